From an optimization exercise on the open Yosys and OpenROAD flow, aimed at a short achievable clock period and few clock cycles; shortcuts taken in it are not production practice. RTL that was checked went through simulation tests only; none was proved equivalent to the original. Order is by start time. A run may have started before the one above it ended, and the first run may already hold edits. Some runs may be left out. An edit can pass the tests and still lose a function that they never use. For run 3, only the layout was checked, not whether the RTL still works.

==> flow/design.v <==
`timescale 1ns / 1ps
module y86 (
    input             clk,
    input             rst,
    output            imem_req,
    output     [63:0] imem_addr,
    input             imem_ready,
    input      [79:0] imem_rdata,
    output            dmem_req,
    output            dmem_we,
    output     [63:0] dmem_addr,
    output     [63:0] dmem_wdata,
    input             dmem_ready,
    input      [63:0] dmem_rdata,
    output            halted,
    output     [1:0]  stat,
    output     [63:0] halt_pc,
    input      [3:0]  dbg_raddr,
    output     [63:0] dbg_rdata
);
    localparam S_FETCH  = 3'd0;
    localparam S_DECODE = 3'd1;
    localparam S_EXEC   = 3'd2;
    localparam S_MEM    = 3'd3;
    localparam S_WB     = 3'd4;
    localparam S_HALT   = 3'd5;
    localparam STAT_HLT = 2'd1;
    localparam STAT_INS = 2'd2;
    reg [2:0]  state;
    reg [63:0] pc;
    reg [79:0] ir;
    reg [63:0] valA, valB, valE, valM;
    reg        cnd;
    reg        zf, sf, of;
    reg [1:0]  stat_r;
    wire        wb_e, wb_m;
    wire [3:0]  dstE, dstM;
    wire [63:0] rf_a, rf_b;
    wire [3:0]  srcA, srcB;
    wire [3:0] icode = ir[79:76];
    wire [3:0] ifun  = ir[75:72];
    wire [3:0] rA    = ir[71:68];
    wire [3:0] rB    = ir[67:64];
    wire needRegids = (icode == 4'h2) || (icode == 4'h3) || (icode == 4'h4) ||
                      (icode == 4'h5) || (icode == 4'h6) || (icode == 4'hA) ||
                      (icode == 4'hB);
    wire needValC   = (icode == 4'h3) || (icode == 4'h4) || (icode == 4'h5) ||
                      (icode == 4'h7) || (icode == 4'h8);
    wire [63:0] valC = needRegids ? ir[63:0] : ir[71:8];
    wire [63:0] valP = pc + 64'd1 + {63'd0, needRegids} + (needValC ? 64'd8 : 64'd0);
    wire icode_valid = (icode <= 4'hB);
    wire ifun_valid  = (icode == 4'h2) ? (ifun <= 4'h6) :
                       (icode == 4'h6) ? (ifun <= 4'h3) :
                       (icode == 4'h7) ? (ifun <= 4'h6) :
                       (ifun == 4'h0);
    wire instr_valid = icode_valid & ifun_valid;
    assign srcA = (icode == 4'h9 || icode == 4'hB) ? 4'h4 : rA;
    assign srcB = (icode == 4'h8 || icode == 4'h9 || icode == 4'hA || icode == 4'hB) ? 4'h4 : rB;
    y86_regfile regs (
        .clk(clk), .rst(rst),
        .srcA(srcA), .srcB(srcB), .dbg(dbg_raddr),
        .outA(rf_a), .outB(rf_b), .outD(dbg_rdata),
        .weE(wb_e), .dstE(dstE), .valE(valE),
        .weM(wb_m), .dstM(dstM), .valM(valM)
    );
    reg  [63:0] aluA, aluB;
    reg  [1:0]  alufun;
    wire [63:0] aluOut;
    wire        alu_zf, alu_sf, alu_of;
    always @(*) begin
        aluA   = 64'd0;
        aluB   = 64'd0;
        alufun = 2'd0;
        case (icode)
            4'h2: begin aluA = valA; aluB = 64'd0; end
            4'h3: begin aluA = valC; aluB = 64'd0; end
            4'h4, 4'h5: begin aluA = valC; aluB = valB; end
            4'h6: begin aluA = valA; aluB = valB; alufun = ifun[1:0]; end
            4'h8, 4'hA: begin aluA = 64'd8; aluB = valB; alufun = 2'd1; end
            4'h9, 4'hB: begin aluA = 64'd8; aluB = valB; end
            default: ;
        endcase
    end
    y86_alu alu (
        .a(aluA), .b(aluB), .fun(alufun),
        .out(aluOut), .zf(alu_zf), .sf(alu_sf), .of(alu_of)
    );
    reg cond;
    always @(*) begin
        case (ifun)
            4'h0: cond = 1'b1;
            4'h1: cond = (sf ^ of) | zf;
            4'h2: cond = sf ^ of;
            4'h3: cond = zf;
            4'h4: cond = ~zf;
            4'h5: cond = ~(sf ^ of);
            4'h6: cond = ~(sf ^ of) & ~zf;
            default: cond = 1'b0;
        endcase
    end
    wire mem_read  = (icode == 4'h5) || (icode == 4'h9) || (icode == 4'hB);
    wire mem_write = (icode == 4'h4) || (icode == 4'h8) || (icode == 4'hA);
    assign dmem_req   = (state == S_MEM) && (mem_read || mem_write);
    assign dmem_we    = mem_write;
    assign dmem_addr  = (icode == 4'h9 || icode == 4'hB) ? valA : valE;
    assign dmem_wdata = (icode == 4'h8) ? valP : valA;
    assign wb_e = (state == S_WB) &&
                  (((icode == 4'h2) && cnd) || (icode == 4'h3) || (icode == 4'h6) ||
                   (icode == 4'h8) || (icode == 4'h9) || (icode == 4'hA) || (icode == 4'hB));
    assign dstE = (icode == 4'h8 || icode == 4'h9 || icode == 4'hA || icode == 4'hB) ? 4'h4 : rB;
    assign wb_m = (state == S_WB) && ((icode == 4'h5) || (icode == 4'hB));
    assign dstM = rA;
    assign imem_req  = (state == S_FETCH);
    assign imem_addr = pc;
    assign halted    = (state == S_HALT);
    assign stat      = stat_r;
    assign halt_pc   = pc;
    always @(posedge clk) begin
        if (rst) begin
            state  <= S_FETCH;
            pc     <= 64'd0;
            zf     <= 1'b1;
            sf     <= 1'b0;
            of     <= 1'b0;
            stat_r <= 2'd0;
        end else begin
            case (state)
                S_FETCH: begin
                    if (imem_ready) begin
                        ir    <= imem_rdata;
                        state <= S_DECODE;
                    end
                end
                S_DECODE: begin
                    if (!instr_valid) begin
                        stat_r <= STAT_INS;
                        state  <= S_HALT;
                    end else if (icode == 4'h0) begin
                        stat_r <= STAT_HLT;
                        state  <= S_HALT;
                    end else begin
                        valA  <= rf_a;
                        valB  <= rf_b;
                        state <= S_EXEC;
                    end
                end
                S_EXEC: begin
                    valE <= aluOut;
                    cnd  <= cond;
                    if (icode == 4'h6) begin
                        zf <= alu_zf;
                        sf <= alu_sf;
                        of <= alu_of;
                    end
                    state <= S_MEM;
                end
                S_MEM: begin
                    if (!(mem_read || mem_write) || dmem_ready) begin
                        if (mem_read)
                            valM <= dmem_rdata;
                        state <= S_WB;
                    end
                end
                S_WB: begin
                    if (icode == 4'h7)
                        pc <= cnd ? valC : valP;
                    else if (icode == 4'h8)
                        pc <= valC;
                    else if (icode == 4'h9)
                        pc <= valM;
                    else
                        pc <= valP;
                    state <= S_FETCH;
                end
                default: state <= S_HALT;
            endcase
        end
    end
endmodule
module y86_regfile (
    input             clk,
    input             rst,
    input      [3:0]  srcA,
    input      [3:0]  srcB,
    input      [3:0]  dbg,
    output     [63:0] outA,
    output     [63:0] outB,
    output     [63:0] outD,
    input             weE,
    input      [3:0]  dstE,
    input      [63:0] valE,
    input             weM,
    input      [3:0]  dstM,
    input      [63:0] valM
);
    reg [63:0] r [0:15];
    integer i;
    assign outA = r[srcA];
    assign outB = r[srcB];
    assign outD = r[dbg];
    always @(posedge clk) begin
        if (rst) begin
            for (i = 0; i < 16; i = i + 1)
                r[i] <= 64'd0;
        end else begin
            for (i = 0; i < 16; i = i + 1) begin
                if (weM && dstM == i[3:0])
                    r[i] <= valM;
                else if (weE && dstE == i[3:0])
                    r[i] <= valE;
            end
        end
    end
endmodule
module y86_alu (
    input      [63:0] a,
    input      [63:0] b,
    input      [1:0]  fun,
    output reg [63:0] out,
    output            zf,
    output            sf,
    output reg        of
);
    always @(*) begin
        case (fun)
            2'd0: out = b + a;
            2'd1: out = b - a;
            2'd2: out = b & a;
            default: out = b ^ a;
        endcase
        case (fun)
            2'd0: of = (a[63] == b[63]) && (out[63] != a[63]);
            2'd1: of = (a[63] != b[63]) && (out[63] != b[63]);
            default: of = 1'b0;
        endcase
    end
    assign zf = (out == 64'd0);
    assign sf = out[63];
endmodule
==> flow/run.sh <==
#!/bin/bash
# synth_recipe.tcl (not shown) runs the flow's synth.tcl, then flattens the netlist and writes it again
# the make line also repeats each setting of config.mk as NAME=value (left out here)
make -C /OpenROAD-flow-scripts/flow DESIGN_CONFIG=/design/flow/config.mk WORK_HOME=/design/flow/orfs CLKGATE_MAP_FILE= SYNTH_SCRIPT=/design/flow/synth_recipe.tcl finish
==> flow/config.mk <==
export PLATFORM = sky130hd
export DESIGN_NAME = y86
export DESIGN_NICKNAME = y86
export VERILOG_FILES = /design/flow/design.v
export SDC_FILE = /design/flow/constraint.sdc
export NUM_CORES = 8
export LEC_CHECK = 0
export CAP_MARGIN = 20
export CORE_MARGIN = 2
export CORE_UTILIZATION = 30
export PLACE_DENSITY = 0.5
export SLEW_MARGIN = 20
==> flow/constraint.sdc <==
create_clock -name core_clock -period 12.0 [get_ports {clk}]
set_input_delay 2.4000 -clock core_clock [delete_from_list [all_inputs] [get_ports {clk}]]
set_output_delay 2.4000 -clock core_clock [all_outputs]
set_load 0.01 [all_outputs]
==> results.txt, run 1 <==
- Top library cells by usage in the layout, fill and taps aside: 1320 x nor2_1, 1135 x mux2i_1, 1096 x dfxtp_1
- Iter 0 DRT Violations: 20700
- Final worst-path cycle share: 93.3%
- Fraction of registers with async set/reset: 0%
- Area of the die: 0.307 mm2
- Number of top-level design ports: 478
- Pins over their slew limit: 0
- Overall routing resource usage: 37.9%
- Number of nets at the end of the flow: 10400
- Number of clock sinks: 1433
- Count of flip-flops with a built-in enable after synthesis: 337
- Router iterations before antenna repair: 15
- Cell Chain, Critical Path: buf_4 -> a21o_4 -> inv_1 -> ha_1 -> inv_1 -> ha_1 -> a31oi_1 -> nand3b_1 -> nor4_1 -> and2_1 -> and3_1 -> nand4_1 -> nor3_1 -> nand3_1 -> xor2_1 -> o21ai_0 -> clkdlybuf4s50_1
- Skew final: 0.101 ns
- Peak Freq: 89.3 MHz
- Via count: 102000
- Synth Warn #: 4
- Share of the synthesized netlist area taken by xor and xnor gates: 1.69%
- Layout cell share with drive strength beyond 1: 7.61%
- Post-detailed-routing wire length: 613 mm
- Clock transition at the registers of the reported paths: 0.06 ns
- Number of global-route vias before repair: 92800
- Mux cell area share after synthesis: 13.5%
- Slew at the pin closest to its max-slew limit: 1.33 ns
- Final Critical Period: 11.20 ns
- Library cell contributing the largest single delay on the critical path: nor4_1
- Worst Setup Path Type: flop to output port
- Delay of the slowest cell on the worst path: 1.09 ns
- Synth Area in Simple Gates: 13.6%
- Final hold violations: 0
- Final setup violation count: 0
- # placed instances: 14000
- Run status: no timing/DRC/antenna violations
- Most frequent standard cell in the layout excluding fill and tap cells: nor2_1
- GRT overflow: 0
- Startpoint type of the worst setup path: flop
- Number of distinct library cell variants in the gate-level netlist after synthesis: 87
- Post-synthesis compound-gate area fraction: 28.0%
- Count of maximum capacitance violations: 0
- Number of buffers on the longest clock path: 4
- Buffers inserted during post-CTS setup optimization: 0
- Synth-to-Final Area Change: 15.2%
- Final HPWL DP: 377 mm
- Antenna-violating nets left: 0
- Arr. time, crit path: 8.80 ns
- TritonCTS clock tree: done
- Library cell used as clock root buffer: clkbuf_16
- Type of destination of the critical path: output port
- Final setup TNS: 0 ns
- Global placer's final weighted congestion: 0.997
- Number of antenna violations at the first check in global routing: 101
- Number of cells in the finished layout apart from fillers: 14300
- Maximum number of pins on one net before global-route repair: 191
- Data required time at the worst endpoint: 9.60 ns
- Cell area after placement: 0.0987 mm2
- Total DRC errors in the routed layout: 0
- Worst-case register-to-register setup slack: 1.72 ns
- Post-synthesis share of cell area spent on full adders, half adders and majority gates: 1.83%
- Core Box Area: 0.302 mm2
- Routed via count divided by cell count: 7.08
- Routed length per instance: 42.8 um
- Depth of the most critical reg-to-reg path: 26
- RSZ-0062 raised after global routing: false
- Later-pin clock latency in the skew report: 0.92 ns
- Largest fanout on the critical path: 64
- Global-route wire length before repair: 815 mm
- Sequential fraction of the synthesis area: 35.3%
- Combined flip-flop and latch cell area: 0.0321 mm2
- Synthesized flop and latch total: 1433
- Syn Area/Cell: 8.64 um2
- Synth Flop Type: dfxtp_1
- Combinational family with the most area after synthesis: compound AO/OA/AOI/OAI gates
- Standard-cell rows: 202
- Number of inserted filler cells in the final layout: 30800
- Worst hold path type: flop to flop
- Post-synthesis cell count: 10500
- H-tree depth: 4
- Hold_buf cts: 0
- Width of the die: 554 um
- Fin Hold WS: 0.512 ns
- Netlist area before placement: 0.0909 mm2
- Effective utilization at floorplan: 30.1%
- Cell area after layout: 0.105 mm2
- Multi-input gate area: 0.0542 mm2
- Worst slew margin relative to its limit: 11.6%
- Die extent in y: 554 um
- Number of buffers inserted by port buffering: 477
- Number of instances on the worst hold path: 2
- # resized after CTS: 0
- Number of buffers created by CTS: 183
-- metal layers --
metal / vias to the layer above / wire [um] / GRT usage [%]
met4: 54 / 44300 / 21.8
met1: 49500 / 234000 / 48.2
met3: 2689 / 96900 / 17.9
met2: 9707 / 237000 / 51.4
li1: 39600 / - / -
met5: - / 887 / 1.30
-- cells in the mapped netlist (42+ instances only) --
| library cell | count | share of area, % |
|---|---|---|
| a31oi_1 | 59 | 0.41 |
| buf_1 | 174 | 0.72 |
| mux2_2 | 77 | 0.95 |
| clkbuf_1 | 1044 | 4.3 |
| a21o_1 | 44 | 0.36 |
| and3_1 | 42 | 0.29 |
| nor3_1 | 79 | 0.44 |
| nand2_1 | 558 | 2.3 |
| nor2b_1 | 110 | 0.76 |
| a222oi_1 | 132 | 1.5 |
| nand3_1 | 178 | 0.98 |
| a22oi_1 | 869 | 7.2 |
| a221oi_1 | 197 | 1.9 |
| o21ai_0 | 221 | 1.2 |
| a22o_1 | 114 | 1.1 |
| nor2_1 | 1368 | 5.6 |
| a211oi_1 | 1062 | 8.8 |
| edfxtp_1 | 337 | 11 |
| dfxtp_1 | 1096 | 24 |
| a21oi_1 | 351 | 1.9 |
| xor2_1 | 68 | 0.66 |
| mux2i_1 | 1137 | 13 |
| o211ai_1 | 56 | 0.46 |
| nor4bb_1 | 48 | 0.53 |
| inv_1 | 68 | 0.28 |
| nand4_1 | 208 | 1.4 |
| buf_4 | 67 | 0.55 |
| o22a_1 | 152 | 1.5 |
| xnor2_1 | 106 | 1.0 |
| ha_1 | 131 | 1.8 |
-- path summary, 6_finish.rpt --
check                           startpoint             end
worst max-delay path                ir[78]  dmem_wdata[60]
worst min-delay path             stat_r[1]       stat_r[1]
worst max register to register      ir[78]              zf
worst min register to register   stat_r[1]       stat_r[1]
-- stage by stage --
stage | setup slack (ns) | utilization, %
finish | 0.802 | 34.7
global route | 0.593 | 34.6
CTS | 0.727 | 34.6
detailed placement | 1.54 | 32.7
global placement | 1.69 | 32.7
floorplan | 2.41 | -
-- cell families after synthesis --
group / Yosys count
compound gates: 3446
buf+inv: 1382
simple gates: 2739
flops: 1433
xor+xnor: 175
mux: 1216
fa+ha+maj: 132
-- worst max-delay path: cells and delay by family (launching register included) --
| kind | cells | cell delay [ns] |
|---|---|---|
| compound gates | 3 | 1.19 |
| buf+inv | 4 | 1.25 |
| fa+ha+maj | 2 | 0.49 |
| xor+xnor | 1 | 0.22 |
| flops | 1 | 0.96 |
| simple gates | 7 | 3.76 |
-- registers in the layout, summed over array words and instances (netlist names), 2 cells and up --
signal / count
regs.r: 1024
ir: 80
pc: 64
valA: 64
valB: 64
valE: 64
valM: 64
state: 3
stat_r: 2
-- final cells by class --
cell class / instances / area share, %
clock inverters: 50 / 0.464
clock buffers: 279 / 5.13
inverters: 69 / 0.247
diodes: 53 / 0.127
flip-flops and latches: 1433 / 30.6
well taps: 3978 / 4.75
multi-input cells: 7708 / 51.7
repair buffers: 770 / 6.95
Testbench counts, summed over its fixed seeds: cycles 125,636.
Power of run 1 is not shown: the default activity estimate is doubtful for this run.
==> run 2: changes to the inputs <==
==> flow/design.v (replaced) <==
`timescale 1ns / 1ps
module y86 (
    input             clk,
    input             rst,
    output            imem_req,
    output     [63:0] imem_addr,
    input             imem_ready,
    input      [79:0] imem_rdata,
    output            dmem_req,
    output            dmem_we,
    output     [63:0] dmem_addr,
    output     [63:0] dmem_wdata,
    input             dmem_ready,
    input      [63:0] dmem_rdata,
    output            halted,
    output     [1:0]  stat,
    output     [63:0] halt_pc,
    input      [3:0]  dbg_raddr,
    output     [63:0] dbg_rdata
);
    localparam STAT_HLT = 2'd1;
    localparam STAT_INS = 2'd2;
    reg [63:0] pc;           
    reg        halt_r;
    reg [1:0]  stat_r;
    reg [63:0] hpc_r;
    reg        zf, sf, of;
    reg [63:0] rf [0:15];
    reg        e_v;          
    reg [1:0]  e_fun;        
    reg        e_setcc;
    reg        e_wE;
    reg [3:0]  e_dstE;
    reg        e_wM;
    reg [3:0]  e_dstM;
    reg        e_rd, e_wr;
    reg        e_addrb;      
    reg        e_ret;
    reg [63:0] e_a, e_b, e_d;
    reg  [63:0] alu_out;
    reg         alu_of;
    always @(*) begin
        case (e_fun)
            2'd0: alu_out = e_b + e_a;
            2'd1: alu_out = e_b - e_a;
            2'd2: alu_out = e_b & e_a;
            default: alu_out = e_b ^ e_a;
        endcase
        case (e_fun)
            2'd0: alu_of = (e_a[63] == e_b[63]) && (alu_out[63] != e_a[63]);
            2'd1: alu_of = (e_a[63] != e_b[63]) && (alu_out[63] != e_b[63]);
            default: alu_of = 1'b0;
        endcase
    end
    wire alu_zf = (alu_out == 64'd0);
    wire alu_sf = alu_out[63];
    wire e_mem = e_v & (e_rd | e_wr);
    wire stall = e_mem & ~dmem_ready;
    assign dmem_req   = e_mem;
    assign dmem_we    = e_wr;
    assign dmem_addr  = e_addrb ? e_b : alu_out;
    assign dmem_wdata = e_d;
    wire weE = e_v & e_wE & ~stall;
    wire weM = e_v & e_wM & ~stall;
    wire        redirect = e_v & e_ret;
    wire [63:0] fpc = redirect ? dmem_rdata : pc;
    assign imem_req  = ~halt_r;
    assign imem_addr = fpc;
    wire f_ok = imem_ready & ~halt_r & ~stall;
    wire [3:0] icode = imem_rdata[79:76];
    wire [3:0] ifun  = imem_rdata[75:72];
    wire [3:0] rA    = imem_rdata[71:68];
    wire [3:0] rB    = imem_rdata[67:64];
    wire i_halt = (icode == 4'h0);
    wire i_rr   = (icode == 4'h2);
    wire i_ir   = (icode == 4'h3);
    wire i_rm   = (icode == 4'h4);
    wire i_mr   = (icode == 4'h5);
    wire i_op   = (icode == 4'h6);
    wire i_j    = (icode == 4'h7);
    wire i_call = (icode == 4'h8);
    wire i_ret  = (icode == 4'h9);
    wire i_push = (icode == 4'hA);
    wire i_pop  = (icode == 4'hB);
    wire needRegids = i_rr | i_ir | i_rm | i_mr | i_op | i_push | i_pop;
    wire needValC   = i_ir | i_rm | i_mr | i_j | i_call;
    wire icode_valid = (icode <= 4'hB);
    wire ifun_valid  = (i_rr | i_j) ? (ifun <= 4'h6) :
                       i_op ? (ifun <= 4'h3) :
                       (ifun == 4'h0);
    wire instr_valid = icode_valid & ifun_valid;
    wire stop = ~instr_valid | i_halt;
    wire [63:0] valC = needRegids ? imem_rdata[63:0] : imem_rdata[71:8];
    wire [3:0]  ilen = needRegids ? (needValC ? 4'd10 : 4'd2) : (needValC ? 4'd9 : 4'd1);
    wire [63:0] valP = fpc + {60'd0, ilen};
    wire c_zf = (e_v & e_setcc) ? alu_zf : zf;
    wire c_sf = (e_v & e_setcc) ? alu_sf : sf;
    wire c_of = (e_v & e_setcc) ? alu_of : of;
    reg cond;
    always @(*) begin
        case (ifun)
            4'h0: cond = 1'b1;
            4'h1: cond = (c_sf ^ c_of) | c_zf;
            4'h2: cond = c_sf ^ c_of;
            4'h3: cond = c_zf;
            4'h4: cond = ~c_zf;
            4'h5: cond = ~(c_sf ^ c_of);
            4'h6: cond = ~(c_sf ^ c_of) & ~c_zf;
            default: cond = 1'b0;
        endcase
    end
    wire [63:0] npc = ((i_j & cond) | i_call) ? valC : valP;
    wire [3:0] srcA = (i_ret | i_pop) ? 4'h4 : rA;
    wire [3:0] srcB = (i_call | i_ret | i_push | i_pop) ? 4'h4 : rB;
    wire [63:0] rdA = (weM && e_dstM == srcA) ? dmem_rdata :
                      (weE && e_dstE == srcA) ? alu_out : rf[srcA];
    wire [63:0] rdB = (weM && e_dstM == srcB) ? dmem_rdata :
                      (weE && e_dstE == srcB) ? alu_out : rf[srcB];
    wire stk = i_call | i_ret | i_push | i_pop;
    always @(posedge clk) begin
        if (rst) begin
            pc     <= 64'd0;
            halt_r <= 1'b0;
            stat_r <= 2'd0;
            e_v    <= 1'b0;
            zf     <= 1'b1;
            sf     <= 1'b0;
            of     <= 1'b0;
        end else begin
            if (e_v & e_setcc) begin
                zf <= alu_zf;
                sf <= alu_sf;
                of <= alu_of;
            end
            if (!stall) begin
                e_v <= f_ok & ~stop;
                if (f_ok & stop) begin
                    halt_r <= 1'b1;
                    stat_r <= instr_valid ? STAT_HLT : STAT_INS;
                    hpc_r  <= fpc;
                end
                pc <= (f_ok & ~stop) ? npc : fpc;
            end
        end
        if (!stall) begin
            e_fun   <= i_op ? ifun[1:0] : (i_call | i_push) ? 2'd1 : 2'd0;
            e_setcc <= i_op;
            e_wE    <= i_op | (i_rr & cond) | i_ir | stk;
            e_dstE  <= stk ? 4'h4 : rB;
            e_wM    <= i_mr | i_pop;
            e_dstM  <= rA;
            e_rd    <= i_mr | i_ret | i_pop;
            e_wr    <= i_rm | i_call | i_push;
            e_addrb <= i_ret | i_pop;
            e_ret   <= i_ret;
            e_a     <= (i_ir | i_rm | i_mr) ? valC : stk ? 64'd8 : rdA;
            e_b     <= (i_rr | i_ir) ? 64'd0 : rdB;
            e_d     <= i_call ? valP : rdA;
        end
    end
    integer i;
    always @(posedge clk) begin
        if (rst) begin
            for (i = 0; i < 16; i = i + 1)
                rf[i] <= 64'd0;
        end else begin
            for (i = 0; i < 16; i = i + 1) begin
                if (weM && e_dstM == i[3:0])
                    rf[i] <= dmem_rdata;
                else if (weE && e_dstE == i[3:0])
                    rf[i] <= alu_out;
            end
        end
    end
    assign dbg_rdata = rf[dbg_raddr];
    assign halted    = halt_r;
    assign stat      = stat_r;
    assign halt_pc   = hpc_r;
endmodule
==> results.txt, run 2 <==
- Final HPWL DP: 403 mm
- Most instantiated library cell after synthesis: nor2_1
- Reg-to-reg critical path endpoint: pc[50]
- Share of the synthesized netlist area taken by xor and xnor gates: 1.39%
- Pins over their slew limit: 0
- Post-detailed-routing wire length: 671 mm
- Mux cell area share after synthesis: 3.80%
- Standard-cell rows: 204
- Number of buffers on the longest clock path: 4
- Startpoint type of the worst setup path: flop
- Number of buffers created by CTS: 175
- Number of antenna violations at the first check in global routing: 68
- Flip-flop count of the largest register, all copies and words added: 1024
- Layout cell share with drive strength beyond 1: 8.77%
- Global-route wire length before repair: 900 mm
- Most instantiated cells after synthesis: 1846 x nor2_1, 1283 x clkbuf_1, 1164 x nand2_1
- Main area contributors after synthesis: dfxtp_1 24%, edfxtp_1 8.8%, a22oi_1 8.3%, nor2_1 7.4%, a211oi_1 6.0%
- Number of top-level design ports: 478
- GRT overflow: 0
- Routed via count divided by cell count: 7.22
- Share of Yosys cell area claimed by the top area cell type: 23.5%
- Number of global-route vias before repair: 105000
- Data required time at the worst endpoint: 9.60 ns
- Netlist area before placement: 0.0933 mm2
- Skew final: 0.0875 ns
- Synth Area in Simple Gates: 19.3%
- TritonCTS clock tree: done
- Worst hold path type: flop to flop
- Later-pin clock latency in the skew report: 0.92 ns
- Total DRC errors in the routed layout: 0
- Layout Check Fail Reasons: antenna violations
- Area of the die: 0.315 mm2
- Number of instances on the worst hold path: 2
- Most frequent standard cell in the layout excluding fill and tap cells: nor2_1
- Library cell used as clock root buffer: clkbuf_16
- Type of destination of the critical path: output port
- Overall routing resource usage: 40.4%
- Depth of the most critical reg-to-reg path: 30
- Hold_buf cts: 0
- Startpoint of the lowest-slack hold path: halt_r
- H-tree depth: 4
- Number of distinct library cell variants in the gate-level netlist after synthesis: 91
- Final worst-path cycle share: 98.2%
- Number of inserted filler cells in the final layout: 32100
- Combined flip-flop and latch cell area: 0.0301 mm2
- Post-synthesis cell count: 12400
- Sequential fraction of the synthesis area: 32.3%
- RSZ-0062 raised after global routing: false
- Maximum number of pins on one net before global-route repair: 201
- Die extent in y: 562 um
- Routed length per instance: 41.0 um
- Post-synthesis share of cell area spent on full adders, half adders and majority gates: 1.80%
- Syn Area/Cell: 7.52 um2
- Multi-input gate area: 0.0584 mm2
- Final setup violation count: 0
- Number of clock sinks: 1368
- Run status: complete, but fails checks
- Router iterations before antenna repair: 14
- Clock transition at the registers of the reported paths: 0.06 ns
- Worst slew margin relative to its limit: 4.43%
- Synth Flop Type: dfxtp_1
- Worst Setup Path Type: flop to output port
- Core Box Area: 0.309 mm2
- Post-synthesis compound-gate area fraction: 35.1%
- Fraction of registers with async set/reset: 0%
- Largest fanout on the critical path: 8
- Crit Reg-Reg Startpoint: e_a[2]
- Buffers inserted during post-CTS setup optimization: 0
- Number of buffers inserted by port buffering: 477
- Global placer's final weighted congestion: 1.01
- Final setup TNS: 0 ns
- Synthesized flop and latch total: 1368
- Antenna-violating nets left: 1
- Iter 0 DRT Violations: 25900
- Utilization after layout: 35.0%
- Top library cells by usage in the layout, fill and taps aside: 1797 x nor2_1, 1139 x nand2_1, 1095 x dfxtp_1
- Arr. time, crit path: 9.38 ns
- Synth area leader: dfxtp_1
- Via count: 118000
- Register with the highest flop count: rf
- Synth Warn #: 2
- Final Critical Period: 11.78 ns
- Combinational family with the most area after synthesis: compound AO/OA/AOI/OAI gates
- Effective utilization at floorplan: 30.2%
- Worst-case register-to-register setup slack: 1.57 ns
- Hold EP: halt_r
- Width of the die: 562 um
- Final hold violations: 0
- Crit. Startpoint: e_a[2]
- Slew at the pin closest to its max-slew limit: 1.42 ns
- Number of nets at the end of the flow: 12300
- Synth-to-Final Area Change: 15.9%
- Count of maximum capacitance violations: 0
- Count of flip-flops with a built-in enable after synthesis: 273
- Peak Freq: 84.9 MHz
-- run 2: cell count changes in the layout (fill, tap and decap cells not counted), moves of 102 or more --
cell | before | now
mux2i_1 | 1135 | 221
buf_4 | 268 | 370
a21oi_1 | 346 | 1012
a22oi_1 | 869 | 1033
a222oi_1 | 132 | 0
o211ai_1 | 56 | 447
a311oi_1 | 5 | 115
o21ai_0 | 213 | 460
a211oi_1 | 1061 | 738
nor2_1 | 1320 | 1797
nand2_1 | 534 | 1139
nor3_1 | 66 | 231
o22ai_1 | 11 | 154
-- run 2: per-layer routing --
metal	share of wire, %	global-route usage [%]	up-vias
li1	-	-	45900
met1	37	51.2	56200
met2	37	53.3	12100
met3	15	17.3	3718
met4	9.7	29.9	34
met5	0.047	0.286	-
-- run 2: kinds of logic (layout without fill, tap and decap cells) --
family	Yosys count	after routing
AO/OA/AOI/OAI	4722	4722
XOR/XNOR	148	148
adder cells (fa/ha/maj)	133	133
buffers and inverters	1558	1323
flip-flops	1368	1368
multiplexers	340	340
other	0	66
AND/OR/NAND/NOR	4125	4125
-- run 2: worst max-delay path, cell delays in order (launching register included) --
cell and delay [ns]:
edfxtp_1 0.47, nor4_1 0.61, nand2_1 0.23, or4_1 0.59
or2_2 0.36, or3_1 0.53, nor3_2 0.48, or3b_2 0.53
nor4_1 0.45, and2_1 0.32, inv_1 0.08, o21ai_0 0.24
xor2_1 0.14, ha_1 0.43, and2_1 0.23, nand3_1 0.18
or3_1 0.45, or4_1 0.44, nand4_2 0.24, o21ai_2 0.11
o21ai_1 0.67, clkdlybuf4s50_1 0.70
-- run 2: worst max path at each step --
stage                     slack [ns]       endpoint
final                           0.22  dmem_addr[63]
after global routing            0.04  dmem_addr[63]
after CTS                       0.05  dmem_addr[62]
after detailed placement        0.97  dmem_addr[62]
after global placement          0.96  dmem_addr[62]
after floorplan                 3.01       hpc_r[0]
-- run 2: layout make-up --
| cell class | instances | area share [%] |
|---|---|---|
| Clock inverter | 68 | 0.647 |
| Antenna cell | 66 | 0.153 |
| Inverter | 139 | 0.490 |
| Multi-Input combinational cell | 9468 | 54.0 |
| Clock buffer | 243 | 4.56 |
| Sequential cell | 1368 | 27.9 |
| Tap cell | 4120 | 4.77 |
| Timing Repair Buffer | 873 | 7.48 |
-- run 2: per-stage QoR --
step                      hold WS (ns)  cell area, um2  cells  setup slack (ns)
after floorplan                  0.470           93300  12400              3.01
after global placement           0.497          102000  16000             0.955
after detailed placement         0.498          102000  16000             0.971
after CTS                        0.511          108000  16300            0.0476
after global routing             0.528          108000  16300            0.0371
final                            0.509          108000  16300             0.217
-- run 2: what timing repair did --
action,4_1_cts,5_1_grt
resized for setup,0,3
hold endpoints to repair,0,0
endpoints found under the setup margin,0,5
Testbench counts for the RTL of run 2, summed over its fixed seeds: cycles 25,156.
Power of run 2 is not shown: the default activity estimate is doubtful for this run.
==> run 3: changes to the inputs <==
==> flow/design.v (replaced) <==
`timescale 1ns / 1ps
module y86 (
    input             clk,
    input             rst,
    output            imem_req,
    output     [63:0] imem_addr,
    input             imem_ready,
    input      [79:0] imem_rdata,
    output            dmem_req,
    output            dmem_we,
    output     [63:0] dmem_addr,
    output     [63:0] dmem_wdata,
    input             dmem_ready,
    input      [63:0] dmem_rdata,
    output            halted,
    output     [1:0]  stat,
    output     [63:0] halt_pc,
    input      [3:0]  dbg_raddr,
    output     [63:0] dbg_rdata
);
    localparam STAT_HLT = 2'd1;
    localparam STAT_INS = 2'd2;
    reg [63:0] pc;           
    reg [63:0] fa;           
    reg [79:0] buf_r;        
    reg [10:0] avh;          
    reg        halt_r;
    reg [1:0]  stat_r;
    reg [63:0] hpc_r;
    reg        zf, sf, of;
    reg [63:0] rf [0:15];
    reg        v1, v2;                   
    reg [1:0]  fun1, fun2;               
    reg        setcc1, setcc2;
    reg        wE1, wE2;
    reg [3:0]  dstE1, dstE2;
    reg [63:0] a1, b1, a2, b2;           
    reg        mv;                       
    reg        m_rd, m_wr, m_ret, m_wM;
    reg [3:0]  m_dstM;
    reg [63:0] m_b, m_off, m_d;          
    wire [63:0] alu1, alu2;
    wire        zf1, sf1, of1, zf2, sf2, of2;
    y86_alu alu_1 (.a(a1), .b(b1), .fun(fun1), .out(alu1), .zf(zf1), .sf(sf1), .of(of1));
    y86_alu alu_2 (.a(a2), .b(b2), .fun(fun2), .out(alu2), .zf(zf2), .sf(sf2), .of(of2));
    wire [63:0] addr;
    y86_add64 addr_add (.a(m_b), .b(m_off), .cin(1'b0), .s(addr));
    wire stall = mv & ~dmem_ready;
    assign dmem_req   = mv;
    assign dmem_we    = m_wr;
    assign dmem_addr  = addr;
    assign dmem_wdata = m_d;
    wire fE1 = v1 & wE1;
    wire fE2 = v2 & wE2;
    wire fM  = mv & m_wM;
    wire weE1 = fE1 & ~stall;
    wire weE2 = fE2 & ~stall;
    wire weM  = fM & ~stall;
    wire c_zf = (v2 & setcc2) ? zf2 : (v1 & setcc1) ? zf1 : zf;
    wire c_sf = (v2 & setcc2) ? sf2 : (v1 & setcc1) ? sf1 : sf;
    wire c_of = (v2 & setcc2) ? of2 : (v1 & setcc1) ? of1 : of;
    wire        redirect = mv & m_ret;
    wire [63:0] base  = redirect ? dmem_rdata : pc;
    wire [63:0] fa_e  = redirect ? dmem_rdata : fa;
    wire [10:0] av    = redirect ? 11'd1 : avh;
    assign imem_req  = ~halt_r;
    assign imem_addr = fa_e;
    wire fetch_ok = imem_ready & ~halt_r & ~stall;
    wire [159:0] win;
    genvar j, k;
    generate
        for (j = 0; j < 20; j = j + 1) begin : wbyte
            wire [7:0] from_buf;
            if (j < 10) begin : inb
                assign from_buf = (|av[10:j+1]) ? buf_r[79 - 8 * j -: 8] : 8'd0;
            end else begin : nob
                assign from_buf = 8'd0;
            end
            wire [7:0] from_mem [0:10];
            for (k = 0; k <= 10; k = k + 1) begin : src
                if (k <= j && j - k < 10) begin : on
                    assign from_mem[k] = av[k] ? imem_rdata[79 - 8 * (j - k) -: 8] : 8'd0;
                end else begin : off
                    assign from_mem[k] = 8'd0;
                end
            end
            assign win[159 - 8 * j -: 8] = from_buf |
                from_mem[0] | from_mem[1] | from_mem[2] | from_mem[3] | from_mem[4] | from_mem[5] |
                from_mem[6] | from_mem[7] | from_mem[8] | from_mem[9] | from_mem[10];
        end
    endgenerate
    wire [3:0]  ic1, fn1, rA1, rB1, ic2, fn2, rA2, rB2;
    wire [63:0] valC1, valC2;
    wire [3:0]  len1, len2;
    wire [3:0]  lh1, lh2;      
    wire        stop1, stop2, valid1;
    y86_dec dec1 (.ins(win[159:80]), .icode(ic1), .ifun(fn1), .rA(rA1), .rB(rB1), .valC(valC1),
                  .len(len1), .lh(lh1), .valid(valid1), .stop(stop1));
    wire [79:0] ins2 = ({80{lh1[0]}} & win[151:72]) | ({80{lh1[1]}} & win[143:64]) |
                       ({80{lh1[2]}} & win[87:8])   | ({80{lh1[3]}} & win[79:0]);
    wire valid2;
    y86_dec dec2 (.ins(ins2), .icode(ic2), .ifun(fn2), .rA(rA2), .rB(rB2), .valC(valC2),
                  .len(len2), .lh(lh2), .valid(valid2), .stop(stop2));
    wire rr1 = (ic1 == 4'h2), ir1 = (ic1 == 4'h3), rm1 = (ic1 == 4'h4), mr1 = (ic1 == 4'h5);
    wire op1 = (ic1 == 4'h6), jx1 = (ic1 == 4'h7), cl1 = (ic1 == 4'h8), rt1 = (ic1 == 4'h9);
    wire ps1 = (ic1 == 4'hA), pp1 = (ic1 == 4'hB);
    wire rr2 = (ic2 == 4'h2), ir2 = (ic2 == 4'h3), rm2 = (ic2 == 4'h4), mr2 = (ic2 == 4'h5);
    wire op2 = (ic2 == 4'h6), jx2 = (ic2 == 4'h7), cl2 = (ic2 == 4'h8), rt2 = (ic2 == 4'h9);
    wire ps2 = (ic2 == 4'hA), pp2 = (ic2 == 4'hB);
    wire stk1 = cl1 | rt1 | ps1 | pp1;
    wire stk2 = cl2 | rt2 | ps2 | pp2;
    wire mem1 = rm1 | mr1 | stk1;
    wire mem2 = rm2 | mr2 | stk2;
    wire cond1 = y86_cond(fn1, c_zf, c_sf, c_of);
    wire cond2 = y86_cond(fn2, c_zf, c_sf, c_of);
    wire [10:0] avge;
    generate
        for (j = 0; j <= 10; j = j + 1) begin : ages
            assign avge[j] = |av[10:j];
        end
    endgenerate
    function integer LEN;
        input integer x;
        begin
            LEN = (x == 0) ? 1 : (x == 1) ? 2 : (x == 2) ? 9 : 10;
        end
    endfunction
    function tge;
        input integer n;
        begin
            tge = (n <= 10) ? (fetch_ok | avge[(n <= 10) ? n : 0]) : (fetch_ok & avge[(n > 10) ? n - 10 : 0]);
        end
    endfunction
    wire have1 = (lh1[0] & tge(1)) | (lh1[1] & tge(2)) | (lh1[2] & tge(9)) | (lh1[3] & tge(10));
    wire [15:0] lh2c;
    generate
        for (j = 0; j < 4; j = j + 1) begin : l2c
            wire [3:0] c = win[159 - 8 * LEN(j) -: 4];
            wire nr = (c == 4'h2) | (c == 4'h3) | (c == 4'h4) | (c == 4'h5) |
                      (c == 4'h6) | (c == 4'hA) | (c == 4'hB);
            wire nv = (c == 4'h3) | (c == 4'h4) | (c == 4'h5) | (c == 4'h7) | (c == 4'h8);
            assign lh2c[4 * j +: 4] = {nr & nv, ~nr & nv, nr & ~nv, ~nr & ~nv};
        end
    endgenerate
    wire [15:0] pair_oh;      
    wire [15:0] pair_have;
    generate
        for (j = 0; j < 4; j = j + 1) begin : pa
            for (k = 0; k < 4; k = k + 1) begin : pb
                assign pair_oh[4 * j + k]   = lh1[j] & lh2c[4 * j + k];
                assign pair_have[4 * j + k] = tge(LEN(j) + LEN(k));
            end
        end
    endgenerate
    wire have2 = |(pair_oh & pair_have);
    wire run   = ~halt_r & ~stall;
    wire any1  = run & (fetch_ok | ~av[0]);
    wire iss1  = any1 & have1 & ~stop1;
    wire take1 = (jx1 & cond1) | cl1;
    wire       wEm1 = op1 | rr1 | ir1 | stk1;
    wire [3:0] dE1  = stk1 ? 4'h4 : rB1;
    wire       wM1  = mr1 | pp1;
    wire       wEm2 = op2 | rr2 | ir2 | stk2;
    wire [3:0] dE2  = stk2 ? 4'h4 : rB2;
    wire       wM2  = mr2 | pp2;
    wire       uA2  = op2 | rr2 | rm2 | ps2;
    wire       uB2  = op2 | rm2 | mr2;
    wire raw = (wEm1 & ((uA2 & dE1 == rA2) | (uB2 & dE1 == rB2) | (stk2 & dE1 == 4'h4))) |
               (wM1  & ((uA2 & rA1 == rA2) | (uB2 & rA1 == rB2) | (stk2 & rA1 == 4'h4)));
    wire waw = (wEm1 & wEm2 & dE1 == dE2) | (wEm1 & wM2 & dE1 == rA2) |
               (wM1 & wEm2 & rA1 == dE2) | (wM1 & wM2 & rA1 == rA2);
    wire ccd = op1 & (rr2 | jx2) & (fn2 != 4'h0);
    wire iss2 = iss1 & ~take1 & ~rt1 & have2 & ~stop2 & ~raw & ~waw & ~ccd & ~(mem1 & mem2);
    wire take2 = (jx2 & cond2) | cl2;
    wire [63:0] inc [0:30];
    generate
        for (j = 0; j <= 30; j = j + 1) begin : incs
            if (j == 0) begin : z
                assign inc[j] = base;
            end else begin : nz
                y86_add64 a_inc (.a(base), .b(j), .cin(1'b0), .s(inc[j]));
            end
        end
    endgenerate
    wire [63:0] fa10;
    y86_add64 a_fa10 (.a(fa_e), .b(64'd10), .cin(1'b0), .s(fa10));
    wire [239:0] winx = {win, 80'd0};
    wire [20:0]  tot_oh = fetch_ok ? {av, 10'd0} : {10'd0, av};
    function [10:0] left_oh;
        input integer c;
        integer t;
        begin
            for (t = 0; t < 10; t = t + 1)
                left_oh[t] = (t + c <= 20) ? tot_oh[(t + c <= 20) ? t + c : 0] : 1'b0;
            left_oh[10] = 1'b0;
            for (t = 10; t <= 20; t = t + 1)
                if (t + c <= 20) left_oh[10] = left_oh[10] | tot_oh[(t + c <= 20) ? t + c : 0];
        end
    endfunction
    wire [63:0] pc_s0 = base;
    wire [63:0] fa_s0 = fetch_ok ? inc[10] : fa_e;
    wire [10:0] av_s0 = left_oh(0);
    wire [79:0] bf_s0 = winx[239 -: 80];
    reg  [63:0] pc_s1, fa_s1, pc_s2, fa_s2;
    reg  [10:0] av_s1, av_s2;
    reg  [79:0] bf_s1, bf_s2;
    integer x, y;
    always @(*) begin
        pc_s1 = 64'd0; fa_s1 = 64'd0; av_s1 = 11'd0; bf_s1 = 80'd0;
        for (x = 0; x < 4; x = x + 1)
            if (lh1[x]) begin
                pc_s1 = inc[LEN(x)];
                fa_s1 = ~fetch_ok ? fa_e : avge[LEN(x)] ? inc[LEN(x) + 10] : fa10;
                av_s1 = left_oh(LEN(x));
                bf_s1 = winx[239 - 8 * LEN(x) -: 80];
            end
        pc_s2 = 64'd0; fa_s2 = 64'd0; av_s2 = 11'd0; bf_s2 = 80'd0;
        for (x = 0; x < 4; x = x + 1)
            for (y = 0; y < 4; y = y + 1)
                if (pair_oh[4 * x + y]) begin
                    pc_s2 = inc[LEN(x) + LEN(y)];
                    fa_s2 = ~fetch_ok ? fa_e :
                            (LEN(x) + LEN(y) < 10 && avge[(LEN(x) + LEN(y) < 10) ? LEN(x) + LEN(y) + 1 : 0]) ?
                            inc[LEN(x) + LEN(y) + 10] : fa10;
                    av_s2 = left_oh(LEN(x) + LEN(y));
                    bf_s2 = winx[239 - 8 * (LEN(x) + LEN(y)) -: 80];
                end
    end
    wire [63:0] ret1 = inc[9];
    wire [63:0] ret2 = ({64{lh1[0]}} & inc[10]) | ({64{lh1[1]}} & inc[11]) |
                       ({64{lh1[2]}} & inc[18]) | ({64{lh1[3]}} & inc[19]);
    function [63:0] fwd;
        input [3:0]  r;
        input [63:0] v;
        begin
            fwd = (fM  && m_dstM == r) ? dmem_rdata :
                  (fE2 && dstE2 == r)  ? alu2 :
                  (fE1 && dstE1 == r)  ? alu1 : v;
        end
    endfunction
    wire [7:0]  rg2_0 = win[159 - 8 * 2 -: 8], rg2_1 = win[159 - 8 * 3 -: 8],
                rg2_2 = win[159 - 8 * 10 -: 8], rg2_3 = win[159 - 8 * 11 -: 8];
    wire [63:0] rfA2 = ({64{lh1[0]}} & rf[rg2_0[7:4]]) | ({64{lh1[1]}} & rf[rg2_1[7:4]]) |
                       ({64{lh1[2]}} & rf[rg2_2[7:4]]) | ({64{lh1[3]}} & rf[rg2_3[7:4]]);
    wire [63:0] rfB2 = ({64{lh1[0]}} & rf[rg2_0[3:0]]) | ({64{lh1[1]}} & rf[rg2_1[3:0]]) |
                       ({64{lh1[2]}} & rf[rg2_2[3:0]]) | ({64{lh1[3]}} & rf[rg2_3[3:0]]);
    wire [63:0] rdA1 = fwd(rA1, rf[rA1]);
    wire [63:0] rdB1 = fwd(rB1, rf[rB1]);
    wire [63:0] rdA2 = fwd(rA2, rfA2);
    wire [63:0] rdB2 = fwd(rB2, rfB2);
    wire [63:0] rdSP = fwd(4'h4, rf[4]);
    wire [63:0] m8 = 64'hffff_ffff_ffff_fff8;
    wire [63:0] a1_n = (op1 | rr1) ? rdA1 : ir1 ? valC1 : (cl1 | ps1) ? m8 : 64'd8;
    wire [63:0] b1_n = (op1 | rm1 | mr1) ? rdB1 : stk1 ? rdSP : 64'd0;
    wire [63:0] a2_n = (op2 | rr2) ? rdA2 : ir2 ? valC2 : (cl2 | ps2) ? m8 : 64'd8;
    wire [63:0] b2_n = (op2 | rm2 | mr2) ? rdB2 : stk2 ? rdSP : 64'd0;
    always @(posedge clk) begin
        if (rst) begin
            pc     <= 64'd0;
            fa     <= 64'd0;
            avh    <= 11'd1;
            halt_r <= 1'b0;
            stat_r <= 2'd0;
            v1     <= 1'b0;
            v2     <= 1'b0;
            mv     <= 1'b0;
            zf     <= 1'b1;
            sf     <= 1'b0;
            of     <= 1'b0;
        end else begin
            if (v2 & setcc2) begin
                zf <= zf2;
                sf <= sf2;
                of <= of2;
            end else if (v1 & setcc1) begin
                zf <= zf1;
                sf <= sf1;
                of <= of1;
            end
            if (!stall) begin
                v1 <= iss1;
                v2 <= iss2;
                mv <= (iss1 & mem1) | (iss2 & mem2);
                if (any1 & stop1) begin
                    halt_r <= 1'b1;
                    stat_r <= valid1 ? STAT_HLT : STAT_INS;
                    hpc_r  <= base;
                end
                if (iss1 & take1) begin
                    pc  <= valC1;
                    fa  <= valC1;
                    avh <= 11'd1;
                end else if (iss1 & rt1) begin
                    avh <= 11'd1;
                end else if (iss2 & take2) begin
                    pc  <= valC2;
                    fa  <= valC2;
                    avh <= 11'd1;
                end else if (iss2 & rt2) begin
                    avh <= 11'd1;
                end else begin
                    pc    <= iss2 ? pc_s2 : iss1 ? pc_s1 : pc_s0;
                    fa    <= iss2 ? fa_s2 : iss1 ? fa_s1 : fa_s0;
                    avh   <= iss2 ? av_s2 : iss1 ? av_s1 : av_s0;
                    buf_r <= iss2 ? bf_s2 : iss1 ? bf_s1 : bf_s0;
                end
            end
        end
        if (!stall) begin
            fun1   <= op1 ? fn1[1:0] : 2'd0;
            setcc1 <= op1;
            wE1    <= op1 | (rr1 & cond1) | ir1 | stk1;
            dstE1  <= dE1;
            a1     <= a1_n;
            b1     <= b1_n;
            fun2   <= op2 ? fn2[1:0] : 2'd0;
            setcc2 <= op2;
            wE2    <= op2 | (rr2 & cond2) | ir2 | stk2;
            dstE2  <= dE2;
            a2     <= a2_n;
            b2     <= b2_n;
            if (mem1) begin
                m_rd   <= mr1 | rt1 | pp1;
                m_wr   <= rm1 | cl1 | ps1;
                m_ret  <= rt1;
                m_wM   <= wM1;
                m_dstM <= rA1;
                m_b    <= b1_n;
                m_off  <= (rm1 | mr1) ? valC1 : (cl1 | ps1) ? m8 : 64'd0;
                m_d    <= cl1 ? ret1 : rdA1;
            end else begin
                m_rd   <= mr2 | rt2 | pp2;
                m_wr   <= rm2 | cl2 | ps2;
                m_ret  <= rt2;
                m_wM   <= wM2;
                m_dstM <= rA2;
                m_b    <= b2_n;
                m_off  <= (rm2 | mr2) ? valC2 : (cl2 | ps2) ? m8 : 64'd0;
                m_d    <= cl2 ? ret2 : rdA2;
            end
        end
    end
    integer i;
    always @(posedge clk) begin
        if (rst) begin
            for (i = 0; i < 16; i = i + 1)
                rf[i] <= 64'd0;
        end else begin
            for (i = 0; i < 16; i = i + 1) begin
                if (weM && m_dstM == i[3:0])
                    rf[i] <= dmem_rdata;
                else if (weE2 && dstE2 == i[3:0])
                    rf[i] <= alu2;
                else if (weE1 && dstE1 == i[3:0])
                    rf[i] <= alu1;
            end
        end
    end
    assign dbg_rdata = rf[dbg_raddr];
    assign halted    = halt_r;
    assign stat      = stat_r;
    assign halt_pc   = hpc_r;
    function y86_cond;
        input [3:0] f;
        input       z, s, o;
        begin
            case (f)
                4'h0: y86_cond = 1'b1;
                4'h1: y86_cond = (s ^ o) | z;
                4'h2: y86_cond = s ^ o;
                4'h3: y86_cond = z;
                4'h4: y86_cond = ~z;
                4'h5: y86_cond = ~(s ^ o);
                4'h6: y86_cond = ~(s ^ o) & ~z;
                default: y86_cond = 1'b0;
            endcase
        end
    endfunction
endmodule
module y86_dec (
    input  [79:0] ins,
    output [3:0]  icode,
    output [3:0]  ifun,
    output [3:0]  rA,
    output [3:0]  rB,
    output [63:0] valC,
    output [3:0]  len,
    output [3:0]  lh,        
    output        valid,
    output        stop       
);
    assign icode = ins[79:76];
    assign ifun  = ins[75:72];
    assign rA    = ins[71:68];
    assign rB    = ins[67:64];
    wire needRegids = (icode == 4'h2) | (icode == 4'h3) | (icode == 4'h4) | (icode == 4'h5) |
                      (icode == 4'h6) | (icode == 4'hA) | (icode == 4'hB);
    wire needValC   = (icode == 4'h3) | (icode == 4'h4) | (icode == 4'h5) | (icode == 4'h7) |
                      (icode == 4'h8);
    assign valC = needRegids ? ins[63:0] : ins[71:8];
    assign lh   = {needRegids & needValC, ~needRegids & needValC,
                   needRegids & ~needValC, ~needRegids & ~needValC};
    assign len  = needRegids ? (needValC ? 4'd10 : 4'd2) : (needValC ? 4'd9 : 4'd1);
    wire ifun_ok = ((icode == 4'h2) | (icode == 4'h7)) ? (ifun <= 4'h6) :
                   (icode == 4'h6) ? (ifun <= 4'h3) : (ifun == 4'h0);
    assign valid = (icode <= 4'hB) & ifun_ok;
    assign stop  = ~valid | (icode == 4'h0);
endmodule
module y86_alu (
    input  [63:0] a,
    input  [63:0] b,
    input  [1:0]  fun,
    output [63:0] out,
    output        zf,
    output        sf,
    output        of
);
    wire        sub = (fun == 2'd1);
    wire [63:0] ax  = a ^ {64{sub}};
    wire [63:0] sum;
    y86_add64 add (.a(b), .b(ax), .cin(sub), .s(sum));
    wire [63:0] lg = fun[0] ? (b ^ a) : (b & a);
    assign out = fun[1] ? lg : sum;
    assign of  = ~fun[1] & (ax[63] == b[63]) & (sum[63] != b[63]);
    wire [63:0] zp = ax ^ b;
    wire [63:0] zk = {ax[62:0] | b[62:0], sub};
    assign zf = fun[1] ? (lg == 64'd0) : (zp == zk);
    assign sf = out[63];
endmodule
module y86_add64 (
    input  [63:0] a,
    input  [63:0] b,
    input         cin,
    output [63:0] s
);
    wire [63:0] p = a ^ b;
    wire [63:0] g0 = a & b;
    wire [63:0] G [0:6];
    wire [63:0] P [0:6];
    assign G[0] = {g0[63:1], g0[0] | (p[0] & cin)};
    assign P[0] = p;
    genvar k, i;
    generate
        for (k = 0; k < 6; k = k + 1) begin : lvl
            for (i = 0; i < 64; i = i + 1) begin : bitk
                if (i >= (1 << k)) begin : comb
                    assign G[k+1][i] = G[k][i] | (P[k][i] & G[k][i - (1 << k)]);
                    assign P[k+1][i] = P[k][i] & P[k][i - (1 << k)];
                end else begin : pass
                    assign G[k+1][i] = G[k][i];
                    assign P[k+1][i] = P[k][i];
                end
            end
        end
    endgenerate
    assign s = p ^ {G[6][62:0], cin};
endmodule
==> flow/flow/run.sh (new file) <==
#!/bin/bash
# Layout: the standard ORFS flow (standard synthesis unchanged), with
# port buffers that resizing may change to any drive strength, timing repair
# that aims for a shorter period than the clock's, and more antenna repair
# passes in routing. All of ORFS's own logs are kept under orfs/logs.
set -euo pipefail
bash standard.sh MATCH_CELL_FOOTPRINT=0 \
  "BUFFER_PORTS_ARGS=-buffer_cell sky130_fd_sc_hd__buf_6" \
  SETUP_SLACK_MARGIN=7 \
  MAX_REPAIR_ANTENNAS_ITER_DRT=10 \
  finish > standard_flow.log 2>&1
==> flow/standard.sh (new file) <==
#!/bin/bash
# synth_recipe.tcl (not shown) runs the flow's synth.tcl, then flattens the netlist and writes it again
# the make line also repeats each setting of config.mk as NAME=value (left out here)
make -C /OpenROAD-flow-scripts/flow DESIGN_CONFIG=/design/flow/config.mk WORK_HOME=/design/flow/orfs CLKGATE_MAP_FILE= SYNTH_SCRIPT=/design/flow/synth_recipe.tcl "${@:-finish}"
--- a/flow/config.mk
+++ b/flow/config.mk
@@ -7,6 +7,6 @@
 export LEC_CHECK = 0
 export CAP_MARGIN = 20
 export CORE_MARGIN = 2
-export CORE_UTILIZATION = 30
-export PLACE_DENSITY = 0.5
+export CORE_UTILIZATION = 35
+export PLACE_DENSITY = 0.55
 export SLEW_MARGIN = 20
removed: flow/run.sh
==> results.txt, run 3 <==
- Synthesized flop and latch total: 1787
- Number of distinct library cell variants in the gate-level netlist after synthesis: 112
- H-tree depth: 5
- Number of global-route vias before repair: 466000
- Standard-cell rows: 303
- Syn Area/Cell: 6.78 um2
- Run status: did not finish
- Number of buffers on the longest clock path: 4
- Effective utilization at floorplan: 35.1%
- Final HPWL DP: 2240 mm
- Global placer's final weighted congestion: 1.35
- Library cell used as clock root buffer: clkbuf_16
- Sequential fraction of the synthesis area: 17.6%
- Synth area leader: a22oi_1
- Netlist area before placement: 0.239 mm2
- Terminating stage of the flow: 5_1_grt
- Width of the die: 830 um
- Most instantiated library cell after synthesis: clkbuf_1
- Overall routing resource usage: 109%
- Number of top-level design ports: 478
- Die extent in y: 830 um
- Number of buffers created by CTS: 275
- Number of clock sinks: 1787
- Main area contributors after synthesis: a22oi_1 12%, dfxtp_1 9.8%, edfxtp_1 7.7%, clkbuf_1 7.1%, nand2_1 5.8%
- Synth Flop Type: dfxtp_1
- Share of Yosys cell area claimed by the top area cell type: 12.5%
- Maximum number of pins on one net before global-route repair: 142
- Synth Warn #: 34
- Global-route wire length before repair: 5230 mm
- Fraction of registers with async set/reset: 0%
- GRT overflow: 75000
- Hold_buf cts: 0
- Error msg: [ERROR GRT-0116] Global routing finished with congestion. Check the congestion regions in the DRC Viewer.
- Post-synthesis cell count: 35200
- Count of flip-flops with a built-in enable after synthesis: 615
- Number of buffers inserted by port buffering: 477
- Most instantiated cells after synthesis: 4502 x clkbuf_1, 3972 x a22oi_1, 3674 x nand2_1
## run 3: cell count changes after synthesis, moves of 417 or more
cell      change
a22oi_1    +2939
a221oi_1    +821
o21ai_0    +1434
a21oi_1    +1607
clkbuf_1   +3219
o211ai_1    +797
nand4_1     +698
nor2_1     +1088
nand3_1     +880
o221ai_1    +705
xnor2_1     +863
nand2_1    +2510
a22o_1      +700
nor3_1      +417
## run 3: cells by family after synthesis
| group | share of synthesized area, % |
|---|---|
| AO/OA/AOI/OAI | 46.5 |
| XOR/XNOR | 4.22 |
| adder cells (fa/ha/maj) | 2.40 |
| buffers and inverters | 8.83 |
| flip-flops | 17.6 |
| multiplexers | 1.44 |
| AND/OR/NAND/NOR | 19.0 |
## run 3: timing repair
action	4_1_cts
gates resized for setup	7921
setup buffers	2840
gates cloned	416
pin swaps	2262
endpoints found under the setup margin	2147
## run 3: layer usage
layer,GRT overflow,track usage (%)
met1,13300,102
met2,41400,127
met3,8239,97.6
met4,11100,109
met5,1043,88.8
## run 3: worst max path at each step
stage,start,endpoint,cells past startpoint,slack (ns)
floorplan,dmem_ready,buf_r[0],16,-1.82
global placement,imem_rdata[78],m_b[21],17,0.99
detailed placement,imem_rdata[77],pc[28],20,1.88
CTS,m_b[13],dmem_addr[52],16,4.50
## run 3: metrics by stage
step                std cells  utilization, %  area, um2  setup slack (ns)
floorplan               35200               -     239000             -1.82
global placement        42100            38.8     264000             0.989
detailed placement      42200            39.0     265000              1.88
CTS                     45900            50.5     344000              4.50
==> run 4: changes to the inputs <==
--- a/flow/design.v
+++ b/flow/design.v
@@ -172,14 +172,13 @@
     wire ccd = op1 & (rr2 | jx2) & (fn2 != 4'h0);
     wire iss2 = iss1 & ~take1 & ~rt1 & have2 & ~stop2 & ~raw & ~waw & ~ccd & ~(mem1 & mem2);
     wire take2 = (jx2 & cond2) | cl2;
+    wire [63:0] hi_inc;
+    y86_add64 a_hi (.a({5'd0, base[63:5]}), .b(64'd0), .cin(1'b1), .s(hi_inc));
     wire [63:0] inc [0:30];
     generate
         for (j = 0; j <= 30; j = j + 1) begin : incs
-            if (j == 0) begin : z
-                assign inc[j] = base;
-            end else begin : nz
-                y86_add64 a_inc (.a(base), .b(j), .cin(1'b0), .s(inc[j]));
-            end
+            wire [5:0] lo = {1'b0, base[4:0]} + j;
+            assign inc[j] = {lo[5] ? hi_inc[58:0] : base[63:5], lo[4:0]};
         end
     endgenerate
     wire [63:0] fa10;
@@ -238,16 +237,10 @@
                   (fE1 && dstE1 == r)  ? alu1 : v;
         end
     endfunction
-    wire [7:0]  rg2_0 = win[159 - 8 * 2 -: 8], rg2_1 = win[159 - 8 * 3 -: 8],
-                rg2_2 = win[159 - 8 * 10 -: 8], rg2_3 = win[159 - 8 * 11 -: 8];
-    wire [63:0] rfA2 = ({64{lh1[0]}} & rf[rg2_0[7:4]]) | ({64{lh1[1]}} & rf[rg2_1[7:4]]) |
-                       ({64{lh1[2]}} & rf[rg2_2[7:4]]) | ({64{lh1[3]}} & rf[rg2_3[7:4]]);
-    wire [63:0] rfB2 = ({64{lh1[0]}} & rf[rg2_0[3:0]]) | ({64{lh1[1]}} & rf[rg2_1[3:0]]) |
-                       ({64{lh1[2]}} & rf[rg2_2[3:0]]) | ({64{lh1[3]}} & rf[rg2_3[3:0]]);
     wire [63:0] rdA1 = fwd(rA1, rf[rA1]);
     wire [63:0] rdB1 = fwd(rB1, rf[rB1]);
-    wire [63:0] rdA2 = fwd(rA2, rfA2);
-    wire [63:0] rdB2 = fwd(rB2, rfB2);
+    wire [63:0] rdA2 = fwd(rA2, rf[rA2]);
+    wire [63:0] rdB2 = fwd(rB2, rf[rB2]);
     wire [63:0] rdSP = fwd(4'h4, rf[4]);
     wire [63:0] m8 = 64'hffff_ffff_ffff_fff8;
     wire [63:0] a1_n = (op1 | rr1) ? rdA1 : ir1 ? valC1 : (cl1 | ps1) ? m8 : 64'd8;
==> flow/flow/run.sh (replaced) <==
#!/bin/bash
# Layout: the standard ORFS flow (standard synthesis unchanged), with
# port buffers that resizing may change to any drive strength, timing repair
# that aims for a shorter period than the clock's, and antenna diodes placed
# with a margin after global routing. ORFS's own logs stay under orfs/logs.
set -euo pipefail
here=$(pwd)
bash standard.sh MATCH_CELL_FOOTPRINT=0 \
  "BUFFER_PORTS_ARGS=-buffer_cell sky130_fd_sc_hd__buf_6" \
  SETUP_SLACK_MARGIN=5 \
  POST_GLOBAL_ROUTE_TCL=$here/flow/antenna.tcl \
  MAX_REPAIR_ANTENNAS_ITER_DRT=10 \
  finish > standard_flow.log 2>&1
==> flow/flow/antenna.tcl (new file) <==
# After global routing: insert antenna diodes with a wide margin on the
# global routes, so that detailed routing leaves no antenna violation to fix
# by routing again.
repair_antennas -ratio_margin 50 -iterations 5
check_placement
--- a/flow/config.mk
+++ b/flow/config.mk
@@ -7,6 +7,6 @@
 export LEC_CHECK = 0
 export CAP_MARGIN = 20
 export CORE_MARGIN = 2
-export CORE_UTILIZATION = 35
-export PLACE_DENSITY = 0.55
+export CORE_UTILIZATION = 30
+export PLACE_DENSITY = 0.5
 export SLEW_MARGIN = 20
==> results.txt, run 4 <==
- Run status: did not finish
- Terminating stage of the flow: 5_1_grt
- Error msg: [ERROR GRT-0116] Global routing finished with congestion. Check the congestion regions in the DRC Viewer.
- Number of distinct library cell variants in the gate-level netlist after synthesis: 122
- Overall routing resource usage: 80.5%
- Global placer's final weighted congestion: 1.22
- Effective utilization at floorplan: 30.1%
- DP Worst Slack: 2.08 ns
- Number of global-route vias before repair: 317000
- Post-synthesis cell count: 29200
- Final HPWL DP: 1840 mm
- Number of top-level design ports: 478
- Synth Warn #: 3
- Sequential fraction of the synthesis area: 20.8%
- Die extent in y: 823 um
- # placed instances: 37100
- Number of buffers inserted by port buffering: 477
- Synth area leader: dfxtp_1
- Netlist area before placement: 0.201 mm2
- Number of clock sinks: 1787
- Synth Flop Type: dfxtp_1
- Syn Area/Cell: 6.88 um2
- Most instantiated library cell after synthesis: nand2_1
- Share of Yosys cell area claimed by the top area cell type: 11.7%
- Most instantiated cells after synthesis: 3302 x nand2_1, 2980 x nor2_1, 2872 x clkbuf_1
- Global-route wire length before repair: 3700 mm
- Width of the die: 823 um
- Main area contributors after synthesis: dfxtp_1 12%, edfxtp_1 9.2%, a22oi_1 7.6%, a21oi_1 6.6%, nand2_1 6.2%
- Number of buffers on the longest clock path: 4
- Fraction of registers with async set/reset: 0%
- Cell area after placement: 0.227 mm2
- Count of flip-flops with a built-in enable after synthesis: 615
- Maximum number of pins on one net before global-route repair: 157
- Synthesized flop and latch total: 1787
- GRT overflow: 501
- H-tree depth: 5
- Library cell used as clock root buffer: clkbuf_16
- Standard-cell rows: 300
- Hold_buf cts: 0
- Number of buffers created by CTS: 267
-- run 4: changes by cell type after synthesis, moves of 75 or more --
cell      change
a211oi_1    +195
a221oi_1    -473
a22o_1      -443
a22oi_1    -1947
a311oi_1     -78
buf_1       -136
buf_2       +147
clkbuf_1   -1630
nand2_1     -372
nand3_1     -395
nand4_1     -469
nor3_1       +94
o221ai_1    -381
xor2_1       -75
-- run 4: logic make-up after synthesis --
| kind of cell | count (synthesis) | synth area share (%) |
|---|---|---|
| AOI/OAI and AO/OA | 12500 | 42.4 |
| and+or+nand+nor | 9094 | 19.8 |
| buffers and inverters | 3976 | 7.67 |
| DFF | 1787 | 20.8 |
| xor gates and xnor gates | 1000 | 4.35 |
| adders and majority gates | 454 | 2.84 |
| muxes | 397 | 2.04 |
-- run 4: worst max path at each step --
stage,startpoint,end,slack (ns),depth (start not counted)
2_1_floorplan,dmem_ready,buf_r[0],-2.96,20
3_3_place_gp,fun2[1],fa[21],1.35,21
3_5_place_dp,imem_rdata[79],m_d[41],2.08,18
4_1_cts,m_b[15],dmem_addr[63],3.82,20
-- run 4: metal layers --
| metal | overflow | GRT usage, % |
|---|---|---|
| met5 | 5 | 43.6 |
| met4 | 205 | 75.3 |
| met2 | 241 | 91.0 |
| met3 | 28 | 69.5 |
| met1 | 22 | 83.7 |
-- run 4: through the flow --
step	TNS, ns	hold WS [ns]
floorplan	-387.37	0.433
CTS	0	0.461
global placement	0	0.449
detailed placement	0	0.453
-- run 4: what timing repair did --
action	CTS
cloned	49
setup buffers	289
setup endpoints to repair	921
pin swaps	172
gates resized for setup	806
endpoints found under the hold margin	0
Testbench counts for the RTL of run 4, summed over its fixed seeds: cycles 19,689.
==> run 5: changes to the inputs <==
--- a/flow/design.v
+++ b/flow/design.v
@@ -21,9 +21,7 @@
     localparam STAT_HLT = 2'd1;
     localparam STAT_INS = 2'd2;
     reg [63:0] pc;           
-    reg [63:0] fa;           
-    reg [79:0] buf_r;        
-    reg [10:0] avh;          
+    wire [79:0] buf_r = 80'd0;
     reg        halt_r;
     reg [1:0]  stat_r;
     reg [63:0] hpc_r;
@@ -61,8 +59,8 @@
     wire c_of = (v2 & setcc2) ? of2 : (v1 & setcc1) ? of1 : of;
     wire        redirect = mv & m_ret;
     wire [63:0] base  = redirect ? dmem_rdata : pc;
-    wire [63:0] fa_e  = redirect ? dmem_rdata : fa;
-    wire [10:0] av    = redirect ? 11'd1 : avh;
+    wire [63:0] fa_e  = base;
+    wire [10:0] av    = 11'd1;
     assign imem_req  = ~halt_r;
     assign imem_addr = fa_e;
     wire fetch_ok = imem_ready & ~halt_r & ~stall;
@@ -237,10 +235,21 @@
                   (fE1 && dstE1 == r)  ? alu1 : v;
         end
     endfunction
-    wire [63:0] rdA1 = fwd(rA1, rf[rA1]);
-    wire [63:0] rdB1 = fwd(rB1, rf[rB1]);
-    wire [63:0] rdA2 = fwd(rA2, rf[rA2]);
-    wire [63:0] rdB2 = fwd(rB2, rf[rB2]);
+    wire [1023:0] rf_all;
+    generate
+        for (j = 0; j < 16; j = j + 1) begin : rfa
+            assign rf_all[64 * j +: 64] = rf[j];
+        end
+    endgenerate
+    wire [63:0] rfA1, rfB1, rfA2, rfB2;
+    y86_rdmux rd_a1 (.regs(rf_all), .sel(rA1), .out(rfA1));
+    y86_rdmux rd_b1 (.regs(rf_all), .sel(rB1), .out(rfB1));
+    y86_rdmux rd_a2 (.regs(rf_all), .sel(rA2), .out(rfA2));
+    y86_rdmux rd_b2 (.regs(rf_all), .sel(rB2), .out(rfB2));
+    wire [63:0] rdA1 = fwd(rA1, rfA1);
+    wire [63:0] rdB1 = fwd(rB1, rfB1);
+    wire [63:0] rdA2 = fwd(rA2, rfA2);
+    wire [63:0] rdB2 = fwd(rB2, rfB2);
     wire [63:0] rdSP = fwd(4'h4, rf[4]);
     wire [63:0] m8 = 64'hffff_ffff_ffff_fff8;
     wire [63:0] a1_n = (op1 | rr1) ? rdA1 : ir1 ? valC1 : (cl1 | ps1) ? m8 : 64'd8;
@@ -250,8 +259,6 @@
     always @(posedge clk) begin
         if (rst) begin
             pc     <= 64'd0;
-            fa     <= 64'd0;
-            avh    <= 11'd1;
             halt_r <= 1'b0;
             stat_r <= 2'd0;
             v1     <= 1'b0;
@@ -281,21 +288,12 @@
                 end
                 if (iss1 & take1) begin
                     pc  <= valC1;
-                    fa  <= valC1;
-                    avh <= 11'd1;
                 end else if (iss1 & rt1) begin
-                    avh <= 11'd1;
                 end else if (iss2 & take2) begin
                     pc  <= valC2;
-                    fa  <= valC2;
-                    avh <= 11'd1;
                 end else if (iss2 & rt2) begin
-                    avh <= 11'd1;
                 end else begin
                     pc    <= iss2 ? pc_s2 : iss1 ? pc_s1 : pc_s0;
-                    fa    <= iss2 ? fa_s2 : iss1 ? fa_s1 : fa_s0;
-                    avh   <= iss2 ? av_s2 : iss1 ? av_s1 : av_s0;
-                    buf_r <= iss2 ? bf_s2 : iss1 ? bf_s1 : bf_s0;
                 end
             end
         end
@@ -349,7 +347,7 @@
             end
         end
     end
-    assign dbg_rdata = rf[dbg_raddr];
+    y86_rdmux rd_dbg (.regs(rf_all), .sel(dbg_raddr), .out(dbg_rdata));
     assign halted    = halt_r;
     assign stat      = stat_r;
     assign halt_pc   = hpc_r;
@@ -448,3 +446,10 @@
     endgenerate
     assign s = p ^ {G[6][62:0], cin};
 endmodule
+module y86_rdmux (
+    input  [1023:0] regs,
+    input  [3:0]    sel,
+    output [63:0]   out
+);
+    assign out = regs[64 * sel +: 64];
+endmodule
--- a/flow/config.mk
+++ b/flow/config.mk
@@ -8,5 +8,6 @@
 export CAP_MARGIN = 20
 export CORE_MARGIN = 2
 export CORE_UTILIZATION = 30
-export PLACE_DENSITY = 0.5
+export PLACE_DENSITY = 0.45
 export SLEW_MARGIN = 20
+export SYNTH_HIERARCHICAL = 1
==> results.txt, run 5 <==
- Routed via count divided by cell count: 7.02
- # resized after CTS: 231
- Startpoint of the lowest-slack hold path: pc[56]
- Number of clock sinks: 1632
- Number of antenna violations at the first check in global routing: 184
- Arr. time, crit path: 8.21 ns
- Top library cells by usage in the layout, fill and taps aside: 2959 x nor2_1, 2467 x a21oi_1, 1710 x nand2_1
- Type of destination of the critical path: flop
- Pins over their slew limit: 12
- Worst hold path type: flop to flop
- Via count: 200000
- Startpoint type of the worst setup path: input pin
- Area of the die: 0.588 mm2
- Number of buffers inserted by port buffering: 477
- Synth Warn #: 9
- Final HPWL DP: 840 mm
- Effective utilization at floorplan: 30.1%
- Worst-case register-to-register setup slack: 4.93 ns
- Worst slew margin relative to its limit: -43.7%
- TritonCTS clock tree: done
- Data required time at the worst endpoint: 12.87 ns
- Final setup TNS: 0 ns
- Number of buffers created by CTS: 229
- Peak Freq: 136 MHz
- Count of maximum capacitance violations: 4
- Final setup violation count: 0
- Total DRC errors in the routed layout: 0
- Number of buffers on the longest clock path: 4
- Flip-flop count of the largest register, all copies and words added: 1024
- Router iterations before antenna repair: 10
- Post-synthesis cell count: 21200
- Maximum number of pins on one net before global-route repair: 152
- Hold EP: pc[56]
- Syn Area/Cell: 8.23 um2
- Hold_buf cts: 0
- Core Box Area: 0.581 mm2
- Global placer's final weighted congestion: 1.07
- GRT overflow: 0
- Skew final: 0.116 ns
- Layout cell share with drive strength beyond 1: 18.6%
- Worst Setup Path Type: input pin to flop
- Netlist area before placement: 0.175 mm2
- Run status: complete, but fails checks
- Global-route wire length before repair: 1650 mm
- Crit Reg-Reg Startpoint: fun2[1]
- Number of top-level design ports: 478
- Overall routing resource usage: 40.4%
- Final worst-path cycle share: 61.2%
- Buffers inserted during post-CTS setup optimization: 66
- Register with the highest flop count: rf
- Library cell used as clock root buffer: clkbuf_16
- Largest fanout on the critical path: 24
- Iter 0 DRT Violations: 41700
- Clock transition at the registers of the reported paths: 0.06 ns
- Routed length per instance: 44.4 um
- Depth of the most critical reg-to-reg path: 24
- Final Critical Period: 7.35 ns
- Final hold violations: 0
- Later-pin clock latency in the skew report: 1.09 ns
- Antenna-violating nets left: 0
- Reg-to-reg critical path endpoint: m_d[54]
- Width of the die: 767 um
- Die extent in y: 767 um
- Most frequent standard cell in the layout excluding fill and tap cells: nor2_1
- Layout Check Fail Reasons: max-capacitance violations, max-slew violations
- H-tree depth: 4
- Post-detailed-routing wire length: 1260 mm
- Slew at the pin closest to its max-slew limit: 2.10 ns
- Number of nets at the end of the flow: 21000
- Synth-to-Final Area Change: 14.3%
- Standard-cell rows: 280
- Number of instances on the worst hold path: 2
- Number of global-route vias before repair: 177000
-- run 5: metrics by stage --
stage | std cells | utilization [%] | setup slack, ns | instance area (um2) | hold WS, ns
final | 28500 | 34.4 | 4.65 | 200000 | 0.454
after CTS | 28200 | 33.9 | 4.92 | 197000 | 0.450
after detailed placement | 27600 | 32.2 | 2.72 | 187000 | 0.442
after global placement | 27600 | 32.2 | 2.83 | 187000 | 0.445
after floorplan | 21300 | - | 1.87 | 175000 | 0.424
-- run 5: layout make-up --
cell class	instances	area, um2
diodes	260	651
clock inverters	115	1420
clock buffers	312	6400
inverters	439	1680
well taps	7755	9700
flip-flops and latches	1632	38000
repair buffers	1332	13600
fillers	60900	381000
multi-input cells	16700	128000
-- run 5: worst max-delay path, cell delays in order --
cell and delay (ns):
buf_6 0.22, nor2b_1 0.10, a211oi_1 0.37, a21oi_4 0.13, nor2_4 0.36, buf_6 0.40, a22o_2 0.46, buf_4 0.42
and2_4 0.53, buf_4 0.39, a22oi_1 0.11, nand2_1 0.23, mux2i_1 0.12, a211oi_1 0.88, a21oi_1 0.39, nand2_1 0.29
a21oi_1 0.10, a21oi_1 0.15
-- run 5: metal layers --
metal  global-route usage [%]  wire (um)
met4                     28.2     108000
met2                     55.5     497000
met3                     16.5     192000
met5                    0.576       2110
met1                     51.0     466000
-- run 5: worst max-delay path by stage --
stage,startpoint,end,cells after the start
global placement,dmem_rdata[5],pc[59],21
finish,imem_rdata[77],m_d[14],18
floorplan,dmem_ready,a1[0],3
CTS,dbg_raddr[1],dbg_rdata[8],6
detailed placement,dmem_rdata[5],pc[59],21
Testbench counts for the RTL of run 5, summed over its fixed seeds: cycles 21,692.
Power of run 5 is not shown: the default activity estimate is doubtful for this run.
==> run 6: changes to the inputs <==
==> flow/flow/run.sh (replaced) <==
#!/bin/bash
# Layout: the standard ORFS flow (standard synthesis unchanged), with
# port buffers that resizing may change to any drive strength, timing repair
# that aims for a shorter period than the clock's, and, after global routing,
# a slew and capacitance repair and antenna diodes placed with a margin
# (flow/antenna.tcl). ORFS's own logs stay under orfs/logs.
set -euo pipefail
here=$(pwd)
bash standard.sh MATCH_CELL_FOOTPRINT=0 \
  "BUFFER_PORTS_ARGS=-buffer_cell sky130_fd_sc_hd__buf_6" \
  SETUP_SLACK_MARGIN=5 \
  POST_GLOBAL_ROUTE_TCL=$here/flow/antenna.tcl \
  MAX_REPAIR_ANTENNAS_ITER_DRT=10 \
  finish > standard_flow.log 2>&1
==> flow/flow/antenna.tcl (replaced) <==
# After global routing and its timing repair: fix the max slew and max
# capacitance that timing repair may have left (on the global routes, with
# a wide margin), then insert antenna diodes with a wide margin, so that
# detailed routing leaves no antenna violation to fix by routing again.
estimate_parasitics -global_routing
global_route -start_incremental
repair_design -slew_margin 40 -cap_margin 40
detailed_placement
global_route -end_incremental
estimate_parasitics -global_routing
repair_antennas -ratio_margin 50 -iterations 5
check_placement
==> results.txt, run 6 <==
- Cell area after placement: 0.187 mm2
- Slew at the pin closest to its max-slew limit: 1.42 ns
- Routed length on met3: 195 mm
- Worst-case register-to-register setup slack: 4.94 ns
- Width of the die: 767 um
- Area of the die: 0.588 mm2
- Worst slew margin relative to its limit: 4.36%
- Met2 routed WL: 497 mm
- Library cell used as clock root buffer: clkbuf_16
- Worst hold path type: flop to flop
- Type of destination of the critical path: flop
- Syn Area/Cell: 8.23 um2
- Final worst-path cycle share: 61.1%
- Critical path buffer and inverter count: 4
- Skew final: 0.122 ns
- Count of maximum capacitance violations: 0
- Number of top-level design ports: 478
- Flip-flop count of the largest register, all copies and words added: 1024
- Number of instances on the worst hold path: 2
- Routed via count divided by cell count: 7.01
- Number of buffers created by CTS: 229
- Number of antenna violations at the first check in global routing: 184
- Hold_buf cts: 0
- Final HPWL DP: 840 mm
- Number of inserted filler cells in the final layout: 60700
- Clock transition at the registers of the reported paths: 0.07 ns
- Post-detailed-routing wire length: 1270 mm
- Number of buffers inserted by port buffering: 477
- Global-route wire length before repair: 1650 mm
- Post-synthesis cell count: 21200
- Number of buffers on the longest clock path: 4
- GRT overflow: 0
- Netlist area before placement: 0.175 mm2
- Data required time at the worst endpoint: 12.87 ns
- Number of nets at the end of the flow: 21000
- Final setup violation count: 0
- Total DRC errors in the routed layout: 0
- Startpoint of the lowest-slack hold path: pc[33]
- Cell area after layout: 0.202 mm2
- Worst Setup Path Type: input pin to flop
- # resized after CTS: 231
- Later-pin clock latency in the skew report: 1.09 ns
- Final Critical Period: 7.33 ns
- Peak Freq: 136 MHz
- Router iterations before antenna repair: 9
- Synth-to-Final Area Change: 15.5%
- TritonCTS clock tree: done
- Layout cell share with drive strength beyond 1: 19.1%
- Global placer's final weighted congestion: 1.07
- Hold EP: pc[33]
- Kind of cell adding the most delay to the critical path: compound AO/OA/AOI/OAI gates
- Top library cells by usage in the layout, fill and taps aside: 2958 x nor2_1, 2457 x a21oi_1, 1709 x nand2_1
- Pins over their slew limit: 0
- Core Box Area: 0.581 mm2
- Iter 0 DRT Violations: 42200
- Final hold violations: 0
- Largest fanout on the critical path: 24
- Via count: 201000
- Cell Chain, Critical Path: buf_6 -> nor2b_1 -> a211oi_1 -> a21oi_4 -> nor2_4 -> buf_6 -> a22o_2 -> buf_4 -> and2_4 -> buf_4 -> a22oi_1 -> nand2_1 -> mux2i_1 -> a211oi_1 -> a21oi_1 -> nand2_1 -> a21oi_1 -> a21oi_1
- Die extent in y: 767 um
- Standard-cell rows: 280
- Routed length per instance: 44.2 um
- Maximum number of pins on one net before global-route repair: 152
- Library cell contributing the largest single delay on the critical path: a211oi_1
- Worst path setup slack after routing: 4.67 ns
- Startpoint type of the worst setup path: input pin
- Run status: no timing/DRC/antenna violations
- Cell repeated most along the worst path: a21oi_1
- Synth Warn #: 9
- Number of clock sinks: 1632
- Fin Hold WS: 0.459 ns
- Delay of the slowest cell on the worst path: 0.92 ns
- Reg-to-reg critical path endpoint: m_d[54]
- Max layer used: met5
- DP Worst Slack: 2.72 ns
- Depth of the most critical reg-to-reg path: 24
- Most frequent standard cell in the layout excluding fill and tap cells: nor2_1
- Number of global-route vias before repair: 177000
- Wl on met1: 463 mm
- Antenna-violating nets left: 0
- Arr. time, crit path: 8.20 ns
- Effective utilization at floorplan: 30.1%
- Crit Reg-Reg Startpoint: fun2[1]
- H-tree depth: 4
- Final setup TNS: 0 ns
- Buffers inserted during post-CTS setup optimization: 66
- Overall routing resource usage: 40.4%
- Register with the highest flop count: rf
## run 6: through the flow
stage          util, %  std cells
6_report          34.7      28600
4_1_cts           33.9      28200
3_5_place_dp      32.2      27600
3_3_place_gp      32.2      27600
2_1_floorplan        -      21300
## run 6: layer usage
layer	vias to the layer above	global-route usage, %
met1	99400	51.0
met2	18200	55.5
met3	4423	16.5
met4	128	28.2
li1	78500	-
met5	-	0.576
## run 6: tightest hold or removal path: cells and delay by family, from the launching register on
family / cells / cell delay [ns]
compound gates: 1 / 0.05
simple gates: 1 / 0.05
flops: 1 / 0.31
## run 6: how the worst max path moves through the flow
| stage | from | end | slack, ns | depth (start not counted) |
|---|---|---|---|---|
| after global placement | dmem_rdata[5] | pc[59] | 2.83 | 21 |
| final | imem_rdata[77] | m_d[14] | 4.67 | 18 |
| after floorplan | dmem_ready | a1[0] | 1.87 | 3 |
| after CTS | dbg_raddr[1] | dbg_rdata[8] | 4.92 | 6 |
| after detailed placement | dmem_rdata[5] | pc[59] | 2.72 | 21 |
## run 6: final cells by class
type | instances | area, um2 | area share [%]
diodes | 274 | 686 | 0.340
clock buffers | 312 | 6400 | 3.17
clock inverters | 115 | 1420 | 0.703
inverters | 439 | 1680 | 0.835
multi-input cells | 16700 | 129000 | 63.8
flip-flops and latches | 1632 | 38000 | 18.8
well taps | 7755 | 9700 | 4.81
repair buffers | 1404 | 15200 | 7.54
Power of run 6 is not shown: the default activity estimate is doubtful for this run.
==> run 7: changes to the inputs <==
--- a/flow/design.v
+++ b/flow/design.v
@@ -21,7 +21,10 @@
     localparam STAT_HLT = 2'd1;
     localparam STAT_INS = 2'd2;
     reg [63:0] pc;           
-    wire [79:0] buf_r = 80'd0;
+    reg [63:0] fa;           
+    localparam CAP = 2;      
+    reg [8*CAP-1:0] buf_r;   
+    reg [CAP:0]     avh;     
     reg        halt_r;
     reg [1:0]  stat_r;
     reg [63:0] hpc_r;
@@ -59,8 +62,8 @@
     wire c_of = (v2 & setcc2) ? of2 : (v1 & setcc1) ? of1 : of;
     wire        redirect = mv & m_ret;
     wire [63:0] base  = redirect ? dmem_rdata : pc;
-    wire [63:0] fa_e  = base;
-    wire [10:0] av    = 11'd1;
+    wire [63:0] fa_e  = redirect ? dmem_rdata : fa;
+    wire [10:0] av    = redirect ? 11'd1 : {{(10 - CAP){1'b0}}, avh};
     assign imem_req  = ~halt_r;
     assign imem_addr = fa_e;
     wire fetch_ok = imem_ready & ~halt_r & ~stall;
@@ -69,14 +72,14 @@
     generate
         for (j = 0; j < 20; j = j + 1) begin : wbyte
             wire [7:0] from_buf;
-            if (j < 10) begin : inb
-                assign from_buf = (|av[10:j+1]) ? buf_r[79 - 8 * j -: 8] : 8'd0;
+            if (j < CAP) begin : inb
+                assign from_buf = (|av[10:j+1]) ? buf_r[8 * CAP - 1 - 8 * j -: 8] : 8'd0;
             end else begin : nob
                 assign from_buf = 8'd0;
             end
             wire [7:0] from_mem [0:10];
             for (k = 0; k <= 10; k = k + 1) begin : src
-                if (k <= j && j - k < 10) begin : on
+                if (k <= CAP && k <= j && j - k < 10) begin : on
                     assign from_mem[k] = av[k] ? imem_rdata[79 - 8 * (j - k) -: 8] : 8'd0;
                 end else begin : off
                     assign from_mem[k] = 8'd0;
@@ -154,7 +157,6 @@
     wire run   = ~halt_r & ~stall;
     wire any1  = run & (fetch_ok | ~av[0]);
     wire iss1  = any1 & have1 & ~stop1;
-    wire take1 = (jx1 & cond1) | cl1;
     wire       wEm1 = op1 | rr1 | ir1 | stk1;
     wire [3:0] dE1  = stk1 ? 4'h4 : rB1;
     wire       wM1  = mr1 | pp1;
@@ -168,8 +170,10 @@
     wire waw = (wEm1 & wEm2 & dE1 == dE2) | (wEm1 & wM2 & dE1 == rA2) |
                (wM1 & wEm2 & rA1 == dE2) | (wM1 & wM2 & rA1 == rA2);
     wire ccd = op1 & (rr2 | jx2) & (fn2 != 4'h0);
-    wire iss2 = iss1 & ~take1 & ~rt1 & have2 & ~stop2 & ~raw & ~waw & ~ccd & ~(mem1 & mem2);
-    wire take2 = (jx2 & cond2) | cl2;
+    wire iss2n = iss1 & ~cl1 & ~rt1 & have2 & ~stop2 & ~raw & ~waw & ~ccd & ~(mem1 & mem2);
+    wire jt1   = iss1 & jx1 & cond1;
+    wire jt2   = iss2n & jx2 & cond2;
+    wire iss2  = iss2n & ~jt1;
     wire [63:0] hi_inc;
     y86_add64 a_hi (.a({5'd0, base[63:5]}), .b(64'd0), .cin(1'b1), .s(hi_inc));
     wire [63:0] inc [0:30];
@@ -183,46 +187,64 @@
     y86_add64 a_fa10 (.a(fa_e), .b(64'd10), .cin(1'b0), .s(fa10));
     wire [239:0] winx = {win, 80'd0};
     wire [20:0]  tot_oh = fetch_ok ? {av, 10'd0} : {10'd0, av};
-    function [10:0] left_oh;
+    function [CAP:0] left_oh;
         input integer c;
         integer t;
         begin
-            for (t = 0; t < 10; t = t + 1)
+            for (t = 0; t < CAP; t = t + 1)
                 left_oh[t] = (t + c <= 20) ? tot_oh[(t + c <= 20) ? t + c : 0] : 1'b0;
-            left_oh[10] = 1'b0;
-            for (t = 10; t <= 20; t = t + 1)
-                if (t + c <= 20) left_oh[10] = left_oh[10] | tot_oh[(t + c <= 20) ? t + c : 0];
+            left_oh[CAP] = 1'b0;
+            for (t = CAP; t <= 20; t = t + 1)
+                if (t + c <= 20) left_oh[CAP] = left_oh[CAP] | tot_oh[(t + c <= 20) ? t + c : 0];
+        end
+    endfunction
+    function [63:0] fa_after;
+        input integer c;
+        integer d;
+        begin
+            d = c + CAP - 10;
+            if (d < 0)
+                fa_after = inc[(c + CAP <= 30) ? c + CAP : 0];
+            else if (d >= CAP)
+                fa_after = fa10;
+            else
+                fa_after = avge[(d >= 0 && d < CAP) ? d + 1 : 0] ? inc[(c + CAP <= 30) ? c + CAP : 0] : fa10;
         end
     endfunction
     wire [63:0] pc_s0 = base;
-    wire [63:0] fa_s0 = fetch_ok ? inc[10] : fa_e;
-    wire [10:0] av_s0 = left_oh(0);
-    wire [79:0] bf_s0 = winx[239 -: 80];
+    wire [63:0] fa_s0 = fetch_ok ? inc[CAP] : fa_e;
+    wire [CAP:0] av_s0 = left_oh(0);
+    wire [8*CAP-1:0] bf_s0 = winx[239 -: 8 * CAP];
     reg  [63:0] pc_s1, fa_s1, pc_s2, fa_s2;
-    reg  [10:0] av_s1, av_s2;
-    reg  [79:0] bf_s1, bf_s2;
+    reg  [CAP:0] av_s1, av_s2;
+    reg  [8*CAP-1:0] bf_s1, bf_s2;
     integer x, y;
     always @(*) begin
-        pc_s1 = 64'd0; fa_s1 = 64'd0; av_s1 = 11'd0; bf_s1 = 80'd0;
+        pc_s1 = 64'd0; fa_s1 = 64'd0; av_s1 = 0; bf_s1 = 0;
         for (x = 0; x < 4; x = x + 1)
             if (lh1[x]) begin
                 pc_s1 = inc[LEN(x)];
-                fa_s1 = ~fetch_ok ? fa_e : avge[LEN(x)] ? inc[LEN(x) + 10] : fa10;
+                fa_s1 = ~fetch_ok ? fa_e : fa_after(LEN(x));
                 av_s1 = left_oh(LEN(x));
-                bf_s1 = winx[239 - 8 * LEN(x) -: 80];
+                bf_s1 = winx[239 - 8 * LEN(x) -: 8 * CAP];
             end
-        pc_s2 = 64'd0; fa_s2 = 64'd0; av_s2 = 11'd0; bf_s2 = 80'd0;
+        pc_s2 = 64'd0; fa_s2 = 64'd0; av_s2 = 0; bf_s2 = 0;
         for (x = 0; x < 4; x = x + 1)
             for (y = 0; y < 4; y = y + 1)
                 if (pair_oh[4 * x + y]) begin
                     pc_s2 = inc[LEN(x) + LEN(y)];
-                    fa_s2 = ~fetch_ok ? fa_e :
-                            (LEN(x) + LEN(y) < 10 && avge[(LEN(x) + LEN(y) < 10) ? LEN(x) + LEN(y) + 1 : 0]) ?
-                            inc[LEN(x) + LEN(y) + 10] : fa10;
+                    fa_s2 = ~fetch_ok ? fa_e : fa_after(LEN(x) + LEN(y));
                     av_s2 = left_oh(LEN(x) + LEN(y));
-                    bf_s2 = winx[239 - 8 * (LEN(x) + LEN(y)) -: 80];
+                    bf_s2 = winx[239 - 8 * (LEN(x) + LEN(y)) -: 8 * CAP];
                 end
     end
+    wire kt1 = iss1 & cl1;
+    wire kt2 = iss2n & cl2;
+    wire flush = (iss1 & rt1) | (iss2n & rt2);
+    wire [63:0] pc_n0  = kt1 ? valC1 : kt2 ? valC2 : iss2n ? pc_s2 : iss1 ? pc_s1 : pc_s0;
+    wire [63:0] fa_n0  = kt1 ? valC1 : kt2 ? valC2 : iss2n ? fa_s2 : iss1 ? fa_s1 : fa_s0;
+    wire [CAP:0] avh_n0 = (kt1 | kt2 | flush) ? 1 : iss2n ? av_s2 : iss1 ? av_s1 : av_s0;
+    wire [8*CAP-1:0] buf_n0 = iss2n ? bf_s2 : iss1 ? bf_s1 : bf_s0;
     wire [63:0] ret1 = inc[9];
     wire [63:0] ret2 = ({64{lh1[0]}} & inc[10]) | ({64{lh1[1]}} & inc[11]) |
                        ({64{lh1[2]}} & inc[18]) | ({64{lh1[3]}} & inc[19]);
@@ -259,6 +281,8 @@
     always @(posedge clk) begin
         if (rst) begin
             pc     <= 64'd0;
+            fa     <= 64'd0;
+            avh    <= 1;
             halt_r <= 1'b0;
             stat_r <= 2'd0;
             v1     <= 1'b0;
@@ -286,15 +310,10 @@
                     stat_r <= valid1 ? STAT_HLT : STAT_INS;
                     hpc_r  <= base;
                 end
-                if (iss1 & take1) begin
-                    pc  <= valC1;
-                end else if (iss1 & rt1) begin
-                end else if (iss2 & take2) begin
-                    pc  <= valC2;
-                end else if (iss2 & rt2) begin
-                end else begin
-                    pc    <= iss2 ? pc_s2 : iss1 ? pc_s1 : pc_s0;
-                end
+                pc    <= jt1 ? valC1 : jt2 ? valC2 : pc_n0;
+                fa    <= jt1 ? valC1 : jt2 ? valC2 : fa_n0;
+                avh   <= (jt1 | jt2) ? 1 : avh_n0;
+                buf_r <= buf_n0;
             end
         end
         if (!stall) begin
@@ -302,22 +321,16 @@
             setcc1 <= op1;
             wE1    <= op1 | (rr1 & cond1) | ir1 | stk1;
             dstE1  <= dE1;
-            a1     <= a1_n;
-            b1     <= b1_n;
             fun2   <= op2 ? fn2[1:0] : 2'd0;
             setcc2 <= op2;
             wE2    <= op2 | (rr2 & cond2) | ir2 | stk2;
             dstE2  <= dE2;
-            a2     <= a2_n;
-            b2     <= b2_n;
             if (mem1) begin
                 m_rd   <= mr1 | rt1 | pp1;
                 m_wr   <= rm1 | cl1 | ps1;
                 m_ret  <= rt1;
                 m_wM   <= wM1;
                 m_dstM <= rA1;
-                m_b    <= b1_n;
-                m_off  <= (rm1 | mr1) ? valC1 : (cl1 | ps1) ? m8 : 64'd0;
                 m_d    <= cl1 ? ret1 : rdA1;
             end else begin
                 m_rd   <= mr2 | rt2 | pp2;
@@ -325,12 +338,23 @@
                 m_ret  <= rt2;
                 m_wM   <= wM2;
                 m_dstM <= rA2;
-                m_b    <= b2_n;
-                m_off  <= (rm2 | mr2) ? valC2 : (cl2 | ps2) ? m8 : 64'd0;
                 m_d    <= cl2 ? ret2 : rdA2;
             end
         end
     end
+    wire [63:0] m_b_n   = mem1 ? b1_n : b2_n;
+    wire [63:0] m_off_n = mem1 ? ((rm1 | mr1) ? valC1 : (cl1 | ps1) ? m8 : 64'd0) :
+                                 ((rm2 | mr2) ? valC2 : (cl2 | ps2) ? m8 : 64'd0);
+    always @(posedge clk) begin
+        if (!stall) begin
+            a1    <= a1_n;
+            b1    <= b1_n;
+            a2    <= a2_n;
+            b2    <= b2_n;
+            m_b   <= m_b_n;
+            m_off <= m_off_n;
+        end
+    end
     integer i;
     always @(posedge clk) begin
         if (rst) begin
--- a/flow/config.mk
+++ b/flow/config.mk
@@ -6,6 +6,8 @@
 export NUM_CORES = 8
 export LEC_CHECK = 0
 export CAP_MARGIN = 20
+export CELL_PAD_IN_SITES_DETAIL_PLACEMENT = 1
+export CELL_PAD_IN_SITES_GLOBAL_PLACEMENT = 2
 export CORE_MARGIN = 2
 export CORE_UTILIZATION = 30
 export PLACE_DENSITY = 0.45
==> results.txt, run 7 <==
- Number of buffers created by CTS: 267
- Flip-flop count of the largest register, all copies and words added: 1024
- Number of antenna violations at the first check in global routing: 384
- Hold_buf cts: 0
- Syn Area/Cell: 7.94 um2
- Hold EP: fa[37]
- Router iterations before antenna repair: 14
- # placed instances: 33300
- Effective utilization at floorplan: 30.1%
- Startpoint of the lowest-slack hold path: fa[37]
- Multi-input gate area: 0.157 mm2
- Utilization after layout: 36.4%
- Number of global-route vias before repair: 235000
- Worst-case register-to-register setup slack: 4.23 ns
- Overall routing resource usage: 53.9%
- Width of the die: 825 um
- Data required time at the worst endpoint: 12.94 ns
- Number of cells in the finished layout apart from fillers: 35200
- Routed length per instance: 55.2 um
- Synth-to-Final Area Change: 20.9%
- Final worst-path cycle share: 65.9%
- Final HPWL DP: 1360 mm
- Number of buffers on the longest clock path: 4
- Number of nets at the end of the flow: 25800
- Number of buffers inserted by port buffering: 477
- TritonCTS clock tree: done
- Reg-to-reg critical path endpoint: pc[22]
- Synth Warn #: 9
- Type of destination of the critical path: flop
- Startpoint type of the worst setup path: input pin
- # resized after CTS: 781
- Total DRC errors in the routed layout: 0
- Global placer's final weighted congestion: 1.12
- Run status: no timing/DRC/antenna violations
- Final Critical Period: 7.91 ns
- Final hold violations: 0
- Core Box Area: 0.672 mm2
- Arr. time, crit path: 8.85 ns
- Via count: 262000
- Number of clock sinks: 1715
- Worst slew margin relative to its limit: 20.5%
- Post-synthesis cell count: 25500
- Global-route wire length before repair: 2460 mm
- Library cell used as clock root buffer: clkbuf_16
- Layout cell share with drive strength beyond 1: 21.9%
- Register with the highest flop count: rf
- Buffers inserted during post-CTS setup optimization: 212
- Maximum number of pins on one net before global-route repair: 166
- Area of the die: 0.681 mm2
- Standard-cell rows: 301
- Die extent in y: 825 um
- Clock transition at the registers of the reported paths: 0.06 ns
- Combined flip-flop and latch cell area: 0.0399 mm2
- Post-detailed-routing wire length: 1940 mm
- Final setup violation count: 0
- Iter 0 DRT Violations: 51700
- Top library cells by usage in the layout, fill and taps aside: 3545 x nor2_1, 2799 x a21oi_1, 1687 x nand2_1
- Slew at the pin closest to its max-slew limit: 1.19 ns
- Peak Freq: 126 MHz
- Crit Reg-Reg Startpoint: mv
- Antenna-violating nets left: 0
- Largest fanout on the critical path: 24
- Later-pin clock latency in the skew report: 1.14 ns
- Depth of the most critical reg-to-reg path: 18
- Routed via count divided by cell count: 7.46
- Pins over their slew limit: 0
- Skew final: 0.147 ns
- Number of inserted filler cells in the final layout: 78500
- Most frequent standard cell in the layout excluding fill and tap cells: nor2_1
- Worst hold path type: flop to flop
- Final setup TNS: 0 ns
- H-tree depth: 5
- Netlist area before placement: 0.202 mm2
- Worst Setup Path Type: input pin to flop
- Number of top-level design ports: 478
- Count of maximum capacitance violations: 0
- GRT overflow: 0
- Number of instances on the worst hold path: 2
[run 7: cell count changes in the layout (fill, tap and decap cells not counted), moves of 76 or more]
cell / change
nor3_1: +162
a22oi_1: +129
a221oi_1: +76
o22ai_1: +96
a211oi_1: +389
buf_4: +667
a21o_1: +132
o21ai_0: +412
a21oi_1: +342
buf_12: +94
nor2_1: +587
diode_2: +692
mux2i_1: +211
[run 7: worst max-delay path by stage]
stage,startpoint,depth (start not counted),endpoint
final,dmem_rdata[2],17,pc[22]
after CTS,fun1[0],31,pc[60]
after detailed placement,dmem_rdata[19],24,fa[62]
after global placement,imem_rdata[77],17,fa[20]
after floorplan,imem_rdata[76],28,pc[28]
[run 7: area by class of cell]
class / instances / share of cell area (%)
tap: 8938 / 4.57
clock inverter: 128 / 0.635
inverter: 485 / 0.845
timing repair buffer: 2201 / 9.28
timing repair inverter: 8 / 0.0553
antenna: 966 / 0.989
clock buffer: 355 / 3.02
multi-input combinational: 20400 / 64.3
sequential: 1715 / 16.3
[run 7: per-stage QoR]
stage | setup WS [ns] | instance area [um2] | hold slack [ns]
floorplan | 4.77 | 203000 | 0.425
global placement | 1.79 | 221000 | 0.464
detailed placement | 2.07 | 221000 | 0.459
CTS | 4.69 | 236000 | 0.467
finish | 4.09 | 245000 | 0.468
[run 7: layer usage]
layer	track usage, %	part of all wire, %	vias to the layer above
li1	-	-	97200
met3	28.9	16	7219
met1	62.0	35	134000
met2	72.2	38	24000
met4	45.3	10	247
met5	4.40	0.26	-
[run 7: worst max-delay path: stages]
cell      delay (ns)
buf_6           0.27
and3_1          0.40
a21oi_4         0.05
inv_2           0.33
ha_1            0.26
clkinv_1        0.50
o211ai_2        0.21
buf_4           0.48
a21oi_4         0.36
buf_4           0.32
nand3_1         0.14
and2_1          0.75
o22ai_1         0.19
o21ai_1         0.93
nand4_1         0.47
and3_1          0.36
nor4_2          0.25
Testbench counts for the RTL of run 7, summed over its fixed seeds: cycles 20,188.
Power of run 7 is not shown: the default activity estimate is doubtful for this run.
==> run 8: changes to the inputs <==
--- a/flow/flow/run.sh
+++ b/flow/flow/run.sh
@@ -8,7 +8,7 @@
 here=$(pwd)
 bash standard.sh MATCH_CELL_FOOTPRINT=0 \
   "BUFFER_PORTS_ARGS=-buffer_cell sky130_fd_sc_hd__buf_6" \
-  SETUP_SLACK_MARGIN=5 \
+  SETUP_SLACK_MARGIN=7 \
   POST_GLOBAL_ROUTE_TCL=$here/flow/antenna.tcl \
   MAX_REPAIR_ANTENNAS_ITER_DRT=10 \
   finish > standard_flow.log 2>&1
==> results.txt, run 8 <==
- Run status: no timing/DRC/antenna violations
- Worst-case register-to-register setup slack: 4.27 ns
- Worst slew margin relative to its limit: 11.4%
- Number of global-route vias before repair: 248000
- Type of destination of the critical path: flop
- Number of buffers on the longest clock path: 4
- Global placer's final weighted congestion: 1.11
- Router iterations before antenna repair: 14
- Standard-cell rows: 301
- Global-route wire length before repair: 2640 mm
- Iter 0 DRT Violations: 61200
- Largest fanout on the critical path: 33
- Cell repeated most along the worst path: buf_4
- Pins over their slew limit: 0
- Syn Area/Cell: 7.94 um2
- Final setup violation count: 0
- Core Box Area: 0.672 mm2
- Final worst-path cycle share: 64.5%
- Final Critical Period: 7.73 ns
- Clock transition at the registers of the reported paths: 0.07 ns
- GRT overflow: 0
- Layout cell share with drive strength beyond 1: 35.2%
- Number of nets at the end of the flow: 27700
- Worst hold path type: flop to flop
- Synth-to-Final Area Change: 43.0%
- Library cell used as clock root buffer: clkbuf_16
- Worst Setup Path Type: flop to flop
- Top library cells by usage in the layout, fill and taps aside: 3407 x nor2_1, 2470 x a21oi_1, 1763 x buf_4
- Synth Warn #: 9
- TritonCTS clock tree: done
- Arr. time, crit path: 8.75 ns
- Skew final: 0.135 ns
- Overall routing resource usage: 58.6%
- Hold_buf cts: 0
- Number of buffers inserted by port buffering: 477
- Delay of the slowest cell on the worst path: 0.61 ns
- Data required time at the worst endpoint: 13.02 ns
- Effective utilization at floorplan: 30.1%
- # resized after CTS: 4237
- Via count: 287000
- Area of the die: 0.681 mm2
- Peak Freq: 129 MHz
- Post-detailed-routing wire length: 2170 mm
- Later-pin clock latency in the skew report: 1.15 ns
- Buffers inserted during post-CTS setup optimization: 1231
- Final setup TNS: 0 ns
- Library cell contributing the largest single delay on the critical path: buf_4
- Number of buffers created by CTS: 266
- Antenna-violating nets left: 0
- Width of the die: 825 um
- Crit. Startpoint: avh[2]
- Critical path buffer and inverter count: 10
- Flip-flop count of the largest register, all copies and words added: 1024
- Startpoint of the lowest-slack hold path: fa[37]
- Kind of cell adding the most delay to the critical path: buffers and inverters
- Count of maximum capacitance violations: 0
- Post-synthesis cell count: 25500
- Number of top-level design ports: 478
- Slew at the pin closest to its max-slew limit: 1.33 ns
- Register with the highest flop count: rf
- Startpoint type of the worst setup path: flop
- Number of clock sinks: 1715
- Total DRC errors in the routed layout: 0
- Number of antenna violations at the first check in global routing: 380
- H-tree depth: 5
- Final HPWL DP: 1360 mm
- Most frequent standard cell in the layout excluding fill and tap cells: nor2_1
- Routed length per instance: 58.3 um
- Die extent in y: 825 um
- Crit Reg-Reg Startpoint: avh[2]
- Routed via count divided by cell count: 7.71
- Final hold violations: 0
- Netlist area before placement: 0.202 mm2
- Maximum number of pins on one net before global-route repair: 130
==> run 8: metrics by stage <==
stage               util (%)  setup WS (ns)  cell area (um2)  hold WS (ns)  instances
floorplan                  -           4.78           204000         0.426      25600
global placement        33.0           1.28           221000         0.448      33300
detailed placement      33.0           2.06           222000         0.450      33300
CTS                     39.6           4.84           266000         0.467      35300
finish                  43.1           4.27           289000         0.473      37200
==> run 8: metal layers <==
layer	GRT usage (%)	share of wire, %	vias up
li1	-	-	101000
met5	8.25	0.49	-
met4	53.1	12	360
met3	37.1	18	10200
met1	64.6	33	145000
met2	75.2	36	30400
==> run 8: worst paths after layout <==
| check | to | depth (start not counted) |
|---|---|---|
| worst max register to register | pc[22] | 26 |
| worst min-delay path | fa[37] | 2 |
| worst max-delay path | pc[22] | 26 |
| worst min register to register | fa[37] | 2 |
==> run 8: final cells by class <==
type / count / area [um2]
Antenna cell: 1078 / 2700
Clock buffer: 354 / 7280
Clock inverter: 125 / 1950
Fill cell: 75500 / 383000
Inverter: 485 / 2200
Multi-Input combinational cell: 20400 / 172000
Sequential cell: 1715 / 39900
Tap cell: 8938 / 11200
Timing Repair Buffer: 4067 / 51800
Timing Repair inverter: 12 / 238
==> run 8: tightest hold or removal path: stages (launching register included) <==
cell and delay [ns]:
dfxtp_1 0.32, nand2_1 0.05, a21oi_1 0.05
Power of run 8 is not shown: the default activity estimate is doubtful for this run.
==> run 9: changes to the inputs <==
==> flow/design.v: back to that of run 5 <==
--- a/flow/config.mk
+++ b/flow/config.mk
@@ -6,8 +6,6 @@
 export NUM_CORES = 8
 export LEC_CHECK = 0
 export CAP_MARGIN = 20
-export CELL_PAD_IN_SITES_DETAIL_PLACEMENT = 1
-export CELL_PAD_IN_SITES_GLOBAL_PLACEMENT = 2
 export CORE_MARGIN = 2
 export CORE_UTILIZATION = 30
 export PLACE_DENSITY = 0.45
==> results.txt, run 9 <==
- Final HPWL DP: 853 mm
- Top library cells by usage in the layout, fill and taps aside: 2736 x nor2_1, 2008 x a21oi_1, 1500 x nand2_1
- Capture point of the worst path: dmem_addr[57]
- Final worst-path cycle share: 59.4%
- Standard-cell rows: 280
- Number of nets at the end of the flow: 23200
- Arr. time, crit path: 4.73 ns
- Overall routing resource usage: 47.6%
- Buffers inserted during post-CTS setup optimization: 1372
- Worst Setup Path Type: flop to output port
- Final Critical Period: 7.13 ns
- Router iterations before antenna repair: 13
- Via count: 226000
- # placed instances: 27700
- Peak Freq: 140 MHz
- Data required time at the worst endpoint: 9.60 ns
- Global-route wire length before repair: 1900 mm
- Startpoint type of the worst setup path: flop
- Final setup TNS: 0 ns
- Largest fanout on the critical path: 5
- Number of top-level design ports: 478
- TritonCTS clock tree: done
- Maximum number of pins on one net before global-route repair: 187
- Hold_buf cts: 0
- Antenna-violating nets left: 0
- Post-detailed-routing wire length: 1510 mm
- Iter 0 DRT Violations: 48400
- Final setup violation count: 0
- Synth-to-Final Area Change: 44.5%
- Routed via count divided by cell count: 7.30
- Total DRC errors in the routed layout: 0
- Global placer's final weighted congestion: 1.05
- Crit. Startpoint: m_b[31]
- Routed length per instance: 48.9 um
- Utilization after layout: 43.4%
- Synth Warn #: 9
- Slew at the pin closest to its max-slew limit: 1.20 ns
- Number of buffers on the longest clock path: 4
- H-tree depth: 4
- Number of buffers created by CTS: 232
- Later-pin clock latency in the skew report: 1.13 ns
- Reg-to-reg critical path endpoint: pc[45]
- Pins over their slew limit: 0
- Effective utilization at floorplan: 30.1%
- Number of clock sinks: 1632
- Number of buffers inserted by port buffering: 477
- Clock transition at the registers of the reported paths: 0.07 ns
- Area of the die: 0.588 mm2
- Library cell used as clock root buffer: clkbuf_16
- Skew final: 0.127 ns
- Type of destination of the critical path: output port
- Depth of the most critical reg-to-reg path: 30
- Register with the highest flop count: rf
- Number of cells in the finished layout apart from fillers: 30900
- GRT overflow: 0
- Final hold violations: 0
- Crit Reg-Reg Startpoint: fun2[1]
- Flip-flop count of the largest register, all copies and words added: 1024
- Number of inserted filler cells in the final layout: 56500
- Number of antenna violations at the first check in global routing: 138
- Number of global-route vias before repair: 193000
- Most frequent standard cell in the layout excluding fill and tap cells: nor2_1
- Syn Area/Cell: 8.23 um2
- Core Box Area: 0.581 mm2
- Worst slew margin relative to its limit: 19.9%
- Worst-case register-to-register setup slack: 5.15 ns
- Run status: no timing/DRC/antenna violations
- Netlist area before placement: 0.175 mm2
- Post-synthesis cell count: 21200
- Count of maximum capacitance violations: 0
- Layout cell share with drive strength beyond 1: 38.2%
- Die extent in y: 767 um
- Width of the die: 767 um
- Worst hold path type: flop to flop
- # resized after CTS: 4134
[run 9: worst min-delay path by stage]
stage / start / endpoint / slack, ns / depth (start not counted)
global placement: pc[43] / pc[43] / 0.44 / 2
CTS: pc[36] / pc[36] / 0.46 / 2
detailed placement: pc[42] / pc[42] / 0.44 / 2
finish: pc[36] / pc[36] / 0.47 / 2
floorplan: pc[30] / pc[30] / 0.42 / 2
[run 9: stage by stage]
stage,hold WS (ns),setup slack (ns),instance area [um2]
floorplan,0.424,1.87,176000
global placement,0.441,2.21,188000
detailed placement,0.443,2.19,188000
CTS,0.463,5.08,233000
finish,0.466,4.87,252000
[run 9: critical path, stage by stage, from the launching register on]
cell and delay [ns]:
edfxtp_1 0.88, ha_2 0.48, inv_1 0.13, o21bai_1 0.09, a21oi_1 0.49, o21bai_1 0.16
a21oi_1 0.22, o21ai_0 0.22, o211ai_1 0.40, a21oi_1 0.14, nor3b_2 0.33, buf_6 0.16
[run 9: final cells by class]
cell class	count	area, um2	share of cell area [%]
sequential	1632	38000	15.1
timing repair buffer	3568	47500	18.8
clock inverter	116	1280	0.507
clock buffer	310	6570	2.60
multi-input combinational	16700	147000	58.1
inverter	439	1850	0.732
antenna	352	881	0.349
tap	7755	9700	3.85
[run 9: metal layers]
layer  vias to the layer above  global-route usage (%)  routed length [um]  part of all wire, %
met5                         -                    4.68                6270                 0.41
met4                       218                    39.9              169000                   11
met3                      7346                    27.1              268000                   18
met2                     23900                    61.2              552000                   37
met1                    111000                    55.7              516000                   34
li1                      83200                       -                   -                    -
Testbench counts for the RTL of run 9, summed over its fixed seeds: cycles 21,692.
Power of run 9 is not shown: the default activity estimate is doubtful for this run.
==> run 10: changes to the inputs <==
--- a/flow/design.v
+++ b/flow/design.v
@@ -21,7 +21,6 @@
     localparam STAT_HLT = 2'd1;
     localparam STAT_INS = 2'd2;
     reg [63:0] pc;           
-    wire [79:0] buf_r = 80'd0;
     reg        halt_r;
     reg [1:0]  stat_r;
     reg [63:0] hpc_r;
@@ -58,45 +57,20 @@
     wire c_sf = (v2 & setcc2) ? sf2 : (v1 & setcc1) ? sf1 : sf;
     wire c_of = (v2 & setcc2) ? of2 : (v1 & setcc1) ? of1 : of;
     wire        redirect = mv & m_ret;
-    wire [63:0] base  = redirect ? dmem_rdata : pc;
-    wire [63:0] fa_e  = base;
-    wire [10:0] av    = 11'd1;
+    wire [63:0] base = redirect ? dmem_rdata : pc;
     assign imem_req  = ~halt_r;
-    assign imem_addr = fa_e;
+    assign imem_addr = base;
     wire fetch_ok = imem_ready & ~halt_r & ~stall;
-    wire [159:0] win;
-    genvar j, k;
-    generate
-        for (j = 0; j < 20; j = j + 1) begin : wbyte
-            wire [7:0] from_buf;
-            if (j < 10) begin : inb
-                assign from_buf = (|av[10:j+1]) ? buf_r[79 - 8 * j -: 8] : 8'd0;
-            end else begin : nob
-                assign from_buf = 8'd0;
-            end
-            wire [7:0] from_mem [0:10];
-            for (k = 0; k <= 10; k = k + 1) begin : src
-                if (k <= j && j - k < 10) begin : on
-                    assign from_mem[k] = av[k] ? imem_rdata[79 - 8 * (j - k) -: 8] : 8'd0;
-                end else begin : off
-                    assign from_mem[k] = 8'd0;
-                end
-            end
-            assign win[159 - 8 * j -: 8] = from_buf |
-                from_mem[0] | from_mem[1] | from_mem[2] | from_mem[3] | from_mem[4] | from_mem[5] |
-                from_mem[6] | from_mem[7] | from_mem[8] | from_mem[9] | from_mem[10];
-        end
-    endgenerate
     wire [3:0]  ic1, fn1, rA1, rB1, ic2, fn2, rA2, rB2;
     wire [63:0] valC1, valC2;
     wire [3:0]  len1, len2;
     wire [3:0]  lh1, lh2;      
-    wire        stop1, stop2, valid1;
-    y86_dec dec1 (.ins(win[159:80]), .icode(ic1), .ifun(fn1), .rA(rA1), .rB(rB1), .valC(valC1),
+    wire        stop1, stop2, valid1, valid2;
+    y86_dec dec1 (.ins(imem_rdata), .icode(ic1), .ifun(fn1), .rA(rA1), .rB(rB1), .valC(valC1),
                   .len(len1), .lh(lh1), .valid(valid1), .stop(stop1));
-    wire [79:0] ins2 = ({80{lh1[0]}} & win[151:72]) | ({80{lh1[1]}} & win[143:64]) |
-                       ({80{lh1[2]}} & win[87:8])   | ({80{lh1[3]}} & win[79:0]);
-    wire valid2;
+    wire [79:0] ins2 = ({80{lh1[0]}} & {imem_rdata[71:0], 8'd0}) |
+                       ({80{lh1[1]}} & {imem_rdata[63:0], 16'd0}) |
+                       ({80{lh1[2]}} & {imem_rdata[7:0], 72'd0});
     y86_dec dec2 (.ins(ins2), .icode(ic2), .ifun(fn2), .rA(rA2), .rB(rB2), .valC(valC2),
                   .len(len2), .lh(lh2), .valid(valid2), .stop(stop2));
     wire rr1 = (ic1 == 4'h2), ir1 = (ic1 == 4'h3), rm1 = (ic1 == 4'h4), mr1 = (ic1 == 4'h5);
@@ -111,50 +85,23 @@
     wire mem2 = rm2 | mr2 | stk2;
     wire cond1 = y86_cond(fn1, c_zf, c_sf, c_of);
     wire cond2 = y86_cond(fn2, c_zf, c_sf, c_of);
-    wire [10:0] avge;
-    generate
-        for (j = 0; j <= 10; j = j + 1) begin : ages
-            assign avge[j] = |av[10:j];
-        end
-    endgenerate
-    function integer LEN;
-        input integer x;
-        begin
-            LEN = (x == 0) ? 1 : (x == 1) ? 2 : (x == 2) ? 9 : 10;
-        end
-    endfunction
-    function tge;
-        input integer n;
+    function [3:0] lenh;
+        input [3:0] c;
+        reg nr, nv;
         begin
-            tge = (n <= 10) ? (fetch_ok | avge[(n <= 10) ? n : 0]) : (fetch_ok & avge[(n > 10) ? n - 10 : 0]);
+            nr = (c == 4'h2) | (c == 4'h3) | (c == 4'h4) | (c == 4'h5) |
+                 (c == 4'h6) | (c == 4'hA) | (c == 4'hB);
+            nv = (c == 4'h3) | (c == 4'h4) | (c == 4'h5) | (c == 4'h7) | (c == 4'h8);
+            lenh = {nr & nv, ~nr & nv, nr & ~nv, ~nr & ~nv};
         end
     endfunction
-    wire have1 = (lh1[0] & tge(1)) | (lh1[1] & tge(2)) | (lh1[2] & tge(9)) | (lh1[3] & tge(10));
-    wire [15:0] lh2c;
-    generate
-        for (j = 0; j < 4; j = j + 1) begin : l2c
-            wire [3:0] c = win[159 - 8 * LEN(j) -: 4];
-            wire nr = (c == 4'h2) | (c == 4'h3) | (c == 4'h4) | (c == 4'h5) |
-                      (c == 4'h6) | (c == 4'hA) | (c == 4'hB);
-            wire nv = (c == 4'h3) | (c == 4'h4) | (c == 4'h5) | (c == 4'h7) | (c == 4'h8);
-            assign lh2c[4 * j +: 4] = {nr & nv, ~nr & nv, nr & ~nv, ~nr & ~nv};
-        end
-    endgenerate
-    wire [15:0] pair_oh;      
-    wire [15:0] pair_have;
-    generate
-        for (j = 0; j < 4; j = j + 1) begin : pa
-            for (k = 0; k < 4; k = k + 1) begin : pb
-                assign pair_oh[4 * j + k]   = lh1[j] & lh2c[4 * j + k];
-                assign pair_have[4 * j + k] = tge(LEN(j) + LEN(k));
-            end
-        end
-    endgenerate
-    wire have2 = |(pair_oh & pair_have);
-    wire run   = ~halt_r & ~stall;
-    wire any1  = run & (fetch_ok | ~av[0]);
-    wire iss1  = any1 & have1 & ~stop1;
-    wire take1 = (jx1 & cond1) | cl1;
+    wire [3:0] lh2_at1 = lenh(imem_rdata[71:68]);     
+    wire [3:0] lh2_at2 = lenh(imem_rdata[63:60]);     
+    wire [3:0] lh2_at9 = lenh(imem_rdata[7:4]);       
+    wire fit = (lh1[0] & ~lh2_at1[3]) | (lh1[1] & (lh2_at2[0] | lh2_at2[1])) | (lh1[2] & lh2_at9[0]);
+    wire run  = ~halt_r & ~stall;
+    wire any1 = run & fetch_ok;
+    wire iss1 = any1 & ~stop1;
     wire       wEm1 = op1 | rr1 | ir1 | stk1;
     wire [3:0] dE1  = stk1 ? 4'h4 : rB1;
     wire       wM1  = mr1 | pp1;
@@ -168,64 +115,31 @@
     wire waw = (wEm1 & wEm2 & dE1 == dE2) | (wEm1 & wM2 & dE1 == rA2) |
                (wM1 & wEm2 & rA1 == dE2) | (wM1 & wM2 & rA1 == rA2);
     wire ccd = op1 & (rr2 | jx2) & (fn2 != 4'h0);
-    wire iss2 = iss1 & ~take1 & ~rt1 & have2 & ~stop2 & ~raw & ~waw & ~ccd & ~(mem1 & mem2);
-    wire take2 = (jx2 & cond2) | cl2;
+    wire iss2n = iss1 & ~cl1 & ~rt1 & fit & ~stop2 & ~raw & ~waw & ~ccd &
+                 ~(mem1 & mem2) & ~rm2 & ~ps2;
+    wire jt1   = iss1 & jx1 & cond1;
+    wire jt2   = iss2n & jx2 & cond2;
+    wire iss2  = iss2n & ~jt1;
     wire [63:0] hi_inc;
-    y86_add64 a_hi (.a({5'd0, base[63:5]}), .b(64'd0), .cin(1'b1), .s(hi_inc));
-    wire [63:0] inc [0:30];
-    generate
-        for (j = 0; j <= 30; j = j + 1) begin : incs
-            wire [5:0] lo = {1'b0, base[4:0]} + j;
-            assign inc[j] = {lo[5] ? hi_inc[58:0] : base[63:5], lo[4:0]};
-        end
-    endgenerate
-    wire [63:0] fa10;
-    y86_add64 a_fa10 (.a(fa_e), .b(64'd10), .cin(1'b0), .s(fa10));
-    wire [239:0] winx = {win, 80'd0};
-    wire [20:0]  tot_oh = fetch_ok ? {av, 10'd0} : {10'd0, av};
-    function [10:0] left_oh;
-        input integer c;
-        integer t;
-        begin
-            for (t = 0; t < 10; t = t + 1)
-                left_oh[t] = (t + c <= 20) ? tot_oh[(t + c <= 20) ? t + c : 0] : 1'b0;
-            left_oh[10] = 1'b0;
-            for (t = 10; t <= 20; t = t + 1)
-                if (t + c <= 20) left_oh[10] = left_oh[10] | tot_oh[(t + c <= 20) ? t + c : 0];
-        end
-    endfunction
-    wire [63:0] pc_s0 = base;
-    wire [63:0] fa_s0 = fetch_ok ? inc[10] : fa_e;
-    wire [10:0] av_s0 = left_oh(0);
-    wire [79:0] bf_s0 = winx[239 -: 80];
-    reg  [63:0] pc_s1, fa_s1, pc_s2, fa_s2;
-    reg  [10:0] av_s1, av_s2;
-    reg  [79:0] bf_s1, bf_s2;
-    integer x, y;
-    always @(*) begin
-        pc_s1 = 64'd0; fa_s1 = 64'd0; av_s1 = 11'd0; bf_s1 = 80'd0;
-        for (x = 0; x < 4; x = x + 1)
-            if (lh1[x]) begin
-                pc_s1 = inc[LEN(x)];
-                fa_s1 = ~fetch_ok ? fa_e : avge[LEN(x)] ? inc[LEN(x) + 10] : fa10;
-                av_s1 = left_oh(LEN(x));
-                bf_s1 = winx[239 - 8 * LEN(x) -: 80];
-            end
-        pc_s2 = 64'd0; fa_s2 = 64'd0; av_s2 = 11'd0; bf_s2 = 80'd0;
-        for (x = 0; x < 4; x = x + 1)
-            for (y = 0; y < 4; y = y + 1)
-                if (pair_oh[4 * x + y]) begin
-                    pc_s2 = inc[LEN(x) + LEN(y)];
-                    fa_s2 = ~fetch_ok ? fa_e :
-                            (LEN(x) + LEN(y) < 10 && avge[(LEN(x) + LEN(y) < 10) ? LEN(x) + LEN(y) + 1 : 0]) ?
-                            inc[LEN(x) + LEN(y) + 10] : fa10;
-                    av_s2 = left_oh(LEN(x) + LEN(y));
-                    bf_s2 = winx[239 - 8 * (LEN(x) + LEN(y)) -: 80];
-                end
-    end
+    y86_add64 a_hi (.a({4'd0, base[63:4]}), .b(64'd0), .cin(1'b1), .s(hi_inc));
+    wire [63:0] inc [1:11];
+    genvar j;
+    generate
+        for (j = 1; j <= 11; j = j + 1) begin : incs
+            wire [4:0] lo = {1'b0, base[3:0]} + j;
+            assign inc[j] = {lo[4] ? hi_inc[59:0] : base[63:4], lo[3:0]};
+        end
+    endgenerate
+    wire [63:0] pc_s1 = ({64{lh1[0]}} & inc[1]) | ({64{lh1[1]}} & inc[2]) |
+                        ({64{lh1[2]}} & inc[9]) | ({64{lh1[3]}} & inc[10]);
+    wire [63:0] pc_s2 = lh1[0] ? (({64{lh2_at1[0]}} & inc[2]) | ({64{lh2_at1[1]}} & inc[3]) |
+                                  ({64{lh2_at1[2]}} & inc[10])) :
+                        lh1[1] ? (({64{lh2_at2[0]}} & inc[3]) | ({64{lh2_at2[1]}} & inc[4])) :
+                                 inc[10];
+    wire [63:0] pc_n0 = (iss1 & cl1) ? valC1 : (iss2n & cl2) ? valC2 :
+                        iss2n ? pc_s2 : iss1 ? pc_s1 : base;
     wire [63:0] ret1 = inc[9];
-    wire [63:0] ret2 = ({64{lh1[0]}} & inc[10]) | ({64{lh1[1]}} & inc[11]) |
-                       ({64{lh1[2]}} & inc[18]) | ({64{lh1[3]}} & inc[19]);
+    wire [63:0] ret2 = inc[10];
     function [63:0] fwd;
         input [3:0]  r;
         input [63:0] v;
@@ -254,8 +168,8 @@
     wire [63:0] m8 = 64'hffff_ffff_ffff_fff8;
     wire [63:0] a1_n = (op1 | rr1) ? rdA1 : ir1 ? valC1 : (cl1 | ps1) ? m8 : 64'd8;
     wire [63:0] b1_n = (op1 | rm1 | mr1) ? rdB1 : stk1 ? rdSP : 64'd0;
-    wire [63:0] a2_n = (op2 | rr2) ? rdA2 : ir2 ? valC2 : (cl2 | ps2) ? m8 : 64'd8;
-    wire [63:0] b2_n = (op2 | rm2 | mr2) ? rdB2 : stk2 ? rdSP : 64'd0;
+    wire [63:0] a2_n = (op2 | rr2) ? rdA2 : ir2 ? valC2 : cl2 ? m8 : 64'd8;
+    wire [63:0] b2_n = (op2 | mr2) ? rdB2 : stk2 ? rdSP : 64'd0;
     always @(posedge clk) begin
         if (rst) begin
             pc     <= 64'd0;
@@ -286,15 +200,7 @@
                     stat_r <= valid1 ? STAT_HLT : STAT_INS;
                     hpc_r  <= base;
                 end
-                if (iss1 & take1) begin
-                    pc  <= valC1;
-                end else if (iss1 & rt1) begin
-                end else if (iss2 & take2) begin
-                    pc  <= valC2;
-                end else if (iss2 & rt2) begin
-                end else begin
-                    pc    <= iss2 ? pc_s2 : iss1 ? pc_s1 : pc_s0;
-                end
+                pc <= jt1 ? valC1 : jt2 ? valC2 : pc_n0;
             end
         end
         if (!stall) begin
@@ -321,13 +227,13 @@
                 m_d    <= cl1 ? ret1 : rdA1;
             end else begin
                 m_rd   <= mr2 | rt2 | pp2;
-                m_wr   <= rm2 | cl2 | ps2;
+                m_wr   <= cl2;
                 m_ret  <= rt2;
                 m_wM   <= wM2;
                 m_dstM <= rA2;
                 m_b    <= b2_n;
-                m_off  <= (rm2 | mr2) ? valC2 : (cl2 | ps2) ? m8 : 64'd0;
-                m_d    <= cl2 ? ret2 : rdA2;
+                m_off  <= mr2 ? valC2 : cl2 ? m8 : 64'd0;
+                m_d    <= ret2;
             end
         end
     end
@@ -348,9 +254,9 @@
         end
     end
     y86_rdmux rd_dbg (.regs(rf_all), .sel(dbg_raddr), .out(dbg_rdata));
-    assign halted    = halt_r;
-    assign stat      = stat_r;
-    assign halt_pc   = hpc_r;
+    assign halted  = halt_r;
+    assign stat    = stat_r;
+    assign halt_pc = hpc_r;
     function y86_cond;
         input [3:0] f;
         input       z, s, o;
==> results.txt, run 10 <==
- Run status: no timing/DRC/antenna violations
- Utilization after layout: 42.0%
- Type of destination of the critical path: output port
- GRT overflow: 0
- Peak Freq: 137 MHz
- Most frequent standard cell in the layout excluding fill and tap cells: nor2_1
- # resized after CTS: 3259
- Effective utilization at floorplan: 30.2%
- Final HPWL DP: 745 mm
- Final setup violation count: 0
- Number of nets at the end of the flow: 20900
- Worst slew margin relative to its limit: 20.8%
- Iter 0 DRT Violations: 44400
- Arr. time, crit path: 4.87 ns
- TritonCTS clock tree: done
- Number of clock sinks: 1632
- Antenna-violating nets left: 0
- Library cell used as clock root buffer: clkbuf_16
- Routed length per instance: 48.8 um
- Layout cell share with drive strength beyond 1: 35.7%
- Worst path setup slack after routing: 4.73 ns
- DP Worst Slack: 2.81 ns
- Number of top-level design ports: 478
- Global-route wire length before repair: 1730 mm
- Number of buffers created by CTS: 220
- Count of maximum capacitance violations: 0
- Final worst-path cycle share: 60.6%
- Number of cells in the finished layout apart from fillers: 28100
- Number of buffers inserted by port buffering: 477
- Standard-cell rows: 272
- Worst hold path type: flop to flop
- Routed via count divided by cell count: 7.30
- Slew at the pin closest to its max-slew limit: 1.19 ns
- Number of antenna violations at the first check in global routing: 155
- # placed instances: 25300
- Total DRC errors in the routed layout: 0
- Clock transition at the registers of the reported paths: 0.06 ns
- Pins over their slew limit: 0
- Netlist area before placement: 0.166 mm2
- Register with the highest flop count: rf
- Buffers inserted during post-CTS setup optimization: 1058
- Global placer's final weighted congestion: 1.03
- Flip-flop count of the largest register, all copies and words added: 1024
- Area of the die: 0.558 mm2
- Synth Warn #: 9
- Maximum number of pins on one net before global-route repair: 170
- Width of the die: 747 um
- Hold_buf cts: 0
- Number of buffers on the longest clock path: 4
- Post-synthesis cell count: 19300
- Core Box Area: 0.549 mm2
- Synth-to-Final Area Change: 39.4%
- Die extent in y: 747 um
- Largest fanout on the critical path: 5
- Final setup TNS: 0 ns
- Number of global-route vias before repair: 177000
- Later-pin clock latency in the skew report: 1.10 ns
- Overall routing resource usage: 45.8%
- Final hold violations: 0
- Final Critical Period: 7.27 ns
- Syn Area/Cell: 8.58 um2
- Data required time at the worst endpoint: 9.60 ns
- Via count: 205000
- Worst Setup Path Type: flop to output port
- Router iterations before antenna repair: 13
- Skew final: 0.106 ns
- Startpoint type of the worst setup path: flop
- Top library cells by usage in the layout, fill and taps aside: 3017 x nor2_1, 1740 x a21oi_1, 1280 x mux4_2
- Post-detailed-routing wire length: 1370 mm
- H-tree depth: 4
-- run 10: layer usage --
metal  global-route usage, %  vias up  wire (um)
li1                        -    75700          -
met3                    28.6     6699     251000
met1                    51.4   101000     455000
met5                    8.73        -       7090
met4                    38.9      240     154000
met2                    59.0    21300     504000
-- run 10: per-stage QoR --
stage,area [um2],hold slack (ns)
detailed placement,178000,0.439
finish,231000,0.449
floorplan,167000,0.425
CTS,217000,0.450
global placement,178000,0.437
-- run 10: path summary, 6_finish.rpt --
path / from / to / slack (ns) / depth (start not counted)
setup / recovery: m_b[5] / dmem_addr[60] / 4.73 / 14
hold / removal: pc[7] / pc[7] / 0.45 / 2
setup reg to reg: fun2[0] / pc[56] / 5.24 / 34
hold reg to reg: pc[7] / pc[7] / 0.45 / 2
-- run 10: area by class of cell --
class                   count  area [um2]
fillers                 53700      318000
multi-input cells       15100      134000
repair buffers           2923       39400
flip-flops and latches   1632       38000
well taps                7261        9080
clock buffers             304        6250
inverters                 419        1760
clock inverters           110        1190
diodes                    392         981
-- run 10: worst max-delay path, cell delays in order, from the launching register on --
cell and delay [ns]:
edfxtp_1 0.76, ha_1 0.62, o211ai_1 0.19, nor3_2 0.31, a211oi_2 0.13, buf_4 0.18
buf_12 0.12, a21oi_4 0.23, a21oi_4 0.12, o21ai_4 0.27, buf_6 0.14, a21oi_4 0.06
o41ai_2 0.26, xor2_1 0.26, buf_6 0.14
Testbench counts for the RTL of run 10, summed over its fixed seeds: cycles 21,951.
Power of run 10 is not shown: the default activity estimate is doubtful for this run.
==> run 11: changes to the inputs <==
--- a/flow/design.v
+++ b/flow/design.v
@@ -203,39 +203,67 @@
                 pc <= jt1 ? valC1 : jt2 ? valC2 : pc_n0;
             end
         end
-        if (!stall) begin
+    end
+    always @(posedge clk) begin
+        if (rst) begin
+            fun1   <= 2'd0;
+            setcc1 <= 1'b0;
+            wE1    <= 1'b0;
+            dstE1  <= 4'd0;
+            fun2   <= 2'd0;
+            setcc2 <= 1'b0;
+            wE2    <= 1'b0;
+            dstE2  <= 4'd0;
+            m_rd   <= 1'b0;
+            m_wr   <= 1'b0;
+            m_ret  <= 1'b0;
+            m_wM   <= 1'b0;
+            m_dstM <= 4'd0;
+        end else if (!stall) begin
             fun1   <= op1 ? fn1[1:0] : 2'd0;
             setcc1 <= op1;
             wE1    <= op1 | (rr1 & cond1) | ir1 | stk1;
             dstE1  <= dE1;
-            a1     <= a1_n;
-            b1     <= b1_n;
             fun2   <= op2 ? fn2[1:0] : 2'd0;
             setcc2 <= op2;
             wE2    <= op2 | (rr2 & cond2) | ir2 | stk2;
             dstE2  <= dE2;
-            a2     <= a2_n;
-            b2     <= b2_n;
             if (mem1) begin
                 m_rd   <= mr1 | rt1 | pp1;
                 m_wr   <= rm1 | cl1 | ps1;
                 m_ret  <= rt1;
                 m_wM   <= wM1;
                 m_dstM <= rA1;
-                m_b    <= b1_n;
-                m_off  <= (rm1 | mr1) ? valC1 : (cl1 | ps1) ? m8 : 64'd0;
-                m_d    <= cl1 ? ret1 : rdA1;
             end else begin
                 m_rd   <= mr2 | rt2 | pp2;
                 m_wr   <= cl2;
                 m_ret  <= rt2;
                 m_wM   <= wM2;
                 m_dstM <= rA2;
-                m_b    <= b2_n;
-                m_off  <= mr2 ? valC2 : cl2 ? m8 : 64'd0;
-                m_d    <= ret2;
             end
         end
+        if (!stall)
+            m_d <= mem1 ? (cl1 ? ret1 : rdA1) : ret2;
+    end
+    wire [63:0] m_b_n   = mem1 ? b1_n : b2_n;
+    wire [63:0] m_off_n = mem1 ? ((rm1 | mr1) ? valC1 : (cl1 | ps1) ? m8 : 64'd0) :
+                                 (mr2 ? valC2 : cl2 ? m8 : 64'd0);
+    always @(posedge clk) begin
+        if (rst) begin
+            a1    <= 64'd0;
+            b1    <= 64'd0;
+            a2    <= 64'd0;
+            b2    <= 64'd0;
+            m_b   <= 64'd0;
+            m_off <= 64'd0;
+        end else if (!stall) begin
+            a1    <= a1_n;
+            b1    <= b1_n;
+            a2    <= a2_n;
+            b2    <= b2_n;
+            m_b   <= m_b_n;
+            m_off <= m_off_n;
+        end
     end
     integer i;
     always @(posedge clk) begin
==> results.txt, run 11 <==
- Run status: no timing/DRC/antenna violations
- Final hold violations: 0
- Standard-cell rows: 271
- Routed length on met3: 253 mm
- Maximum number of pins on one net before global-route repair: 174
- Arr. time, crit path: 4.52 ns
- Number of nets at the end of the flow: 21400
- Worst-case register-to-register setup slack: 5.49 ns
- Slew at the pin closest to its max-slew limit: 1.16 ns
- Syn Area/Cell: 8.30 um2
- Later-pin clock latency in the skew report: 1.11 ns
- Number of antenna violations at the first check in global routing: 129
- Die extent in y: 744 um
- Worst Setup Path Type: input pin to output port
- # placed instances: 25700
- TritonCTS clock tree: done
- Startpoint of the lowest-slack hold path: m_b[45]
- Number of clock sinks: 1632
- Depth of the most critical reg-to-reg path: 27
- Post-detailed-routing wire length: 1380 mm
- Number of global-route vias before repair: 176000
- Post-synthesis cell count: 19800
- Total DRC errors in the routed layout: 0
- Skew final: 0.149 ns
- H-tree depth: 4
- Top library cells by usage in the layout, fill and taps aside: 2422 x nor2_1, 1600 x a21oi_1, 1450 x dfxtp_1
- Hold_buf cts: 0
- Data required time at the worst endpoint: 9.60 ns
- Cell repeated most along the worst path: clkbuf_16
- Wl on met1: 472 mm
- Final HPWL DP: 772 mm
- Number of cells in the finished layout apart from fillers: 28500
- Worst hold path type: flop to flop
- Overall routing resource usage: 45.8%
- Buffers inserted during post-CTS setup optimization: 1005
- Register with the highest flop count: rf
- Peak Freq: 144 MHz
- Antenna-violating nets left: 0
- Number of instances on the worst hold path: 2
- Crit Reg-Reg Startpoint: fun1[1]
- Number of inserted filler cells in the final layout: 52800
- Core Box Area: 0.545 mm2
- Iter 0 DRT Violations: 43200
- Via count: 206000
- Max layer used: met5
- Library cell used as clock root buffer: clkbuf_16
- Pins over their slew limit: 0
- Most frequent standard cell in the layout excluding fill and tap cells: nor2_1
- Cell Chain, Critical Path: buf_16 -> buf_12 -> clkbuf_16 -> clkbuf_16 -> mux4_2 -> a22oi_2 -> nand2_4 -> buf_6
- Width of the die: 744 um
- GRT overflow: 0
- Routed length per instance: 48.5 um
- Number of top-level design ports: 478
- Synth-to-Final Area Change: 42.7%
- Global-route wire length before repair: 1720 mm
- Library cell contributing the largest single delay on the critical path: mux4_2
- Flip-flop count of the largest register, all copies and words added: 1024
- Final setup TNS: 0 ns
- Global placer's final weighted congestion: 1.06
- Number of buffers created by CTS: 222
- Area of the die: 0.553 mm2
- # resized after CTS: 3575
- Reg-to-reg critical path endpoint: pc[12]
- Count of maximum capacitance violations: 0
- Routed via count divided by cell count: 7.23
- Synth Warn #: 9
- Clock transition at the registers of the reported paths: 0.06 ns
- Netlist area before placement: 0.164 mm2
- Final Critical Period: 6.92 ns
- Effective utilization at floorplan: 30.1%
- Met2 routed WL: 501 mm
- Number of buffers on the longest clock path: 4
- Delay of the slowest cell on the worst path: 0.52 ns
- Final worst-path cycle share: 57.7%
- Startpoint type of the worst setup path: input pin
- Layout cell share with drive strength beyond 1: 37.9%
- Number of buffers inserted by port buffering: 477
- Final setup violation count: 0
- Worst slew margin relative to its limit: 22.7%
- Router iterations before antenna repair: 14
- Hold EP: m_b[45]
- Largest fanout on the critical path: 8
- Type of destination of the critical path: output port
run 11: layer usage:
| layer | vias to the layer above | GRT usage (%) |
|---|---|---|
| met4 | 232 | 35.4 |
| met5 | - | 6.99 |
| met1 | 102000 | 53.8 |
| li1 | 77000 | - |
| met2 | 20800 | 59.2 |
| met3 | 6150 | 27.1 |
run 11: how the worst max path moves through the flow:
stage / cells past startpoint / end / startpoint
after CTS: 8 / dbg_rdata[26] / dbg_raddr[0]
after global placement: 19 / m_b[45] / imem_rdata[78]
after detailed placement: 18 / pc[31] / imem_rdata[78]
final: 8 / dbg_rdata[11] / dbg_raddr[0]
after floorplan: 26 / pc[45] / imem_rdata[76]
run 11: through the flow:
stage / hold slack, ns / instance area (um2) / setup slack, ns / util, %
6_report: 0.486 / 234000 / 5.08 / 43.0
4_1_cts: 0.476 / 215000 / 5.20 / 39.5
3_5_place_dp: 0.465 / 177000 / 3.27 / 32.4
3_3_place_gp: 0.461 / 177000 / 3.27 / 32.4
2_1_floorplan: 0.429 / 166000 / 5.66 / -
run 11: worst max-delay path, delay by kind of cell:
kind | cells | cell delay (ns)
compound gates | 1 | 0.25
mux | 1 | 0.52
simple gates | 1 | 0.31
buf+inv | 5 | 0.99
run 11: cell type report:
type                            count  area (um2)  share of cell area (%)
Multi-Input combinational cell  15500      140000                    59.8
Timing Repair Buffer             2994       40900                    17.5
Sequential cell                  1632       34100                    14.5
Tap cell                         7234        9050                    3.86
Clock buffer                      313        6460                    2.76
Inverter                          436        1910                   0.815
Clock inverter                     98        1070                   0.455
Antenna cell                      288         721                   0.308
Testbench counts for the RTL of run 11, summed over its fixed seeds: cycles 21,951.
Power of run 11 is not shown: the default activity estimate is doubtful for this run.
==> run 12: changes to the inputs <==
--- a/flow/design.v
+++ b/flow/design.v
@@ -385,5 +385,32 @@
     input  [3:0]    sel,
     output [63:0]   out
 );
-    assign out = regs[64 * sel +: 64];
+    wire [15:0] oh;
+    y86_dec16 dec (.sel(sel), .oh(oh));
+    y86_ohmux mux (.regs(regs), .oh(oh), .out(out));
+endmodule
+module y86_dec16 (
+    input  [3:0]  sel,
+    output [15:0] oh
+);
+    genvar i;
+    generate
+        for (i = 0; i < 16; i = i + 1) begin : d
+            assign oh[i] = (sel == i);
+        end
+    endgenerate
+endmodule
+module y86_ohmux (
+    input  [1023:0] regs,
+    input  [15:0]   oh,
+    output [63:0]   out
+);
+    reg [63:0] o;
+    integer i;
+    always @(*) begin
+        o = 64'd0;
+        for (i = 0; i < 16; i = i + 1)
+            o = o | ({64{oh[i]}} & regs[64 * i +: 64]);
+    end
+    assign out = o;
 endmodule
==> results.txt, run 12 <==
- Run status: did not finish
- Terminating stage of the flow: 5_1_grt
- Error msg: [ERROR GRT-0232] Routing congestion too high. Check the congestion heatmap in the GUI.
- Number of buffers on the longest clock path: 4
- Width of the die: 727 um
- Library cell used as clock root buffer: clkbuf_16
- Effective utilization at floorplan: 30.1%
- Final HPWL DP: 927 mm
- Number of top-level design ports: 478
- Netlist area before placement: 0.157 mm2
- Synth Warn #: 10
- Overall routing resource usage: 58.3%
- DP Worst Slack: 3.41 ns
- GRT overflow: 2
- H-tree depth: 4
- Standard-cell rows: 265
- Die extent in y: 727 um
- Global placer's final weighted congestion: 1.06
- Post-synthesis cell count: 20600
- Syn Area/Cell: 7.60 um2
- Number of buffers inserted by port buffering: 477
- Number of clock sinks: 1632
- Number of buffers created by CTS: 226
- Maximum number of pins on one net before global-route repair: 179
==> run 12: routing by layer <==
metal | GRT usage, % | overflow
met4 | 54.0 | 0
met2 | 72.9 | 1
met5 | 24.3 | 0
met1 | 62.2 | 1
met3 | 39.9 | 0
==> run 12: worst min path at each step <==
stage / start / end / slack [ns]
4_1_cts: m_b[7] / m_b[7] / 0.47
3_3_place_gp: setcc2 / setcc2 / 0.46
2_1_floorplan: fun1[1] / fun1[1] / 0.43
3_5_place_dp: setcc2 / setcc2 / 0.47
==> run 12: what timing repair did <==
action | 4_1_cts
endpoints found under the setup margin | 1615
setup buffers | 1235
hold buffers | 0
resized for setup | 3937
gates cloned | 335
pin swaps | 1191
==> run 12: per-stage QoR <==
| stage | hold WS [ns] | area [um2] | std cells | utilization, % |
|---|---|---|---|---|
| after global placement | 0.459 | 170000 | 26300 | 32.6 |
| after CTS | 0.473 | 213000 | 28300 | 40.9 |
| after detailed placement | 0.467 | 170000 | 26300 | 32.6 |
| after floorplan | 0.429 | 160000 | 20700 | - |
Testbench counts for the RTL of run 12, summed over its fixed seeds: cycles 21,951.
==> run 13: changes to the inputs <==
--- a/flow/design.v
+++ b/flow/design.v
@@ -21,6 +21,10 @@
     localparam STAT_HLT = 2'd1;
     localparam STAT_INS = 2'd2;
     reg [63:0] pc;           
+    reg [63:0] fa;           
+    localparam CAP = 2;      
+    reg [8*CAP-1:0] buf_r;   
+    reg [CAP:0]     avh;     
     reg        halt_r;
     reg [1:0]  stat_r;
     reg [63:0] hpc_r;
@@ -57,20 +61,45 @@
     wire c_sf = (v2 & setcc2) ? sf2 : (v1 & setcc1) ? sf1 : sf;
     wire c_of = (v2 & setcc2) ? of2 : (v1 & setcc1) ? of1 : of;
     wire        redirect = mv & m_ret;
-    wire [63:0] base = redirect ? dmem_rdata : pc;
+    wire [63:0] base  = redirect ? dmem_rdata : pc;
+    wire [63:0] fa_e  = redirect ? dmem_rdata : fa;
+    wire [10:0] av    = redirect ? 11'd1 : {{(10 - CAP){1'b0}}, avh};
     assign imem_req  = ~halt_r;
-    assign imem_addr = base;
+    assign imem_addr = fa_e;
     wire fetch_ok = imem_ready & ~halt_r & ~stall;
+    wire [159:0] win;
+    genvar j, k;
+    generate
+        for (j = 0; j < 20; j = j + 1) begin : wbyte
+            wire [7:0] from_buf;
+            if (j < CAP) begin : inb
+                assign from_buf = (|av[10:j+1]) ? buf_r[8 * CAP - 1 - 8 * j -: 8] : 8'd0;
+            end else begin : nob
+                assign from_buf = 8'd0;
+            end
+            wire [7:0] from_mem [0:10];
+            for (k = 0; k <= 10; k = k + 1) begin : src
+                if (k <= CAP && k <= j && j - k < 10) begin : on
+                    assign from_mem[k] = av[k] ? imem_rdata[79 - 8 * (j - k) -: 8] : 8'd0;
+                end else begin : off
+                    assign from_mem[k] = 8'd0;
+                end
+            end
+            assign win[159 - 8 * j -: 8] = from_buf |
+                from_mem[0] | from_mem[1] | from_mem[2] | from_mem[3] | from_mem[4] | from_mem[5] |
+                from_mem[6] | from_mem[7] | from_mem[8] | from_mem[9] | from_mem[10];
+        end
+    endgenerate
     wire [3:0]  ic1, fn1, rA1, rB1, ic2, fn2, rA2, rB2;
     wire [63:0] valC1, valC2;
     wire [3:0]  len1, len2;
     wire [3:0]  lh1, lh2;      
-    wire        stop1, stop2, valid1, valid2;
-    y86_dec dec1 (.ins(imem_rdata), .icode(ic1), .ifun(fn1), .rA(rA1), .rB(rB1), .valC(valC1),
+    wire        stop1, stop2, valid1;
+    y86_dec dec1 (.ins(win[159:80]), .icode(ic1), .ifun(fn1), .rA(rA1), .rB(rB1), .valC(valC1),
                   .len(len1), .lh(lh1), .valid(valid1), .stop(stop1));
-    wire [79:0] ins2 = ({80{lh1[0]}} & {imem_rdata[71:0], 8'd0}) |
-                       ({80{lh1[1]}} & {imem_rdata[63:0], 16'd0}) |
-                       ({80{lh1[2]}} & {imem_rdata[7:0], 72'd0});
+    wire [79:0] ins2 = ({80{lh1[0]}} & win[151:72]) | ({80{lh1[1]}} & win[143:64]) |
+                       ({80{lh1[2]}} & win[87:8])   | ({80{lh1[3]}} & win[79:0]);
+    wire valid2;
     y86_dec dec2 (.ins(ins2), .icode(ic2), .ifun(fn2), .rA(rA2), .rB(rB2), .valC(valC2),
                   .len(len2), .lh(lh2), .valid(valid2), .stop(stop2));
     wire rr1 = (ic1 == 4'h2), ir1 = (ic1 == 4'h3), rm1 = (ic1 == 4'h4), mr1 = (ic1 == 4'h5);
@@ -85,23 +114,49 @@
     wire mem2 = rm2 | mr2 | stk2;
     wire cond1 = y86_cond(fn1, c_zf, c_sf, c_of);
     wire cond2 = y86_cond(fn2, c_zf, c_sf, c_of);
-    function [3:0] lenh;
-        input [3:0] c;
-        reg nr, nv;
+    wire [10:0] avge;
+    generate
+        for (j = 0; j <= 10; j = j + 1) begin : ages
+            assign avge[j] = |av[10:j];
+        end
+    endgenerate
+    function integer LEN;
+        input integer x;
         begin
-            nr = (c == 4'h2) | (c == 4'h3) | (c == 4'h4) | (c == 4'h5) |
-                 (c == 4'h6) | (c == 4'hA) | (c == 4'hB);
-            nv = (c == 4'h3) | (c == 4'h4) | (c == 4'h5) | (c == 4'h7) | (c == 4'h8);
-            lenh = {nr & nv, ~nr & nv, nr & ~nv, ~nr & ~nv};
+            LEN = (x == 0) ? 1 : (x == 1) ? 2 : (x == 2) ? 9 : 10;
         end
     endfunction
-    wire [3:0] lh2_at1 = lenh(imem_rdata[71:68]);     
-    wire [3:0] lh2_at2 = lenh(imem_rdata[63:60]);     
-    wire [3:0] lh2_at9 = lenh(imem_rdata[7:4]);       
-    wire fit = (lh1[0] & ~lh2_at1[3]) | (lh1[1] & (lh2_at2[0] | lh2_at2[1])) | (lh1[2] & lh2_at9[0]);
-    wire run  = ~halt_r & ~stall;
-    wire any1 = run & fetch_ok;
-    wire iss1 = any1 & ~stop1;
+    function tge;
+        input integer n;
+        begin
+            tge = (n <= 10) ? (fetch_ok | avge[(n <= 10) ? n : 0]) : (fetch_ok & avge[(n > 10) ? n - 10 : 0]);
+        end
+    endfunction
+    wire have1 = (lh1[0] & tge(1)) | (lh1[1] & tge(2)) | (lh1[2] & tge(9)) | (lh1[3] & tge(10));
+    wire [15:0] lh2c;
+    generate
+        for (j = 0; j < 4; j = j + 1) begin : l2c
+            wire [3:0] c = win[159 - 8 * LEN(j) -: 4];
+            wire nr = (c == 4'h2) | (c == 4'h3) | (c == 4'h4) | (c == 4'h5) |
+                      (c == 4'h6) | (c == 4'hA) | (c == 4'hB);
+            wire nv = (c == 4'h3) | (c == 4'h4) | (c == 4'h5) | (c == 4'h7) | (c == 4'h8);
+            assign lh2c[4 * j +: 4] = {nr & nv, ~nr & nv, nr & ~nv, ~nr & ~nv};
+        end
+    endgenerate
+    wire [15:0] pair_oh;      
+    wire [15:0] pair_have;
+    generate
+        for (j = 0; j < 4; j = j + 1) begin : pa
+            for (k = 0; k < 4; k = k + 1) begin : pb
+                assign pair_oh[4 * j + k]   = lh1[j] & lh2c[4 * j + k];
+                assign pair_have[4 * j + k] = tge(LEN(j) + LEN(k));
+            end
+        end
+    endgenerate
+    wire have2 = |(pair_oh & pair_have);
+    wire run   = ~halt_r & ~stall;
+    wire any1  = run & (fetch_ok | ~av[0]);
+    wire iss1  = any1 & have1 & ~stop1;
     wire       wEm1 = op1 | rr1 | ir1 | stk1;
     wire [3:0] dE1  = stk1 ? 4'h4 : rB1;
     wire       wM1  = mr1 | pp1;
@@ -115,31 +170,84 @@
     wire waw = (wEm1 & wEm2 & dE1 == dE2) | (wEm1 & wM2 & dE1 == rA2) |
                (wM1 & wEm2 & rA1 == dE2) | (wM1 & wM2 & rA1 == rA2);
     wire ccd = op1 & (rr2 | jx2) & (fn2 != 4'h0);
-    wire iss2n = iss1 & ~cl1 & ~rt1 & fit & ~stop2 & ~raw & ~waw & ~ccd &
-                 ~(mem1 & mem2) & ~rm2 & ~ps2;
+    wire iss2n = iss1 & ~cl1 & ~rt1 & have2 & ~stop2 & ~raw & ~waw & ~ccd & ~(mem1 & mem2);
     wire jt1   = iss1 & jx1 & cond1;
     wire jt2   = iss2n & jx2 & cond2;
     wire iss2  = iss2n & ~jt1;
     wire [63:0] hi_inc;
-    y86_add64 a_hi (.a({4'd0, base[63:4]}), .b(64'd0), .cin(1'b1), .s(hi_inc));
-    wire [63:0] inc [1:11];
-    genvar j;
+    y86_add64 a_hi (.a({5'd0, base[63:5]}), .b(64'd0), .cin(1'b1), .s(hi_inc));
+    wire [63:0] inc [0:30];
     generate
-        for (j = 1; j <= 11; j = j + 1) begin : incs
-            wire [4:0] lo = {1'b0, base[3:0]} + j;
-            assign inc[j] = {lo[4] ? hi_inc[59:0] : base[63:4], lo[3:0]};
+        for (j = 0; j <= 30; j = j + 1) begin : incs
+            wire [5:0] lo = {1'b0, base[4:0]} + j;
+            assign inc[j] = {lo[5] ? hi_inc[58:0] : base[63:5], lo[4:0]};
         end
     endgenerate
-    wire [63:0] pc_s1 = ({64{lh1[0]}} & inc[1]) | ({64{lh1[1]}} & inc[2]) |
-                        ({64{lh1[2]}} & inc[9]) | ({64{lh1[3]}} & inc[10]);
-    wire [63:0] pc_s2 = lh1[0] ? (({64{lh2_at1[0]}} & inc[2]) | ({64{lh2_at1[1]}} & inc[3]) |
-                                  ({64{lh2_at1[2]}} & inc[10])) :
-                        lh1[1] ? (({64{lh2_at2[0]}} & inc[3]) | ({64{lh2_at2[1]}} & inc[4])) :
-                                 inc[10];
-    wire [63:0] pc_n0 = (iss1 & cl1) ? valC1 : (iss2n & cl2) ? valC2 :
-                        iss2n ? pc_s2 : iss1 ? pc_s1 : base;
+    wire [63:0] fa10;
+    y86_add64 a_fa10 (.a(fa_e), .b(64'd10), .cin(1'b0), .s(fa10));
+    wire [239:0] winx = {win, 80'd0};
+    wire [20:0]  tot_oh = fetch_ok ? {av, 10'd0} : {10'd0, av};
+    function [CAP:0] left_oh;
+        input integer c;
+        integer t;
+        begin
+            for (t = 0; t < CAP; t = t + 1)
+                left_oh[t] = (t + c <= 20) ? tot_oh[(t + c <= 20) ? t + c : 0] : 1'b0;
+            left_oh[CAP] = 1'b0;
+            for (t = CAP; t <= 20; t = t + 1)
+                if (t + c <= 20) left_oh[CAP] = left_oh[CAP] | tot_oh[(t + c <= 20) ? t + c : 0];
+        end
+    endfunction
+    function [63:0] fa_after;
+        input integer c;
+        integer d;
+        begin
+            d = c + CAP - 10;
+            if (d < 0)
+                fa_after = inc[(c + CAP <= 30) ? c + CAP : 0];
+            else if (d >= CAP)
+                fa_after = fa10;
+            else
+                fa_after = avge[(d >= 0 && d < CAP) ? d + 1 : 0] ? inc[(c + CAP <= 30) ? c + CAP : 0] : fa10;
+        end
+    endfunction
+    wire [63:0] pc_s0 = base;
+    wire [63:0] fa_s0 = fetch_ok ? inc[CAP] : fa_e;
+    wire [CAP:0] av_s0 = left_oh(0);
+    wire [8*CAP-1:0] bf_s0 = winx[239 -: 8 * CAP];
+    reg  [63:0] pc_s1, fa_s1, pc_s2, fa_s2;
+    reg  [CAP:0] av_s1, av_s2;
+    reg  [8*CAP-1:0] bf_s1, bf_s2;
+    integer x, y;
+    always @(*) begin
+        pc_s1 = 64'd0; fa_s1 = 64'd0; av_s1 = 0; bf_s1 = 0;
+        for (x = 0; x < 4; x = x + 1)
+            if (lh1[x]) begin
+                pc_s1 = inc[LEN(x)];
+                fa_s1 = ~fetch_ok ? fa_e : fa_after(LEN(x));
+                av_s1 = left_oh(LEN(x));
+                bf_s1 = winx[239 - 8 * LEN(x) -: 8 * CAP];
+            end
+        pc_s2 = 64'd0; fa_s2 = 64'd0; av_s2 = 0; bf_s2 = 0;
+        for (x = 0; x < 4; x = x + 1)
+            for (y = 0; y < 4; y = y + 1)
+                if (pair_oh[4 * x + y]) begin
+                    pc_s2 = inc[LEN(x) + LEN(y)];
+                    fa_s2 = ~fetch_ok ? fa_e : fa_after(LEN(x) + LEN(y));
+                    av_s2 = left_oh(LEN(x) + LEN(y));
+                    bf_s2 = winx[239 - 8 * (LEN(x) + LEN(y)) -: 8 * CAP];
+                end
+    end
+    wire kt1 = iss1 & cl1;
+    wire kt2 = iss2n & cl2;
+    wire flush = (iss1 & rt1) | (iss2n & rt2);
+    wire [63:0] pc_n0  = kt1 ? valC1 : kt2 ? valC2 : iss2n ? pc_s2 : iss1 ? pc_s1 : pc_s0;
+    wire [63:0] fa_n0  = kt1 ? valC1 : kt2 ? valC2 : iss2n ? fa_s2 : iss1 ? fa_s1 : fa_s0;
+    wire [CAP:0] avh_n0 = (kt1 | kt2 | flush) ? 1 : iss2n ? av_s2 : iss1 ? av_s1 : av_s0;
+    wire [8*CAP-1:0] buf_n0 = iss2n ? bf_s2 : iss1 ? bf_s1 : bf_s0;
     wire [63:0] ret1 = inc[9];
-    wire [63:0] ret2 = inc[10];
+    wire [63:0] ret2 = ({64{lh1[0]}} & inc[10]) | ({64{lh1[1]}} & inc[11]) |
+                       ({64{lh1[2]}} & inc[18]) | ({64{lh1[3]}} & inc[19]);
     function [63:0] fwd;
         input [3:0]  r;
         input [63:0] v;
@@ -168,11 +276,14 @@
     wire [63:0] m8 = 64'hffff_ffff_ffff_fff8;
     wire [63:0] a1_n = (op1 | rr1) ? rdA1 : ir1 ? valC1 : (cl1 | ps1) ? m8 : 64'd8;
     wire [63:0] b1_n = (op1 | rm1 | mr1) ? rdB1 : stk1 ? rdSP : 64'd0;
-    wire [63:0] a2_n = (op2 | rr2) ? rdA2 : ir2 ? valC2 : cl2 ? m8 : 64'd8;
-    wire [63:0] b2_n = (op2 | mr2) ? rdB2 : stk2 ? rdSP : 64'd0;
+    wire [63:0] a2_n = (op2 | rr2) ? rdA2 : ir2 ? valC2 : (cl2 | ps2) ? m8 : 64'd8;
+    wire [63:0] b2_n = (op2 | rm2 | mr2) ? rdB2 : stk2 ? rdSP : 64'd0;
     always @(posedge clk) begin
         if (rst) begin
             pc     <= 64'd0;
+            fa     <= 64'd0;
+            avh    <= 1;
+            buf_r  <= 0;
             halt_r <= 1'b0;
             stat_r <= 2'd0;
             v1     <= 1'b0;
@@ -200,12 +311,24 @@
                     stat_r <= valid1 ? STAT_HLT : STAT_INS;
                     hpc_r  <= base;
                 end
-                pc <= jt1 ? valC1 : jt2 ? valC2 : pc_n0;
+                pc    <= jt1 ? valC1 : jt2 ? valC2 : pc_n0;
+                fa    <= jt1 ? valC1 : jt2 ? valC2 : fa_n0;
+                avh   <= (jt1 | jt2) ? 1 : avh_n0;
+                buf_r <= buf_n0;
             end
         end
     end
+    wire [63:0] m_b_n   = mem1 ? b1_n : b2_n;
+    wire [63:0] m_off_n = mem1 ? ((rm1 | mr1) ? valC1 : (cl1 | ps1) ? m8 : 64'd0) :
+                                 ((rm2 | mr2) ? valC2 : (cl2 | ps2) ? m8 : 64'd0);
     always @(posedge clk) begin
         if (rst) begin
+            a1     <= 64'd0;
+            b1     <= 64'd0;
+            a2     <= 64'd0;
+            b2     <= 64'd0;
+            m_b    <= 64'd0;
+            m_off  <= 64'd0;
             fun1   <= 2'd0;
             setcc1 <= 1'b0;
             wE1    <= 1'b0;
@@ -220,6 +343,12 @@
             m_wM   <= 1'b0;
             m_dstM <= 4'd0;
         end else if (!stall) begin
+            a1     <= a1_n;
+            b1     <= b1_n;
+            a2     <= a2_n;
+            b2     <= b2_n;
+            m_b    <= m_b_n;
+            m_off  <= m_off_n;
             fun1   <= op1 ? fn1[1:0] : 2'd0;
             setcc1 <= op1;
             wE1    <= op1 | (rr1 & cond1) | ir1 | stk1;
@@ -236,34 +365,14 @@
                 m_dstM <= rA1;
             end else begin
                 m_rd   <= mr2 | rt2 | pp2;
-                m_wr   <= cl2;
+                m_wr   <= rm2 | cl2 | ps2;
                 m_ret  <= rt2;
                 m_wM   <= wM2;
                 m_dstM <= rA2;
             end
         end
         if (!stall)
-            m_d <= mem1 ? (cl1 ? ret1 : rdA1) : ret2;
-    end
-    wire [63:0] m_b_n   = mem1 ? b1_n : b2_n;
-    wire [63:0] m_off_n = mem1 ? ((rm1 | mr1) ? valC1 : (cl1 | ps1) ? m8 : 64'd0) :
-                                 (mr2 ? valC2 : cl2 ? m8 : 64'd0);
-    always @(posedge clk) begin
-        if (rst) begin
-            a1    <= 64'd0;
-            b1    <= 64'd0;
-            a2    <= 64'd0;
-            b2    <= 64'd0;
-            m_b   <= 64'd0;
-            m_off <= 64'd0;
-        end else if (!stall) begin
-            a1    <= a1_n;
-            b1    <= b1_n;
-            a2    <= a2_n;
-            b2    <= b2_n;
-            m_b   <= m_b_n;
-            m_off <= m_off_n;
-        end
+            m_d <= mem1 ? (cl1 ? ret1 : rdA1) : (cl2 ? ret2 : rdA2);
     end
     integer i;
     always @(posedge clk) begin
@@ -282,9 +391,9 @@
         end
     end
     y86_rdmux rd_dbg (.regs(rf_all), .sel(dbg_raddr), .out(dbg_rdata));
-    assign halted  = halt_r;
-    assign stat    = stat_r;
-    assign halt_pc = hpc_r;
+    assign halted    = halt_r;
+    assign stat      = stat_r;
+    assign halt_pc   = hpc_r;
     function y86_cond;
         input [3:0] f;
         input       z, s, o;
==> results.txt, run 13 <==
- Maximum number of pins on one net before global-route repair: 132
- Width of the die: 810 um
- Number of top-level design ports: 478
- DP Worst Slack: 2.37 ns
- Standard-cell rows: 296
- Netlist area before placement: 0.195 mm2
- H-tree depth: 4
- Error msg: [ERROR GRT-0232] Routing congestion too high. Check the congestion heatmap in the GUI.
- Number of buffers on the longest clock path: 4
- Library cell used as clock root buffer: clkbuf_16
- GRT overflow: 1
- Die extent in y: 810 um
- Overall routing resource usage: 69.4%
- Hold_buf cts: 0
- Effective utilization at floorplan: 30.0%
- Number of clock sinks: 1715
- Synth Warn #: 10
- Terminating stage of the flow: 5_1_grt
- Number of buffers created by CTS: 244
- Global placer's final weighted congestion: 1.15
- Final HPWL DP: 1450 mm
- Run status: did not finish
- Syn Area/Cell: 7.17 um2
- Number of buffers inserted by port buffering: 477
- Post-synthesis cell count: 27200
==> run 13: how the worst min path moves through the flow <==
stage	start	cells after the start	to
4_1_cts	m_b[39]	2	m_b[39]
3_5_place_dp	m_b[39]	2	m_b[39]
3_3_place_gp	m_b[39]	2	m_b[39]
2_1_floorplan	fun1[1]	2	fun1[1]
==> run 13: stage by stage <==
| stage | hold slack, ns | cell area (um2) | cells |
|---|---|---|---|
| after detailed placement | 0.454 | 217000 | 34500 |
| after global placement | 0.448 | 217000 | 34400 |
| after CTS | 0.463 | 265000 | 36700 |
| after floorplan | 0.429 | 202000 | 27300 |
==> run 13: routing by layer <==
metal	overflow	global-route usage, %
met1	0	69.2
met2	0	84.8
met3	1	53.5
met4	0	71.3
met5	0	30.9
==> run 13: timing repair <==
action	4_1_cts
gates resized for setup	4032
cloned	339
pin swaps	1249
setup endpoints to repair	1885
setup buffers	1495
Testbench counts for the RTL of run 13, summed over its fixed seeds: cycles 20,188.
==> run 14: changes to the inputs <==
--- a/flow/design.v
+++ b/flow/design.v
@@ -21,10 +21,6 @@
     localparam STAT_HLT = 2'd1;
     localparam STAT_INS = 2'd2;
     reg [63:0] pc;           
-    reg [63:0] fa;           
-    localparam CAP = 2;      
-    reg [8*CAP-1:0] buf_r;   
-    reg [CAP:0]     avh;     
     reg        halt_r;
     reg [1:0]  stat_r;
     reg [63:0] hpc_r;
@@ -61,45 +57,20 @@
     wire c_sf = (v2 & setcc2) ? sf2 : (v1 & setcc1) ? sf1 : sf;
     wire c_of = (v2 & setcc2) ? of2 : (v1 & setcc1) ? of1 : of;
     wire        redirect = mv & m_ret;
-    wire [63:0] base  = redirect ? dmem_rdata : pc;
-    wire [63:0] fa_e  = redirect ? dmem_rdata : fa;
-    wire [10:0] av    = redirect ? 11'd1 : {{(10 - CAP){1'b0}}, avh};
+    wire [63:0] base = redirect ? dmem_rdata : pc;
     assign imem_req  = ~halt_r;
-    assign imem_addr = fa_e;
+    assign imem_addr = base;
     wire fetch_ok = imem_ready & ~halt_r & ~stall;
-    wire [159:0] win;
-    genvar j, k;
-    generate
-        for (j = 0; j < 20; j = j + 1) begin : wbyte
-            wire [7:0] from_buf;
-            if (j < CAP) begin : inb
-                assign from_buf = (|av[10:j+1]) ? buf_r[8 * CAP - 1 - 8 * j -: 8] : 8'd0;
-            end else begin : nob
-                assign from_buf = 8'd0;
-            end
-            wire [7:0] from_mem [0:10];
-            for (k = 0; k <= 10; k = k + 1) begin : src
-                if (k <= CAP && k <= j && j - k < 10) begin : on
-                    assign from_mem[k] = av[k] ? imem_rdata[79 - 8 * (j - k) -: 8] : 8'd0;
-                end else begin : off
-                    assign from_mem[k] = 8'd0;
-                end
-            end
-            assign win[159 - 8 * j -: 8] = from_buf |
-                from_mem[0] | from_mem[1] | from_mem[2] | from_mem[3] | from_mem[4] | from_mem[5] |
-                from_mem[6] | from_mem[7] | from_mem[8] | from_mem[9] | from_mem[10];
-        end
-    endgenerate
     wire [3:0]  ic1, fn1, rA1, rB1, ic2, fn2, rA2, rB2;
     wire [63:0] valC1, valC2;
     wire [3:0]  len1, len2;
     wire [3:0]  lh1, lh2;      
-    wire        stop1, stop2, valid1;
-    y86_dec dec1 (.ins(win[159:80]), .icode(ic1), .ifun(fn1), .rA(rA1), .rB(rB1), .valC(valC1),
+    wire        stop1, stop2, valid1, valid2;
+    y86_dec dec1 (.ins(imem_rdata), .icode(ic1), .ifun(fn1), .rA(rA1), .rB(rB1), .valC(valC1),
                   .len(len1), .lh(lh1), .valid(valid1), .stop(stop1));
-    wire [79:0] ins2 = ({80{lh1[0]}} & win[151:72]) | ({80{lh1[1]}} & win[143:64]) |
-                       ({80{lh1[2]}} & win[87:8])   | ({80{lh1[3]}} & win[79:0]);
-    wire valid2;
+    wire [79:0] ins2 = ({80{lh1[0]}} & {imem_rdata[71:0], 8'd0}) |
+                       ({80{lh1[1]}} & {imem_rdata[63:0], 16'd0}) |
+                       ({80{lh1[2]}} & {imem_rdata[7:0], 72'd0});
     y86_dec dec2 (.ins(ins2), .icode(ic2), .ifun(fn2), .rA(rA2), .rB(rB2), .valC(valC2),
                   .len(len2), .lh(lh2), .valid(valid2), .stop(stop2));
     wire rr1 = (ic1 == 4'h2), ir1 = (ic1 == 4'h3), rm1 = (ic1 == 4'h4), mr1 = (ic1 == 4'h5);
@@ -114,49 +85,23 @@
     wire mem2 = rm2 | mr2 | stk2;
     wire cond1 = y86_cond(fn1, c_zf, c_sf, c_of);
     wire cond2 = y86_cond(fn2, c_zf, c_sf, c_of);
-    wire [10:0] avge;
-    generate
-        for (j = 0; j <= 10; j = j + 1) begin : ages
-            assign avge[j] = |av[10:j];
-        end
-    endgenerate
-    function integer LEN;
-        input integer x;
-        begin
-            LEN = (x == 0) ? 1 : (x == 1) ? 2 : (x == 2) ? 9 : 10;
-        end
-    endfunction
-    function tge;
-        input integer n;
+    function [3:0] lenh;
+        input [3:0] c;
+        reg nr, nv;
         begin
-            tge = (n <= 10) ? (fetch_ok | avge[(n <= 10) ? n : 0]) : (fetch_ok & avge[(n > 10) ? n - 10 : 0]);
+            nr = (c == 4'h2) | (c == 4'h3) | (c == 4'h4) | (c == 4'h5) |
+                 (c == 4'h6) | (c == 4'hA) | (c == 4'hB);
+            nv = (c == 4'h3) | (c == 4'h4) | (c == 4'h5) | (c == 4'h7) | (c == 4'h8);
+            lenh = {nr & nv, ~nr & nv, nr & ~nv, ~nr & ~nv};
         end
     endfunction
-    wire have1 = (lh1[0] & tge(1)) | (lh1[1] & tge(2)) | (lh1[2] & tge(9)) | (lh1[3] & tge(10));
-    wire [15:0] lh2c;
-    generate
-        for (j = 0; j < 4; j = j + 1) begin : l2c
-            wire [3:0] c = win[159 - 8 * LEN(j) -: 4];
-            wire nr = (c == 4'h2) | (c == 4'h3) | (c == 4'h4) | (c == 4'h5) |
-                      (c == 4'h6) | (c == 4'hA) | (c == 4'hB);
-            wire nv = (c == 4'h3) | (c == 4'h4) | (c == 4'h5) | (c == 4'h7) | (c == 4'h8);
-            assign lh2c[4 * j +: 4] = {nr & nv, ~nr & nv, nr & ~nv, ~nr & ~nv};
-        end
-    endgenerate
-    wire [15:0] pair_oh;      
-    wire [15:0] pair_have;
-    generate
-        for (j = 0; j < 4; j = j + 1) begin : pa
-            for (k = 0; k < 4; k = k + 1) begin : pb
-                assign pair_oh[4 * j + k]   = lh1[j] & lh2c[4 * j + k];
-                assign pair_have[4 * j + k] = tge(LEN(j) + LEN(k));
-            end
-        end
-    endgenerate
-    wire have2 = |(pair_oh & pair_have);
-    wire run   = ~halt_r & ~stall;
-    wire any1  = run & (fetch_ok | ~av[0]);
-    wire iss1  = any1 & have1 & ~stop1;
+    wire [3:0] lh2_at1 = lenh(imem_rdata[71:68]);     
+    wire [3:0] lh2_at2 = lenh(imem_rdata[63:60]);     
+    wire [3:0] lh2_at9 = lenh(imem_rdata[7:4]);       
+    wire fit = (lh1[0] & ~lh2_at1[3]) | (lh1[1] & (lh2_at2[0] | lh2_at2[1])) | (lh1[2] & lh2_at9[0]);
+    wire run  = ~halt_r & ~stall;
+    wire any1 = run & fetch_ok;
+    wire iss1 = any1 & ~stop1;
     wire       wEm1 = op1 | rr1 | ir1 | stk1;
     wire [3:0] dE1  = stk1 ? 4'h4 : rB1;
     wire       wM1  = mr1 | pp1;
@@ -170,84 +115,31 @@
     wire waw = (wEm1 & wEm2 & dE1 == dE2) | (wEm1 & wM2 & dE1 == rA2) |
                (wM1 & wEm2 & rA1 == dE2) | (wM1 & wM2 & rA1 == rA2);
     wire ccd = op1 & (rr2 | jx2) & (fn2 != 4'h0);
-    wire iss2n = iss1 & ~cl1 & ~rt1 & have2 & ~stop2 & ~raw & ~waw & ~ccd & ~(mem1 & mem2);
+    wire iss2n = iss1 & ~cl1 & ~rt1 & fit & ~stop2 & ~raw & ~waw & ~ccd &
+                 ~(mem1 & mem2);
     wire jt1   = iss1 & jx1 & cond1;
     wire jt2   = iss2n & jx2 & cond2;
     wire iss2  = iss2n & ~jt1;
     wire [63:0] hi_inc;
-    y86_add64 a_hi (.a({5'd0, base[63:5]}), .b(64'd0), .cin(1'b1), .s(hi_inc));
-    wire [63:0] inc [0:30];
+    y86_add64 a_hi (.a({4'd0, base[63:4]}), .b(64'd0), .cin(1'b1), .s(hi_inc));
+    wire [63:0] inc [1:11];
+    genvar j;
     generate
-        for (j = 0; j <= 30; j = j + 1) begin : incs
-            wire [5:0] lo = {1'b0, base[4:0]} + j;
-            assign inc[j] = {lo[5] ? hi_inc[58:0] : base[63:5], lo[4:0]};
+        for (j = 1; j <= 11; j = j + 1) begin : incs
+            wire [4:0] lo = {1'b0, base[3:0]} + j;
+            assign inc[j] = {lo[4] ? hi_inc[59:0] : base[63:4], lo[3:0]};
         end
     endgenerate
-    wire [63:0] fa10;
-    y86_add64 a_fa10 (.a(fa_e), .b(64'd10), .cin(1'b0), .s(fa10));
-    wire [239:0] winx = {win, 80'd0};
-    wire [20:0]  tot_oh = fetch_ok ? {av, 10'd0} : {10'd0, av};
-    function [CAP:0] left_oh;
-        input integer c;
-        integer t;
-        begin
-            for (t = 0; t < CAP; t = t + 1)
-                left_oh[t] = (t + c <= 20) ? tot_oh[(t + c <= 20) ? t + c : 0] : 1'b0;
-            left_oh[CAP] = 1'b0;
-            for (t = CAP; t <= 20; t = t + 1)
-                if (t + c <= 20) left_oh[CAP] = left_oh[CAP] | tot_oh[(t + c <= 20) ? t + c : 0];
-        end
-    endfunction
-    function [63:0] fa_after;
-        input integer c;
-        integer d;
-        begin
-            d = c + CAP - 10;
-            if (d < 0)
-                fa_after = inc[(c + CAP <= 30) ? c + CAP : 0];
-            else if (d >= CAP)
-                fa_after = fa10;
-            else
-                fa_after = avge[(d >= 0 && d < CAP) ? d + 1 : 0] ? inc[(c + CAP <= 30) ? c + CAP : 0] : fa10;
-        end
-    endfunction
-    wire [63:0] pc_s0 = base;
-    wire [63:0] fa_s0 = fetch_ok ? inc[CAP] : fa_e;
-    wire [CAP:0] av_s0 = left_oh(0);
-    wire [8*CAP-1:0] bf_s0 = winx[239 -: 8 * CAP];
-    reg  [63:0] pc_s1, fa_s1, pc_s2, fa_s2;
-    reg  [CAP:0] av_s1, av_s2;
-    reg  [8*CAP-1:0] bf_s1, bf_s2;
-    integer x, y;
-    always @(*) begin
-        pc_s1 = 64'd0; fa_s1 = 64'd0; av_s1 = 0; bf_s1 = 0;
-        for (x = 0; x < 4; x = x + 1)
-            if (lh1[x]) begin
-                pc_s1 = inc[LEN(x)];
-                fa_s1 = ~fetch_ok ? fa_e : fa_after(LEN(x));
-                av_s1 = left_oh(LEN(x));
-                bf_s1 = winx[239 - 8 * LEN(x) -: 8 * CAP];
-            end
-        pc_s2 = 64'd0; fa_s2 = 64'd0; av_s2 = 0; bf_s2 = 0;
-        for (x = 0; x < 4; x = x + 1)
-            for (y = 0; y < 4; y = y + 1)
-                if (pair_oh[4 * x + y]) begin
-                    pc_s2 = inc[LEN(x) + LEN(y)];
-                    fa_s2 = ~fetch_ok ? fa_e : fa_after(LEN(x) + LEN(y));
-                    av_s2 = left_oh(LEN(x) + LEN(y));
-                    bf_s2 = winx[239 - 8 * (LEN(x) + LEN(y)) -: 8 * CAP];
-                end
-    end
-    wire kt1 = iss1 & cl1;
-    wire kt2 = iss2n & cl2;
-    wire flush = (iss1 & rt1) | (iss2n & rt2);
-    wire [63:0] pc_n0  = kt1 ? valC1 : kt2 ? valC2 : iss2n ? pc_s2 : iss1 ? pc_s1 : pc_s0;
-    wire [63:0] fa_n0  = kt1 ? valC1 : kt2 ? valC2 : iss2n ? fa_s2 : iss1 ? fa_s1 : fa_s0;
-    wire [CAP:0] avh_n0 = (kt1 | kt2 | flush) ? 1 : iss2n ? av_s2 : iss1 ? av_s1 : av_s0;
-    wire [8*CAP-1:0] buf_n0 = iss2n ? bf_s2 : iss1 ? bf_s1 : bf_s0;
+    wire [63:0] pc_s1 = ({64{lh1[0]}} & inc[1]) | ({64{lh1[1]}} & inc[2]) |
+                        ({64{lh1[2]}} & inc[9]) | ({64{lh1[3]}} & inc[10]);
+    wire [63:0] pc_s2 = lh1[0] ? (({64{lh2_at1[0]}} & inc[2]) | ({64{lh2_at1[1]}} & inc[3]) |
+                                  ({64{lh2_at1[2]}} & inc[10])) :
+                        lh1[1] ? (({64{lh2_at2[0]}} & inc[3]) | ({64{lh2_at2[1]}} & inc[4])) :
+                                 inc[10];
+    wire [63:0] pc_n0 = (iss1 & cl1) ? valC1 : (iss2n & cl2) ? valC2 :
+                        iss2n ? pc_s2 : iss1 ? pc_s1 : base;
     wire [63:0] ret1 = inc[9];
-    wire [63:0] ret2 = ({64{lh1[0]}} & inc[10]) | ({64{lh1[1]}} & inc[11]) |
-                       ({64{lh1[2]}} & inc[18]) | ({64{lh1[3]}} & inc[19]);
+    wire [63:0] ret2 = inc[10];
     function [63:0] fwd;
         input [3:0]  r;
         input [63:0] v;
@@ -281,9 +173,6 @@
     always @(posedge clk) begin
         if (rst) begin
             pc     <= 64'd0;
-            fa     <= 64'd0;
-            avh    <= 1;
-            buf_r  <= 0;
             halt_r <= 1'b0;
             stat_r <= 2'd0;
             v1     <= 1'b0;
@@ -311,24 +200,12 @@
                     stat_r <= valid1 ? STAT_HLT : STAT_INS;
                     hpc_r  <= base;
                 end
-                pc    <= jt1 ? valC1 : jt2 ? valC2 : pc_n0;
-                fa    <= jt1 ? valC1 : jt2 ? valC2 : fa_n0;
-                avh   <= (jt1 | jt2) ? 1 : avh_n0;
-                buf_r <= buf_n0;
+                pc <= jt1 ? valC1 : jt2 ? valC2 : pc_n0;
             end
         end
     end
-    wire [63:0] m_b_n   = mem1 ? b1_n : b2_n;
-    wire [63:0] m_off_n = mem1 ? ((rm1 | mr1) ? valC1 : (cl1 | ps1) ? m8 : 64'd0) :
-                                 ((rm2 | mr2) ? valC2 : (cl2 | ps2) ? m8 : 64'd0);
     always @(posedge clk) begin
         if (rst) begin
-            a1     <= 64'd0;
-            b1     <= 64'd0;
-            a2     <= 64'd0;
-            b2     <= 64'd0;
-            m_b    <= 64'd0;
-            m_off  <= 64'd0;
             fun1   <= 2'd0;
             setcc1 <= 1'b0;
             wE1    <= 1'b0;
@@ -343,12 +220,6 @@
             m_wM   <= 1'b0;
             m_dstM <= 4'd0;
         end else if (!stall) begin
-            a1     <= a1_n;
-            b1     <= b1_n;
-            a2     <= a2_n;
-            b2     <= b2_n;
-            m_b    <= m_b_n;
-            m_off  <= m_off_n;
             fun1   <= op1 ? fn1[1:0] : 2'd0;
             setcc1 <= op1;
             wE1    <= op1 | (rr1 & cond1) | ir1 | stk1;
@@ -374,6 +245,26 @@
         if (!stall)
             m_d <= mem1 ? (cl1 ? ret1 : rdA1) : (cl2 ? ret2 : rdA2);
     end
+    wire [63:0] m_b_n   = mem1 ? b1_n : b2_n;
+    wire [63:0] m_off_n = mem1 ? ((rm1 | mr1) ? valC1 : (cl1 | ps1) ? m8 : 64'd0) :
+                                 ((rm2 | mr2) ? valC2 : (cl2 | ps2) ? m8 : 64'd0);
+    always @(posedge clk) begin
+        if (rst) begin
+            a1    <= 64'd0;
+            b1    <= 64'd0;
+            a2    <= 64'd0;
+            b2    <= 64'd0;
+            m_b   <= 64'd0;
+            m_off <= 64'd0;
+        end else if (!stall) begin
+            a1    <= a1_n;
+            b1    <= b1_n;
+            a2    <= a2_n;
+            b2    <= b2_n;
+            m_b   <= m_b_n;
+            m_off <= m_off_n;
+        end
+    end
     integer i;
     always @(posedge clk) begin
         if (rst) begin
@@ -391,9 +282,9 @@
         end
     end
     y86_rdmux rd_dbg (.regs(rf_all), .sel(dbg_raddr), .out(dbg_rdata));
-    assign halted    = halt_r;
-    assign stat      = stat_r;
-    assign halt_pc   = hpc_r;
+    assign halted  = halt_r;
+    assign stat    = stat_r;
+    assign halt_pc = hpc_r;
     function y86_cond;
         input [3:0] f;
         input       z, s, o;
@@ -494,32 +385,5 @@
     input  [3:0]    sel,
     output [63:0]   out
 );
-    wire [15:0] oh;
-    y86_dec16 dec (.sel(sel), .oh(oh));
-    y86_ohmux mux (.regs(regs), .oh(oh), .out(out));
-endmodule
-module y86_dec16 (
-    input  [3:0]  sel,
-    output [15:0] oh
-);
-    genvar i;
-    generate
-        for (i = 0; i < 16; i = i + 1) begin : d
-            assign oh[i] = (sel == i);
-        end
-    endgenerate
-endmodule
-module y86_ohmux (
-    input  [1023:0] regs,
-    input  [15:0]   oh,
-    output [63:0]   out
-);
-    reg [63:0] o;
-    integer i;
-    always @(*) begin
-        o = 64'd0;
-        for (i = 0; i < 16; i = i + 1)
-            o = o | ({64{oh[i]}} & regs[64 * i +: 64]);
-    end
-    assign out = o;
+    assign out = regs[64 * sel +: 64];
 endmodule
==> results.txt, run 14 <==
- Run status: no timing/DRC/antenna violations
- Area of the die: 0.566 mm2
- Maximum number of pins on one net before global-route repair: 186
- Via count: 214000
- Width of the die: 752 um
- Critical path buffer and inverter count: 2
- GRT overflow: 0
- Final setup TNS: 0 ns
- Number of inserted filler cells in the final layout: 54000
- Routed length per instance: 47.9 um
- Cell Chain, Critical Path: fa_2 -> fa_2 -> a211oi_4 -> o21ai_4 -> a211oi_2 -> buf_4 -> a21oi_4 -> a21oi_4 -> o21ai_4 -> o21ai_4 -> nor2_2 -> nor4_4 -> buf_6
- Count of maximum capacitance violations: 0
- Later-pin clock latency in the skew report: 1.12 ns
- Number of cells in the finished layout apart from fillers: 29300
- Worst Setup Path Type: flop to output port
- TritonCTS clock tree: done
- Global-route wire length before repair: 1750 mm
- Final setup violation count: 0
- Hold_buf cts: 0
- Synth-to-Final Area Change: 42.4%
- Standard-cell rows: 274
- Worst slew margin relative to its limit: 20.4%
- Final worst-path cycle share: 57.9%
- Number of global-route vias before repair: 182000
- Number of buffers created by CTS: 229
- Cell repeated most along the worst path: o21ai_4
- Clock transition at the registers of the reported paths: 0.06 ns
- Antenna-violating nets left: 0
- Router iterations before antenna repair: 17
- Global placer's final weighted congestion: 1.05
- Post-detailed-routing wire length: 1410 mm
- Pins over their slew limit: 0
- Most frequent standard cell in the layout excluding fill and tap cells: nor2_1
- Syn Area/Cell: 8.23 um2
- Library cell contributing the largest single delay on the critical path: fa_2
- Fin Hold WS: 0.472 ns
- Layout cell share with drive strength beyond 1: 37.7%
- Number of buffers inserted by port buffering: 477
- Overall routing resource usage: 45.3%
- Worst hold path type: flop to flop
- Synth Warn #: 9
- Number of clock sinks: 1632
- Number of nets at the end of the flow: 22100
- Effective utilization at floorplan: 30.1%
- Skew final: 0.153 ns
- Final Critical Period: 6.95 ns
- Core Box Area: 0.557 mm2
- Delay of the slowest cell on the worst path: 0.46 ns
- Kind of cell adding the most delay to the critical path: compound AO/OA/AOI/OAI gates
- Number of antenna violations at the first check in global routing: 110
- Worst-case register-to-register setup slack: 5.31 ns
- Post-synthesis cell count: 20400
- Netlist area before placement: 0.168 mm2
- Final hold violations: 0
- Buffers inserted during post-CTS setup optimization: 1104
- Data required time at the worst endpoint: 9.60 ns
- # placed instances: 26400
- Final HPWL DP: 773 mm
- Die extent in y: 752 um
- Startpoint type of the worst setup path: flop
- DP Worst Slack: 2.80 ns
- Register with the highest flop count: rf
- Routed via count divided by cell count: 7.29
- Slew at the pin closest to its max-slew limit: 1.19 ns
- Top library cells by usage in the layout, fill and taps aside: 2682 x nor2_1, 1905 x a21oi_1, 1461 x dfxtp_1
- Library cell used as clock root buffer: clkbuf_16
- Worst path setup slack after routing: 5.05 ns
- Largest fanout on the critical path: 4
- Arr. time, crit path: 4.55 ns
- Number of top-level design ports: 478
- Type of destination of the critical path: output port
- Total DRC errors in the routed layout: 0
- Iter 0 DRT Violations: 43700
- H-tree depth: 4
- Flip-flop count of the largest register, all copies and words added: 1024
- Peak Freq: 144 MHz
- Number of buffers on the longest clock path: 4
- # resized after CTS: 3575
## run 14: final cells by class
type | count | area, um2 | area share [%]
diodes | 267 | 668 | 0.279
clock buffers | 347 | 6860 | 2.87
clock inverters | 58 | 587 | 0.245
inverters | 428 | 1930 | 0.809
multi-input cells | 16000 | 144000 | 60.1
flip-flops and latches | 1632 | 34100 | 14.2
well taps | 7452 | 9320 | 3.90
repair buffers | 3143 | 42000 | 17.6
repair inverters | 3 | 42.5 | 0.0178
## run 14: final timing paths
| path | cells after the start | end | startpoint |
|---|---|---|---|
| setup / recovery | 13 | dmem_addr[56] | m_off[0] |
| hold / removal | 2 | wE1 | wE1 |
| setup reg to reg | 35 | pc[53] | fun1[1] |
| hold reg to reg | 2 | wE1 | wE1 |
## run 14: tightest hold or removal path, stage by stage, from the launching register on
cell and delay, ns:
dfxtp_1 0.31, nand2_1 0.05, a21oi_1 0.06
## run 14: per-stage QoR
step | area [um2] | utilization, %
after detailed placement | 180000 | 32.3
final | 239000 | 42.9
after global placement | 180000 | 32.3
after floorplan | 170000 | -
after CTS | 220000 | 39.5
## run 14: layer usage
metal / up-vias / GRT usage, % / routed length [um]
met4: 230 / 35.9 / 157000
met5: - / 4.37 / 5840
li1: 79600 / - / -
met2: 21700 / 60.0 / 517000
met3: 6925 / 26.8 / 254000
met1: 106000 / 51.9 / 472000
Testbench counts for the RTL of run 14, summed over its fixed seeds: cycles 21,692.
Power of run 14 is not shown: the default activity estimate is doubtful for this run.
==> run 15: changes to the inputs <==
--- a/flow/config.mk
+++ b/flow/config.mk
@@ -7,7 +7,7 @@
 export LEC_CHECK = 0
 export CAP_MARGIN = 20
 export CORE_MARGIN = 2
-export CORE_UTILIZATION = 30
-export PLACE_DENSITY = 0.45
+export CORE_UTILIZATION = 34
+export PLACE_DENSITY = 0.5
 export SLEW_MARGIN = 20
 export SYNTH_HIERARCHICAL = 1
==> results.txt, run 15 <==
- Top library cells by usage in the layout, fill and taps aside: 2702 x nor2_1, 1911 x a21oi_1, 1472 x dfxtp_1
- Worst slew margin relative to its limit: 21.9%
- Grt met3 use: 32.6%
- Number of buffers created by CTS: 222
- Slew at the pin closest to its max-slew limit: 1.17 ns
- Iter 0 DRT Violations: 44900
- H-tree depth: 4
- Overall routing resource usage: 50.2%
- Global routing met2 resource utilization: 65.2%
- Layout cell share with drive strength beyond 1: 37.5%
- Number of clock sinks: 1632
- Library cell used as clock root buffer: clkbuf_16
- Arr. time, crit path: 4.56 ns
- Global-route wire length before repair: 1720 mm
- Number of nets at the end of the flow: 22000
- Post-detailed-routing wire length: 1360 mm
- Number of top-level design ports: 478
- Clock transition at the registers of the reported paths: 0.06 ns
- Die extent in y: 707 um
- Final setup TNS: 0 ns
- GRT overflow: 0
- Netlist area before placement: 0.168 mm2
- Syn Area/Cell: 8.23 um2
- Synth Warn #: 9
- Final worst-path cycle share: 58.0%
- Post-synthesis cell count: 20400
- Number of buffers on the longest clock path: 4
- Count of maximum capacitance violations: 0
- Synth-to-Final Area Change: 41.0%
- Run status: no timing/DRC/antenna violations
- Maximum number of pins on one net before global-route repair: 167
- Final HPWL DP: 756 mm
- Number of inserted filler cells in the final layout: 46000
- Worst Setup Path Type: flop to output port
- Pins over their slew limit: 0
- Core Box Area: 0.493 mm2
- Routed via count divided by cell count: 7.57
- TritonCTS clock tree: done
- Total DRC errors in the routed layout: 0
- Final setup violation count: 0
- Worst hold path type: flop to flop
- Most frequent standard cell in the layout excluding fill and tap cells: nor2_1
- Gr busiest metal: met2
- Cell area after layout: 0.237 mm2
- Via count: 215000
- Data required time at the worst endpoint: 9.60 ns
- Skew final: 0.150 ns
- Area of the die: 0.500 mm2
- Peak Freq: 144 MHz
- Hold_buf cts: 0
- # resized after CTS: 3512
- Largest fanout on the critical path: 8
- Width of the die: 707 um
- Cell area after placement: 0.179 mm2
- Flip-flop count of the largest register, all copies and words added: 1024
- Effective utilization at floorplan: 34.1%
- Startpoint type of the worst setup path: flop
- Antenna-violating nets left: 0
- Routed length per instance: 48.0 um
- Global placer's final weighted congestion: 1.05
- Number of antenna violations at the first check in global routing: 118
- Number of global-route vias before repair: 184000
- Router iterations before antenna repair: 23
- Standard-cell rows: 258
- Number of buffers inserted by port buffering: 477
- Fraction of met1 tracks used by global routing: 55.2%
- Later-pin clock latency in the skew report: 1.11 ns
- Register with the highest flop count: rf
- Final Critical Period: 6.96 ns
- Buffers inserted during post-CTS setup optimization: 1133
- Final hold violations: 0
- Type of destination of the critical path: output port
==> run 15: final timing paths <==
| kind | startpoint | slack, ns | cells past startpoint | to |
|---|---|---|---|---|
| min | wE1 | 0.47 | 2 | wE1 |
| max | m_b[34] | 5.04 | 12 | dmem_addr[57] |
| max reg2reg | fun1[1] | 5.24 | 36 | m_b[52] |
| min reg2reg | wE1 | 0.47 | 2 | wE1 |
==> run 15: critical path: stages (launching register included) <==
cell,delay (ns)
dfxtp_1,0.36
ha_1,0.45
a21o_1,0.25
a21o_1,0.19
a21o_1,0.22
o21bai_1,0.17
a21oi_1,0.36
o21ai_0,0.36
o211ai_1,0.28
buf_4,0.17
a21oi_1,0.08
nor3b_2,0.41
buf_6,0.18
==> run 15: area by class of cell <==
| type | instances | area (um2) | share of cell area (%) |
|---|---|---|---|
| Timing Repair inverter | 2 | 38.8 | 0.0164 |
| Timing Repair Buffer | 3112 | 41400 | 17.5 |
| Tap cell | 6500 | 8130 | 3.44 |
| Inverter | 428 | 1890 | 0.799 |
| Multi-Input combinational cell | 16000 | 143000 | 60.4 |
| Clock buffer | 326 | 6570 | 2.78 |
| Antenna cell | 322 | 806 | 0.340 |
| Clock inverter | 80 | 971 | 0.410 |
| Sequential cell | 1632 | 34000 | 14.4 |
==> run 15: per-layer routing <==
metal  vias up  wire length [um]
li1      79500                 -
met1    105000            439000
met2     22800            494000
met3      7695            258000
met4       295            162000
met5         -              9260
==> run 15: metrics by stage <==
| stage | setup WS, ns | utilization (%) | cells | hold WS [ns] |
|---|---|---|---|---|
| finish | 5.04 | 48.0 | 28400 | 0.473 |
| CTS | 5.17 | 44.4 | 27400 | 0.472 |
| detailed placement | 3.18 | 36.3 | 25500 | 0.464 |
| global placement | 3.17 | 36.2 | 25500 | 0.441 |
| floorplan | 5.66 | - | 20500 | 0.432 |
Power of run 15 is not shown: the default activity estimate is doubtful for this run.
==> run 16: changes to the inputs <==
--- a/flow/flow/run.sh
+++ b/flow/flow/run.sh
@@ -8,7 +8,7 @@
 here=$(pwd)
 bash standard.sh MATCH_CELL_FOOTPRINT=0 \
   "BUFFER_PORTS_ARGS=-buffer_cell sky130_fd_sc_hd__buf_6" \
-  SETUP_SLACK_MARGIN=7 \
+  SETUP_SLACK_MARGIN=9 \
   POST_GLOBAL_ROUTE_TCL=$here/flow/antenna.tcl \
   MAX_REPAIR_ANTENNAS_ITER_DRT=10 \
   finish > standard_flow.log 2>&1
--- a/flow/config.mk
+++ b/flow/config.mk
@@ -7,7 +7,7 @@
 export LEC_CHECK = 0
 export CAP_MARGIN = 20
 export CORE_MARGIN = 2
-export CORE_UTILIZATION = 34
-export PLACE_DENSITY = 0.5
+export CORE_UTILIZATION = 30
+export PLACE_DENSITY = 0.45
 export SLEW_MARGIN = 20
 export SYNTH_HIERARCHICAL = 1
==> results.txt, run 16 <==
- Run status: did not finish
- Terminating stage of the flow: 5_1_grt
- Error msg: [ERROR GRT-0232] Routing congestion too high. Check the congestion heatmap in the GUI.
- Synth Warn #: 9
- Width of the die: 752 um
- Number of buffers inserted by port buffering: 477
- Overall routing resource usage: 55.4%
- Post-synthesis cell count: 20400
- H-tree depth: 4
- Syn Area/Cell: 8.23 um2
- Global placer's final weighted congestion: 1.01
- Final HPWL DP: 783 mm
- GRT overflow: 1
- Netlist area before placement: 0.168 mm2
- Number of buffers on the longest clock path: 4
- Maximum number of pins on one net before global-route repair: 175
- Number of top-level design ports: 478
- Die extent in y: 752 um
- Standard-cell rows: 274
- Effective utilization at floorplan: 30.1%
- Number of clock sinks: 1632
- Library cell used as clock root buffer: clkbuf_16
- Number of buffers created by CTS: 224
-- run 16: worst min path at each step --
stage,endpoint,slack [ns],cells after the start
CTS,wE1,0.46,2
global placement,wE1,0.44,2
floorplan,wE1,0.43,2
detailed placement,wE1,0.45,2
-- run 16: routing by layer --
layer | global-route usage (%) | GRT overflow
met5 | 29.4 | 0
met4 | 52.9 | 0
met3 | 43.0 | 0
met2 | 67.5 | 1
met1 | 56.3 | 0
-- run 16: repair_timing --
item	4_1_cts
cloned	702
pin swaps	1126
gates resized for setup	5417
setup buffers	1795
hold buffers	0
setup endpoints to repair	2009
-- run 16: through the flow --
stage	setup WS, ns	instance area, um2	hold slack (ns)	cells
floorplan	5.66	175000	0.432	20500
global placement	3.15	182000	0.443	26400
detailed placement	3.20	182000	0.449	26400
CTS	5.10	243000	0.463	29400

## what the ideal ports hide
The results above use ideal ports. As a check the final layouts listed here were re-extracted and re-timed, cells and wires unchanged. Step 1: set_driving_cell puts a clkbuf_16 on clk and a buf_2 on each other input, an assumption about the parent block. Step 2 adds t to the input delays and takes it off the output delays; t is the mean of the earliest and latest rising clock arrival at the registers after step 1. Input paths then give back, and output paths get back, about the clock's delay inside the block. a / b / c = ideal / step 1 / step 2; a / b = the first two.
run	t (ns)	slack for setup (ns)	hold WS [ns]	worst setup path after step 2	cell pins on the clock port's net
run 1	0.980	0.802 / 0.695 / 1.675	0.512 / 0.512 / 0.512	register to output	1
run 2	0.980	0.217 / 0.112 / 1.092	0.509 / 0.509 / 0.509	register to output	1
run 5	1.166	4.653 / 4.601 / 3.584	0.454 / 0.454 / 0.454	input to register	1
run 6	1.170	4.669 / 4.581 / 3.595	0.459 / 0.459 / 0.459	input to register	1
run 7	1.228	4.094 / 4.214 / 2.985	0.468 / 0.468 / 0.468	input to register	1
run 8	1.248	4.266 / 4.266 / 3.198	0.473 / 0.473 / 0.473	input to register	1
run 9	1.205	4.875 / 4.461 / 4.300	0.466 / 0.466 / 0.466	input to register	1
run 10	1.189	4.726 / 4.544 / 4.267	0.449 / 0.449 / 0.449	input to register	1
run 11	1.181	5.078 / 4.859 / 4.577	0.486 / 0.486 / 0.486	input to register	1
run 14	1.186	5.054 / 4.660 / 4.323	0.472 / 0.472 / 0.472	input to register	1
run 15	1.167	5.045 / 4.546 / 4.543	0.473 / 0.473 / 0.473	input to register	1
The setup slack of run 7, which loses most, moves by +0.120 ns with the drivers and by -1.109 ns with both steps.
